This design comes from an exercise in tuning for small area, a short achievable clock period and few clock cycles on the open sky130 flow, not from production work.
RTL that was checked went through simulation tests only; none was proved equivalent to the original.
The runs stand in the order in which they began. Some may have run side by side, so a run need not build on the results above it, and the first need not be the original design.
Not every run is shown, and edits may drop behaviour that the tests do not exercise.
Function not checked in runs 4 to 14: the RTL went through the layout flow alone.
No activity file was given, so power comes from the tool's default toggle rates.

<file path="run.sh">
#!/bin/bash
# synth_recipe.tcl (not shown) runs the flow's synth.tcl, then flattens the netlist and writes it again
# the make line also repeats each setting of config.mk as NAME=value (left out here)
make -C /OpenROAD-flow-scripts/flow DESIGN_CONFIG=/design/flow/config.mk WORK_HOME=/design/flow/orfs CLKGATE_MAP_FILE= SYNTH_SCRIPT=/design/flow/synth_recipe.tcl finish
</file>
<file path="config.mk">
export PLATFORM = sky130hd
export DESIGN_NAME = pred_eval_top
export DESIGN_NICKNAME = pred_eval_top
export VERILOG_FILES = /design/flow/design.v
export SDC_FILE = /design/flow/constraint.sdc
export NUM_CORES = 4
export LEC_CHECK = 0
export CAP_MARGIN = 20
export CORE_MARGIN = 2
export CORE_UTILIZATION = 40
export SETUP_SLACK_MARGIN = 0.3
export SLEW_MARGIN = 20
</file>
<file path="constraint.sdc">
create_clock -name core_clock -period 7.0 [get_ports {clk}]
set_input_delay 1.4000 -clock core_clock [delete_from_list [all_inputs] [get_ports {clk}]]
set_output_delay 1.4000 -clock core_clock [all_outputs]
set_load 0.01 [all_outputs]
</file>
<file path="design.v">
module kvs_LatchedRelay #(
    parameter WIDTH = 16
    )
    (
    input  wire             clk,
    input  wire             rst,
    input  wire             in_valid,
    output wire             in_ready,
    input  wire [WIDTH-1:0] in_data,
    output wire             out_valid,
    input  wire             out_ready,
    output wire [WIDTH-1:0] out_data
);
    reg inReady;
    reg [WIDTH-1:0] bufData;
    reg bufValid;
    reg useInputLine;
    wire outValid;
    assign in_ready = inReady;
    assign out_data = (useInputLine==1'b1) ? in_data : bufData;
    assign outValid = (useInputLine==1'b1) ? in_valid : bufValid;
    assign out_valid = outValid;
    always @(posedge clk) begin
        if (rst==1'b1) begin
            inReady <= 1'b0;
            bufValid <= 1'b0;
            useInputLine <= 1'b0;
        end else begin
            inReady <= out_ready | ~outValid;
            useInputLine <= out_ready;
            if ((out_ready==1'b0 && inReady==1'b1) || bufValid==1'b0) begin
                bufData <= in_data;
                bufValid <= in_valid;
                if (in_valid==1'b0) begin
                    useInputLine <= 1'b1;
                end
            end
        end
    end
endmodule
module nukv_Predicate_Eval #(
	parameter MEMORY_WIDTH = 512,
    parameter META_WIDTH = 96,
	parameter GENERATE_COMMANDS = 1,
	parameter SUPPORT_SCANS = 0
	)
    (
	input wire         clk,
	input wire         rst,
	input wire [META_WIDTH+MEMORY_WIDTH-1:0] pred_data,
	input wire pred_valid,
	input wire pred_scan,
	output reg pred_ready,
	input  wire [MEMORY_WIDTH-1:0] value_data,
	input  wire         value_valid,
	input  wire 		value_last,
	input  wire 		value_drop,
	output wire         value_ready,
	output wire [MEMORY_WIDTH-1:0] output_data,
	output wire         output_valid,
	output wire			output_last,
	output wire			output_drop,
	input  wire         output_ready,	
	output reg 	cmd_valid,
	output reg[15:0] cmd_length,
    output reg[META_WIDTH-1:0] cmd_meta,
	input  wire		cmd_ready, 
	input scan_on_outside,
	output reg error_input
);
    localparam[2:0] 
    	ST_IDLE = 0,
    	ST_READING = 1,
    	ST_LAST = 2;
    reg[2:0] state;
    wire[16+31:0] pred_data_config;
    wire[META_WIDTH-1: 0] pred_data_meta;
    assign pred_data_config = pred_data[META_WIDTH +: 48];
    assign pred_data_meta = pred_data[0 +: META_WIDTH];
    reg[11:0] find_offset;
    reg[3:0]  find_function;
    reg[31:0] find_value;
    reg out_valid;
    wire out_ready;
    reg[MEMORY_WIDTH-1:0] out_data;
    reg out_drop;
    reg out_last;
    wire out_b_valid;
    wire out_b_ready;
    wire[MEMORY_WIDTH-1:0] out_b_data;
    wire out_b_drop;
    wire out_b_last;
    reg[META_WIDTH-1: 0] meta_word;
    reg drop;
    reg[15:0] curr_offset;
    reg[15:0] total_length;
    reg[15:0] curr_offset_p128;
    reg scanning;
    reg entered_via_scan;
    wire enter_ifs;
    reg readInValue;
    wire stateBasedReady = (state==ST_IDLE) ? (pred_valid | scanning) : readInValue;
    assign value_ready = (stateBasedReady & out_ready);
    reg[31:0] slice[0:63];
    wire[MEMORY_WIDTH+31:0] value_data_ext = {32'd0, value_data};
    reg[MEMORY_WIDTH-1:0] slice_full;
    reg slice_valid;
    reg slice_drop;
    reg slice_last;
    integer xx;
    always @(posedge clk) begin
    	if (rst) begin
    		state <= ST_IDLE;
    		out_valid <= 0;
    		pred_ready <= 0;
    		scanning <= 0;    	
    		if (GENERATE_COMMANDS==1) begin
    			cmd_valid <= 0;
    		end
    		entered_via_scan <= 0;
    		error_input <= 0;
            readInValue <= 0;
            slice_valid <= 0;
    	end
    	else begin
    	    error_input <= 0;
    		if (GENERATE_COMMANDS==1 && cmd_valid==1 && cmd_ready==1) begin
    			cmd_valid <= 0;
    		end
    		if (out_valid==1 && out_ready==1) begin
    			out_valid <= 0;
                out_last <= 0;
                out_drop <= 0;
    		end
    		pred_ready <= 0;                        
            if (slice_valid==1 && out_ready==1) begin
                slice_valid <= 0;
            end
            if (value_valid==1 && value_ready==1) begin
                for (xx=0; xx<64; xx=xx+1) begin
                    slice[xx][31:0] <= value_data_ext[xx*8 +: 32];
                end
                slice_full <= value_data;
                slice_drop <= value_drop;
                slice_valid <= 1;
                slice_last <= value_last;
            end 
    		case (state)
    			ST_IDLE: begin
    				if (pred_valid==1 && value_valid==1 && out_ready==1 && (SUPPORT_SCANS==0 || scan_on_outside==0 || (SUPPORT_SCANS==1 && pred_scan==1))) begin
    					scanning <= SUPPORT_SCANS==1 ? pred_scan : 0;
    					entered_via_scan <= pred_scan;
    					pred_ready <= 1;
    					find_offset <= pred_data_config[11:0];
    					find_function <= pred_data_config[15:12];
    					find_value <= pred_data_config[16 +: 32];
                        meta_word <= pred_data_meta;
    					curr_offset <= 0;
                        curr_offset_p128 <= 128;
    					total_length <= value_data[15:0];    					
    					state <= ST_READING;
    					drop <= 0;
                        out_drop <= 0;
                        readInValue <= 1;
    					if (value_data[15:0] <= 64) begin
                            state <= ST_LAST;                                
                            if (value_valid==1 && value_ready==1) begin
                               readInValue <= 0;
                            end
    					end
    				end else if (SUPPORT_SCANS==1 && scanning==1 && value_valid==1 && out_ready==1) begin
    					entered_via_scan <= 1;	
    					curr_offset <= 0;
                        curr_offset_p128 <= 128;
    					total_length <= value_data[15:0];    					
    					state <= ST_READING;
    					drop <= 0;
                        out_drop <= 0;
                        readInValue <= 1;
    					if (value_data[15:0] <= 64) begin
    						if (value_data>0) begin
                                state <= ST_LAST;                               
                            end else begin
                                state <= ST_IDLE;
                            end
                            if (value_valid==1 && value_ready==1) begin
                                readInValue <= 0;
                            end
    					end
    				end else if (SUPPORT_SCANS==1 && pred_valid==1 && pred_scan==1 && pred_ready==0) begin
                        scanning <= 1;   
                        pred_ready <= 1;      
                        find_offset <= pred_data_config[11:0];
                        find_function <= pred_data_config[15:12];
                        find_value <= pred_data_config[16 +: 32];
                        meta_word <= pred_data_meta;                          
                    end
    			end
    			ST_READING: begin
    				if (slice_valid==1 && out_ready==1) begin
    					curr_offset <= curr_offset+64;
                        curr_offset_p128 <= curr_offset+64+128;
    					if (curr_offset_p128>=total_length) begin
    						state <= ST_LAST;    						
                            if (value_valid==1 && value_ready==1) begin
                                readInValue <= 0;
                            end
    					end else begin
    						state <= ST_READING;
    					end
    					if (find_offset!=0 && find_offset<curr_offset+64 && find_offset>=curr_offset) begin    					
    						drop <= 0;
    						case (find_function)
    							4'b0000 : 
    								if (slice[find_offset[5:0]]!=find_value) begin
    									drop <= 1;
    								end 
    							4'b0001 : 
    								if (slice[find_offset[5:0]]>find_value) begin
    									drop <= 1;
    								end
    							4'b0010 : 
    								if (slice[find_offset[5:0]]<find_value) begin
    									drop <= 1;
    								end    								
    							4'b0011 : 
    								if (slice[find_offset[5:0]]==find_value) begin
    									drop <= 1;
    								end    								
    						endcase
    					end
    					out_valid <= 1;
    					out_drop <= 0;
    					out_last <= 0;
    					out_data <= slice_full;
    				end
    			end
    			ST_LAST: begin
                    if (value_valid==1 && readInValue==0 && slice_valid==0) begin
                        readInValue <= 1;    
                    end else begin
                        readInValue <= 0;
                    end
                    if (value_valid==1 && value_ready==1) begin
                        readInValue <= 0;
                    end
    				if (slice_valid==1 && out_ready==1) begin
	    				out_valid <= 1;
	    				out_drop <= slice_drop | drop;
	    				out_last <= 1;
	    				out_data <= slice_full;
	    				if (GENERATE_COMMANDS==1 && scanning==1 && entered_via_scan==1) begin
	    					cmd_valid <= 1;
	    					cmd_length <= (total_length+7)/8;
                            cmd_meta <= meta_word;
	    					if (total_length==0 || total_length>1024) begin
	    					  error_input <= 1;
	    					  cmd_length <= 4;
                              out_drop <= 1;
	    					end
	    				end
	    				if (find_offset!=0 && find_offset<curr_offset+64 && find_offset>=curr_offset) begin
	    						case (find_function)
	    							4'b0000 : 
	    								if (slice[find_offset[5:0]]!=find_value) begin
	    									out_drop <= 1;
	    								end
	    							4'b0001 : 
	    								if (slice[find_offset[5:0]]>find_value) begin
	    									out_drop <= 1;
	    								end
	    							4'b0010 : 
	    								if (slice[find_offset[5:0]]<find_value) begin
	    									out_drop <= 1;
	    								end    								
	    							4'b0011 : 
	    								if (slice[find_offset[5:0]]==find_value) begin
	    									out_drop <= 1;
	    								end    								
	    						endcase
	   					end
	   					state <= ST_IDLE;
                        readInValue <= 0;
	   					entered_via_scan <= 0;
    				end
    			end
    		endcase    		
    	end
    end
	kvs_LatchedRelay #(
		.WIDTH(MEMORY_WIDTH+2)
	) relayreg (
	    .clk(clk),
	    .rst(rst),
	    .in_valid(out_valid),
	    .in_ready(out_ready),
	    .in_data({out_drop, out_last, out_data}),
	    .out_valid(output_valid),
	    .out_ready(output_ready),
	    .out_data({output_drop, output_last, output_data})
	);    
endmodule
module pred_eval_top (
    input  wire         clk,
    input  wire         rst,
    input  wire [47:0]  pred_config,
    input  wire         pred_valid,
    output wire         pred_ready,
    input  wire [511:0] value_data,
    input  wire         value_valid,
    input  wire         value_last,
    input  wire         value_drop,
    output wire         value_ready,
    output wire [511:0] output_data,
    output wire         output_valid,
    output wire         output_last,
    output wire         output_drop,
    input  wire         output_ready
);
    wire        cmd_valid_unused;
    wire [15:0] cmd_length_unused;
    wire [95:0] cmd_meta_unused;
    wire        error_input_unused;
    nukv_Predicate_Eval #(
        .MEMORY_WIDTH(512),
        .META_WIDTH(96),
        .GENERATE_COMMANDS(0),
        .SUPPORT_SCANS(0)
    ) pred_eval (
        .clk(clk),
        .rst(rst),
        .pred_data({464'd0, pred_config, 96'd0}),
        .pred_valid(pred_valid),
        .pred_scan(1'b0),
        .pred_ready(pred_ready),
        .value_data(value_data),
        .value_valid(value_valid),
        .value_last(value_last),
        .value_drop(value_drop),
        .value_ready(value_ready),
        .output_data(output_data),
        .output_valid(output_valid),
        .output_last(output_last),
        .output_drop(output_drop),
        .output_ready(output_ready),
        .cmd_valid(cmd_valid_unused),
        .cmd_length(cmd_length_unused),
        .cmd_meta(cmd_meta_unused),
        .cmd_ready(1'b1),
        .scan_on_outside(1'b0),
        .error_input(error_input_unused)
    );
endmodule
</file>
==> results of run 1 <==
-- area by class of cell --
| type | instances | area (sq um) | area share, % |
|---|---|---|---|
| Sequential cell | 1634 | 49000 | 54.9 |
| Timing Repair Buffer | 1380 | 13500 | 15.1 |
| Clock buffer | 209 | 4360 | 4.88 |
| Antenna cell | 22 | 55.1 | 0.0617 |
| Multi-Input combinational cell | 2373 | 18600 | 20.8 |
| Clock inverter | 87 | 778 | 0.872 |
| Tap cell | 2233 | 2790 | 3.13 |
| Inverter | 60 | 225 | 0.252 |
-- metal layers --
| layer | up-vias | share of wire (%) |
|---|---|---|
| li1 | 20405 | - |
| met4 | 56 | 7.7 |
| met2 | 4161 | 43 |
| met3 | 1281 | 13 |
| met1 | 27078 | 37 |
| met5 | - | 0.11 |
-- critical path, cell delays in order (launching register included) --
cell,delay [ns]
edfxtp_1,0.71
nor4bb_1,0.61
and3b_1,0.95
buf_4,0.47
buf_4,0.21
a22oi_1,0.08
nand2_1,0.14
nor4_1,0.05
nand2_1,0.17
o22a_1,0.42
ha_1,0.21
nand4_1,0.12
nor4_1,0.39
nand2_1,0.10
nor2_1,0.16
and4_1,0.27
ha_1,0.25
nor3_1,0.33
nor3_1,0.08
and4_1,0.20
a21oi_1,0.13
-- kinds of logic after synthesis --
group / Yosys count / synth area share [%]
flops: 1634 / 71.3
buf+inv: 321 / 1.95
simple gates: 679 / 5.00
xor+xnor: 14 / 0.179
compound gates: 1091 / 11.8
mux: 526 / 8.62
fa+ha+maj: 63 / 1.15
-- synthesized netlist by cell type (all sizes together), types with 9 or more instances --
cell type,instances
nand2,210
nor2,130
nand3,36
clkbuf,166
buf,95
nand4,160
dfxtp,9
nor3,37
mux2,522
o21ai,13
inv,59
a21oi,55
edfxtp,1625
a31oi,16
nor4,56
a22oi,948
ha,63
-- placed cells by master (no fill, tap or decap), types with 7 or more instances in the layout --
master / n
clkinv_2: 23
clkbuf_16: 168
clkdlybuf4s50_1: 1082
nor2_1: 68
clkbuf_1: 41
nor2_4: 17
nand4_1: 160
mux2_2: 522
nor2_2: 45
bufinv_16: 8
clkinv_1: 33
nor3_1: 37
xor2_1: 7
buf_4: 262
buf_12: 36
edfxtp_1: 1625
a222oi_1: 8
o21ai_0: 13
nand2_1: 208
nand3_1: 36
xnor2_1: 7
a22oi_1: 948
nor4_1: 55
a21oi_1: 54
dfxtp_1: 8
inv_1: 58
diode_2: 22
a31oi_1: 16
ha_1: 63
-- sequential cells by signal, summed over array words and instances, names as in the netlist, 2 cells and up --
register                    cells
pred_eval.relayreg.bufData    514
pred_eval.out_data            512
pred_eval.slice_full          440
pred_eval.slice                72
pred_eval.find_value           32
pred_eval.total_length         16
pred_eval.find_offset          12
pred_eval.curr_offset_p128     10
pred_eval.curr_offset           9
pred_eval.find_function         4
pred_eval.state                 2
-- power breakdown --
| group | leakage, nW | switching [mW] | internal [mW] |
|---|---|---|---|
| combinational | 12.4 | 1.13 | 0.976 |
| clock | 2.50 | 3.80 | 4.73 |
| sequential | 15.1 | 0.533 | 11.2 |
| total | 30.0 | 5.46 | 16.9 |
-- stage by stage --
stage          setup TNS, ns  area, sq um
2_1_floorplan       -4466.53        68700
3_3_place_gp               0        84100
3_5_place_dp               0        84100
4_1_cts                    0        89200
5_1_grt                    0        89200
6_report                   0        89300
-- how the worst max path moves through the flow --
stage / to / slack (ns) / cells after the start / start
3_5_place_dp: pred_eval.out_drop / 1.06 / 20 / pred_eval.find_offset[5]
4_1_cts: pred_eval.out_drop / 1.02 / 20 / pred_eval.find_offset[5]
6_report: pred_eval.out_drop / 0.78 / 20 / pred_eval.find_offset[3]
3_3_place_gp: pred_eval.out_drop / 1.0 / 20 / pred_eval.find_offset[5]
2_1_floorplan: pred_eval.relayreg.bufData[0] / -3.37 / 2 / rst
5_1_grt: pred_eval.out_drop / 0.61 / 20 / pred_eval.find_offset[5]
==> impl_metrics.csv, run 1 <==
group,metric,value,unit
cts,cts_buffer_depth,3,
synthesis,ys_seq_area_share,71.3,%
critical_path,cp.arrival,6.92,ns
pwr,vdd.ir_drop.worst,267,uV
placement,io_buffers,1082,
timing,post-route-min-period,6.22,ns
min_path,min_from,"pred_eval.out_data[412]",
finish,fillerInstances,14232,
timing,fin_skew,0.0439,ns
routing,viasPerCell,6.62,
global_route,grt_start_max_net_pins,142,
die,die_area,0.175,sq mm
min_path,hold_path_class,"flop to flop",
pwr,power_density,250,mW/mm^2
critical_path,r2r_end,"pred_eval.out_drop",
timing,worst_pin_slew,1.26,ns
job,max-cap-violations,0,
finish,final_core_util,52.2,%
finish,nNetsFinal,6245,
timing,setup_viol,0,
routing,vias,52981,
global_route,met2_usage,59.0,%
routing,drc_errors,0,
global_route,grt.total_usage,40.7,%
cts,holdBufCountCts,0,
die,die_w,418,um
global_route,globalRoute.totalOverflow,0,
global_route,met3_usage,16.7,%
synthesis,synth_area_leader_cell,"edfxtp_1",
critical_path,path_class,"flop to flop",
die,core_area,0.171,sq mm
routing,wl_per_cell,45.7,um
global_route,gr-max-usage-layer,"met2",
synthesis,async_reset_ff_share,0,%
critical_path,worst_ep_required_time,7.70,ns
routing,drt_pass1_iterations,7,
min_path,holdPathEnd,"pred_eval.relayreg.bufData[412]",
timing,rsz0062_at_grt,"false",
cts,cts_setup_buffers,0,
placement,hpwlAfterDp,272000,um
critical_path,r2r_setup_slack,0.78,ns
synthesis,synth_edf_count,1625,
global_route,grt_pass1_vias,50862,
synthesis,synth-warning-count,3,
synthesis,yosys.cell_types.count,55,
die,start_util,40.1,%
timing,maxSlewViolCount,0,
synthesis,synth_area,0.0686,sq mm
timing,slew_headroom,16.2,%
placement,dpl_worst_slack,1.06,ns
critical_path,startpoint_type,"flop",
critical_path,reg2regPathDepth,20,
synthesis,synth_fp_nets,4958,
synthesis,synth_top_area_share,71.1,%
finish,syn2layout_area_growth,30.1,%
cts,cts_resized,0,
placement,placed_cells,7680,
timing,whs,0.414,ns
pwr,p_leak,30.0,nW
routing,drt_wl_total,366000,um
critical_path,rr_startpoint,"pred_eval.find_offset[3]",
min_path,min_path_cells,0,
synthesis,syn_avg_cell_area,15.9,sq um
cts,clkTransAtPathRegs,0.08,ns
cts,cts_tree,"done",
synthesis,synth_top_flop_cell,"edfxtp_1",
synthesis,yosys-top-cells-area,"edfxtp_1, a22oi_1, mux2_2, nand4_1, ha_1",
die,num_rows,152,
finish,drive_above_1_share,19.6,%
timing,period_share,88.8,%
cts,cts_buffers,166,
finish,final_cells,7998,
timing,hold_viol,0,
run_status,outcome,"complete, no violations",
cts,clock_latency,0.85,ns
critical_path,crit_fanout,16,
cts,clock-sinks,1634,
critical_path,end_kind,"flop",
cts,root_buffer,"clkbuf_16",
placement,gp_congestion,1.05,
synthesis,synthCells,4328,
die,ios,1084,
timing,fin_ws,0.785,ns
routing,ant_nets,0,
routing,dr.first_iter.drc_count,8515,
cts,h-tree-depth,4,
die,die_h,418,um
global_route,antenna_found_initial,74,
timing,max_freq,161,MHz
synthesis,yosys_register_bits,1634,
global_route,grt_use_met1,50.1,%
pwr,power.total,22.3,mW
global_route,grt_pass1_wl,473000,um
Testbench counts, summed over its fixed seeds: cycles 30,653.
==> run 2: changes to the inputs <==
==> design.v (replaced) <==
module kvs_LatchedRelay #(
    parameter WIDTH = 16
    )
    (
    input  wire             clk,
    input  wire             rst,
    input  wire             in_valid,
    output wire             in_ready,
    input  wire [WIDTH-1:0] in_data,
    output wire             out_valid,
    input  wire             out_ready,
    output wire [WIDTH-1:0] out_data
);
    reg inReady;
    reg [WIDTH-1:0] bufData;
    reg bufValid;
    reg useInputLine;
    wire outValid;
    assign in_ready = inReady;
    assign out_data = (useInputLine==1'b1) ? in_data : bufData;
    assign outValid = (useInputLine==1'b1) ? in_valid : bufValid;
    assign out_valid = outValid;
    always @(posedge clk) begin
        if (rst==1'b1) begin
            inReady <= 1'b0;
            bufValid <= 1'b0;
            useInputLine <= 1'b0;
        end else begin
            inReady <= out_ready | ~outValid;
            useInputLine <= out_ready;
            if ((out_ready==1'b0 && inReady==1'b1) || bufValid==1'b0) begin
                bufData <= in_data;
                bufValid <= in_valid;
                if (in_valid==1'b0) begin
                    useInputLine <= 1'b1;
                end
            end
        end
    end
endmodule
module nukv_Predicate_Eval (
    input  wire         clk,
    input  wire         rst,
    input  wire [47:0]  pred_config,
    input  wire         pred_valid,
    output wire         pred_ready,
    input  wire [511:0] value_data,
    input  wire         value_valid,
    input  wire         value_last,
    input  wire         value_drop,
    output wire         value_ready,
    output wire [511:0] output_data,
    output wire         output_valid,
    output wire         output_last,
    output wire         output_drop,
    input  wire         output_ready
);
    wire [11:0] find_offset   = pred_config[11:0];
    wire [3:0]  find_function = pred_config[15:12];
    wire [31:0] find_value    = pred_config[47:16];
    reg  [5:0]  word_idx;    
    reg         drop;        
    reg         evaluated;   
    wire [543:0] value_data_ext = {32'd0, value_data};
    wire [31:0]  field = value_data_ext[find_offset[5:0]*8 +: 32];
    reg fail;
    always @(*) begin
        case (find_function)
            4'd0:    fail = (field != find_value);
            4'd1:    fail = (field >  find_value);
            4'd2:    fail = (field <  find_value);
            4'd3:    fail = (field == find_value);
            default: fail = 1'b0;
        endcase
    end
    wire hit   = (find_offset != 12'd0) && (find_offset[11:6] == word_idx);
    wire hold  = value_last & hit & ~evaluated;
    wire both  = pred_valid & value_valid & ~rst;
    wire go    = output_ready & ~hold & ~rst;
    assign value_ready  = pred_valid & go;
    assign pred_ready   = value_valid & value_last & go;
    assign output_valid = both & go;
    assign output_data  = value_data;
    assign output_last  = value_last;
    assign output_drop  = value_last & (value_drop | drop);
    always @(posedge clk) begin
        if (rst) begin
            word_idx  <= 6'd0;
            drop      <= 1'b0;
            evaluated <= 1'b0;
        end else if (both) begin
            if (hold) begin
                evaluated <= 1'b1;
                drop      <= fail;
            end else if (output_ready) begin
                if (value_last) begin
                    word_idx  <= 6'd0;
                    drop      <= 1'b0;
                    evaluated <= 1'b0;
                end else begin
                    word_idx <= word_idx + 6'd1;
                    if (hit)
                        drop <= fail;
                end
            end
        end
    end
endmodule
module pred_eval_top (
    input  wire         clk,
    input  wire         rst,
    input  wire [47:0]  pred_config,
    input  wire         pred_valid,
    output wire         pred_ready,
    input  wire [511:0] value_data,
    input  wire         value_valid,
    input  wire         value_last,
    input  wire         value_drop,
    output wire         value_ready,
    output wire [511:0] output_data,
    output wire         output_valid,
    output wire         output_last,
    output wire         output_drop,
    input  wire         output_ready
);
    nukv_Predicate_Eval pred_eval (
        .clk(clk),
        .rst(rst),
        .pred_config(pred_config),
        .pred_valid(pred_valid),
        .pred_ready(pred_ready),
        .value_data(value_data),
        .value_valid(value_valid),
        .value_last(value_last),
        .value_drop(value_drop),
        .value_ready(value_ready),
        .output_data(output_data),
        .output_valid(output_valid),
        .output_last(output_last),
        .output_drop(output_drop),
        .output_ready(output_ready)
    );
endmodule
==> impl_metrics.csv, run 2 <==
group,metric,value,unit
synthesis,synth_area_leader_cell,"mux4_2",
synthesis,async_reset_ff_share,0,%
synthesis,yosys_register_bits,8,
synthesis,syn_avg_cell_area,11.5,sq um
run_status,haltStage,"I/O pin placement (3_2_place_iop)",
synthesis,synthCells,1822,
run_status,outcome,"did not finish",
die,start_util,40.6,%
run_status,tool.error,"[ERROR PPL-0024] Number of IO pins (1084) exceeds maximum number of available positions (836). Increase the die perimeter from 929.50um to 1474.24um.",
die,die_h,232,um
die,die_w,232,um
synthesis,synthTopCellsByCount,"buf_4, mux4_2, mux2i_1",
synthesis,synth_top_area_share,56.0,%
synthesis,yosys.cell_types.count,56,
die,num_rows,83,
synthesis,synth-warning-count,1,
synthesis,synth_area,0.0209,sq mm
synthesis,synth_fp_nets,2422,
synthesis,yosys-top-cells-area,"mux4_2, buf_4, mux2i_1, ha_1, a21oi_1",
synthesis,synth_edf_count,0,
synthesis,ys_seq_area_share,0.768,%
synthesis,synth_top_flop_cell,"dfxtp_1",
synthesis,yosysMostFrequentCell,"buf_4",
==> run 2: logic make-up after synthesis <==
group,after synthesis,share of synthesized area [%]
buf+inv,721,23.1
mux,671,63.5
compound gates,204,6.17
simple gates,175,4.09
fa+ha+maj,33,1.98
xor+xnor,10,0.420
flops,8,0.768
Testbench counts for the RTL of run 2, summed over its fixed seeds: cycles 27,904.
==> run 3: changes to the inputs <==
--- a/config.mk
+++ b/config.mk
@@ -6,7 +6,7 @@
 export NUM_CORES = 4
 export LEC_CHECK = 0
 export CAP_MARGIN = 20
-export CORE_MARGIN = 2
-export CORE_UTILIZATION = 40
+export CORE_AREA = 5 5 375 375
+export DIE_AREA = 0 0 380 380
 export SETUP_SLACK_MARGIN = 0.3
 export SLEW_MARGIN = 20
==> impl_metrics.csv, run 3 <==
group,metric,value,unit
finish,drive_above_1_share,27.6,%
synthesis,syn_avg_cell_area,11.5,sq um
cts,cts_buffers,3,
pwr,power.total,2.62,mW
cts,cts_buffer_depth,2,
synthesis,synth_edf_count,0,
pwr,power_density,86.7,mW/mm^2
synthesis,synth_area_leader_cell,"mux4_2",
job,max-cap-violations,0,
timing,whs,0.475,ns
global_route,globalRoute.totalOverflow,0,
synthesis,async_reset_ff_share,0,%
critical_path,path_cells,"buf_8, buf_12, buf_4, mux4_2, mux4_2, nor2b_1, a211oi_1, a21oi_1, ha_1, nand4_1, nor4_1, buf_4, nand3_1, mux2_2, nand3_1, o31ai_1",
die,die_h,380,um
finish,final_cell_mix,"clkdlybuf4s50_1, mux4_2, mux2i_1, a21oi_1, buf_4",
finish,syn2layout_area_growth,44.8,%
finish,nNetsFinal,2901,
routing,ant_nets,0,
finish,design_area,0.0302,sq mm
min_path,min_path_cells,2,
cts,h-tree-depth,1,
die,num_rows,135,
synthesis,synth_area,0.0209,sq mm
finish,largest_reg_flops,6,
synthesis,yosysMostFrequentCell,"buf_4",
min_path,min_from,"pred_eval.evaluated",
cts,cts_setup_buffers,0,
placement,gp_congestion,0.971,
pwr,p_leak,10.1,nW
run_status,outcome,"complete, no violations",
timing,tns,0,ns
routing,vias,20461,
cts,root_buffer,"clkbuf_16",
critical_path,r2r_setup_slack,4.39,ns
synthesis,synthTopCellsByCount,"buf_4, mux4_2, mux2i_1",
global_route,grt_pass1_vias,20278,
pwr,power.switching,1.26,mW
synthesis,ys_seq_area_share,0.768,%
global_route,antenna_found_initial,94,
cts,clock-sinks,8,
timing,hold_viol,0,
finish,regMostFlops,"pred_eval.word_idx",
finish,reg.largest.list,"pred_eval.word_idx: 6 flops, pred_eval.drop: 1 flops, pred_eval.evaluated: 1 flops",
die,die_w,380,um
critical_path,r2r_end,"pred_eval.drop",
synthesis,synth-warning-count,1,
die,start_util,15.4,%
critical_path,startpoint_type,"primary input",
cts,cts_tree,"done",
critical_path,reg2regPathDepth,6,
synthesis,yosys_register_bits,8,
routing,viasPerCell,4.98,
synthesis,synth_fp_nets,2422,
routing,drc_errors,0,
cts,holdBufCountCts,0,
routing,wl_per_cell,40.6,um
pwr,p_int,1.36,mW
pwr,p_sw_share,48.0,%
global_route,grt.total_usage,21.9,%
placement,hpwlAfterDp,147000,um
synthesis,synthCells,1822,
timing,max_freq,170,MHz
die,die_area,0.144,sq mm
critical_path,worst_ep_required_time,7.13,ns
finish,layout_commonest_cell,"clkdlybuf4s50_1",
synthesis,synth_top_flop_cell,"dfxtp_1",
pwr,vdd.ir_drop.worst,53.7,uV
timing,period_share,84.2,%
synthesis,synth_top_area_share,56.0,%
critical_path,rr_startpoint,"pred_eval.word_idx[4]",
routing,drt_wl_total,167000,um
timing,slew_headroom,41.5,%
critical_path,end_kind,"flop",
placement,place_area,0.0301,sq mm
timing,maxSlewViolCount,0,
critical_path,path_class,"primary input to flop",
critical_path,max_stage_delay,0.50,ns
die,core_area,0.136,sq mm
critical_path,critPathSlowestCell,"mux4_2",
synthesis,yosys-top-cells-area,"mux4_2, buf_4, mux2i_1, ha_1, a21oi_1",
timing,worst_pin_slew,0.877,ns
global_route,grt_start_max_net_pins,86,
cts,clkTransAtPathRegs,0.05,ns
timing,post-route-min-period,5.89,ns
pwr,seqPwrFrac,1.8,%
critical_path,crit_fanout,53,
pwr,share_comb_of_total_power,94.2,%
timing,setup_viol,0,
routing,dr.first_iter.drc_count,2459,
synthesis,yosys.cell_types.count,56,
min_path,hold_path_class,"flop to flop",
pwr,power.clock.fraction,4.0,%
routing,drt_pass1_iterations,5,
finish,final_core_util,22.2,%
critical_path,cp.arrival,6.02,ns
cts,clock_latency,0.24,ns
cts,cts_resized,0,
die,ios,1084,
min_path,holdPathEnd,"pred_eval.evaluated",
global_route,grt_pass1_wl,214000,um
placement,io_buffers,1083,
timing,fin_skew,0.0116,ns
timing,rsz0062_at_grt,"false",
-- run 3: cell counts after synthesis --
Identical to the previous run, type by type.
-- run 3: cells by family (layout without fill, tap and decap cells) --
logic type / count (synthesis) / count (layout) / share of synthesized area (%)
muxes: 671 / 671 / 63.5
buffers and inverters: 721 / 1198 / 23.1
AOI/OAI and AO/OA: 204 / 204 / 6.17
other: 0 / 31 / 0
and+or+nand+nor: 175 / 175 / 4.09
xor gates and xnor gates: 10 / 10 / 0.420
DFF: 8 / 8 / 0.768
adders and majority gates: 33 / 33 / 1.98
-- run 3: worst max path at each step --
stage / slack (ns) / from / cells after the start / to
floorplan: 1.95 / pred_config[0] / 12 / pred_eval.drop
global route: 0.87 / pred_config[1] / 13 / pred_eval.drop
detailed placement: 0.72 / pred_config[1] / 13 / pred_eval.drop
global placement: 0.54 / pred_config[1] / 13 / pred_eval.drop
finish: 1.11 / pred_config[0] / 16 / pred_eval.drop
CTS: 0.99 / pred_config[1] / 13 / pred_eval.drop
-- run 3: stage by stage --
step,setup WS (ns),instances
floorplan,1.95,1822
global placement,0.536,4076
detailed placement,0.722,4077
CTS,0.986,4080
global route,0.867,4096
finish,1.11,4111
-- run 3: power by group through the flow --
| stage | registers (mW) | clock network, mW | logic (mW) |
|---|---|---|---|
| after floorplan | 0.0470 | 0 | 1.28 |
| after global placement | 0.0471 | 0 | 2.47 |
| after detailed placement | 0.0471 | 0 | 2.48 |
| after CTS | 0.0462 | 0.109 | 2.49 |
| after global routing | 0.0462 | 0.115 | 2.58 |
| final | 0.0462 | 0.105 | 2.47 |
-- run 3: cell type report --
cell class,instances,area (sq um)
well taps,1781,2230
flip-flops and latches,8,160
diodes,31,77.6
clock buffers,3,75.1
fillers,14590,106000
repair buffers,1158,11600
multi-input cells,1093,15900
inverters,37,139
-- run 3: worst max-delay path: cells and delay by family --
family,cells,cell delay (ns)
buffers and inverters,4,1.28
muxes,3,1.25
adders and majority gates,1,0.36
AOI/OAI and AO/OA,3,0.74
and+or+nand+nor,5,0.87
-- run 3: layer usage --
layer,vias up,track usage [%],part of all wire (%)
li1,7938,-,-
met1,10614,26.5,38
met2,1640,35.9,47
met3,225,10.0,13
met4,44,4.47,2.5
met5,-,0,0.18
==> run 4: changes to the inputs <==
--- a/design.v
+++ b/design.v
@@ -61,8 +61,38 @@
     reg  [5:0]  word_idx;    
     reg         drop;        
     reg         evaluated;   
-    wire [543:0] value_data_ext = {32'd0, value_data};
-    wire [31:0]  field = value_data_ext[find_offset[5:0]*8 +: 32];
+    wire [1:0] sh_hi  = find_offset[5:4];
+    wire [1:0] sh_mid = find_offset[3:2];
+    wire [1:0] sh_lo  = find_offset[1:0];
+    wire [1023:0] ext0 = {512'd0, value_data};
+    wire [151:0]  ext1;
+    wire [55:0]   ext2;
+    wire [31:0]   field;
+    genvar k;
+    generate
+        for (k = 0; k < 19; k = k + 1) begin : g_hi
+            assign ext1[k*8 +: 8] = mux4(sh_hi, ext0[k*8 +: 8], ext0[(k+16)*8 +: 8],
+                                         ext0[(k+32)*8 +: 8], ext0[(k+48)*8 +: 8]);
+        end
+        for (k = 0; k < 7; k = k + 1) begin : g_mid
+            assign ext2[k*8 +: 8] = mux4(sh_mid, ext1[k*8 +: 8], ext1[(k+4)*8 +: 8],
+                                         ext1[(k+8)*8 +: 8], ext1[(k+12)*8 +: 8]);
+        end
+        for (k = 0; k < 4; k = k + 1) begin : g_lo
+            assign field[k*8 +: 8] = mux4(sh_lo, ext2[k*8 +: 8], ext2[(k+1)*8 +: 8],
+                                          ext2[(k+2)*8 +: 8], ext2[(k+3)*8 +: 8]);
+        end
+    endgenerate
+    function [7:0] mux4;
+        input [1:0] sel;
+        input [7:0] a, b, c, d;
+        case (sel)
+            2'd0: mux4 = a;
+            2'd1: mux4 = b;
+            2'd2: mux4 = c;
+            default: mux4 = d;
+        endcase
+    endfunction
     reg fail;
     always @(*) begin
         case (find_function)
==> flow/run.sh (new file) <==
#!/bin/bash
# Standard ORFS layout, except that the port buffers are the smallest
# plain buffer (repair_design still upsizes any that need it).
set -euo pipefail
bash standard.sh BUFFER_PORTS_ARGS="-buffer_cell sky130_fd_sc_hd__buf_1" finish > standard.log 2>&1
==> standard.sh (new file) <==
#!/bin/bash
# synth_recipe.tcl (not shown) runs the flow's synth.tcl, then flattens the netlist and writes it again
# the make line also repeats each setting of config.mk as NAME=value (left out here)
make -C /OpenROAD-flow-scripts/flow DESIGN_CONFIG=/design/flow/config.mk WORK_HOME=/design/flow/orfs CLKGATE_MAP_FILE= SYNTH_SCRIPT=/design/flow/synth_recipe.tcl "${@:-finish}"
removed: run.sh
==> impl_metrics.csv, run 4 <==
group,metric,value,unit
routing,drt_wl_total,145000,um
timing,tns,0,ns
timing,slew_headroom,32.8,%
timing,post-route-min-period,5.92,ns
global_route,grt.total_usage,18.9,%
synthesis,synth-warning-count,1,
synthesis,syn_avg_cell_area,9.73,sq um
routing,viasPerCell,3.61,
synthesis,async_reset_ff_share,0,%
critical_path,r2r_end,"pred_eval.drop",
finish,design_area,0.0134,sq mm
synthesis,synth_area,0.0109,sq mm
die,start_util,8.02,%
critical_path,startpoint_type,"primary input",
die,num_rows,135,
critical_path,path_class,"primary input to primary output",
finish,nNetsFinal,2250,
synthesis,yosys_register_bits,8,
cts,root_buffer,"clkbuf_16",
synthesis,synth_fp_nets,1720,
finish,final_cell_mix,"buf_1, mux4_2, mux2i_1, nand2_1, inv_1",
synthesis,synth_edf_count,0,
timing,setup_viol,0,
finish,drive_above_1_share,13.8,%
job,max-cap-violations,0,
finish,layout_commonest_cell,"buf_1",
placement,gp_congestion,0.980,
synthesis,synthCells,1120,
cts,cts_buffers,3,
finish,reg.largest.list,"pred_eval.word_idx: 6 flops, pred_eval.drop: 1 flops, pred_eval.evaluated: 1 flops",
finish,syn2layout_area_growth,23.3,%
routing,vias,12513,
cts,cts_buffer_depth,2,
die,core_area,0.136,sq mm
cts,cts_tree,"done",
min_path,holdPathEnd,"pred_eval.evaluated",
global_route,grt_pass1_wl,172000,um
finish,final_core_util,9.89,%
routing,drc_errors,0,
placement,place_area,0.0133,sq mm
run_status,outcome,"complete, no violations",
routing,ant_nets,0,
min_path,min_path_cells,2,
pwr,vdd.ir_drop.worst,52.2,uV
global_route,grt_start_max_net_pins,65,
die,die_h,380,um
global_route,globalRoute.totalOverflow,0,
critical_path,rr_startpoint,"pred_eval.word_idx[1]",
die,die_w,380,um
synthesis,synthTopCellsByCount,"buf_4, mux4_2, mux2i_1",
timing,max_freq,169,MHz
critical_path,reg2regPathDepth,6,
critical_path,end_kind,"primary output",
timing,hold_viol,0,
cts,cts_resized,0,
routing,wl_per_cell,41.8,um
min_path,min_from,"pred_eval.evaluated",
pwr,p_leak,3.87,nW
cts,holdBufCountCts,0,
min_path,hold_path_class,"flop to flop",
synthesis,synth_top_area_share,38.0,%
synthesis,yosysMostFrequentCell,"buf_4",
timing,worst_pin_slew,0.999,ns
cts,h-tree-depth,1,
cts,clkTransAtPathRegs,0.05,ns
synthesis,ys_seq_area_share,1.47,%
global_route,antenna_found_initial,139,
routing,dr.first_iter.drc_count,1281,
timing,period_share,84.6,%
synthesis,yosys-top-cells-area,"mux4_2, buf_4, mux2i_1, ha_1, nand2_1",
finish,regMostFlops,"pred_eval.word_idx",
placement,hpwlAfterDp,137000,um
timing,fin_skew,0.0103,ns
cts,clock_latency,0.24,ns
cts,cts_setup_buffers,0,
synthesis,synth_area_leader_cell,"mux4_2",
pwr,power_density,105,mW/mm^2
cts,clock-sinks,8,
synthesis,synth_top_flop_cell,"dfxtp_1",
critical_path,r2r_setup_slack,4.88,ns
global_route,grt_pass1_vias,12128,
die,die_area,0.144,sq mm
routing,drt_pass1_iterations,5,
critical_path,worst_ep_required_time,5.60,ns
finish,largest_reg_flops,6,
synthesis,yosys.cell_types.count,42,
critical_path,cp.arrival,4.52,ns
timing,rsz0062_at_grt,"false",
placement,io_buffers,1083,
critical_path,crit_fanout,32,
timing,maxSlewViolCount,0,
die,ios,1084,
==> run 4: cell count changes after synthesis, sizes merged, moves of 8 or more <==
| cell | previous run | this run |
|---|---|---|
| mux4 | 519 | 184 |
| nor2 | 45 | 24 |
| clkbuf | 79 | 28 |
| o22ai | 11 | 0 |
| mux2i | 130 | 57 |
| o221ai | 8 | 0 |
| xor2 | 10 | 0 |
| xnor2 | 0 | 9 |
| nor2b | 26 | 3 |
| a21oi | 65 | 34 |
| buf | 605 | 547 |
| a211oi | 34 | 1 |
==> run 4: critical path, cell delays in order <==
cell and delay [ns]:
clkbuf_4 0.43, nor4_1 1.00, and3_1 0.36, o41ai_1 0.10, buf_4 0.18, nor3b_1 0.59
buf_1 0.37
==> run 4: kinds of logic after synthesis <==
| logic type | after synthesis | share of synthesized area, % |
|---|---|---|
| xor+xnor | 9 | 0.724 |
| fa+ha+maj | 33 | 3.79 |
| compound gates | 98 | 5.27 |
| buf+inv | 610 | 39.4 |
| mux | 257 | 45.0 |
| simple gates | 105 | 4.41 |
| flops | 8 | 1.47 |
==> run 4: layer usage <==
| layer | share of wire, % | up-vias | GRT usage, % |
|---|---|---|---|
| met5 | 0.20 | - | 0 |
| met2 | 45 | 1105 | 29.7 |
| met4 | 2.5 | 22 | 3.92 |
| li1 | - | 4711 | - |
| met3 | 16 | 238 | 12.6 |
| met1 | 37 | 6437 | 21.3 |
==> run 4: where the power goes <==
part,internal (mW),total (mW),switching (mW),leakage (nW)
sequential,0.0461,0.0464,0.000379,0.0645
combinational,0.428,1.26,0.837,3.76
clock,0.0742,0.102,0.0275,0.0372
total,0.548,1.41,0.865,3.87
==> run 4: worst max path at each step <==
| stage | slack, ns | endpoint | from | depth (start not counted) |
|---|---|---|---|---|
| after floorplan | 2.14 | pred_eval.drop | pred_config[5] | 15 |
| after global placement | 0.72 | pred_eval.drop | pred_config[4] | 15 |
| after detailed placement | 0.85 | pred_eval.drop | pred_config[4] | 15 |
| after CTS | 1.10 | pred_eval.drop | pred_config[4] | 15 |
| after global routing | 0.81 | pred_eval.drop | pred_config[4] | 15 |
| final | 1.08 | value_ready | pred_config[3] | 7 |
==> run 4: layout make-up <==
type | count | area [sq um]
sequential | 8 | 160
antenna | 34 | 85.1
fill | 16095 | 122000
clock buffer | 3 | 75.1
multi-input combinational | 502 | 6450
timing repair buffer | 1100 | 4300
inverter | 35 | 131
tap | 1781 | 2230
==> run 4: through the flow <==
stage | worst slack, ns | hold slack (ns) | power [mW] | std cells
after global routing | 0.810 | 0.520 | 1.51 | 3443
after floorplan | 2.14 | 0.446 | 0.788 | 1120
after global placement | 0.717 | 0.460 | 1.34 | 3426
after detailed placement | 0.847 | 0.469 | 1.33 | 3426
after CTS | 1.10 | 0.477 | 1.44 | 3429
final | 1.08 | 0.480 | 1.41 | 3463
==> run 5: changes to the inputs <==
--- a/design.v
+++ b/design.v
@@ -59,11 +59,13 @@
     wire [3:0]  find_function = pred_config[15:12];
     wire [31:0] find_value    = pred_config[47:16];
     reg  [5:0]  word_idx;    
+    reg         word_nz;     
     reg         drop;        
     reg         evaluated;   
-    wire [1:0] sh_hi  = find_offset[5:4];
-    wire [1:0] sh_mid = find_offset[3:2];
-    wire [1:0] sh_lo  = find_offset[1:0];
+    reg  [5:0]  sel;         
+    wire [1:0] sh_hi  = sel[5:4];
+    wire [1:0] sh_mid = sel[3:2];
+    wire [1:0] sh_lo  = sel[1:0];
     wire [1023:0] ext0 = {512'd0, value_data};
     wire [151:0]  ext1;
     wire [55:0]   ext2;
@@ -93,18 +95,46 @@
             default: mux4 = d;
         endcase
     endfunction
+    wire [31:0] cmp_gt0 = field & ~find_value;
+    wire [31:0] cmp_eq0 = ~(field ^ find_value);
+    wire [15:0] cmp_gt1, cmp_eq1;
+    wire [7:0]  cmp_gt2, cmp_eq2;
+    wire [3:0]  cmp_gt3, cmp_eq3;
+    wire [1:0]  cmp_gt4, cmp_eq4;
+    generate
+        for (k = 0; k < 16; k = k + 1) begin : g_c1
+            assign cmp_gt1[k] = cmp_gt0[2*k+1] | (cmp_eq0[2*k+1] & cmp_gt0[2*k]);
+            assign cmp_eq1[k] = cmp_eq0[2*k+1] & cmp_eq0[2*k];
+        end
+        for (k = 0; k < 8; k = k + 1) begin : g_c2
+            assign cmp_gt2[k] = cmp_gt1[2*k+1] | (cmp_eq1[2*k+1] & cmp_gt1[2*k]);
+            assign cmp_eq2[k] = cmp_eq1[2*k+1] & cmp_eq1[2*k];
+        end
+        for (k = 0; k < 4; k = k + 1) begin : g_c3
+            assign cmp_gt3[k] = cmp_gt2[2*k+1] | (cmp_eq2[2*k+1] & cmp_gt2[2*k]);
+            assign cmp_eq3[k] = cmp_eq2[2*k+1] & cmp_eq2[2*k];
+        end
+        for (k = 0; k < 2; k = k + 1) begin : g_c4
+            assign cmp_gt4[k] = cmp_gt3[2*k+1] | (cmp_eq3[2*k+1] & cmp_gt3[2*k]);
+            assign cmp_eq4[k] = cmp_eq3[2*k+1] & cmp_eq3[2*k];
+        end
+    endgenerate
+    wire field_gt = cmp_gt4[1] | (cmp_eq4[1] & cmp_gt4[0]);
+    wire field_eq = cmp_eq4[1] & cmp_eq4[0];
     reg fail;
     always @(*) begin
         case (find_function)
-            4'd0:    fail = (field != find_value);
-            4'd1:    fail = (field >  find_value);
-            4'd2:    fail = (field <  find_value);
-            4'd3:    fail = (field == find_value);
+            4'd0:    fail = ~field_eq;
+            4'd1:    fail = field_gt;
+            4'd2:    fail = ~field_gt & ~field_eq;
+            4'd3:    fail = field_eq;
             default: fail = 1'b0;
         endcase
     end
-    wire hit   = (find_offset != 12'd0) && (find_offset[11:6] == word_idx);
-    wire hold  = value_last & hit & ~evaluated;
+    wire hit   = (find_offset[11:6] == word_idx) &
+                 (word_nz | (find_offset[5:0] != 6'd0));
+    wire fresh = (sel == find_offset[5:0]);
+    wire hold  = hit & (~fresh | (value_last & ~evaluated));
     wire both  = pred_valid & value_valid & ~rst;
     wire go    = output_ready & ~hold & ~rst;
     assign value_ready  = pred_valid & go;
@@ -113,22 +143,29 @@
     assign output_data  = value_data;
     assign output_last  = value_last;
     assign output_drop  = value_last & (value_drop | drop);
+    always @(posedge clk)
+        sel <= find_offset[5:0];
     always @(posedge clk) begin
         if (rst) begin
             word_idx  <= 6'd0;
+            word_nz   <= 1'b0;
             drop      <= 1'b0;
             evaluated <= 1'b0;
         end else if (both) begin
             if (hold) begin
-                evaluated <= 1'b1;
-                drop      <= fail;
+                if (fresh) begin
+                    evaluated <= 1'b1;
+                    drop      <= fail;
+                end
             end else if (output_ready) begin
                 if (value_last) begin
                     word_idx  <= 6'd0;
+                    word_nz   <= 1'b0;
                     drop      <= 1'b0;
                     evaluated <= 1'b0;
                 end else begin
                     word_idx <= word_idx + 6'd1;
+                    word_nz  <= 1'b1;
                     if (hit)
                         drop <= fail;
                 end
--- a/config.mk
+++ b/config.mk
@@ -8,5 +8,5 @@
 export CAP_MARGIN = 20
 export CORE_AREA = 5 5 375 375
 export DIE_AREA = 0 0 380 380
-export SETUP_SLACK_MARGIN = 0.3
+export SETUP_SLACK_MARGIN = 2.0
 export SLEW_MARGIN = 20
==> impl_metrics.csv, run 5 <==
group,metric,value,unit
critical_path,cp.arrival,4.90,ns
timing,post-route-min-period,4.78,ns
timing,period_share,68.2,%
timing,fin_ws,2.22,ns
finish,final_core_util,10.2,%
die,die_w,380,um
synthesis,yosys.cell_types.count,46,
placement,gp_congestion,1.03,
synthesis,yosys-top-cells-area,"buf_4, mux4_2, mux2i_1, ha_1, a21oi_1",
placement,dpl_worst_slack,1.24,ns
synthesis,yosysMostFrequentCell,"buf_4",
timing,fin_skew,0.00235,ns
die,num_rows,135,
global_route,grt.total_usage,18.0,%
finish,drive_above_1_share,12.9,%
timing,worst_pin_slew,1.05,ns
cts,clock-sinks,15,
critical_path,path_class,"primary input to flop",
critical_path,crit_fanout,3,
timing,tns,0,ns
finish,nNetsFinal,2426,
cts,h-tree-depth,1,
cts,cts_buffers,3,
pwr,seqPwrFrac,7.3,%
run_status,outcome,"complete, no violations",
placement,placed_cells,3598,
pwr,vdd.ir_drop.worst,49.9,uV
timing,max_freq,209,MHz
pwr,p_sw_share,60.6,%
synthesis,synthTopCellsByCount,"buf_4, mux4_2, mux2i_1",
die,die_h,380,um
routing,ant_nets,0,
critical_path,rr_startpoint,"pred_eval.sel[4]",
min_path,min_from,"pred_eval.word_nz",
critical_path,r2r_setup_slack,2.32,ns
cts,holdBufCountCts,0,
job,max-cap-violations,0,
die,core_area,0.136,sq mm
cts,cts_tree,"done",
timing,rsz0062_at_grt,"false",
placement,place_area,0.0136,sq mm
synthesis,yosys.area_share.simple,7.05,%
global_route,grt_pass1_vias,12698,
min_path,min_path_cells,2,
placement,hpwlAfterDp,130000,um
pwr,power_density,104,mW/mm^2
min_path,hold_path_class,"flop to flop",
cts,clock_latency,0.25,ns
finish,layout_commonest_cell,"buf_1",
cts,root_buffer,"clkbuf_16",
pwr,power.total,1.44,mW
global_route,grt_pass1_wl,167000,um
critical_path,startpoint_type,"primary input",
critical_path,worst_ep_required_time,7.12,ns
synthesis,synth-xor-area-share,0.940,%
cts,cts_buffer_depth,2,
pwr,power.switching,875,uW
routing,drt_wl_total,139000,um
die,die_area,0.144,sq mm
synthesis,yosys_register_bits,15,
critical_path,end_kind,"flop",
routing,vias,13200,
die,start_util,8.24,%
timing,maxSlewViolCount,0,
finish,design_area,0.0139,sq mm
synthesis,synth_fp_nets,1890,
synthesis,synth_top_family_by_area,"buffers and inverters",
timing,slew_headroom,30.3,%
critical_path,reg2regPathDepth,18,
routing,dr.first_iter.drc_count,1065,
global_route,globalRoute.totalOverflow,0,
pwr,p_int,568,uW
finish,reg.largest.list,"pred_eval.sel: 6 flops, pred_eval.word_idx: 6 flops",
pwr,power.clock.fraction,8.1,%
synthesis,synth_area,0.0112,sq mm
synthesis,async_reset_ff_share,0,%
finish,syn2layout_area_growth,24.3,%
synthesis,synth_area_leader_cell,"buf_4",
synthesis,synth_edf_count,0,
pwr,share_comb_of_total_power,84.6,%
routing,wl_per_cell,38.3,um
synthesis,synth_compound_area_share,9.88,%
synthesis,synth.area.mux_share,36.4,%
timing,whs,0.498,ns
die,ios,1084,
synthesis,synthAdderAreaFrac,3.69,%
timing,hold_viol,0,
routing,viasPerCell,3.63,
synthesis,synth-warning-count,1,
synthesis,syn_avg_cell_area,8.67,sq um
critical_path,r2r_end,"pred_eval.drop",
global_route,antenna_found_initial,138,
routing,drt_pass1_iterations,7,
min_path,holdPathEnd,"pred_eval.word_nz",
finish,final_cells,3632,
cts,clkTransAtPathRegs,0.05,ns
finish,final_cell_mix,"buf_1, mux4_2, mux2i_1, nor2_1, nand2_1",
synthesis,ys_seq_area_share,2.68,%
routing,drc_errors,0,
pwr,p_leak,4.21,nW
placement,io_buffers,1083,
synthesis,synth_top_area_share,35.0,%
timing,setup_viol,0,
synthesis,synth_top_flop_cell,"dfxtp_1",
synthesis,synthCells,1290,
global_route,grt_start_max_net_pins,57,
==> run 5: cells by family (layout without fill, tap and decap cells) <==
group	after synthesis	after routing
compound gates	189	189
xor+xnor	12	12
other cells	0	26
mux	241	241
flops	15	15
buf+inv	626	1161
fa+ha+maj	33	33
simple gates	174	174
==> run 5: timing repair <==
item,4_1_cts,5_1_grt
gates resized for setup,17,20
endpoints found under the hold margin,0,0
setup endpoints to repair,1,2
pin swaps,1,0
setup buffers,3,1
==> run 5: worst max-delay path by stage <==
stage | startpoint | to | cells after the start
floorplan | value_data[509] | pred_eval.drop | 14
global placement | value_data[320] | pred_eval.drop | 14
detailed placement | value_data[320] | pred_eval.drop | 14
CTS | value_data[326] | pred_eval.drop | 15
global route | value_data[87] | pred_eval.drop | 16
finish | value_data[356] | pred_eval.drop | 15
==> run 5: final cells by class <==
class / instances / area, sq um
timing repair buffer: 1120 / 4460
antenna: 26 / 65.1
sequential: 15 / 318
multi-input combinational: 649 / 6620
tap: 1781 / 2230
inverter: 37 / 139
clock buffer: 4 / 78.8
fill: 16129 / 122000
==> run 5: layer usage <==
layer  vias to the layer above  track usage, %  routed length, um
met5                         -               0                133
met4                        22            3.22               4010
met3                       284            9.21              18900
met2                      1121            30.1              64000
met1                      6557            20.9              52000
li1                       5216               -                  -
==> run 5: power by group through the flow <==
stage | combinational [mW] | clock [mW] | sequential, mW
3_3_place_gp | 1.21 | 0 | 0.113
5_1_grt | 1.31 | 0.121 | 0.106
4_1_cts | 1.23 | 0.119 | 0.107
2_1_floorplan | 0.723 | 0 | 0.0903
6_report | 1.22 | 0.117 | 0.105
3_5_place_dp | 1.21 | 0 | 0.113
==> run 5: worst max-delay path, stage by stage <==
cell,delay (ns)
buf_1,0.13
mux4_2,0.49
mux2_2,0.35
nor2_1,0.14
a21oi_2,0.11
a21oi_1,0.44
a21oi_1,0.17
ha_1,0.33
nand4_1,0.21
nor4_4,0.39
a22oi_1,0.14
o2111ai_1,0.15
and2_1,0.17
o211a_1,0.16
o21ai_0,0.09
==> run 6: changes to the inputs <==
--- a/config.mk
+++ b/config.mk
@@ -8,5 +8,5 @@
 export CAP_MARGIN = 20
 export CORE_AREA = 5 5 375 375
 export DIE_AREA = 0 0 380 380
-export SETUP_SLACK_MARGIN = 2.0
+export SETUP_SLACK_MARGIN = 0.3
 export SLEW_MARGIN = 20
==> impl_metrics.csv, run 6 <==
group,metric,value,unit
timing,worst_pin_slew,1.19,ns
critical_path,cp.arrival,5.72,ns
cts,clock_latency,0.25,ns
critical_path,path_class,"primary input to flop",
routing,wl_per_cell,37.9,um
cts,cts_buffer_depth,2,
finish,layout_commonest_cell,"buf_1",
finish,syn2layout_area_growth,22.7,%
routing,drc_errors,0,
routing,vias,13124,
routing,drt_wl_total,138000,um
critical_path,r2r_end,"pred_eval.drop",
timing,post-route-min-period,5.55,ns
die,ios,1084,
synthesis,synthCells,1290,
placement,placed_cells,3598,
job,max-cap-violations,0,
synthesis,yosys_register_bits,15,
cts,clock-sinks,15,
cts,cts_tree,"done",
die,die_h,380,um
cts,cts_buffers,3,
timing,tns,0,ns
min_path,hold_path_class,"flop to flop",
cts,cts_setup_buffers,0,
placement,io_buffers,1083,
routing,ant_nets,0,
pwr,seqPwrFrac,7.7,%
routing,drt_pass1_iterations,8,
timing,period_share,79.3,%
pwr,share_comb_of_total_power,84.1,%
die,start_util,8.24,%
finish,final_cell_mix,"buf_1, mux4_2, mux2i_1, a21oi_1, nor2_1",
critical_path,startpoint_type,"primary input",
cts,h-tree-depth,1,
routing,viasPerCell,3.61,
die,core_area,0.136,sq mm
critical_path,end_kind,"flop",
timing,maxSlewViolCount,0,
min_path,min_path_cells,2,
synthesis,yosys-top-cells-area,"buf_4, mux4_2, mux2i_1, ha_1, a21oi_1",
cts,root_buffer,"clkbuf_16",
synthesis,yosys.cell_types.count,46,
critical_path,cp-startpoint,"value_data[320]",
cts,cts_resized,0,
finish,seq_area,318,sq um
timing,slew_headroom,20.9,%
synthesis,synth_top_area_share,35.0,%
timing,fin_skew,0.00167,ns
placement,gp_congestion,1.03,
synthesis,async_reset_ff_share,0,%
synthesis,synth_area_leader_cell,"buf_4",
critical_path,r2r_setup_slack,1.61,ns
synthesis,synth_area,0.0112,sq mm
synthesis,yosysMostFrequentCell,"buf_4",
pwr,p_int,559,uW
global_route,globalRoute.totalOverflow,0,
critical_path,rr_startpoint,"pred_eval.sel[4]",
finish,multi_input_area,0.00649,sq mm
critical_path,crit_fanout,3,
timing,max_freq,180,MHz
finish,reg.largest.list,"pred_eval.sel: 6 flops, pred_eval.word_idx: 6 flops",
finish,fillerInstances,16134,
critical_path,reg2regPathDepth,14,
synthesis,syn_avg_cell_area,8.67,sq um
timing,fin_ws,1.45,ns
critical_path,worst_ep_required_time,7.17,ns
run_status,outcome,"complete, no violations",
die,die_w,380,um
synthesis,synth_top_flop_cell,"dfxtp_1",
cts,holdBufCountCts,0,
finish,final_cells,3637,
routing,dr.first_iter.drc_count,1051,
cts,clkTransAtPathRegs,0.05,ns
global_route,grt_pass1_vias,12669,
synthesis,synth_edf_count,0,
pwr,power_density,103,mW/mm^2
pwr,power.switching,856,uW
synthesis,ys_seq_area_share,2.68,%
die,num_rows,135,
pwr,p_sw_share,60.5,%
timing,setup_viol,0,
synthesis,synth_fp_nets,1890,
global_route,antenna_found_initial,139,
timing,rsz0062_at_grt,"false",
placement,hpwlAfterDp,130000,um
timing,hold_viol,0,
pwr,power.total,1.41,mW
global_route,grt_pass1_wl,166000,um
die,die_area,0.144,sq mm
placement,dpl_worst_slack,1.24,ns
global_route,grt_start_max_net_pins,57,
synthesis,synth-warning-count,1,
critical_path,cp-endpoint,"pred_eval.drop",
pwr,vdd.ir_drop.worst,50.8,uV
global_route,grt.total_usage,18.0,%
synthesis,synthTopCellsByCount,"buf_4, mux4_2, mux2i_1",
finish,drive_above_1_share,11.1,%
pwr,p_leak,4.16,nW
finish,nNetsFinal,2422,
pwr,power.clock.fraction,8.2,%
run 6: cell counts after synthesis:
Identical to the previous run, type by type.
run 6: final cells by class:
| cell class | count | share of cell area, % |
|---|---|---|
| well taps | 1781 | 16.2 |
| multi-input cells | 649 | 47.3 |
| flip-flops and latches | 15 | 2.32 |
| clock buffers | 4 | 0.574 |
| diodes | 35 | 0.638 |
| repair buffers | 1116 | 32.0 |
| inverters | 37 | 1.01 |
run 6: kinds of logic (layout without fill, tap and decap cells):
| group | Yosys count | in the layout | share of synthesized area [%] |
|---|---|---|---|
| other | 0 | 35 | 0 |
| xor gates and xnor gates | 12 | 12 | 0.940 |
| adders and majority gates | 33 | 33 | 3.69 |
| buffers and inverters | 626 | 1157 | 39.4 |
| and+or+nand+nor | 174 | 174 | 7.05 |
| muxes | 241 | 241 | 36.4 |
| DFF | 15 | 15 | 2.68 |
| AOI/OAI and AO/OA | 189 | 189 | 9.88 |
run 6: how the worst min path moves through the flow:
stage                               start                     to  slack (ns)
finish                  pred_eval.word_nz      pred_eval.word_nz        0.50
floorplan           pred_eval.word_idx[1]  pred_eval.word_idx[1]        0.47
global route        pred_eval.word_idx[1]  pred_eval.word_idx[1]        0.53
detailed placement      pred_eval.word_nz      pred_eval.word_nz        0.49
CTS                     pred_eval.word_nz      pred_eval.word_nz        0.50
global placement        pred_eval.word_nz      pred_eval.word_nz        0.50
run 6: metal layers:
metal	track usage (%)	share of wire, %	vias up
li1	-	-	5207
met1	20.8	37	6535
met2	29.9	46	1094
met3	9.29	13	266
met4	3.29	3.1	22
met5	0	0.098	-
run 6: critical path: stages:
cell	delay, ns
buf_1	0.16
mux4_2	0.51
o21ai_0	0.56
a21oi_1	0.41
a21oi_1	0.64
a21oi_1	0.20
ha_1	0.33
nand4_1	0.14
nor4_1	0.52
a22oi_1	0.18
o2111ai_1	0.17
o21a_1	0.14
o311ai_0	0.15
o21ai_0	0.21
run 6: through the flow:
step	instance area (sq um)	utilization, %	hold WS [ns]
after floorplan	11200	-	0.468
after global placement	13600	9.99	0.500
after detailed placement	13600	9.99	0.493
after CTS	13600	10.0	0.501
after global routing	13700	10.1	0.527
final	13700	10.1	0.498
run 6: power by group through the flow:
stage	sequential, mW	clock (mW)	combinational [mW]
after floorplan	0.0903	0	0.723
after global placement	0.113	0	1.21
after detailed placement	0.113	0	1.21
after CTS	0.111	0.119	1.21
after global routing	0.111	0.122	1.28
final	0.109	0.116	1.19
==> run 7: changes to the inputs <==
--- a/design.v
+++ b/design.v
@@ -55,17 +55,17 @@
     output wire         output_drop,
     input  wire         output_ready
 );
-    wire [11:0] find_offset   = pred_config[11:0];
-    wire [3:0]  find_function = pred_config[15:12];
-    wire [31:0] find_value    = pred_config[47:16];
+    reg  [11:0] find_offset;
+    reg  [3:0]  find_function;
+    reg  [31:0] find_value;
+    reg         have_pred;   
     reg  [5:0]  word_idx;    
     reg         word_nz;     
     reg         drop;        
     reg         evaluated;   
-    reg  [5:0]  sel;         
-    wire [1:0] sh_hi  = sel[5:4];
-    wire [1:0] sh_mid = sel[3:2];
-    wire [1:0] sh_lo  = sel[1:0];
+    wire [1:0] sh_hi  = find_offset[5:4];
+    wire [1:0] sh_mid = find_offset[3:2];
+    wire [1:0] sh_lo  = find_offset[1:0];
     wire [1023:0] ext0 = {512'd0, value_data};
     wire [151:0]  ext1;
     wire [55:0]   ext2;
@@ -133,18 +133,29 @@
     end
     wire hit   = (find_offset[11:6] == word_idx) &
                  (word_nz | (find_offset[5:0] != 6'd0));
-    wire fresh = (sel == find_offset[5:0]);
-    wire hold  = hit & (~fresh | (value_last & ~evaluated));
-    wire both  = pred_valid & value_valid & ~rst;
+    wire hold  = hit & value_last & ~evaluated;
+    wire both  = have_pred & value_valid & ~rst;
     wire go    = output_ready & ~hold & ~rst;
-    assign value_ready  = pred_valid & go;
-    assign pred_ready   = value_valid & value_last & go;
+    wire done  = both & go & value_last;     
+    assign value_ready  = have_pred & go;
+    assign pred_ready   = ~rst & (~have_pred | (value_valid & value_last & go));
     assign output_valid = both & go;
     assign output_data  = value_data;
     assign output_last  = value_last;
     assign output_drop  = value_last & (value_drop | drop);
-    always @(posedge clk)
-        sel <= find_offset[5:0];
+    always @(posedge clk) begin
+        if (rst)
+            have_pred <= 1'b0;
+        else if (pred_valid & pred_ready)
+            have_pred <= 1'b1;
+        else if (done)
+            have_pred <= 1'b0;
+        if (pred_valid & pred_ready) begin
+            find_offset   <= pred_config[11:0];
+            find_function <= pred_config[15:12];
+            find_value    <= pred_config[47:16];
+        end
+    end
     always @(posedge clk) begin
         if (rst) begin
             word_idx  <= 6'd0;
@@ -153,10 +164,8 @@
             evaluated <= 1'b0;
         end else if (both) begin
             if (hold) begin
-                if (fresh) begin
-                    evaluated <= 1'b1;
-                    drop      <= fail;
-                end
+                evaluated <= 1'b1;
+                drop      <= fail;
             end else if (output_ready) begin
                 if (value_last) begin
                     word_idx  <= 6'd0;
--- a/config.mk
+++ b/config.mk
@@ -8,5 +8,5 @@
 export CAP_MARGIN = 20
 export CORE_AREA = 5 5 375 375
 export DIE_AREA = 0 0 380 380
-export SETUP_SLACK_MARGIN = 0.3
+export SETUP_SLACK_MARGIN = 2.0
 export SLEW_MARGIN = 20
==> impl_metrics.csv, run 7 <==
group,metric,value,unit
routing,dr.first_iter.drc_count,1393,
cts,holdBufCountCts,0,
critical_path,path_class,"flop to flop",
critical_path,cp.arrival,5.07,ns
finish,final_core_util,11.1,%
synthesis,yosys-top-cells-area,"mux4_2, buf_4, edfxtp_1, mux2i_1, ha_1",
timing,worst_pin_slew,1.13,ns
synthesis,syn_avg_cell_area,10.1,sq um
synthesis,yosysMostFrequentCell,"buf_4",
timing,setup_viol,0,
cts,root_buffer,"clkbuf_16",
timing,post-route-min-period,4.83,ns
placement,hpwlAfterDp,129000,um
finish,nNetsFinal,2361,
min_path,min_from,"pred_eval.word_nz",
synthesis,synth_fp_nets,1834,
cts,h-tree-depth,3,
cts,cts_buffers,9,
critical_path,worst_ep_required_time,7.24,ns
synthesis,yosys_register_bits,58,
cts,cts_tree,"done",
global_route,grt_start_max_net_pins,87,
synthesis,yosys.cell_types.count,41,
cts,cts_buffer_depth,2,
placement,gp_congestion,1.07,
routing,drt_pass1_iterations,7,
timing,period_share,69.0,%
global_route,grt_pass1_vias,13092,
run_status,outcome,"complete, no violations",
timing,tns,0,ns
synthesis,synth_edf_count,48,
synthesis,synth_top_area_share,32.9,%
timing,max_freq,207,MHz
timing,fin_skew,0.0129,ns
cts,cts_resized,0,
critical_path,crit_fanout,86,
critical_path,end_kind,"flop",
synthesis,synth_top_flop_cell,"edfxtp_1",
pwr,p_leak,4.50,nW
pwr,power_density,125,mW/mm^2
routing,drt_wl_total,140000,um
cts,cts_setup_buffers,0,
die,start_util,9.17,%
global_route,grt.total_usage,18.3,%
finish,regMostFlops,"pred_eval.find_value",
die,num_rows,135,
routing,ant_nets,0,
pwr,vdd.ir_drop.worst,93.8,uV
finish,largest_reg_flops,32,
die,ios,1084,
routing,drc_errors,0,
global_route,antenna_found_initial,155,
cts,clock-sinks,58,
cts,clkTransAtPathRegs,0.05,ns
critical_path,startpoint_type,"flop",
timing,slew_headroom,24.6,%
synthesis,async_reset_ff_share,0,%
die,die_area,0.144,sq mm
routing,viasPerCell,3.80,
finish,final_cell_mix,"buf_1, mux4_2, nand2_1, edfxtp_1, mux2i_1",
critical_path,r2r_end,"pred_eval.drop",
min_path,min_path_cells,2,
routing,vias,13599,
global_route,globalRoute.totalOverflow,0,
die,die_h,380,um
finish,reg.largest.list,"pred_eval.find_value: 32 flops, pred_eval.find_offset: 12 flops, pred_eval.word_idx: 6 flops",
synthesis,ys_seq_area_share,13.2,%
timing,hold_viol,0,
die,core_area,0.136,sq mm
cts,clock_latency,0.34,ns
routing,wl_per_cell,39.0,um
timing,maxSlewViolCount,0,
min_path,hold_path_class,"flop to flop",
critical_path,r2r_setup_slack,2.17,ns
synthesis,synth_area,0.0125,sq mm
synthesis,synthCells,1234,
timing,rsz0062_at_grt,"false",
finish,syn2layout_area_growth,21.3,%
finish,drive_above_1_share,12.5,%
min_path,holdPathEnd,"pred_eval.word_nz",
critical_path,reg2regPathDepth,14,
synthesis,synth_area_leader_cell,"mux4_2",
finish,fillerInstances,15914,
job,max-cap-violations,0,
die,die_w,380,um
synthesis,synth-warning-count,1,
placement,io_buffers,1083,
synthesis,synthTopCellsByCount,"buf_4, mux4_2, nand2_1",
global_route,grt_pass1_wl,169000,um
finish,layout_commonest_cell,"buf_1",
critical_path,rr_startpoint,"pred_eval.find_offset[4]",
run 7: changes by cell type after synthesis, moves of 9 or more:
cell / before / now
edfxtp_1: 0 / 48
nor2_1: 65 / 34
a31oi_1: 3 / 12
o211ai_1: 41 / 0
mux4_2: 124 / 182
o21ai_1: 24 / 12
mux2i_1: 81 / 45
a21oi_1: 79 / 28
o21ai_0: 27 / 42
nand2_1: 57 / 97
mux2_2: 32 / 8
run 7: kinds of logic after synthesis:
logic type	Yosys count	share of synthesized area [%]
AOI/OAI and AO/OA	112	5.06
xor gates and xnor gates	9	0.633
adders and majority gates	33	3.32
buffers and inverters	621	34.9
DFF	58	13.2
muxes	235	37.3
and+or+nand+nor	166	5.64
run 7: layout make-up:
type                       count  area, sq um  share of cell area [%]
antenna                       36         90.1                   0.597
clock inverter                 7         60.1                   0.398
multi-input combinational    555         6480                    42.9
timing repair buffer        1096         4220                    28.0
sequential                    58         1640                    10.9
tap                         1781         2230                    14.8
clock buffer                   9          225                    1.49
inverter                      41          154                    1.02
run 7: metal layers:
metal	vias up	part of all wire, %	GRT usage [%]
met4	58	2.5	3.23
met1	6891	37	20.3
met5	-	0.28	0
met3	331	14	11.3
met2	1256	46	30.1
li1	5063	-	-
run 7: metrics by stage:
step	setup WS [ns]	power [mW]	area, sq um	cells	hold slack, ns
4_1_cts	2.03	1.92	15000	3547	0.477
3_5_place_dp	1.95	1.47	14700	3531	0.464
2_1_floorplan	2.79	1.05	12500	1234	0.442
6_report	2.17	1.89	15100	3583	0.469
3_3_place_gp	1.81	1.46	14700	3531	0.450
5_1_grt	2.01	1.99	15000	3558	0.507
run 7: how the worst max path moves through the flow:
stage,end,slack (ns),from
global placement,pred_eval.drop,1.81,value_data[377]
finish,pred_eval.drop,2.17,pred_eval.find_offset[4]
detailed placement,pred_eval.drop,1.95,value_data[377]
floorplan,pred_eval.drop,2.79,value_data[481]
global route,pred_eval.drop,2.01,pred_eval.find_offset[4]
CTS,pred_eval.drop,2.03,pred_eval.find_offset[5]
run 7: power breakdown:
group	switching (mW)	internal (mW)	total [mW]
Combinational	0.702	0.363	1.07
Sequential	0.00526	0.389	0.394
Clock	0.165	0.271	0.435
run 7: critical path, cell delays in order (launching register included):
cell	delay (ns)
edfxtp_1	0.46
clkbuf_16	0.39
mux4_2	0.71
mux4_2	0.58
mux2_2	0.32
nor2_1	0.09
a31oi_1	0.06
ha_1	0.34
a21oi_1	0.17
nor2_1	0.07
a211oi_1	0.21
o21ai_0	0.15
a221oi_1	0.43
a21oi_1	0.12
o31ai_1	0.23
==> run 8: changes to the inputs <==
--- a/design.v
+++ b/design.v
@@ -96,41 +96,37 @@
         endcase
     endfunction
     wire [31:0] cmp_gt0 = field & ~find_value;
-    wire [31:0] cmp_eq0 = ~(field ^ find_value);
-    wire [15:0] cmp_gt1, cmp_eq1;
-    wire [7:0]  cmp_gt2, cmp_eq2;
-    wire [3:0]  cmp_gt3, cmp_eq3;
-    wire [1:0]  cmp_gt4, cmp_eq4;
+    wire [31:0] cmp_lt0 = ~field & find_value;
+    wire [15:0] cmp_gt1, cmp_lt1;
+    wire [7:0]  cmp_gt2, cmp_lt2;
+    wire [3:0]  cmp_gt3, cmp_lt3;
+    wire [1:0]  cmp_gt4, cmp_lt4;
     generate
         for (k = 0; k < 16; k = k + 1) begin : g_c1
-            assign cmp_gt1[k] = cmp_gt0[2*k+1] | (cmp_eq0[2*k+1] & cmp_gt0[2*k]);
-            assign cmp_eq1[k] = cmp_eq0[2*k+1] & cmp_eq0[2*k];
+            assign cmp_gt1[k] = cmp_gt0[2*k+1] | (~cmp_lt0[2*k+1] & cmp_gt0[2*k]);
+            assign cmp_lt1[k] = cmp_lt0[2*k+1] | (~cmp_gt0[2*k+1] & cmp_lt0[2*k]);
         end
         for (k = 0; k < 8; k = k + 1) begin : g_c2
-            assign cmp_gt2[k] = cmp_gt1[2*k+1] | (cmp_eq1[2*k+1] & cmp_gt1[2*k]);
-            assign cmp_eq2[k] = cmp_eq1[2*k+1] & cmp_eq1[2*k];
+            assign cmp_gt2[k] = cmp_gt1[2*k+1] | (~cmp_lt1[2*k+1] & cmp_gt1[2*k]);
+            assign cmp_lt2[k] = cmp_lt1[2*k+1] | (~cmp_gt1[2*k+1] & cmp_lt1[2*k]);
         end
         for (k = 0; k < 4; k = k + 1) begin : g_c3
-            assign cmp_gt3[k] = cmp_gt2[2*k+1] | (cmp_eq2[2*k+1] & cmp_gt2[2*k]);
-            assign cmp_eq3[k] = cmp_eq2[2*k+1] & cmp_eq2[2*k];
+            assign cmp_gt3[k] = cmp_gt2[2*k+1] | (~cmp_lt2[2*k+1] & cmp_gt2[2*k]);
+            assign cmp_lt3[k] = cmp_lt2[2*k+1] | (~cmp_gt2[2*k+1] & cmp_lt2[2*k]);
         end
         for (k = 0; k < 2; k = k + 1) begin : g_c4
-            assign cmp_gt4[k] = cmp_gt3[2*k+1] | (cmp_eq3[2*k+1] & cmp_gt3[2*k]);
-            assign cmp_eq4[k] = cmp_eq3[2*k+1] & cmp_eq3[2*k];
+            assign cmp_gt4[k] = cmp_gt3[2*k+1] | (~cmp_lt3[2*k+1] & cmp_gt3[2*k]);
+            assign cmp_lt4[k] = cmp_lt3[2*k+1] | (~cmp_gt3[2*k+1] & cmp_lt3[2*k]);
         end
     endgenerate
-    wire field_gt = cmp_gt4[1] | (cmp_eq4[1] & cmp_gt4[0]);
-    wire field_eq = cmp_eq4[1] & cmp_eq4[0];
-    reg fail;
-    always @(*) begin
-        case (find_function)
-            4'd0:    fail = ~field_eq;
-            4'd1:    fail = field_gt;
-            4'd2:    fail = ~field_gt & ~field_eq;
-            4'd3:    fail = field_eq;
-            default: fail = 1'b0;
-        endcase
-    end
+    wire field_gt = cmp_gt4[1] | (~cmp_lt4[1] & cmp_gt4[0]);
+    wire field_lt = cmp_lt4[1] | (~cmp_gt4[1] & cmp_lt4[0]);
+    wire fn_ne = (find_function == 4'd0);
+    wire fn_gt = (find_function == 4'd1);
+    wire fn_lt = (find_function == 4'd2);
+    wire fn_eq = (find_function == 4'd3);
+    wire fail  = field_gt ? (fn_ne | fn_gt) :
+                 field_lt ? (fn_ne | fn_lt) : fn_eq;
     wire hit   = (find_offset[11:6] == word_idx) &
                  (word_nz | (find_offset[5:0] != 6'd0));
     wire hold  = hit & value_last & ~evaluated;
@@ -156,27 +152,31 @@
             find_value    <= pred_config[47:16];
         end
     end
+    wire upd = both & hit & (value_last ? ~evaluated : go);
+    always @(posedge clk) begin
+        if (rst)
+            drop <= 1'b0;
+        else if (upd)
+            drop <= fail;
+        else if (done)
+            drop <= 1'b0;
+    end
     always @(posedge clk) begin
         if (rst) begin
             word_idx  <= 6'd0;
             word_nz   <= 1'b0;
-            drop      <= 1'b0;
             evaluated <= 1'b0;
         end else if (both) begin
             if (hold) begin
                 evaluated <= 1'b1;
-                drop      <= fail;
             end else if (output_ready) begin
                 if (value_last) begin
                     word_idx  <= 6'd0;
                     word_nz   <= 1'b0;
-                    drop      <= 1'b0;
                     evaluated <= 1'b0;
                 end else begin
                     word_idx <= word_idx + 6'd1;
                     word_nz  <= 1'b1;
-                    if (hit)
-                        drop <= fail;
                 end
             end
         end
==> impl_metrics.csv, run 8 <==
group,metric,value,unit
pwr,p_sw_share,46.6,%
pwr,p_leak,4.85,nW
timing,fin_ws,2.13,ns
timing,fin_skew,0.0152,ns
synthesis,synth_top_family_by_area,"buffers and inverters",
pwr,power.total,2.11,mW
pwr,power_density,130,mW/mm^2
synthesis,yosys.cell_types.count,79,
critical_path,max_stage_delay,0.65,ns
pwr,p_int,1.13,mW
cts,h-tree-depth,3,
timing,max_freq,205,MHz
pwr,power.switching,982,uW
synthesis,synth_fp_nets,1934,
finish,regMostFlops,"pred_eval.find_value",
critical_path,critPathSlowestCell,"and2b_2",
synthesis,ys_seq_area_share,12.3,%
critical_path,reg2regPathDepth,16,
synthesis,syn_avg_cell_area,9.73,sq um
global_route,antenna_found_initial,202,
cts,clock-sinks,58,
synthesis,synth_top_area_share,29.6,%
finish,final_cells,3764,
routing,drc_errors,0,
run_status,outcome,"complete, no violations",
critical_path,crit_buf_inv,2,
routing,drt_pass1_iterations,5,
routing,vias,15251,
job,max-cap-violations,0,
cts,holdBufCountCts,0,
critical_path,end_kind,"flop",
placement,dpl_worst_slack,1.33,ns
die,num_rows,135,
timing,period_share,69.6,%
synthesis,yosys-top-cells-area,"buf_4, mux4_2, edfxtp_1, mux2i_1, mux2_2",
synthesis,synthCells,1366,
timing,slew_headroom,39.8,%
global_route,grt_pass1_vias,14141,
min_path,min_path_cells,2,
min_path,hold_path_class,"flop to flop",
die,core_area,0.136,sq mm
synthesis,synth.area.mux_share,31.9,%
critical_path,r2r_end,"pred_eval.drop",
die,die_h,380,um
placement,io_buffers,1083,
cts,cts_buffers,9,
synthesis,synth_top_flop_cell,"edfxtp_1",
routing,ant_nets,0,
synthesis,synthAdderAreaFrac,2.39,%
routing,drt_wl_total,168000,um
critical_path,cp.arrival,5.15,ns
cts,root_buffer,"clkbuf_16",
synthesis,synth_compound_area_share,12.0,%
timing,hold_viol,0,
timing,post-route-min-period,4.87,ns
critical_path,worst_path_most_repeated_cell,"a221o_1",
timing,whs,0.472,ns
finish,reg.largest.list,"pred_eval.find_value: 32 flops, pred_eval.find_offset: 12 flops, pred_eval.word_idx: 6 flops",
synthesis,yosys_register_bits,58,
finish,final_cell_mix,"buf_1, mux4_2, mux2i_1, nand2_1, buf_4",
critical_path,rr_startpoint,"pred_eval.find_offset[5]",
global_route,globalRoute.totalOverflow,0,
cts,clkTransAtPathRegs,0.06,ns
critical_path,crit_fanout,57,
timing,worst_pin_slew,0.907,ns
min_path,min_from,"pred_eval.evaluated",
die,die_area,0.144,sq mm
pwr,seqPwrFrac,19.0,%
pwr,share_comb_of_total_power,55.8,%
synthesis,synthTopCellsByCount,"buf_4, mux4_2, mux2i_1",
routing,dr.first_iter.drc_count,1493,
die,die_w,380,um
synthesis,synth_area,0.0133,sq mm
routing,viasPerCell,4.05,
finish,drive_above_1_share,14.2,%
synthesis,synth-xor-area-share,0.527,%
cts,cts_buffer_depth,2,
pwr,power.clock.fraction,25.1,%
critical_path,startpoint_type,"flop",
finish,nNetsFinal,2492,
synthesis,synth-warning-count,1,
synthesis,synth_edf_count,48,
finish,layout_commonest_cell,"buf_1",
synthesis,async_reset_ff_share,0,%
finish,largest_reg_flops,32,
min_path,holdPathEnd,"pred_eval.evaluated",
global_route,grt_start_max_net_pins,58,
cts,clock_latency,0.34,ns
global_route,grt_pass1_wl,199000,um
synthesis,yosys.area_share.simple,6.92,%
finish,syn2layout_area_growth,22.0,%
critical_path,r2r_setup_slack,2.13,ns
die,start_util,9.79,%
placement,gp_congestion,1.06,
cts,cts_tree,"done",
placement,place_area,0.0155,sq mm
pwr,vdd.ir_drop.worst,92.4,uV
finish,fillerInstances,15888,
critical_path,path_cells,"buf_12, and2b_2, buf_4, a221o_1, a31oi_1, nor2b_1, a221o_1, nand2_1, a21o_1, maj3_2, o21ai_1, a32oi_1, o311ai_2, mux2_1, mux2i_1, o2bb2ai_1",
timing,setup_viol,0,
routing,wl_per_cell,44.7,um
placement,placed_cells,3679,
synthesis,yosysMostFrequentCell,"buf_4",
critical_path,path_class,"flop to flop",
timing,rsz0062_at_grt,"false",
critical_path,worst_ep_required_time,7.27,ns
timing,maxSlewViolCount,0,
timing,tns,0,ns
critical_path,cp_top_family,"compound AO/OA/AOI/OAI gates",
placement,hpwlAfterDp,155000,um
finish,design_area,0.0162,sq mm
global_route,grt.total_usage,22.0,%
finish,final_core_util,11.9,%
synthesis,synth_area_leader_cell,"buf_4",
die,ios,1084,
==> run 8: how the worst max path moves through the flow <==
stage	cells past startpoint	slack, ns	to	start
6_report	16	2.13	pred_eval.drop	pred_eval.find_offset[5]
5_1_grt	16	1.98	pred_eval.drop	pred_eval.find_offset[5]
4_1_cts	15	2.02	pred_eval.drop	value_data[137]
3_5_place_dp	13	1.33	pred_eval.drop	value_data[46]
3_3_place_gp	13	1.37	pred_eval.drop	value_data[46]
2_1_floorplan	14	2.52	pred_eval.drop	value_data[177]
==> run 8: timing repair <==
action | CTS | global route
setup endpoints to repair | 2 | 2
gates resized for setup | 11 | 10
buffers inserted | 11 | 4
==> run 8: metal layers <==
layer,track usage [%],routed length [um]
met2,36.6,77800
met4,7.68,7970
met3,15.9,28300
met5,0,575
met1,21.3,53400
==> run 8: cell families (layout without fill, tap and decap cells) <==
logic type	after synthesis	in the layout
flip-flops	58	58
buffers and inverters	603	1166
XOR/XNOR	8	8
multiplexers	253	253
AO/OA/AOI/OAI	221	221
other	0	54
adder cells (fa/ha/maj)	30	30
AND/OR/NAND/NOR	193	193
==> run 8: area by class of cell <==
class / instances / area (sq um) / share of cell area [%]
inverters: 11 / 41.3 / 0.255
diodes: 54 / 135 / 0.833
flip-flops and latches: 58 / 1640 / 10.1
clock inverters: 7 / 125 / 0.772
repair buffers: 1139 / 4550 / 28.1
well taps: 1781 / 2230 / 13.7
clock buffers: 9 / 225 / 1.39
multi-input cells: 705 / 7270 / 44.8
==> run 8: worst reg2reg max path, stage by stage (launching register included) <==
cell       delay, ns
edfxtp_1        0.49
buf_12          0.23
and2b_2         0.82
buf_4           0.31
a221o_1         0.34
a31oi_1         0.61
nor2b_1         0.23
a221o_1         0.22
nand2_1         0.10
a21o_1          0.17
maj3_2          0.30
o21ai_1         0.12
a32oi_1         0.14
o311ai_2        0.13
mux2_1          0.37
mux2i_1         0.12
o2bb2ai_1       0.12
==> run 8: power by group through the flow <==
stage	combinational [mW]	sequential, mW	clock, mW
CTS	1.17	0.401	0.540
detailed placement	1.16	0.411	0
global route	1.24	0.402	0.553
finish	1.18	0.401	0.530
floorplan	0.699	0.401	0
global placement	1.14	0.411	0
==> run 9: changes to the inputs <==
==> flow/run.sh (replaced) <==
#!/bin/bash
# Standard ORFS layout, except that the port buffers are the smallest
# plain buffer (repair_design still upsizes any that need it) and pins may
# sit on adjacent routing tracks, so the die need not be pin-limited.
set -euo pipefail
bash standard.sh \
  BUFFER_PORTS_ARGS="-buffer_cell sky130_fd_sc_hd__buf_1" \
  PLACE_PINS_ARGS="-min_distance 1 -min_distance_in_tracks" \
  finish > standard.log 2>&1
--- a/config.mk
+++ b/config.mk
@@ -6,7 +6,7 @@
 export NUM_CORES = 4
 export LEC_CHECK = 0
 export CAP_MARGIN = 20
-export CORE_AREA = 5 5 375 375
-export DIE_AREA = 0 0 380 380
+export CORE_AREA = 5 5 175 175
+export DIE_AREA = 0 0 180 180
 export SETUP_SLACK_MARGIN = 2.0
 export SLEW_MARGIN = 20
==> impl_metrics.csv, run 9 <==
group,metric,value,unit
routing,dr.first_iter.drc_count,1372,
finish,final_core_util,49.1,%
timing,rsz0062_at_grt,"false",
timing,worst_pin_slew,0.958,ns
global_route,grt_pass1_wl,94000,um
timing,tns,0,ns
die,start_util,46.4,%
timing,fin_ws,2.24,ns
placement,io_buffers,1083,
synthesis,synth_top_flop_cell,"edfxtp_1",
finish,drive_above_1_share,12.1,%
synthesis,async_reset_ff_share,0,%
critical_path,max_stage_delay,0.50,ns
synthesis,synth_area,0.0133,sq mm
global_route,grt_pass1_vias,13766,
finish,syn2layout_area_growth,5.65,%
critical_path,cp_top_family,"compound AO/OA/AOI/OAI gates",
min_path,min_path_cells,2,
critical_path,r2r_end,"pred_eval.drop",
routing,ant_nets,0,
timing,period_share,68.1,%
cts,cts_tree,"done",
finish,final_cell_mix,"buf_1, mux4_2, mux2i_1, nand2_1, edfxtp_1",
pwr,seqPwrFrac,21.8,%
critical_path,end_kind,"flop",
cts,clock-sinks,58,
cts,clkTransAtPathRegs,0.05,ns
cts,cts_buffers,9,
cts,cts_buffer_depth,2,
critical_path,crit_buf_inv,1,
pwr,vdd.ir_drop.worst,118,uV
synthesis,synthTopCellsByCount,"buf_4, mux4_2, mux2i_1",
global_route,grt_start_max_net_pins,87,
pwr,power_density,131,mW/mm^2
critical_path,cp.arrival,5.02,ns
critical_path,worst_path_most_repeated_cell,"maj3_2",
synthesis,synthCells,1366,
synthesis,syn_avg_cell_area,9.73,sq um
die,core_area,0.0286,sq mm
synthesis,synth_top_area_share,29.6,%
critical_path,r2r_setup_slack,2.34,ns
synthesis,yosys-top-cells-area,"buf_4, mux4_2, edfxtp_1, mux2i_1, mux2_2",
placement,hpwlAfterDp,58700,um
die,die_h,180,um
critical_path,startpoint_type,"primary input",
global_route,globalRoute.totalOverflow,0,
synthesis,yosys.cell_types.count,79,
critical_path,rr_startpoint,"pred_eval.find_offset[5]",
critical_path,path_class,"primary input to flop",
timing,setup_viol,0,
timing,hold_viol,0,
critical_path,critPathSlowestCell,"a221oi_1",
finish,nNetsFinal,2463,
synthesis,yosys_register_bits,58,
cts,clock_latency,0.33,ns
global_route,antenna_found_initial,25,
global_route,grt.total_usage,38.5,%
pwr,power.total,1.83,mW
min_path,holdPathEnd,"pred_eval.word_nz",
routing,drc_errors,0,
critical_path,worst_ep_required_time,7.25,ns
routing,drt_wl_total,68100,um
die,ios,1084,
routing,viasPerCell,6.11,
die,die_w,180,um
die,die_area,0.0324,sq mm
placement,gp_congestion,1.09,
critical_path,path_cells,"buf_1, mux4_1, a22o_1, a221oi_1, o22ai_1, nor2_1, maj3_2, maj3_2, maj3_2, a21o_1, a21oi_1, o311ai_1, mux2_1, mux2i_1, o2bb2ai_1",
routing,wl_per_cell,29.5,um
synthesis,synth-warning-count,1,
finish,reg.largest.list,"pred_eval.find_value: 32 flops, pred_eval.find_offset: 12 flops, pred_eval.word_idx: 6 flops",
pwr,share_comb_of_total_power,50.7,%
finish,regMostFlops,"pred_eval.find_value",
critical_path,reg2regPathDepth,14,
placement,dpl_worst_slack,1.98,ns
pwr,p_leak,4.67,nW
timing,fin_skew,0.00638,ns
synthesis,yosysMostFrequentCell,"buf_4",
pwr,power.switching,724,uW
run_status,outcome,"complete, no violations",
synthesis,synth_edf_count,48,
job,max-cap-violations,0,
cts,h-tree-depth,3,
die,num_rows,62,
min_path,hold_path_class,"flop to flop",
pwr,power.clock.fraction,27.5,%
finish,fillerInstances,2840,
pwr,p_int,1.11,mW
placement,placed_cells,2253,
min_path,min_from,"pred_eval.word_nz",
finish,largest_reg_flops,32,
critical_path,crit_fanout,3,
timing,max_freq,210,MHz
timing,slew_headroom,36.0,%
timing,post-route-min-period,4.76,ns
finish,layout_commonest_cell,"buf_1",
routing,vias,14095,
pwr,p_sw_share,39.5,%
timing,maxSlewViolCount,0,
synthesis,ys_seq_area_share,12.3,%
finish,final_cells,2306,
cts,root_buffer,"clkbuf_16",
synthesis,synth_area_leader_cell,"buf_4",
synthesis,synth_fp_nets,1934,
routing,drt_pass1_iterations,23,
## run 9: cell count changes in the layout (fill, tap and decap cells not counted), sizes merged
cell	delta
clkinvlp	+2
clkinv	-2
buf	-29
diode	-32
## run 9: how the worst max path moves through the flow
stage | start | to | slack [ns] | cells after the start
after floorplan | value_data[177] | pred_eval.drop | 2.52 | 14
final | value_data[217] | pred_eval.drop | 2.24 | 15
after CTS | pred_eval.find_offset[2] | pred_eval.drop | 2.00 | 15
after global routing | value_data[217] | pred_eval.drop | 2.05 | 15
after detailed placement | pred_eval.find_offset[4] | pred_eval.drop | 1.98 | 15
after global placement | value_data[177] | pred_eval.drop | 2.08 | 15
## run 9: area by class of cell
type                       instances  area, sq um  share of cell area [%]
sequential                        58         1640                    11.7
tap                              384          480                    3.42
timing repair buffer            1110         4310                    30.7
multi-input combinational        705         7170                    51.0
clock buffer                       9          225                    1.60
inverter                          11         45.0                   0.321
antenna                           22         55.1                   0.392
clock inverter                     7          116                   0.828
## run 9: repair_timing
item,in CTS,in global routing
setup buffers,3,12
resized for setup,0,8
setup endpoints to repair,1,1
hold buffers,0,0
hold endpoints to repair,0,0
## run 9: per-stage QoR
stage | hold WS [ns] | cell area (sq um)
after CTS | 0.484 | 13900
after global placement | 0.445 | 13500
after detailed placement | 0.470 | 13500
after global routing | 0.502 | 14000
after floorplan | 0.428 | 13300
final | 0.486 | 14000
## run 9: power by group through the flow
stage          clock network, mW  logic, mW  registers (mW)
5_1_grt                    0.529      0.978           0.401
3_3_place_gp                   0      0.898           0.412
3_5_place_dp                   0      0.899           0.411
2_1_floorplan                  0      0.699           0.401
4_1_cts                    0.507      0.908           0.403
6_report                   0.505      0.929           0.400
## run 9: kinds of logic after synthesis
kind of cell               Yosys count  share of synthesized area, %
buffers and inverters              603                          33.9
AOI/OAI and AO/OA                  221                          12.0
adders and majority gates           30                          2.39
xor gates and xnor gates             8                         0.527
muxes                              253                          31.9
and+or+nand+nor                    193                          6.92
DFF                                 58                          12.3
## run 9: layer usage
metal  wire, um  share of wire (%)  global-route usage [%]  vias up
li1           -                  -                       -     5669
met1      24000                 35                    43.9     6836
met2      32700                 48                    65.9     1289
met3       7120                 10                    10.3      297
met4       4270                6.3                    20.4        4
met5         22              0.032                       0        -
## run 9: worst reg2reg max path, delay by kind of cell (launching register included)
family | cells | cell delay [ns]
AOI/OAI and AO/OA | 7 | 1.79
DFF | 1 | 0.56
and+or+nand+nor | 1 | 0.10
muxes | 3 | 1.12
buffers and inverters | 2 | 0.70
adders and majority gates | 1 | 0.31
==> run 10: changes to the inputs <==
--- a/design.v
+++ b/design.v
@@ -55,17 +55,16 @@
     output wire         output_drop,
     input  wire         output_ready
 );
-    reg  [11:0] find_offset;
-    reg  [3:0]  find_function;
+    reg  [5:0]  find_word;   
+    reg         fail_gt;     
+    reg         fail_lt;     
+    reg         fail_eq;     
     reg  [31:0] find_value;
     reg         have_pred;   
     reg  [5:0]  word_idx;    
-    reg         word_nz;     
+    reg         armed;       
     reg         drop;        
-    reg         evaluated;   
-    wire [1:0] sh_hi  = find_offset[5:4];
-    wire [1:0] sh_mid = find_offset[3:2];
-    wire [1:0] sh_lo  = find_offset[1:0];
+    reg  [3:0] sh_hi, sh_mid, sh_lo;    
     wire [1023:0] ext0 = {512'd0, value_data};
     wire [151:0]  ext1;
     wire [55:0]   ext2;
@@ -73,27 +72,26 @@
     genvar k;
     generate
         for (k = 0; k < 19; k = k + 1) begin : g_hi
-            assign ext1[k*8 +: 8] = mux4(sh_hi, ext0[k*8 +: 8], ext0[(k+16)*8 +: 8],
+            assign ext1[k*8 +: 8] = sel4(sh_hi, ext0[k*8 +: 8], ext0[(k+16)*8 +: 8],
                                          ext0[(k+32)*8 +: 8], ext0[(k+48)*8 +: 8]);
         end
         for (k = 0; k < 7; k = k + 1) begin : g_mid
-            assign ext2[k*8 +: 8] = mux4(sh_mid, ext1[k*8 +: 8], ext1[(k+4)*8 +: 8],
+            assign ext2[k*8 +: 8] = sel4(sh_mid, ext1[k*8 +: 8], ext1[(k+4)*8 +: 8],
                                          ext1[(k+8)*8 +: 8], ext1[(k+12)*8 +: 8]);
         end
         for (k = 0; k < 4; k = k + 1) begin : g_lo
-            assign field[k*8 +: 8] = mux4(sh_lo, ext2[k*8 +: 8], ext2[(k+1)*8 +: 8],
+            assign field[k*8 +: 8] = sel4(sh_lo, ext2[k*8 +: 8], ext2[(k+1)*8 +: 8],
                                           ext2[(k+2)*8 +: 8], ext2[(k+3)*8 +: 8]);
         end
     endgenerate
-    function [7:0] mux4;
-        input [1:0] sel;
+    function [7:0] sel4;
+        input [3:0] oh;
         input [7:0] a, b, c, d;
-        case (sel)
-            2'd0: mux4 = a;
-            2'd1: mux4 = b;
-            2'd2: mux4 = c;
-            default: mux4 = d;
-        endcase
+        sel4 = ({8{oh[0]}} & a) | ({8{oh[1]}} & b) | ({8{oh[2]}} & c) | ({8{oh[3]}} & d);
+    endfunction
+    function [3:0] onehot2;
+        input [1:0] v;
+        onehot2 = 4'd1 << v;
     endfunction
     wire [31:0] cmp_gt0 = field & ~find_value;
     wire [31:0] cmp_lt0 = ~field & find_value;
@@ -121,18 +119,12 @@
     endgenerate
     wire field_gt = cmp_gt4[1] | (~cmp_lt4[1] & cmp_gt4[0]);
     wire field_lt = cmp_lt4[1] | (~cmp_gt4[1] & cmp_lt4[0]);
-    wire fn_ne = (find_function == 4'd0);
-    wire fn_gt = (find_function == 4'd1);
-    wire fn_lt = (find_function == 4'd2);
-    wire fn_eq = (find_function == 4'd3);
-    wire fail  = field_gt ? (fn_ne | fn_gt) :
-                 field_lt ? (fn_ne | fn_lt) : fn_eq;
-    wire hit   = (find_offset[11:6] == word_idx) &
-                 (word_nz | (find_offset[5:0] != 6'd0));
-    wire hold  = hit & value_last & ~evaluated;
+    wire hold  = armed & value_last;
     wire both  = have_pred & value_valid & ~rst;
     wire go    = output_ready & ~hold & ~rst;
-    wire done  = both & go & value_last;     
+    wire take  = both & go;                  
+    wire done  = take & value_last;          
+    wire load  = pred_valid & pred_ready;    
     assign value_ready  = have_pred & go;
     assign pred_ready   = ~rst & (~have_pred | (value_valid & value_last & go));
     assign output_valid = both & go;
@@ -142,45 +134,45 @@
     always @(posedge clk) begin
         if (rst)
             have_pred <= 1'b0;
-        else if (pred_valid & pred_ready)
+        else if (load)
             have_pred <= 1'b1;
         else if (done)
             have_pred <= 1'b0;
-        if (pred_valid & pred_ready) begin
-            find_offset   <= pred_config[11:0];
-            find_function <= pred_config[15:12];
+        if (load) begin
+            find_word     <= pred_config[11:6];
+            sh_hi         <= onehot2(pred_config[5:4]);
+            sh_mid        <= onehot2(pred_config[3:2]);
+            sh_lo         <= onehot2(pred_config[1:0]);
+            fail_gt <= (pred_config[15:12] == 4'd0) | (pred_config[15:12] == 4'd1);
+            fail_lt <= (pred_config[15:12] == 4'd0) | (pred_config[15:12] == 4'd2);
+            fail_eq <= (pred_config[15:12] == 4'd3);
             find_value    <= pred_config[47:16];
         end
     end
-    wire upd = both & hit & (value_last ? ~evaluated : go);
-    always @(posedge clk) begin
-        if (rst)
-            drop <= 1'b0;
-        else if (upd)
-            drop <= fail;
-        else if (done)
-            drop <= 1'b0;
-    end
+    wire [5:0] word_idx_next = word_idx + 6'd1;
     always @(posedge clk) begin
         if (rst) begin
-            word_idx  <= 6'd0;
-            word_nz   <= 1'b0;
-            evaluated <= 1'b0;
-        end else if (both) begin
-            if (hold) begin
-                evaluated <= 1'b1;
-            end else if (output_ready) begin
-                if (value_last) begin
-                    word_idx  <= 6'd0;
-                    word_nz   <= 1'b0;
-                    evaluated <= 1'b0;
-                end else begin
-                    word_idx <= word_idx + 6'd1;
-                    word_nz  <= 1'b1;
-                end
-            end
+            word_idx <= 6'd0;
+            armed    <= 1'b0;
+        end else begin
+            if (take)
+                word_idx <= value_last ? 6'd0 : word_idx_next;
+            if (load)
+                armed <= (pred_config[11:6] == 6'd0) & (pred_config[5:0] != 6'd0);
+            else if (both & hold)
+                armed <= 1'b0;
+            else if (take)
+                armed <= ~value_last & (find_word == word_idx_next);
         end
     end
+    wire upd  = both & armed & (value_last | output_ready);
+    wire keep = ~rst & ~upd & ~done;
+    wire drop_next = (field_gt & upd & fail_gt) |
+                     (field_lt & upd & fail_lt) |
+                     (~field_gt & ~field_lt & upd & fail_eq) |
+                     (keep & drop);
+    always @(posedge clk)
+        drop <= drop_next;
 endmodule
 module pred_eval_top (
     input  wire         clk,
==> impl_metrics.csv, run 10 <==
group,metric,value,unit
routing,drt_wl_total,67900,um
min_path,min_path_cells,2,
timing,slew_headroom,31.8,%
timing,fin_ws,2.24,ns
cts,clkTransAtPathRegs,0.05,ns
finish,nNetsFinal,2618,
timing,maxSlewViolCount,0,
synthesis,async_reset_ff_share,0,%
synthesis,ys_seq_area_share,14.0,%
synthesis,synth-warning-count,1,
timing,period_share,68.1,%
timing,worst_pin_slew,1.02,ns
finish,final_cell_mix,"buf_1, a22o_1, o21ai_0, a22oi_1",
cts,cts_buffers,9,
synthesis,syn_avg_cell_area,8.15,sq um
critical_path,path_cells,"buf_1, a22o_1, a221oi_1, o2111ai_1, a2111oi_1, o21ai_1, a2bb2oi_1, nor2_1, a21oi_1, o21bai_1, or4_1, a31oi_1, a2bb2oi_1",
synthesis,synth_top_flop_cell,"edfxtp_1",
finish,layout_commonest_cell,"buf_1",
pwr,power.total,1.68,mW
routing,drt_pass1_iterations,6,
die,die_area,0.0324,sq mm
critical_path,max_stage_delay,1.00,ns
critical_path,end_kind,"flop",
timing,rsz0062_at_grt,"false",
global_route,grt_pass1_wl,94500,um
cts,clock_latency,0.32,ns
die,num_rows,62,
critical_path,r2r_setup_slack,2.46,ns
synthesis,synthTopCellsByCount,"buf_4, a22o_1, o21ai_0",
run_status,outcome,"complete, no violations",
global_route,gr-max-usage-layer,"met2",
cts,cts_buffer_depth,2,
timing,max_freq,210,MHz
timing,fin_skew,0.00408,ns
critical_path,cp_top_family,"compound AO/OA/AOI/OAI gates",
global_route,grt.total_usage,37.7,%
critical_path,worst_path_most_repeated_cell,"a2bb2oi_1",
placement,hpwlAfterDp,56900,um
routing,drc_errors,0,
routing,vias,15605,
die,core_area,0.0286,sq mm
timing,setup_viol,0,
finish,final_cells,2458,
synthesis,synth_area,0.0127,sq mm
placement,placed_cells,2423,
finish,fillerInstances,3071,
global_route,grt_start_max_net_pins,118,
die,die_h,180,um
pwr,p_leak,4.14,nW
routing,wl_per_cell,27.6,um
synthesis,synth_top_area_share,31.3,%
global_route,grt_pass1_vias,14939,
critical_path,critPathSlowestCell,"a2111oi_1",
routing,dr.first_iter.drc_count,1653,
synthesis,synth_fp_nets,2121,
cts,holdBufCountCts,0,
die,die_w,180,um
critical_path,r2r_end,"pred_eval.drop",
global_route,globalRoute.totalOverflow,0,
finish,regMostFlops,"pred_eval.find_value",
die,start_util,44.2,%
critical_path,path_class,"primary input to flop",
critical_path,crit_buf_inv,1,
timing,whs,0.528,ns
finish,reg.largest.list,"pred_eval.find_value: 32 flops, pred_eval.find_word: 6 flops, pred_eval.word_idx: 6 flops",
global_route,grt_use_met1,43.7,%
cts,h-tree-depth,3,
critical_path,worst_ep_required_time,7.26,ns
cts,cts_setup_buffers,0,
timing,hold_viol,0,
finish,drive_above_1_share,2.73,%
finish,largest_reg_flops,32,
synthesis,yosysMostFrequentCell,"buf_4",
synthesis,synthCells,1553,
cts,clock-sinks,62,
critical_path,crit_fanout,4,
min_path,min_from,"pred_eval.word_idx[4]",
global_route,met2_usage,59.7,%
job,max-cap-violations,0,
synthesis,yosys.cell_types.count,68,
critical_path,rr_startpoint,"pred_eval.sh_hi[1]",
synthesis,yosys-top-cells-area,"buf_4, edfxtp_1, a22o_1, a22oi_1, o21ai_0",
global_route,met3_usage,13.8,%
synthesis,synth_edf_count,53,
cts,cts_tree,"done",
cts,root_buffer,"clkbuf_16",
finish,syn2layout_area_growth,4.03,%
critical_path,cp-startpoint,"value_data[122]",
placement,dpl_worst_slack,1.99,ns
placement,io_buffers,1083,
min_path,holdPathEnd,"pred_eval.word_idx[4]",
routing,ant_nets,0,
synthesis,synth_area_leader_cell,"buf_4",
min_path,hold_path_class,"flop to flop",
critical_path,reg2regPathDepth,13,
critical_path,startpoint_type,"primary input",
timing,post-route-min-period,4.76,ns
global_route,antenna_found_initial,28,
pwr,power_density,128,mW/mm^2
placement,gp_congestion,1.17,
die,ios,1084,
synthesis,yosys_register_bits,62,
cts,cts_resized,0,
timing,tns,0,ns
critical_path,cp.arrival,5.02,ns
routing,viasPerCell,6.35,
pwr,vdd.ir_drop.worst,138,uV
-- run 10: changes by cell type after synthesis, sizes merged, moves of 20 or more --
cell,change
a22oi,+90
o21ai,+106
nand2,-41
a222oi,+23
mux4,-129
mux2,-39
mux2i,-85
a22o,+146
a21boi,+62
maj3,-20
o41ai,+37
a41oi,+48
-- run 10: per-layer routing --
layer  routed length [um]  share of wire (%)
met1                25300                 37
met2                30200                 44
met4                 4320                6.4
met3                 8040                 12
met5                  105               0.15
-- run 10: cells by family after synthesis --
family	count (synthesis)	share of synthesized area [%]
xor gates and xnor gates	9	0.623
and+or+nand+nor	141	5.77
adders and majority gates	10	0.850
DFF	62	14.0
buffers and inverters	639	36.8
AOI/OAI and AO/OA	692	42.0
-- run 10: area by class of cell --
class | instances | area, sq um | share of cell area, %
diodes | 19 | 47.5 | 0.361
clock inverters | 4 | 48.8 | 0.370
clock buffers | 12 | 236 | 1.80
inverters | 22 | 82.6 | 0.627
flip-flops and latches | 62 | 1770 | 13.4
multi-input cells | 852 | 6240 | 47.4
repair buffers | 1103 | 4270 | 32.4
well taps | 384 | 480 | 3.65
-- run 10: how the worst max path moves through the flow --
stage,end,depth (start not counted)
2_1_floorplan,pred_eval.drop,11
3_3_place_gp,pred_eval.drop,13
3_5_place_dp,pred_eval.drop,13
4_1_cts,pred_eval.drop,13
5_1_grt,pred_eval.drop,13
6_report,pred_eval.drop,13
-- run 10: where the power goes --
| group | switching, mW | internal [mW] | leakage (nW) | total (mW) |
|---|---|---|---|---|
| Combinational | 0.544 | 0.286 | 3.43 | 0.830 |
| Sequential | 0.0110 | 0.418 | 0.569 | 0.429 |
| Clock | 0.150 | 0.275 | 0.141 | 0.424 |
| Total | 0.705 | 0.979 | 4.14 | 1.68 |
-- run 10: tightest hold or removal path: stages, from the launching register on --
cell     delay, ns
dfxtp_1       0.34
o21ai_0       0.08
a21oi_1       0.06
-- run 10: per-stage QoR --
step,cell area (sq um),utilization [%]
after floorplan,12700,-
final,13200,46.0
after detailed placement,12800,44.9
after CTS,13100,45.9
after global routing,13200,46.0
after global placement,12800,44.9
==> run 11: changes to the inputs <==
==> design.v (replaced) <==
module kvs_LatchedRelay #(
    parameter WIDTH = 16
    )
    (
    input  wire             clk,
    input  wire             rst,
    input  wire             in_valid,
    output wire             in_ready,
    input  wire [WIDTH-1:0] in_data,
    output wire             out_valid,
    input  wire             out_ready,
    output wire [WIDTH-1:0] out_data
);
    reg inReady;
    reg [WIDTH-1:0] bufData;
    reg bufValid;
    reg useInputLine;
    wire outValid;
    assign in_ready = inReady;
    assign out_data = (useInputLine==1'b1) ? in_data : bufData;
    assign outValid = (useInputLine==1'b1) ? in_valid : bufValid;
    assign out_valid = outValid;
    always @(posedge clk) begin
        if (rst==1'b1) begin
            inReady <= 1'b0;
            bufValid <= 1'b0;
            useInputLine <= 1'b0;
        end else begin
            inReady <= out_ready | ~outValid;
            useInputLine <= out_ready;
            if ((out_ready==1'b0 && inReady==1'b1) || bufValid==1'b0) begin
                bufData <= in_data;
                bufValid <= in_valid;
                if (in_valid==1'b0) begin
                    useInputLine <= 1'b1;
                end
            end
        end
    end
endmodule
module nukv_Predicate_Eval (
    input  wire         clk,
    input  wire         rst,
    input  wire [47:0]  pred_config,
    input  wire         pred_valid,
    output wire         pred_ready,
    input  wire [511:0] value_data,
    input  wire         value_valid,
    input  wire         value_last,
    input  wire         value_drop,
    output wire         value_ready,
    output wire [511:0] output_data,
    output wire         output_valid,
    output wire         output_last,
    output wire         output_drop,
    input  wire         output_ready
);
    reg         have_pred;   
    reg  [5:0]  find_word;   
    reg  [7:0]  sh_a;        
    reg  [7:0]  sh_b;        
    reg         fail_gt;     
    reg         fail_lt;     
    reg         fail_eq;     
    reg  [31:0] find_value;
    reg  [5:0]  word_idx;    
    reg         armed;       
    reg         cmp_valid;   
    reg  [3:0]  byte_gt;     
    reg  [3:0]  byte_lt;     
    wire [1023:0] ext0 = {512'd0, value_data};
    wire [87:0]   ext1;
    wire [31:0]   field;
    genvar k;
    generate
        for (k = 0; k < 11; k = k + 1) begin : g_a
            assign ext1[k*8 +: 8] = sel8(sh_a,
                ext0[(k+0)*8 +: 8],  ext0[(k+8)*8 +: 8],  ext0[(k+16)*8 +: 8], ext0[(k+24)*8 +: 8],
                ext0[(k+32)*8 +: 8], ext0[(k+40)*8 +: 8], ext0[(k+48)*8 +: 8], ext0[(k+56)*8 +: 8]);
        end
        for (k = 0; k < 4; k = k + 1) begin : g_b
            assign field[k*8 +: 8] = sel8(sh_b,
                ext1[(k+0)*8 +: 8], ext1[(k+1)*8 +: 8], ext1[(k+2)*8 +: 8], ext1[(k+3)*8 +: 8],
                ext1[(k+4)*8 +: 8], ext1[(k+5)*8 +: 8], ext1[(k+6)*8 +: 8], ext1[(k+7)*8 +: 8]);
        end
    endgenerate
    function [7:0] sel8;
        input [7:0] oh;
        input [7:0] d0, d1, d2, d3, d4, d5, d6, d7;
        sel8 = ({8{oh[0]}} & d0) | ({8{oh[1]}} & d1) | ({8{oh[2]}} & d2) | ({8{oh[3]}} & d3) |
               ({8{oh[4]}} & d4) | ({8{oh[5]}} & d5) | ({8{oh[6]}} & d6) | ({8{oh[7]}} & d7);
    endfunction
    function [7:0] onehot3;
        input [2:0] v;
        onehot3 = 8'd1 << v;
    endfunction
    function [1:0] cmp8;     
        input [7:0] a, b;
        reg [7:0] g0, l0;
        reg [3:0] g1, l1;
        reg [1:0] g2, l2;
        integer i;
        begin
            g0 = a & ~b;
            l0 = ~a & b;
            for (i = 0; i < 4; i = i + 1) begin
                g1[i] = g0[2*i+1] | (~l0[2*i+1] & g0[2*i]);
                l1[i] = l0[2*i+1] | (~g0[2*i+1] & l0[2*i]);
            end
            for (i = 0; i < 2; i = i + 1) begin
                g2[i] = g1[2*i+1] | (~l1[2*i+1] & g1[2*i]);
                l2[i] = l1[2*i+1] | (~g1[2*i+1] & l1[2*i]);
            end
            cmp8 = {g2[1] | (~l2[1] & g2[0]), l2[1] | (~g2[1] & l2[0])};
        end
    endfunction
    wire [3:0] field_gt, field_lt;
    generate
        for (k = 0; k < 4; k = k + 1) begin : g_cmp
            assign {field_gt[k], field_lt[k]} = cmp8(field[k*8 +: 8], find_value[k*8 +: 8]);
        end
    endgenerate
    wire res_gt = byte_gt[3] | (~byte_lt[3] & (byte_gt[2] | (~byte_lt[2] &
                  (byte_gt[1] | (~byte_lt[1] & byte_gt[0])))));
    wire res_lt = byte_lt[3] | (~byte_gt[3] & (byte_lt[2] | (~byte_gt[2] &
                  (byte_lt[1] | (~byte_gt[1] & byte_lt[0])))));
    wire fail   = cmp_valid & (res_gt ? fail_gt : res_lt ? fail_lt : fail_eq);
    wire hold  = armed & value_last;         
    wire both  = have_pred & value_valid & ~rst;
    wire go    = output_ready & ~hold & ~rst;
    wire take  = both & go;                  
    wire done  = take & value_last;          
    wire load  = pred_valid & pred_ready;    
    wire cmp   = both & armed & (value_last | output_ready);   
    assign value_ready  = have_pred & go;
    assign pred_ready   = ~rst & (~have_pred | (value_valid & value_last & go));
    assign output_valid = both & go;
    assign output_data  = value_data;
    assign output_last  = value_last;
    assign output_drop  = value_last & (value_drop | fail);
    always @(posedge clk) begin
        if (rst)
            have_pred <= 1'b0;
        else if (load)
            have_pred <= 1'b1;
        else if (done)
            have_pred <= 1'b0;
        if (load) begin
            find_word  <= pred_config[11:6];
            sh_a       <= onehot3(pred_config[5:3]);
            sh_b       <= onehot3(pred_config[2:0]);
            fail_gt    <= (pred_config[15:12] == 4'd0) | (pred_config[15:12] == 4'd1);
            fail_lt    <= (pred_config[15:12] == 4'd0) | (pred_config[15:12] == 4'd2);
            fail_eq    <= (pred_config[15:12] == 4'd3);
            find_value <= pred_config[47:16];
        end
    end
    wire [5:0] word_idx_next = word_idx + 6'd1;
    always @(posedge clk) begin
        if (rst) begin
            word_idx <= 6'd0;
            armed    <= 1'b0;
        end else begin
            if (take)
                word_idx <= value_last ? 6'd0 : word_idx_next;
            if (load)
                armed <= (pred_config[11:6] == 6'd0) & (pred_config[5:0] != 6'd0);
            else if (cmp)
                armed <= 1'b0;
            else if (take)
                armed <= ~value_last & (find_word == word_idx_next);
        end
    end
    always @(posedge clk) begin
        if (rst)
            cmp_valid <= 1'b0;
        else if (cmp)
            cmp_valid <= 1'b1;
        else if (done)
            cmp_valid <= 1'b0;
        if (cmp) begin
            byte_gt <= field_gt;
            byte_lt <= field_lt;
        end
    end
endmodule
module pred_eval_top (
    input  wire         clk,
    input  wire         rst,
    input  wire [47:0]  pred_config,
    input  wire         pred_valid,
    output wire         pred_ready,
    input  wire [511:0] value_data,
    input  wire         value_valid,
    input  wire         value_last,
    input  wire         value_drop,
    output wire         value_ready,
    output wire [511:0] output_data,
    output wire         output_valid,
    output wire         output_last,
    output wire         output_drop,
    input  wire         output_ready
);
    nukv_Predicate_Eval pred_eval (
        .clk(clk),
        .rst(rst),
        .pred_config(pred_config),
        .pred_valid(pred_valid),
        .pred_ready(pred_ready),
        .value_data(value_data),
        .value_valid(value_valid),
        .value_last(value_last),
        .value_drop(value_drop),
        .value_ready(value_ready),
        .output_data(output_data),
        .output_valid(output_valid),
        .output_last(output_last),
        .output_drop(output_drop),
        .output_ready(output_ready)
    );
endmodule
==> flow/run.sh (replaced) <==
#!/bin/bash
# Standard ORFS layout, except that the port buffers are the smallest
# plain buffer (repair_design still upsizes any that need it).
set -euo pipefail
bash standard.sh BUFFER_PORTS_ARGS="-buffer_cell sky130_fd_sc_hd__buf_1" finish > standard.log 2>&1
--- a/config.mk
+++ b/config.mk
@@ -6,7 +6,7 @@
 export NUM_CORES = 4
 export LEC_CHECK = 0
 export CAP_MARGIN = 20
-export CORE_AREA = 5 5 175 175
-export DIE_AREA = 0 0 180 180
+export CORE_AREA = 5 5 375 375
+export DIE_AREA = 0 0 380 380
 export SETUP_SLACK_MARGIN = 2.0
 export SLEW_MARGIN = 20
==> impl_metrics.csv, run 11 <==
group,metric,value,unit
global_route,grt_start_max_net_pins,60,
placement,hpwlAfterDp,139000,um
synthesis,yosys-top-cells-area,"buf_4, a22oi_1, edfxtp_1, a41oi_1, nand4_1",
critical_path,worst_ep_required_time,7.10,ns
job,max-cap-violations,0,
cts,cts_buffers,9,
critical_path,cp.arrival,4.71,ns
cts,cts_buffer_depth,2,
timing,tns,0,ns
synthesis,synthCells,1510,
pwr,power.total,1.95,mW
timing,worst_pin_slew,1.06,ns
placement,placed_cells,3805,
routing,wl_per_cell,40.3,um
timing,period_share,65.9,%
finish,syn2layout_area_growth,23.2,%
pwr,power_density,129,mW/mm^2
critical_path,crit_fanout,32,
die,num_rows,135,
synthesis,syn_avg_cell_area,8.17,sq um
routing,viasPerCell,4.37,
timing,max_freq,217,MHz
synthesis,yosys.cell_types.count,58,
pwr,p_leak,4.21,nW
synthesis,ys_seq_area_share,17.3,%
die,ios,1084,
min_path,hold_path_class,"flop to flop",
critical_path,worst_path_most_repeated_cell,"nor3_1",
synthesis,yosysMostFrequentCell,"buf_4",
routing,dr.first_iter.drc_count,2616,
cts,clock_latency,0.36,ns
cts,cts_setup_buffers,0,
critical_path,max_stage_delay,0.86,ns
finish,largest_reg_flops,32,
timing,fin_ws,2.38,ns
timing,slew_headroom,28.9,%
critical_path,path_class,"flop to flop",
synthesis,synthTopCellsByCount,"buf_4, a22oi_1, edfxtp_1",
pwr,vdd.ir_drop.worst,107,uV
finish,layout_commonest_cell,"buf_1",
synthesis,synth_top_area_share,31.4,%
placement,dpl_worst_slack,1.98,ns
timing,rsz0062_at_grt,"false",
finish,final_cell_mix,"buf_1, a22oi_1, edfxtp_1, nand4_1, buf_4",
synthesis,synth_fp_nets,2078,
cts,clkTransAtPathRegs,0.07,ns
cts,clock-sinks,74,
critical_path,critPathSlowestCell,"nor3_1",
routing,ant_nets,0,
finish,final_core_util,11.2,%
global_route,grt_pass1_vias,15475,
global_route,grt.total_usage,20.4,%
global_route,antenna_found_initial,139,
pwr,share_comb_of_total_power,48.3,%
synthesis,synth_top_flop_cell,"edfxtp_1",
timing,setup_viol,0,
synthesis,synth_edf_count,65,
synthesis,yosys_register_bits,74,
die,start_util,9.08,%
synthesis,synth-warning-count,1,
critical_path,crit_buf_inv,1,
cts,holdBufCountCts,0,
pwr,p_int,1.03,mW
pwr,power.switching,920,uW
global_route,grt_pass1_wl,190000,um
placement,io_buffers,1083,
routing,drt_pass1_iterations,9,
routing,vias,17018,
die,die_area,0.144,sq mm
run_status,outcome,"complete, no violations",
cts,root_buffer,"clkbuf_16",
routing,drc_errors,0,
finish,reg.largest.list,"pred_eval.find_value: 32 flops, pred_eval.sh_a: 8 flops, pred_eval.sh_b: 8 flops",
die,die_w,380,um
finish,drive_above_1_share,3.68,%
synthesis,synth_area,0.0123,sq mm
die,core_area,0.136,sq mm
synthesis,synth_area_leader_cell,"buf_4",
finish,nNetsFinal,2603,
global_route,globalRoute.totalOverflow,0,
critical_path,cp_top_family,"simple AND/OR/NAND/NOR gates",
cts,cts_resized,0,
timing,hold_viol,0,
critical_path,startpoint_type,"flop",
cts,cts_tree,"done",
pwr,p_sw_share,47.1,%
critical_path,end_kind,"flop",
finish,regMostFlops,"pred_eval.find_value",
placement,gp_congestion,1.08,
finish,final_cells,3893,
routing,drt_wl_total,157000,um
synthesis,async_reset_ff_share,0,%
critical_path,path_cells,"buf_4, a22oi_1, nand4_1, a22o_1, nor3_1, maj3_1, a21oi_1, nor3_1, o31ai_1",
timing,post-route-min-period,4.62,ns
pwr,seqPwrFrac,26.1,%
timing,fin_skew,0.0145,ns
timing,maxSlewViolCount,0,
cts,h-tree-depth,3,
die,die_h,380,um
pwr,power.clock.fraction,25.6,%
## run 11: changes by cell type after synthesis, moves of 27 or more
| cell | change |
|---|---|
| a21boi_0 | -53 |
| o21ai_0 | -97 |
| a22o_1 | -145 |
| o41ai_1 | -33 |
| nand4_1 | +40 |
| buf_2 | +27 |
| a22oi_1 | +253 |
## run 11: power by group through the flow
stage | clock network, mW | logic, mW | registers, mW
CTS | 0.513 | 0.939 | 0.509
global placement | 0 | 0.927 | 0.519
global route | 0.531 | 0.989 | 0.511
floorplan | 0 | 0.535 | 0.510
detailed placement | 0 | 0.936 | 0.519
finish | 0.500 | 0.944 | 0.510
## run 11: cell type report
class                      count  area [sq um]
fill                       15981        121000
timing repair buffer        1131          4500
inverter                      25          93.8
sequential                    74          2130
clock inverter                 7          85.1
tap                         1781          2230
multi-input combinational    794          5750
antenna                       72           180
clock buffer                   9           225
## run 11: worst paths after layout
check                 startpoint                   end  slack (ns)  cells past startpoint
min reg2reg  pred_eval.cmp_valid   pred_eval.cmp_valid        0.49                      2
max reg2reg    pred_eval.sh_a[5]  pred_eval.byte_gt[2]        2.38                      9
max            pred_eval.sh_a[5]  pred_eval.byte_gt[2]        2.38                      9
min          pred_eval.cmp_valid   pred_eval.cmp_valid        0.49                      2
## run 11: kinds of logic (layout without fill, tap and decap cells)
family | Yosys count | count (layout) | share of synthesized area (%)
buf+inv | 642 | 1172 | 36.2
compound gates | 566 | 566 | 35.1
simple gates | 196 | 196 | 8.82
flops | 74 | 74 | 17.3
fa+ha+maj | 24 | 24 | 1.97
xor+xnor | 8 | 8 | 0.568
other cells | 0 | 72 | 0
## run 11: routing by layer
layer	global-route usage, %	vias to the layer above	routed length (um)
met4	5.56	82	4610
li1	-	6560	-
met2	31.8	1624	68700
met1	23.1	8419	58600
met3	12.7	333	23900
met5	1.59	-	874
## run 11: per-stage QoR
step,area (sq um),hold slack [ns]
after floorplan,12300,0.437
after global placement,14700,0.447
after detailed placement,14700,0.466
after CTS,15000,0.476
after global routing,15100,0.506
final,15200,0.489
## run 11: worst reg2reg max path, cell delays in order (launching register included)
cell and delay [ns]:
edfxtp_1 0.77, buf_4 0.45, a22oi_1 0.39, nand4_1 0.67, a22o_1 0.44, nor3_1 0.86
maj3_1 0.33, a21oi_1 0.05, nor3_1 0.28, o31ai_1 0.12
==> run 12: changes to the inputs <==
==> flow/run.sh (replaced) <==
#!/bin/bash
# Standard ORFS layout, except that the port buffers are the smallest
# plain buffer (repair_design still upsizes any that need it) and pins may
# sit on adjacent routing tracks, so the die need not be pin-limited.
set -euo pipefail
bash standard.sh \
  BUFFER_PORTS_ARGS="-buffer_cell sky130_fd_sc_hd__buf_1" \
  PLACE_PINS_ARGS="-min_distance 1 -min_distance_in_tracks" \
  finish > standard.log 2>&1
--- a/config.mk
+++ b/config.mk
@@ -6,7 +6,7 @@
 export NUM_CORES = 4
 export LEC_CHECK = 0
 export CAP_MARGIN = 20
-export CORE_AREA = 5 5 375 375
-export DIE_AREA = 0 0 380 380
+export CORE_AREA = 5 5 175 175
+export DIE_AREA = 0 0 180 180
 export SETUP_SLACK_MARGIN = 2.0
 export SLEW_MARGIN = 20
==> impl_metrics.csv, run 12 <==
group,metric,value,unit
routing,drt_pass1_iterations,8,
finish,largest_reg_flops,32,
global_route,globalRoute.totalOverflow,0,
synthesis,synth_top_family_by_area,"buffers and inverters",
cts,cts_setup_buffers,0,
pwr,power.total,1.72,mW
synthesis,synth.area.mux_share,0,%
critical_path,crit_fanout,12,
synthesis,synth_area,0.0123,sq mm
timing,rsz0062_at_grt,"false",
synthesis,yosys.cell_types.count,58,
synthesis,synth_area_leader_cell,"buf_4",
finish,fillerInstances,3084,
die,start_util,43.1,%
timing,maxSlewViolCount,0,
critical_path,cp.arrival,2.68,ns
placement,hpwlAfterDp,64900,um
critical_path,end_kind,"primary output",
pwr,power_density,132,mW/mm^2
synthesis,synthCells,1510,
pwr,vdd.ir_drop.worst,176,uV
placement,placed_cells,2379,
routing,drc_errors,0,
routing,ant_nets,0,
job,max-cap-violations,0,
die,die_h,180,um
global_route,grt_pass1_vias,14887,
cts,clock_latency,0.33,ns
global_route,grt_start_max_net_pins,81,
timing,max_freq,245,MHz
synthesis,synth-warning-count,1,
critical_path,startpoint_type,"primary input",
critical_path,critPathSlowestCell,"nand2_1",
timing,slew_headroom,29.0,%
die,num_rows,62,
critical_path,path_class,"primary input to primary output",
cts,cts_tree,"done",
finish,reg.largest.list,"pred_eval.find_value: 32 flops, pred_eval.sh_a: 8 flops, pred_eval.sh_b: 8 flops",
finish,regMostFlops,"pred_eval.find_value",
cts,clock-sinks,74,
timing,post-route-min-period,4.08,ns
pwr,seqPwrFrac,29.9,%
timing,fin_ws,2.92,ns
routing,wl_per_cell,31.8,um
synthesis,yosys-top-cells-area,"buf_4, a22oi_1, edfxtp_1, a41oi_1, nand4_1",
cts,h-tree-depth,3,
synthesis,synthAdderAreaFrac,1.97,%
timing,whs,0.466,ns
finish,design_area,0.0130,sq mm
routing,drt_wl_total,77500,um
finish,final_cells,2435,
placement,gp_congestion,1.21,
placement,place_area,0.0126,sq mm
synthesis,yosys_register_bits,74,
finish,layout_commonest_cell,"buf_1",
timing,worst_pin_slew,1.06,ns
critical_path,worst_ep_required_time,5.60,ns
global_route,antenna_found_initial,52,
finish,final_core_util,45.5,%
timing,hold_viol,0,
pwr,p_int,1.01,mW
critical_path,max_stage_delay,0.27,ns
pwr,power.switching,706,uW
finish,seq_area,0.00213,sq mm
pwr,p_sw_share,41.1,%
timing,fin_skew,0.00476,ns
pwr,share_comb_of_total_power,44.3,%
cts,root_buffer,"clkbuf_16",
routing,vias,16178,
die,ios,1084,
routing,dr.first_iter.drc_count,2558,
cts,holdBufCountCts,0,
placement,dpl_worst_slack,2.92,ns
run_status,outcome,"complete, no violations",
placement,io_buffers,1083,
global_route,grt.total_usage,43.2,%
synthesis,yosysMostFrequentCell,"buf_4",
finish,syn2layout_area_growth,5.70,%
pwr,power.clock.fraction,25.8,%
synthesis,ys_seq_area_share,17.3,%
pwr,p_leak,4.02,nW
cts,cts_resized,0,
timing,tns,0,ns
timing,setup_viol,0,
cts,cts_buffers,9,
synthesis,synthTopCellsByCount,"buf_4, a22oi_1, edfxtp_1",
cts,cts_buffer_depth,2,
synthesis,synth_fp_nets,2078,
synthesis,yosys.area_share.simple,8.82,%
synthesis,async_reset_ff_share,0,%
min_path,hold_path_class,"flop to flop",
routing,viasPerCell,6.64,
die,die_area,0.0324,sq mm
die,core_area,0.0286,sq mm
synthesis,syn_avg_cell_area,8.17,sq um
finish,nNetsFinal,2574,
die,die_w,180,um
synthesis,synth_edf_count,65,
synthesis,synth_top_area_share,31.4,%
critical_path,path_cells,"buf_1, nor2b_1, nand2_1, a21oi_1, nand2_1, inv_1, buf_1",
timing,period_share,58.3,%
synthesis,synth_compound_area_share,35.1,%
synthesis,synth_top_flop_cell,"edfxtp_1",
finish,drive_above_1_share,2.14,%
global_route,grt_pass1_wl,105000,um
finish,multi_input_area,0.00573,sq mm
synthesis,synth-xor-area-share,0.568,%
cts,clkTransAtPathRegs,0.06,ns
finish,final_cell_mix,"buf_1, a22oi_1, edfxtp_1, nand4_1, a41oi_1",
[run 12: cell counts after synthesis]
Identical to the previous run, type by type.
[run 12: path summary, 6_finish.rpt]
check / from / endpoint / slack [ns] / cells after the start
worst max-delay path: rst / output_valid / 2.92 / 7
worst min-delay path: pred_eval.cmp_valid / pred_eval.cmp_valid / 0.47 / 2
worst max register to register: pred_eval.sh_a[0] / pred_eval.byte_lt[0] / 3.22 / 9
worst min register to register: pred_eval.cmp_valid / pred_eval.cmp_valid / 0.47 / 2
[run 12: metal layers]
| layer | GRT usage (%) | vias up | share of wire, % |
|---|---|---|---|
| li1 | - | 6466 | - |
| met1 | 52.1 | 7606 | 36 |
| met2 | 63.7 | 1655 | 42 |
| met3 | 20.8 | 425 | 16 |
| met4 | 22.0 | 26 | 6.4 |
| met5 | 2.22 | - | 0.21 |
[run 12: power groups by stage]
stage / Sequential [mW] / Clock (mW) / Combinational [mW]
after floorplan: 0.510 / 0 / 0.535
after global placement: 0.522 / 0 / 0.729
after detailed placement: 0.522 / 0 / 0.731
after CTS: 0.513 / 0.453 / 0.733
after global routing: 0.515 / 0.469 / 0.793
final: 0.514 / 0.443 / 0.760
[run 12: worst max-delay path, delay by kind of cell]
family          cells  cell delay, ns
simple gates        3            0.55
compound gates      1            0.20
buf+inv             3            0.53
[run 12: area by class of cell]
type / instances / area share (%)
clock buffer: 10 / 1.76
tap: 384 / 3.69
antenna: 40 / 0.768
sequential: 74 / 16.4
inverter: 25 / 0.720
timing repair buffer: 1102 / 32.3
clock inverter: 6 / 0.442
multi-input combinational: 794 / 44.0
[run 12: cell families after synthesis]
group	after synthesis
buffers and inverters	642
DFF	74
xor gates and xnor gates	8
adders and majority gates	24
AOI/OAI and AO/OA	566
and+or+nand+nor	196
==> run 13: changes to the inputs <==
--- a/config.mk
+++ b/config.mk
@@ -8,5 +8,5 @@
 export CAP_MARGIN = 20
 export CORE_AREA = 5 5 175 175
 export DIE_AREA = 0 0 180 180
-export SETUP_SLACK_MARGIN = 2.0
+export SETUP_SLACK_MARGIN = 4.0
 export SLEW_MARGIN = 20
==> impl_metrics.csv, run 13 <==
group,metric,value,unit
run_status,outcome,"did not finish",
run_status,haltStage,"global routing (5_1_grt)",
run_status,tool.error,"[ERROR GRT-0232] Routing congestion too high. Check the congestion heatmap in the GUI.",
die,die_w,180,um
placement,hpwlAfterDp,59800,um
global_route,grt_start_max_net_pins,79,
synthesis,ys_seq_area_share,17.3,%
synthesis,synth_fp_nets,2078,
synthesis,synth_top_flop_cell,"edfxtp_1",
cts,h-tree-depth,3,
die,num_rows,62,
cts,holdBufCountCts,0,
synthesis,synth_area,0.0123,sq mm
synthesis,synthCells,1510,
synthesis,synth_edf_count,65,
synthesis,synth-warning-count,1,
die,die_h,180,um
synthesis,yosys-top-cells-area,"buf_4, a22oi_1, edfxtp_1, a41oi_1, nand4_1",
synthesis,synthTopCellsByCount,"buf_4, a22oi_1, edfxtp_1",
cts,clock-sinks,74,
die,ios,1084,
cts,cts_buffers,9,
synthesis,syn_avg_cell_area,8.17,sq um
synthesis,async_reset_ff_share,0,%
synthesis,yosysMostFrequentCell,"buf_4",
placement,gp_congestion,1.17,
global_route,globalRoute.totalOverflow,236,
synthesis,yosys.cell_types.count,58,
synthesis,synth_area_leader_cell,"buf_4",
cts,root_buffer,"clkbuf_16",
synthesis,yosys_register_bits,74,
global_route,grt.total_usage,75.6,%
cts,cts_buffer_depth,2,
synthesis,synth_top_area_share,31.4,%
die,start_util,43.1,%
placement,io_buffers,1083,
-- run 13: cell counts after synthesis --
Identical to the previous run, type by type.
-- run 13: per-stage QoR --
step           instance area (sq um)  setup WS (ns)  instances  hold WS (ns)
2_1_floorplan                  12600           3.67       1510         0.437
3_3_place_gp                   12900           3.08       2383         0.456
3_5_place_dp                   12900           3.06       2383         0.456
4_1_cts                        19700           3.52       2505         0.475
-- run 13: per-layer routing --
layer	overflow	global-route usage, %
met5	1	31.6
met4	88	65.1
met2	136	89.7
met1	7	78.2
met3	4	65.6
-- run 13: timing repair --
| action | CTS |
|---|---|
| buffers inserted | 105 |
| endpoints found under the setup margin | 583 |
| cloned | 1 |
| gates resized for setup | 1853 |
| pin swaps | 40 |
-- run 13: kinds of logic after synthesis --
family,after synthesis,share of synthesized area (%)
simple gates,196,8.82
flops,74,17.3
buf+inv,642,36.2
xor+xnor,8,0.568
fa+ha+maj,24,1.97
compound gates,566,35.1
-- run 13: worst max path at each step --
stage	end	slack (ns)	cells past startpoint
floorplan	output_valid	3.67	5
global placement	output_valid	3.08	7
detailed placement	output_valid	3.06	7
CTS	value_ready	3.52	6
-- run 13: power groups by stage --
stage	sequential (mW)	clock [mW]	combinational, mW
after floorplan	0.509	0	0.547
after global placement	0.514	0	0.725
after detailed placement	0.514	0	0.731
after CTS	0.504	0.435	1.12
==> run 14: changes to the inputs <==
--- a/config.mk
+++ b/config.mk
@@ -8,5 +8,5 @@
 export CAP_MARGIN = 20
 export CORE_AREA = 5 5 175 175
 export DIE_AREA = 0 0 180 180
-export SETUP_SLACK_MARGIN = 4.0
+export SETUP_SLACK_MARGIN = 3.0
 export SLEW_MARGIN = 20
==> impl_metrics.csv, run 14 <==
group,metric,value,unit
run_status,outcome,"complete, no violations",
placement,place_area,0.0126,sq mm
die,num_rows,62,
die,die_h,180,um
timing,fin_ws,3.16,ns
finish,regMostFlops,"pred_eval.find_value",
cts,cts_tree,"done",
synthesis,synth_area,0.0123,sq mm
finish,nNetsFinal,2574,
timing,period_share,54.8,%
synthesis,synthCells,1510,
die,start_util,43.1,%
routing,dr.first_iter.drc_count,2626,
critical_path,startpoint_type,"primary input",
cts,root_buffer,"clkbuf_16",
timing,post-route-min-period,3.84,ns
critical_path,critPathSlowestCell,"clkbuf_2",
timing,worst_pin_slew,1.10,ns
synthesis,synthTopCellsByCount,"buf_4, a22oi_1, edfxtp_1",
finish,reg.largest.list,"pred_eval.find_value: 32 flops, pred_eval.sh_a: 8 flops, pred_eval.sh_b: 8 flops",
synthesis,ys_seq_area_share,17.3,%
critical_path,worst_ep_required_time,5.60,ns
finish,seq_area,0.00213,sq mm
critical_path,cp.arrival,2.44,ns
cts,h-tree-depth,3,
critical_path,max_stage_delay,0.19,ns
synthesis,yosys_register_bits,74,
critical_path,crit_buf_inv,3,
critical_path,cp_top_family,"buffers and inverters",
finish,fillerInstances,3083,
finish,layout_commonest_cell,"buf_1",
timing,fin_skew,0.00553,ns
timing,tns,0,ns
timing,maxSlewViolCount,0,
synthesis,yosys-top-cells-area,"buf_4, a22oi_1, edfxtp_1, a41oi_1, nand4_1",
synthesis,synth_top_area_share,31.4,%
critical_path,path_cells,"clkbuf_2, nor2b_2, nand2_1, a21oi_2, nand2_2, inv_1, buf_1",
pwr,p_leak,4.02,nW
synthesis,synth_area_leader_cell,"buf_4",
finish,final_cell_mix,"buf_1, a22oi_1, edfxtp_1, nand4_1, a41oi_1",
routing,vias,16122,
synthesis,synth-warning-count,1,
routing,wl_per_cell,31.9,um
pwr,vdd.ir_drop.worst,176,uV
global_route,antenna_found_initial,52,
placement,io_buffers,1083,
die,core_area,0.0286,sq mm
routing,ant_nets,0,
routing,drt_pass1_iterations,9,
cts,clock-sinks,74,
finish,multi_input_area,0.00574,sq mm
finish,design_area,0.0130,sq mm
synthesis,yosysMostFrequentCell,"buf_4",
cts,cts_buffer_depth,2,
synthesis,synth_edf_count,65,
critical_path,end_kind,"primary output",
finish,syn2layout_area_growth,5.70,%
routing,drc_errors,0,
synthesis,async_reset_ff_share,0,%
die,die_area,0.0324,sq mm
routing,viasPerCell,6.63,
cts,holdBufCountCts,0,
global_route,grt_pass1_vias,14887,
cts,clkTransAtPathRegs,0.06,ns
die,die_w,180,um
placement,hpwlAfterDp,64900,um
critical_path,crit_fanout,12,
placement,gp_congestion,1.21,
cts,cts_buffers,9,
cts,cts_setup_buffers,0,
global_route,grt.total_usage,43.2,%
synthesis,synth_top_flop_cell,"edfxtp_1",
synthesis,yosys.cell_types.count,58,
timing,whs,0.467,ns
synthesis,syn_avg_cell_area,8.17,sq um
placement,dpl_worst_slack,2.92,ns
pwr,power.total,1.72,mW
global_route,grt_start_max_net_pins,81,
finish,largest_reg_flops,32,
timing,setup_viol,0,
timing,hold_viol,0,
timing,rsz0062_at_grt,"false",
finish,drive_above_1_share,2.34,%
timing,slew_headroom,26.9,%
routing,drt_wl_total,77700,um
global_route,globalRoute.totalOverflow,0,
pwr,power_density,132,mW/mm^2
global_route,grt_pass1_wl,105000,um
synthesis,synth_fp_nets,2078,
cts,clock_latency,0.33,ns
min_path,hold_path_class,"flop to flop",
die,ios,1084,
critical_path,path_class,"primary input to primary output",
job,max-cap-violations,0,
timing,max_freq,261,MHz
==> run 14: layout make-up <==
cell class / count / area share, %
Antenna cell: 36 / 0.691
Clock buffer: 10 / 1.76
Clock inverter: 6 / 0.442
Inverter: 25 / 0.720
Multi-Input combinational cell: 794 / 44.1
Sequential cell: 74 / 16.4
Tap cell: 384 / 3.69
Timing Repair Buffer: 1102 / 32.3
==> run 14: cell families (layout without fill, tap and decap cells) <==
| logic type | Yosys count | count (layout) | share of synthesized area (%) |
|---|---|---|---|
| other | 0 | 36 | 0 |
| flip-flops | 74 | 74 | 17.3 |
| buffers and inverters | 642 | 1143 | 36.2 |
| AO/OA/AOI/OAI | 566 | 566 | 35.1 |
| AND/OR/NAND/NOR | 196 | 196 | 8.82 |
| adder cells (fa/ha/maj) | 24 | 24 | 1.97 |
| XOR/XNOR | 8 | 8 | 0.568 |
==> run 14: tightest hold or removal path, stage by stage (launching register included) <==
cell	delay, ns
dfxtp_1	0.31
nand2_1	0.06
a21oi_1	0.05
==> run 14: power by group <==
part	leakage, nW	switching [mW]	internal (mW)
logic	3.23	0.518	0.243
registers	0.665	0.0176	0.496
clock network	0.134	0.171	0.273
==> run 14: worst paths after layout <==
check	from	endpoint	slack, ns	cells past startpoint
setup / recovery	rst	output_valid	3.16	7
hold / removal	pred_eval.cmp_valid	pred_eval.cmp_valid	0.47	2
setup reg to reg	pred_eval.sh_b[2]	pred_eval.byte_lt[0]	3.18	8
hold reg to reg	pred_eval.cmp_valid	pred_eval.cmp_valid	0.47	2
==> run 14: stage by stage <==
| stage | cells | util (%) |
|---|---|---|
| 6_report | 2431 | 45.5 |
| 5_1_grt | 2421 | 45.4 |
| 4_1_cts | 2395 | 45.2 |
| 3_5_place_dp | 2379 | 44.2 |
| 3_3_place_gp | 2379 | 44.2 |
| 2_1_floorplan | 1510 | - |
==> run 14: routing by layer <==
layer,track usage (%),routed length [um],vias to the layer above,part of all wire [%]
met5,2.22,168,-,0.22
met4,22.0,4810,28,6.2
met3,20.8,12100,432,16
met2,63.7,32500,1619,42
met1,52.1,28100,7589,36
li1,-,-,6454,-
==> run 14: timing repair <==
item                                    CTS  global route
gates resized for setup                   1             3
pin swaps                                 0             0
endpoints found under the setup margin    1             1
==> run 15: changes to the inputs <==
--- a/design.v
+++ b/design.v
@@ -55,19 +55,22 @@
     output wire         output_drop,
     input  wire         output_ready
 );
-    reg         have_pred;   
+    wire [11:0] find_offset = pred_config[11:0];
+    wire [3:0]  find_function = pred_config[15:12];
+    wire [31:0] find_value  = pred_config[47:16];
+    reg         fresh;       
     reg  [5:0]  find_word;   
+    reg         off_lo_nz;   
     reg  [7:0]  sh_a;        
     reg  [7:0]  sh_b;        
+    reg  [5:0]  word_idx;    
+    reg         consumed;    
+    reg         cmp_valid;   
+    reg  [3:0]  byte_gt;     
+    reg  [3:0]  byte_lt;     
     reg         fail_gt;     
     reg         fail_lt;     
     reg         fail_eq;     
-    reg  [31:0] find_value;
-    reg  [5:0]  word_idx;    
-    reg         armed;       
-    reg         cmp_valid;   
-    reg  [3:0]  byte_gt;     
-    reg  [3:0]  byte_lt;     
     wire [1023:0] ext0 = {512'd0, value_data};
     wire [87:0]   ext1;
     wire [31:0]   field;
@@ -125,50 +128,38 @@
     wire res_lt = byte_lt[3] | (~byte_gt[3] & (byte_lt[2] | (~byte_gt[2] &
                   (byte_lt[1] | (~byte_gt[1] & byte_lt[0])))));
     wire fail   = cmp_valid & (res_gt ? fail_gt : res_lt ? fail_lt : fail_eq);
-    wire hold  = armed & value_last;         
-    wire both  = have_pred & value_valid & ~rst;
-    wire go    = output_ready & ~hold & ~rst;
-    wire take  = both & go;                  
+    wire off_zero = (find_word == 6'd0) & ~off_lo_nz;
+    wire armed = ~consumed & fresh & (find_word == word_idx) & ~off_zero;   
+    wire stall = ~consumed & (~fresh | (armed & value_last));
+    wire go    = output_ready & ~stall & ~rst;
+    wire take  = value_valid & go;           
     wire done  = take & value_last;          
-    wire load  = pred_valid & pred_ready;    
-    wire cmp   = both & armed & (value_last | output_ready);   
-    assign value_ready  = have_pred & go;
-    assign pred_ready   = ~rst & (~have_pred | (value_valid & value_last & go));
-    assign output_valid = both & go;
+    wire cmp   = ~rst & value_valid & armed & (value_last | output_ready);
+    wire free  = take & ~consumed & ~armed & (off_zero | value_last);
+    assign value_ready  = go;
+    assign pred_ready   = cmp | free;
+    assign output_valid = take;
     assign output_data  = value_data;
     assign output_last  = value_last;
     assign output_drop  = value_last & (value_drop | fail);
     always @(posedge clk) begin
-        if (rst)
-            have_pred <= 1'b0;
-        else if (load)
-            have_pred <= 1'b1;
-        else if (done)
-            have_pred <= 1'b0;
-        if (load) begin
-            find_word  <= pred_config[11:6];
-            sh_a       <= onehot3(pred_config[5:3]);
-            sh_b       <= onehot3(pred_config[2:0]);
-            fail_gt    <= (pred_config[15:12] == 4'd0) | (pred_config[15:12] == 4'd1);
-            fail_lt    <= (pred_config[15:12] == 4'd0) | (pred_config[15:12] == 4'd2);
-            fail_eq    <= (pred_config[15:12] == 4'd3);
-            find_value <= pred_config[47:16];
-        end
-    end
-    wire [5:0] word_idx_next = word_idx + 6'd1;
+        fresh     <= ~rst & pred_valid & ~pred_ready;
+        find_word <= find_offset[11:6];
+        off_lo_nz <= (find_offset[5:0] != 6'd0);
+        sh_a      <= onehot3(find_offset[5:3]);
+        sh_b      <= onehot3(find_offset[2:0]);
+    end
     always @(posedge clk) begin
         if (rst) begin
             word_idx <= 6'd0;
-            armed    <= 1'b0;
+            consumed <= 1'b0;
         end else begin
             if (take)
-                word_idx <= value_last ? 6'd0 : word_idx_next;
-            if (load)
-                armed <= (pred_config[11:6] == 6'd0) & (pred_config[5:0] != 6'd0);
-            else if (cmp)
-                armed <= 1'b0;
-            else if (take)
-                armed <= ~value_last & (find_word == word_idx_next);
+                word_idx <= value_last ? 6'd0 : word_idx + 6'd1;
+            if (done)
+                consumed <= 1'b0;
+            else if (cmp | free)
+                consumed <= 1'b1;
         end
     end
     always @(posedge clk) begin
@@ -181,6 +172,9 @@
         if (cmp) begin
             byte_gt <= field_gt;
             byte_lt <= field_lt;
+            fail_gt <= (find_function == 4'd0) | (find_function == 4'd1);
+            fail_lt <= (find_function == 4'd0) | (find_function == 4'd2);
+            fail_eq <= (find_function == 4'd3);
         end
     end
 endmodule
--- a/config.mk
+++ b/config.mk
@@ -8,5 +8,5 @@
 export CAP_MARGIN = 20
 export CORE_AREA = 5 5 175 175
 export DIE_AREA = 0 0 180 180
-export SETUP_SLACK_MARGIN = 3.0
+export SETUP_SLACK_MARGIN = 4.0
 export SLEW_MARGIN = 20
==> impl_metrics.csv, run 15 <==
group,metric,value,unit
run_status,outcome,"did not finish",
run_status,haltStage,"global routing (5_1_grt)",
run_status,tool.error,"[ERROR GRT-0116] Global routing finished with congestion. Check the congestion regions in the DRC Viewer.",
placement,io_buffers,1083,
synthesis,syn_avg_cell_area,7.49,sq um
synthesis,synth_fp_nets,2038,
synthesis,synth_top_area_share,35.1,%
die,ios,1084,
synthesis,synth-warning-count,1,
cts,h-tree-depth,2,
global_route,grt_pass1_vias,17506,
placement,hpwlAfterDp,62700,um
synthesis,synth_area,0.0110,sq mm
global_route,grt_pass1_wl,118000,um
die,num_rows,62,
synthesis,synthCells,1470,
synthesis,yosys.cell_types.count,60,
die,start_util,38.4,%
synthesis,synth_edf_count,11,
synthesis,async_reset_ff_share,0,%
placement,place_area,0.0115,sq mm
cts,cts_buffer_depth,2,
die,die_h,180,um
placement,gp_congestion,1.16,
synthesis,ys_seq_area_share,8.82,%
cts,root_buffer,"clkbuf_16",
synthesis,synth_top_flop_cell,"dfxtp_1",
cts,clock-sinks,43,
global_route,grt.total_usage,48.2,%
synthesis,yosysMostFrequentCell,"buf_4",
die,die_w,180,um
synthesis,synth_area_leader_cell,"buf_4",
synthesis,yosys_register_bits,43,
global_route,globalRoute.totalOverflow,8,
global_route,grt_start_max_net_pins,57,
synthesis,synthTopCellsByCount,"buf_4, a22oi_1, nand4_1",
synthesis,yosys-top-cells-area,"buf_4, a22oi_1, dfxtp_1, nand4_1, edfxtp_1",
cts,cts_buffers,5,
-- run 15: changes by cell type after synthesis, sizes merged, moves of 12 or more --
cell / change
maj3: -12
a22oi: +23
a41oi: -23
a31oi: -12
o21ai: -15
dfxtp: +23
edfxtp: -54
-- run 15: power by group through the flow --
stage,sequential (mW),combinational [mW],clock [mW]
floorplan,0.273,0.641,0
global placement,0.303,0.857,0
detailed placement,0.303,0.864,0
CTS,0.294,1.28,0.252
-- run 15: worst max path at each step --
| stage | endpoint | start | slack, ns | cells past startpoint |
|---|---|---|---|---|
| floorplan | pred_ready | value_last | 3.39 | 5 |
| global placement | pred_ready | value_last | 2.91 | 5 |
| detailed placement | pred_ready | value_last | 2.87 | 5 |
| CTS | pred_ready | value_last | 3.29 | 6 |
-- run 15: timing repair --
action,CTS
pin swaps,72
setup endpoints to repair,525
gates resized for setup,1906
hold buffers,0
setup buffers,48
-- run 15: logic make-up after synthesis --
kind of cell / count (synthesis) / share of synthesized area, %
buffers and inverters: 641 / 40.4
AOI/OAI and AO/OA: 558 / 38.5
and+or+nand+nor: 204 / 10.1
DFF: 43 / 8.82
adders and majority gates: 12 / 1.14
xor gates and xnor gates: 11 / 0.875
muxes: 1 / 0.0910
-- run 15: routing by layer --
layer	overflow	track usage [%]
met1	0	47.6
met2	6	72.6
met3	0	24.6
met4	2	45.4
met5	0	1.63
-- run 15: stage by stage --
stage / power, mW / setup slack [ns] / hold slack, ns / utilization [%] / std cells
floorplan: 0.914 / 3.39 / 0.429 / - / 1470
global placement: 1.16 / 2.91 / 0.455 / 40.1 / 2337
detailed placement: 1.17 / 2.87 / 0.478 / 40.1 / 2337
CTS: 1.82 / 3.29 / 0.487 / 62.0 / 2393
Testbench counts for the RTL of run 15, summed over its fixed seeds: cycles 28,135.
==> run 16: changes to the inputs <==
--- a/config.mk
+++ b/config.mk
@@ -8,5 +8,5 @@
 export CAP_MARGIN = 20
 export CORE_AREA = 5 5 175 175
 export DIE_AREA = 0 0 180 180
-export SETUP_SLACK_MARGIN = 4.0
+export SETUP_SLACK_MARGIN = 3.4
 export SLEW_MARGIN = 20
==> impl_metrics.csv, run 16 <==
group,metric,value,unit
routing,viasPerCell,6.47,
die,num_rows,62,
run_status,outcome,"complete, no violations",
critical_path,startpoint_type,"primary input",
timing,rsz0062_at_grt,"true",
routing,dr.first_iter.drc_count,2018,
timing,fin_skew,0.00478,ns
synthesis,synthCells,1470,
timing,tns,0,ns
finish,final_cell_mix,"buf_1, a22oi_1, nand4_1, nand2_1, buf_4",
critical_path,critPathSlowestCell,"o2111a_2",
finish,fillerInstances,3155,
global_route,grt_pass1_vias,14859,
cts,clock_latency,0.28,ns
die,die_area,0.0324,sq mm
timing,maxSlewViolCount,0,
die,core_area,0.0286,sq mm
pwr,p_int,701,uW
finish,design_area,0.0120,sq mm
global_route,grt_pass1_wl,98200,um
timing,setup_viol,0,
pwr,power.switching,716,uW
pwr,power.total,1.42,mW
die,ios,1084,
pwr,vdd.ir_drop.worst,92.8,uV
global_route,antenna_found_initial,46,
placement,placed_cells,2338,
synthesis,synth-warning-count,1,
pwr,power.clock.fraction,15.4,%
finish,reg.largest.list,"pred_eval.sh_a: 8 flops, pred_eval.sh_b: 8 flops",
global_route,grt_start_max_net_pins,59,
synthesis,yosys_register_bits,43,
critical_path,cp.arrival,2.33,ns
routing,ant_nets,0,
synthesis,yosys-top-cells-area,"buf_4, a22oi_1, dfxtp_1, nand4_1, edfxtp_1",
synthesis,yosys.cell_types.count,60,
synthesis,synth_area_leader_cell,"buf_4",
synthesis,yosysMostFrequentCell,"buf_4",
cts,clock-sinks,43,
timing,period_share,53.3,%
routing,vias,15602,
cts,h-tree-depth,2,
placement,gp_congestion,1.14,
job,max-cap-violations,0,
cts,cts_buffers,5,
synthesis,async_reset_ff_share,0,%
timing,hold_viol,0,
pwr,power_density,119,mW/mm^2
placement,dpl_worst_slack,2.85,ns
cts,cts_tree,"done",
timing,max_freq,268,MHz
routing,drc_errors,0,
pwr,share_comb_of_total_power,63.7,%
synthesis,ys_seq_area_share,8.82,%
routing,drt_wl_total,72500,um
die,start_util,38.4,%
synthesis,synth_fp_nets,2038,
placement,hpwlAfterDp,60000,um
synthesis,synth_edf_count,11,
global_route,grt.total_usage,39.5,%
routing,drt_pass1_iterations,8,
synthesis,synth_top_area_share,35.1,%
finish,final_cells,2410,
timing,post-route-min-period,3.73,ns
critical_path,max_stage_delay,0.27,ns
finish,syn2layout_area_growth,8.63,%
finish,nNetsFinal,2548,
critical_path,path_cells,"buf_8, inv_8, o21a_1, o2111a_2, a31o_4, buf_6",
timing,fin_ws,3.27,ns
critical_path,path_class,"primary input to primary output",
finish,drive_above_1_share,4.14,%
critical_path,crit_fanout,3,
critical_path,worst_ep_required_time,5.60,ns
pwr,p_sw_share,50.5,%
placement,place_area,0.0114,sq mm
routing,wl_per_cell,30.1,um
finish,layout_commonest_cell,"buf_1",
placement,io_buffers,1083,
global_route,globalRoute.totalOverflow,0,
finish,final_core_util,41.8,%
synthesis,syn_avg_cell_area,7.49,sq um
pwr,seqPwrFrac,20.9,%
synthesis,synth_area,0.0110,sq mm
die,die_h,180,um
die,die_w,180,um
synthesis,synth_top_flop_cell,"dfxtp_1",
pwr,p_leak,3.47,nW
cts,cts_buffer_depth,2,
cts,root_buffer,"clkbuf_16",
timing,slew_headroom,53.6,%
critical_path,end_kind,"primary output",
timing,whs,0.464,ns
synthesis,synthTopCellsByCount,"buf_4, a22oi_1, nand4_1",
cts,clkTransAtPathRegs,0.06,ns
timing,worst_pin_slew,0.696,ns
min_path,hold_path_class,"flop to flop",
-- run 16: cell counts after synthesis --
Identical to the previous run, type by type.
-- run 16: timing repair --
action | 4_1_cts | 5_1_grt
resized for setup | 16 | 20
pin swaps | 5 | 17
setup buffers | 8 | 11
hold buffers | 0 | 0
endpoints found under the setup margin | 7 | 10
-- run 16: power by group through the flow --
| stage | clock [mW] | combinational (mW) | sequential [mW] |
|---|---|---|---|
| floorplan | 0 | 0.627 | 0.273 |
| global placement | 0 | 0.834 | 0.303 |
| detailed placement | 0 | 0.841 | 0.303 |
| CTS | 0.225 | 0.854 | 0.298 |
| global route | 0.235 | 0.953 | 0.297 |
| finish | 0.218 | 0.902 | 0.296 |
-- run 16: worst paths after layout --
kind,depth (start not counted),start,to,slack [ns]
max,6,value_last,pred_ready,3.27
min,2,pred_eval.cmp_valid,pred_eval.cmp_valid,0.46
min reg2reg,2,pred_eval.cmp_valid,pred_eval.cmp_valid,0.46
max reg2reg,8,pred_eval.sh_a[2],pred_eval.byte_lt[2],3.47
-- run 16: worst max-delay path, delay by kind of cell --
family	cells	cell delay (ns)
AO/OA/AOI/OAI	3	0.69
buffers and inverters	3	0.24
-- run 16: cell type report --
cell class	instances	area (sq um)	share of cell area, %
multi-input combinational	786	5730	48.0
sequential	43	1000	8.38
antenna	45	113	0.942
tap	384	480	4.02
clock inverter	2	12.5	0.105
timing repair buffer	1117	4380	36.6
clock buffer	6	129	1.08
inverter	27	109	0.911
-- run 16: cell families after synthesis --
group | Yosys count | synth area share [%]
flip-flops | 43 | 8.82
XOR/XNOR | 11 | 0.875
AO/OA/AOI/OAI | 558 | 38.5
buffers and inverters | 641 | 40.4
AND/OR/NAND/NOR | 204 | 10.1
adder cells (fa/ha/maj) | 12 | 1.14
multiplexers | 1 | 0.0910
-- run 16: metal layers --
metal | vias to the layer above | global-route usage (%) | share of wire (%)
met3 | 441 | 11.8 | 12
met1 | 7214 | 44.4 | 34
met2 | 1667 | 62.7 | 44
li1 | 6272 | - | -
met5 | - | 0 | 0.083
met4 | 8 | 30.5 | 9.3
==> run 17: changes to the inputs <==
--- a/config.mk
+++ b/config.mk
@@ -8,5 +8,5 @@
 export CAP_MARGIN = 20
 export CORE_AREA = 5 5 175 175
 export DIE_AREA = 0 0 180 180
-export SETUP_SLACK_MARGIN = 3.4
+export SETUP_SLACK_MARGIN = 3.0
 export SLEW_MARGIN = 20
==> impl_metrics.csv, run 17 <==
group,metric,value,unit
run_status,outcome,"complete, no violations",
critical_path,startpoint_type,"primary input",
synthesis,synth_top_flop_cell,"dfxtp_1",
job,max-cap-violations,0,
finish,nNetsFinal,2532,
routing,wl_per_cell,29.0,um
critical_path,reg2regPathDepth,9,
critical_path,r2r_setup_slack,3.53,ns
synthesis,synth_fp_nets,2038,
routing,ant_nets,0,
global_route,grt.total_usage,38.2,%
placement,hpwlAfterDp,57800,um
die,num_rows,62,
global_route,antenna_found_initial,37,
pwr,power_density,125,mW/mm^2
synthesis,synth-warning-count,1,
synthesis,yosys-top-cells-area,"buf_4, a22oi_1, dfxtp_1, nand4_1, edfxtp_1",
die,die_area,0.0324,sq mm
timing,tns,0,ns
synthesis,synth_area,0.0110,sq mm
finish,final_cell_mix,"buf_1, a22oi_1, nand4_1, nand2_1, a21oi_1",
min_path,min_path_cells,2,
timing,slew_headroom,46.8,%
synthesis,syn_avg_cell_area,7.49,sq um
routing,drt_pass1_iterations,7,
critical_path,path_class,"primary input to primary output",
routing,drc_errors,0,
synthesis,yosys.cell_types.count,60,
pwr,share_comb_of_total_power,59.6,%
global_route,grt_start_max_net_pins,59,
critical_path,rr_startpoint,"pred_eval.sh_a[1]",
synthesis,yosys_register_bits,43,
placement,gp_congestion,1.14,
pwr,power.switching,700,uW
routing,vias,15208,
finish,syn2layout_area_growth,5.88,%
placement,io_buffers,1083,
cts,h-tree-depth,2,
synthesis,yosysMostFrequentCell,"buf_4",
cts,clock_latency,0.28,ns
cts,cts_buffers,5,
pwr,power.clock.fraction,20.0,%
critical_path,cp.arrival,2.49,ns
pwr,vdd.ir_drop.worst,112,uV
finish,fillerInstances,3125,
critical_path,r2r_end,"pred_eval.byte_gt[3]",
timing,max_freq,257,MHz
min_path,hold_path_class,"flop to flop",
cts,root_buffer,"clkbuf_16",
timing,worst_pin_slew,0.799,ns
timing,post-route-min-period,3.89,ns
pwr,p_int,755,uW
synthesis,ys_seq_area_share,8.82,%
die,die_h,180,um
synthesis,async_reset_ff_share,0,%
die,die_w,180,um
cts,cts_tree,"done",
global_route,globalRoute.totalOverflow,0,
timing,maxSlewViolCount,0,
timing,setup_viol,0,
synthesis,synth_top_area_share,35.1,%
cts,clock-sinks,43,
finish,reg.largest.list,"pred_eval.sh_a: 8 flops, pred_eval.sh_b: 8 flops",
timing,period_share,55.6,%
timing,fin_ws,3.11,ns
die,start_util,38.4,%
routing,drt_wl_total,69100,um
critical_path,end_kind,"primary output",
timing,fin_skew,0.00464,ns
cts,clkTransAtPathRegs,0.06,ns
global_route,grt_pass1_vias,14686,
routing,viasPerCell,6.38,
timing,rsz0062_at_grt,"false",
synthesis,synthCells,1470,
synthesis,synth_edf_count,11,
critical_path,worst_ep_required_time,5.60,ns
pwr,seqPwrFrac,20.4,%
min_path,holdPathEnd,"pred_eval.cmp_valid",
finish,layout_commonest_cell,"buf_1",
die,core_area,0.0286,sq mm
pwr,p_sw_share,48.1,%
cts,cts_buffer_depth,2,
timing,hold_viol,0,
finish,drive_above_1_share,2.29,%
global_route,grt_pass1_wl,95900,um
die,ios,1084,
pwr,p_leak,3.35,nW
routing,dr.first_iter.drc_count,1943,
min_path,min_from,"pred_eval.cmp_valid",
synthesis,synth_area_leader_cell,"buf_4",
critical_path,crit_fanout,4,
synthesis,synthTopCellsByCount,"buf_4, a22oi_1, nand4_1",
placement,dpl_worst_slack,2.72,ns
run 17: cell counts after synthesis:
Identical to the previous run, type by type.
run 17: how the worst max path moves through the flow:
stage	from	endpoint	slack [ns]	cells after the start
4_1_cts	value_last	pred_ready	3.03	6
3_5_place_dp	rst	pred_ready	2.72	6
3_3_place_gp	rst	pred_ready	2.76	6
6_report	value_last	pred_ready	3.11	6
2_1_floorplan	rst	pred_ready	3.22	4
5_1_grt	value_last	pred_ready	3.06	6
run 17: critical path: stages:
cell and delay [ns]:
buf_1 0.13, inv_1 0.09, o21a_1 0.21, o2111a_2 0.27, a31o_2 0.25, buf_1 0.13
run 17: layout make-up:
class	instances	area, sq um	area share [%]
multi-input cells	786	5590	48.0
clock buffers	6	129	1.11
diodes	36	90.1	0.773
flip-flops and latches	43	998	8.57
well taps	384	480	4.12
inverters	27	101	0.870
clock inverters	2	60.1	0.515
repair buffers	1101	4200	36.0
run 17: cell families (layout without fill, tap and decap cells):
| family | after synthesis | after routing | share of synthesized area, % |
|---|---|---|---|
| adder cells (fa/ha/maj) | 12 | 12 | 1.14 |
| buffers and inverters | 641 | 1136 | 40.4 |
| other | 0 | 36 | 0 |
| AND/OR/NAND/NOR | 204 | 204 | 10.1 |
| multiplexers | 1 | 1 | 0.0910 |
| flip-flops | 43 | 43 | 8.82 |
| AO/OA/AOI/OAI | 558 | 558 | 38.5 |
| XOR/XNOR | 11 | 11 | 0.875 |
run 17: metrics by stage:
step	instances	power (mW)	hold slack, ns	utilization, %	instance area (sq um)
floorplan	1470	0.900	0.429	-	11000
global placement	2339	1.13	0.451	39.6	11300
detailed placement	2339	1.14	0.449	39.6	11300
CTS	2347	1.44	0.458	40.3	11500
global route	2382	1.52	0.479	40.7	11600
finish	2385	1.46	0.455	40.7	11700
run 17: power groups by stage:
stage                     clock network [mW]  registers, mW  logic [mW]
after floorplan                            0          0.273       0.627
after global placement                     0          0.300       0.832
after detailed placement                   0          0.301       0.843
after CTS                              0.296          0.296       0.846
after global routing                   0.307          0.298       0.919
final                                  0.291          0.297       0.868
run 17: per-layer routing:
layer | track usage (%) | part of all wire (%)
met3 | 11.3 | 12
met1 | 43.4 | 36
met4 | 25.4 | 8.1
met2 | 62.2 | 45
met5 | 0 | 0.088
run 17: repair_timing:
| action | in CTS | in global routing |
|---|---|---|
| buffers inserted | 0 | 2 |
| hold buffers | 0 | 0 |
| endpoints found under the setup margin | 1 | 1 |
| gates resized for setup | 3 | 0 |
==> run 18: changes to the inputs <==
--- a/design.v
+++ b/design.v
@@ -58,19 +58,23 @@
     wire [11:0] find_offset = pred_config[11:0];
     wire [3:0]  find_function = pred_config[15:12];
     wire [31:0] find_value  = pred_config[47:16];
-    reg         fresh;       
-    reg  [5:0]  find_word;   
-    reg         off_lo_nz;   
     reg  [7:0]  sh_a;        
     reg  [7:0]  sh_b;        
     reg  [5:0]  word_idx;    
     reg         consumed;    
+    reg  [3:0]  cur_gt;      
+    reg  [3:0]  cur_lt;      
+    reg         cmp_last;    
     reg         cmp_valid;   
-    reg  [3:0]  byte_gt;     
-    reg  [3:0]  byte_lt;     
+    reg  [3:0]  held_gt;     
+    reg  [3:0]  held_lt;
     reg         fail_gt;     
     reg         fail_lt;     
     reg         fail_eq;     
+    reg         armed;       
+    reg         waiting;     
+    reg         free_any;    
+    reg         free_last;   
     wire [1023:0] ext0 = {512'd0, value_data};
     wire [87:0]   ext1;
     wire [31:0]   field;
@@ -123,55 +127,56 @@
             assign {field_gt[k], field_lt[k]} = cmp8(field[k*8 +: 8], find_value[k*8 +: 8]);
         end
     endgenerate
+    wire [3:0] byte_gt = cmp_last ? cur_gt : held_gt;
+    wire [3:0] byte_lt = cmp_last ? cur_lt : held_lt;
     wire res_gt = byte_gt[3] | (~byte_lt[3] & (byte_gt[2] | (~byte_lt[2] &
                   (byte_gt[1] | (~byte_lt[1] & byte_gt[0])))));
     wire res_lt = byte_lt[3] | (~byte_gt[3] & (byte_lt[2] | (~byte_gt[2] &
                   (byte_lt[1] | (~byte_gt[1] & byte_lt[0])))));
     wire fail   = cmp_valid & (res_gt ? fail_gt : res_lt ? fail_lt : fail_eq);
-    wire off_zero = (find_word == 6'd0) & ~off_lo_nz;
-    wire armed = ~consumed & fresh & (find_word == word_idx) & ~off_zero;   
-    wire stall = ~consumed & (~fresh | (armed & value_last));
+    wire stall = waiting | (armed & value_last);
     wire go    = output_ready & ~stall & ~rst;
     wire take  = value_valid & go;           
     wire done  = take & value_last;          
     wire cmp   = ~rst & value_valid & armed & (value_last | output_ready);
-    wire free  = take & ~consumed & ~armed & (off_zero | value_last);
+    wire free  = ~rst & value_valid & output_ready & (free_any | (free_last & value_last));
     assign value_ready  = go;
     assign pred_ready   = cmp | free;
     assign output_valid = take;
     assign output_data  = value_data;
     assign output_last  = value_last;
     assign output_drop  = value_last & (value_drop | fail);
+    wire       consumed_n = ~rst & ~done & (consumed | cmp | free);
+    wire       fresh_n    = ~rst & pred_valid & ~pred_ready;
+    wire [5:0] word_idx_n = (rst | done) ? 6'd0 : take ? word_idx + 6'd1 : word_idx;
+    wire       off_zero_n = (find_offset == 12'd0);
+    wire       open_n     = ~consumed_n & fresh_n;      
+    wire       armed_n    = open_n & ~off_zero_n & (find_offset[11:6] == word_idx_n);
     always @(posedge clk) begin
-        fresh     <= ~rst & pred_valid & ~pred_ready;
-        find_word <= find_offset[11:6];
-        off_lo_nz <= (find_offset[5:0] != 6'd0);
         sh_a      <= onehot3(find_offset[5:3]);
         sh_b      <= onehot3(find_offset[2:0]);
+        word_idx  <= word_idx_n;
+        consumed  <= consumed_n;
+        armed     <= armed_n;
+        waiting   <= ~consumed_n & ~fresh_n;
+        free_any  <= open_n & off_zero_n;
+        free_last <= open_n & ~armed_n;
     end
     always @(posedge clk) begin
-        if (rst) begin
-            word_idx <= 6'd0;
-            consumed <= 1'b0;
-        end else begin
-            if (take)
-                word_idx <= value_last ? 6'd0 : word_idx + 6'd1;
-            if (done)
-                consumed <= 1'b0;
-            else if (cmp | free)
-                consumed <= 1'b1;
-        end
-    end
-    always @(posedge clk) begin
+        cur_gt   <= field_gt;
+        cur_lt   <= field_lt;
+        cmp_last <= cmp;
         if (rst)
             cmp_valid <= 1'b0;
         else if (cmp)
             cmp_valid <= 1'b1;
         else if (done)
             cmp_valid <= 1'b0;
+        if (cmp_last) begin
+            held_gt <= cur_gt;
+            held_lt <= cur_lt;
+        end
         if (cmp) begin
-            byte_gt <= field_gt;
-            byte_lt <= field_lt;
             fail_gt <= (find_function == 4'd0) | (find_function == 4'd1);
             fail_lt <= (find_function == 4'd0) | (find_function == 4'd2);
             fail_eq <= (find_function == 4'd3);
==> flow/run.sh (replaced) <==
#!/bin/bash
# Standard ORFS layout, except that the port buffers are the smallest
# plain buffer (repair_design still upsizes any that need it) and pins may
# sit on adjacent routing tracks, so the die need not be pin-limited. The
# clock pin is placed first, with no other pin near it (flow/io.tcl).
set -euo pipefail
bash standard.sh \
  BUFFER_PORTS_ARGS="-buffer_cell sky130_fd_sc_hd__buf_1" \
  PLACE_PINS_ARGS="-min_distance 1 -min_distance_in_tracks -exclude left:84-96" \
  IO_CONSTRAINTS="$PWD/flow/io.tcl" \
  finish > standard.log 2>&1
==> flow/io.tcl (new file) <==
# The clock port, whose net the clock tree routes with wider spacing, sits
# alone mid-way up the left edge; place_pins keeps the other pins away from
# that stretch of the edge.
place_pin -pin_name clk -layer met3 -location {0.4 90.1} -pin_size {0.8 0.3} -force_to_die_boundary
--- a/config.mk
+++ b/config.mk
@@ -8,5 +8,5 @@
 export CAP_MARGIN = 20
 export CORE_AREA = 5 5 175 175
 export DIE_AREA = 0 0 180 180
-export SETUP_SLACK_MARGIN = 3.0
+export SETUP_SLACK_MARGIN = 3.4
 export SLEW_MARGIN = 20
==> impl_metrics.csv, run 18 <==
group,metric,value,unit
timing,post-route-min-period,3.59,ns
die,die_area,0.0324,sq mm
pwr,power.total,1.50,mW
synthesis,synth-xor-area-share,0.855,%
timing,slew_headroom,23.4,%
die,die_h,180,um
die,num_rows,62,
global_route,grt_start_max_net_pins,89,
timing,fin_skew,0.00482,ns
synthesis,synth_top_family_by_area,"buffers and inverters",
synthesis,synth_edf_count,3,
synthesis,synth_top_flop_cell,"dfxtp_1",
timing,rsz0062_at_grt,"true",
synthesis,yosys.cell_types.count,64,
die,start_util,39.3,%
finish,reg.largest.list,"pred_eval.sh_a: 8 flops, pred_eval.sh_b: 8 flops, pred_eval.word_idx: 6 flops",
critical_path,path_class,"primary input to primary output",
critical_path,cp.arrival,2.19,ns
global_route,grt_pass1_wl,102000,um
timing,worst_pin_slew,1.15,ns
global_route,grt.total_usage,41.8,%
routing,drt_wl_total,76200,um
global_route,antenna_found_initial,75,
critical_path,end_kind,"primary output",
min_path,min_from,"pred_eval.held_gt[0]",
timing,whs,0.464,ns
global_route,globalRoute.totalOverflow,0,
die,core_area,0.0286,sq mm
synthesis,synthAdderAreaFrac,1.49,%
cts,h-tree-depth,2,
synthesis,yosys-top-cells-area,"buf_4, a22oi_1, dfxtp_1, nand4_1, a41oi_1",
cts,cts_buffer_depth,2,
critical_path,r2r_setup_slack,3.46,ns
synthesis,yosys.area_share.simple,9.35,%
critical_path,reg2regPathDepth,8,
placement,hpwlAfterDp,63500,um
pwr,vdd.ir_drop.worst,118,uV
run_status,outcome,"complete, no violations",
placement,io_buffers,1083,
routing,dr.first_iter.drc_count,2169,
cts,cts_buffers,5,
global_route,grt_pass1_vias,14924,
cts,clock-sinks,48,
timing,setup_viol,0,
cts,root_buffer,"clkbuf_16",
timing,hold_viol,0,
die,ios,1083,
synthesis,synth_area,0.0113,sq mm
finish,layout_commonest_cell,"buf_1",
finish,syn2layout_area_growth,6.56,%
min_path,min_path_cells,2,
placement,gp_congestion,1.16,
synthesis,synth_area_leader_cell,"buf_4",
critical_path,crit_fanout,4,
routing,drt_pass1_iterations,10,
pwr,power_density,125,mW/mm^2
finish,final_cell_mix,"buf_1, a22oi_1, nand4_1, dfxtp_1, nor2_1",
cts,holdBufCountCts,0,
synthesis,synth-warning-count,1,
routing,viasPerCell,6.42,
cts,clkTransAtPathRegs,0.07,ns
critical_path,rr_startpoint,"pred_eval.sh_b[0]",
routing,wl_per_cell,31.4,um
timing,period_share,51.2,%
synthesis,synthCells,1473,
routing,vias,15580,
min_path,hold_path_class,"flop to flop",
synthesis,yosys_register_bits,48,
routing,ant_nets,0,
synthesis,synth_fp_nets,2041,
critical_path,startpoint_type,"primary input",
timing,max_freq,279,MHz
synthesis,ys_seq_area_share,8.80,%
timing,maxSlewViolCount,0,
synthesis,yosysMostFrequentCell,"buf_4",
synthesis,synthTopCellsByCount,"buf_4, a22oi_1, nand4_1",
synthesis,syn_avg_cell_area,7.65,sq um
timing,tns,0,ns
min_path,holdPathEnd,"pred_eval.held_gt[0]",
pwr,p_leak,3.41,nW
finish,final_core_util,41.9,%
cts,clock_latency,0.29,ns
job,max-cap-violations,0,
cts,cts_tree,"done",
critical_path,worst_ep_required_time,5.60,ns
finish,nNetsFinal,2540,
synthesis,synth_top_area_share,34.3,%
finish,drive_above_1_share,4.00,%
synthesis,synth.area.mux_share,0.867,%
synthesis,async_reset_ff_share,0,%
routing,drc_errors,0,
die,die_w,180,um
synthesis,synth_compound_area_share,38.5,%
critical_path,r2r_end,"pred_eval.cur_gt[1]",
[run 18: cell types whose count changed after synthesis, sizes merged, moves of 6 or more]
cell and change:
a41oi +13, mux2 +6, xnor2 +6, nand2 -17
dfxtp +13, a211oi -7, o21ai +6, o211ai -6
nor2 +7, xor2 -6, edfxtp -8
[run 18: metal layers]
layer,global-route usage [%],routed length (um),vias up
met5,0,201,-
met4,37.5,7850,20
met3,15.5,9090,426
met2,66.4,34100,1579
met1,43.1,24900,7251
li1,-,-,6304
[run 18: worst max path at each step]
stage          depth (start not counted)  slack (ns)            to          from
6_report                               4        3.41  output_valid           rst
5_1_grt                                4        3.37  output_valid           rst
4_1_cts                                4        3.41   value_ready  output_ready
3_5_place_dp                           4        3.07  output_valid           rst
3_3_place_gp                           4        3.11  output_valid           rst
2_1_floorplan                          2        3.46  output_valid    value_last
[run 18: final cells by class]
type | count | area [sq um]
Inverter | 24 | 93.8
Tap cell | 384 | 480
Clock buffer | 5 | 125
Fill cell | 3191 | 16600
Multi-Input combinational cell | 786 | 5780
Sequential cell | 48 | 1020
Timing Repair Buffer | 1107 | 4280
Clock inverter | 3 | 46.3
Antenna cell | 69 | 173
[run 18: logic make-up after synthesis]
logic type | count (synthesis)
AO/OA/AOI/OAI | 562
multiplexers | 9
buffers and inverters | 639
AND/OR/NAND/NOR | 188
adder cells (fa/ha/maj) | 16
XOR/XNOR | 11
flip-flops | 48
[run 18: critical path, cell delays in order]
cell       delay [ns]
buf_8            0.10
nand2b_4         0.14
a2111oi_4        0.35
buf_2            0.19
[run 18: where the power goes]
part / leakage (nW) / internal, mW / switching (mW)
logic: 2.92 / 0.295 / 0.601
clock network: 0.0809 / 0.170 / 0.108
registers: 0.407 / 0.296 / 0.0347
total: 3.41 / 0.761 / 0.743
[run 18: metrics by stage]
stage / instances / instance area (sq um) / setup slack (ns)
2_1_floorplan: 1473 / 11300 / 3.46
3_3_place_gp: 2341 / 11500 / 3.11
3_5_place_dp: 2341 / 11500 / 3.07
4_1_cts: 2350 / 11700 / 3.41
5_1_grt: 2415 / 12000 / 3.37
6_report: 2426 / 12000 / 3.41
[run 18: what timing repair did]
action	in CTS	in global routing
setup endpoints to repair	3	9
cloned	0	0
hold endpoints to repair	0	0
setup buffers	1	6
resized for setup	4	19
pin swaps	1	2
Testbench counts for the RTL of run 18, summed over its fixed seeds: cycles 28,135.
==> run 19: changes to the inputs <==
--- a/config.mk
+++ b/config.mk
@@ -8,5 +8,5 @@
 export CAP_MARGIN = 20
 export CORE_AREA = 5 5 175 175
 export DIE_AREA = 0 0 180 180
-export SETUP_SLACK_MARGIN = 3.4
+export SETUP_SLACK_MARGIN = 3.7
 export SLEW_MARGIN = 20
==> impl_metrics.csv, run 19 <==
group,metric,value,unit
finish,layout_commonest_cell,"buf_1",
global_route,grt.total_usage,41.8,%
die,ios,1083,
placement,io_buffers,1083,
timing,maxSlewViolCount,0,
cts,cts_tree,"done",
global_route,grt_pass1_vias,14981,
synthesis,syn_avg_cell_area,7.65,sq um
critical_path,startpoint_type,"flop",
critical_path,reg2regPathDepth,8,
synthesis,yosys_register_bits,48,
routing,ant_nets,0,
cts,cts_buffer_depth,2,
timing,post-route-min-period,3.48,ns
synthesis,synth_top_area_share,34.3,%
finish,syn2layout_area_growth,9.67,%
synthesis,ys_seq_area_share,8.80,%
synthesis,yosys-top-cells-area,"buf_4, a22oi_1, dfxtp_1, nand4_1, a41oi_1",
critical_path,rr_startpoint,"pred_eval.sh_a[4]",
routing,dr.first_iter.drc_count,2057,
synthesis,synth_area_leader_cell,"buf_4",
synthesis,synth_area,0.0113,sq mm
finish,nNetsFinal,2549,
timing,setup_viol,0,
finish,final_cell_mix,"buf_1, a22oi_1, nand4_1, dfxtp_1, nor2_1",
pwr,power_density,123,mW/mm^2
routing,drt_pass1_iterations,10,
min_path,holdPathEnd,"pred_eval.held_gt[0]",
critical_path,end_kind,"primary output",
placement,placed_cells,2338,
min_path,min_path_cells,2,
timing,tns,0,ns
die,start_util,39.3,%
critical_path,worst_ep_required_time,5.60,ns
timing,slew_headroom,32.7,%
pwr,vdd.ir_drop.worst,107,uV
finish,final_cells,2424,
cts,cts_buffers,5,
critical_path,cp.arrival,2.08,ns
die,die_area,0.0324,sq mm
die,core_area,0.0286,sq mm
routing,wl_per_cell,31.2,um
synthesis,synth_top_flop_cell,"dfxtp_1",
die,die_w,180,um
critical_path,r2r_setup_slack,3.87,ns
cts,clock_latency,0.29,ns
synthesis,synth-warning-count,1,
synthesis,synth_fp_nets,2041,
cts,clock-sinks,48,
critical_path,path_cells,"mux2_4, a21oi_2, o21a_1, nor2_2, o311ai_1, o211a_1, o21a_1, buf_2",
global_route,grt_start_max_net_pins,66,
finish,drive_above_1_share,7.37,%
critical_path,r2r_end,"pred_eval.cur_lt[2]",
die,num_rows,62,
global_route,antenna_found_initial,61,
min_path,hold_path_class,"flop to flop",
synthesis,synthTopCellsByCount,"buf_4, a22oi_1, nand4_1",
timing,hold_viol,0,
cts,root_buffer,"clkbuf_16",
timing,max_freq,287,MHz
global_route,globalRoute.totalOverflow,0,
cts,h-tree-depth,2,
run_status,outcome,"complete, no violations",
synthesis,synthCells,1473,
synthesis,yosysMostFrequentCell,"buf_4",
routing,drc_errors,0,
placement,hpwlAfterDp,62900,um
synthesis,async_reset_ff_share,0,%
critical_path,max_stage_delay,0.43,ns
cts,holdBufCountCts,0,
timing,rsz0062_at_grt,"true",
critical_path,crit_fanout,7,
global_route,grt_pass1_wl,103000,um
synthesis,synth_edf_count,3,
critical_path,path_class,"flop to primary output",
routing,viasPerCell,6.51,
min_path,min_from,"pred_eval.held_gt[0]",
routing,vias,15773,
critical_path,worst_path_most_repeated_cell,"o21a_1",
timing,fin_skew,0.00606,ns
finish,reg.largest.list,"pred_eval.sh_a: 8 flops, pred_eval.sh_b: 8 flops, pred_eval.word_idx: 6 flops",
cts,clkTransAtPathRegs,0.07,ns
placement,gp_congestion,1.16,
critical_path,critPathSlowestCell,"dfxtp_4",
synthesis,yosys.cell_types.count,64,
pwr,p_leak,3.56,nW
routing,drt_wl_total,75600,um
timing,period_share,49.7,%
timing,worst_pin_slew,1.01,ns
die,die_h,180,um
job,max-cap-violations,0,
## run 19: changes by cell type in the layout (fill, tap and decap cells not counted), sizes merged
cell      previous run  this run
buf               1106      1107
bufinv               1         0
clkbuf               6        15
clkinv               0         1
clkinvlp             2         1
diode               69        58
## run 19: layout make-up
| cell class | instances | area [sq um] |
|---|---|---|
| diodes | 58 | 145 |
| clock buffers | 6 | 150 |
| clock inverters | 2 | 16.3 |
| fillers | 3151 | 16300 |
| inverters | 24 | 91.3 |
| multi-input cells | 786 | 6050 |
| flip-flops and latches | 48 | 1030 |
| well taps | 384 | 480 |
| repair buffers | 1116 | 4390 |
## run 19: where the power goes
part	internal, mW	switching (mW)
registers	0.296	0.0401
clock network	0.155	0.105
logic	0.317	0.605
total	0.768	0.750
## run 19: worst max-delay path by stage
| stage | endpoint | cells after the start | from |
|---|---|---|---|
| floorplan | output_valid | 2 | value_last |
| global placement | output_valid | 4 | rst |
| detailed placement | output_valid | 4 | rst |
| CTS | output_drop | 8 | pred_eval.cmp_last |
| global route | output_drop | 8 | pred_eval.cmp_last |
| finish | output_drop | 8 | pred_eval.cmp_last |
## run 19: logic make-up after synthesis
group	after synthesis	share of synthesized area, %
multiplexers	9	0.867
flip-flops	48	8.80
buffers and inverters	639	40.1
AO/OA/AOI/OAI	562	38.5
AND/OR/NAND/NOR	188	9.35
XOR/XNOR	11	0.855
adder cells (fa/ha/maj)	16	1.49
## run 19: repair_timing
item / 4_1_cts / 5_1_grt
setup buffers: 7 / 13
pin swaps: 11 / 51
cloned: 0 / 0
setup endpoints to repair: 15 / 18
gates resized for setup: 49 / 58
## run 19: critical path, delay by kind of cell (launching register included)
family,cells,cell delay [ns]
AO/OA/AOI/OAI,5,0.87
buffers and inverters,1,0.12
flip-flops,1,0.43
multiplexers,1,0.33
AND/OR/NAND/NOR,1,0.05
## run 19: metal layers
metal / part of all wire, % / track usage (%) / vias up
met4: 8.5 / 29.9 / 14
met5: 0.11 / 0 / -
met2: 44 / 66.3 / 1565
li1: - / - / 6323
met3: 13 / 15.5 / 429
met1: 34 / 46.0 / 7442
## run 19: through the flow
step	setup slack [ns]	power (mW)	util, %	hold slack, ns	instance area, sq um
final	3.52	1.52	43.1	0.473	12400
after global routing	3.42	1.58	43.0	0.485	12300
after CTS	3.53	1.47	41.5	0.469	11900
after detailed placement	3.11	1.19	40.2	0.451	11500
after global placement	3.13	1.18	40.2	0.438	11500
after floorplan	3.46	0.944	-	0.420	11300
==> run 20: changes to the inputs <==
--- a/config.mk
+++ b/config.mk
@@ -6,7 +6,7 @@
 export NUM_CORES = 4
 export LEC_CHECK = 0
 export CAP_MARGIN = 20
-export CORE_AREA = 5 5 175 175
-export DIE_AREA = 0 0 180 180
+export CORE_AREA = 5 5 195 195
+export DIE_AREA = 0 0 200 200
 export SETUP_SLACK_MARGIN = 3.7
 export SLEW_MARGIN = 20
==> impl_metrics.csv, run 20 <==
group,metric,value,unit
synthesis,yosysMostFrequentCell,"buf_4",
timing,maxSlewViolCount,0,
finish,final_cell_mix,"buf_1, a22oi_1, nand4_1, dfxtp_1, nor2_1",
critical_path,startpoint_type,"primary input",
job,max-cap-violations,0,
synthesis,yosys_register_bits,48,
critical_path,path_class,"primary input to primary output",
routing,viasPerCell,6.26,
synthesis,ys_seq_area_share,8.80,%
global_route,globalRoute.totalOverflow,0,
cts,clock_latency,0.28,ns
finish,fillerInstances,3941,
finish,syn2layout_area_growth,11.5,%
routing,drt_pass1_iterations,7,
global_route,grt_pass1_wl,101000,um
finish,layout_commonest_cell,"buf_1",
synthesis,synth_area_leader_cell,"buf_4",
die,start_util,31.7,%
global_route,gr-max-usage-layer,"met2",
timing,whs,0.466,ns
die,ios,1083,
finish,design_area,0.0126,sq mm
cts,clock-sinks,48,
finish,reg.largest.list,"pred_eval.sh_a: 8 flops, pred_eval.sh_b: 8 flops, pred_eval.word_idx: 6 flops",
cts,cts_buffer_depth,2,
critical_path,worst_ep_required_time,5.60,ns
critical_path,crit_fanout,3,
die,die_w,200,um
die,core_area,0.0356,sq mm
critical_path,end_kind,"primary output",
synthesis,synthTopCellsByCount,"buf_4, a22oi_1, nand4_1",
die,die_area,0.0400,sq mm
synthesis,synth_edf_count,3,
cts,root_buffer,"clkbuf_16",
global_route,antenna_found_initial,42,
global_route,met2_usage,58.0,%
routing,ant_nets,0,
routing,drt_wl_total,77600,um
routing,dr.first_iter.drc_count,1909,
die,die_h,200,um
placement,place_area,0.0116,sq mm
synthesis,synth_area,0.0113,sq mm
synthesis,async_reset_ff_share,0,%
synthesis,synth_top_area_share,34.3,%
cts,clkTransAtPathRegs,0.06,ns
synthesis,synthCells,1473,
placement,placed_cells,2419,
timing,rsz0062_at_grt,"true",
die,num_rows,69,
synthesis,synth_fp_nets,2041,
synthesis,synth-warning-count,1,
cts,h-tree-depth,2,
timing,max_freq,288,MHz
finish,nNetsFinal,2552,
placement,hpwlAfterDp,64100,um
finish,final_cells,2476,
pwr,vdd.ir_drop.worst,151,uV
pwr,power_density,122,mW/mm^2
pwr,p_leak,3.59,nW
cts,cts_buffers,5,
placement,gp_congestion,1.10,
critical_path,cp.arrival,2.07,ns
synthesis,yosys.cell_types.count,64,
critical_path,r2r_setup_slack,3.86,ns
routing,drc_errors,0,
synthesis,syn_avg_cell_area,7.65,sq um
synthesis,yosys-top-cells-area,"buf_4, a22oi_1, dfxtp_1, nand4_1, a41oi_1",
routing,wl_per_cell,31.4,um
global_route,grt_start_max_net_pins,54,
global_route,grt_pass1_vias,14533,
timing,hold_viol,0,
global_route,grt_use_met1,38.2,%
cts,cts_tree,"done",
global_route,grt.total_usage,34.4,%
finish,drive_above_1_share,8.11,%
timing,post-route-min-period,3.47,ns
timing,fin_skew,0.00352,ns
placement,io_buffers,1083,
routing,vias,15491,
timing,tns,0,ns
timing,setup_viol,0,
min_path,hold_path_class,"flop to flop",
run_status,outcome,"complete, no violations",
timing,period_share,49.5,%
global_route,met3_usage,12.0,%
timing,slew_headroom,48.3,%
synthesis,synth_top_flop_cell,"dfxtp_1",
timing,worst_pin_slew,0.775,ns
run 20: cell counts after synthesis:
Identical to the previous run, type by type.
run 20: critical path, stage by stage:
cell and delay (ns):
buf_8 0.10, nand2b_4 0.15, a2111oi_4 0.22, buf_2 0.19
run 20: kinds of logic (layout without fill, tap and decap cells):
group | Yosys count | count (layout) | share of synthesized area [%]
AND/OR/NAND/NOR | 188 | 188 | 9.35
XOR/XNOR | 11 | 11 | 0.855
adder cells (fa/ha/maj) | 16 | 16 | 1.49
buffers and inverters | 639 | 1151 | 40.1
multiplexers | 9 | 9 | 0.867
flip-flops | 48 | 48 | 8.80
other | 0 | 30 | 0
AO/OA/AOI/OAI | 562 | 562 | 38.5
run 20: path summary, 6_finish.rpt:
| path | startpoint | to | depth (start not counted) |
|---|---|---|---|
| max | rst | output_valid | 4 |
| min | pred_eval.held_gt[0] | pred_eval.held_gt[0] | 2 |
| max reg2reg | pred_eval.sh_a[2] | pred_eval.cur_gt[1] | 10 |
| min reg2reg | pred_eval.held_gt[0] | pred_eval.held_gt[0] | 2 |
run 20: power breakdown:
part	switching [mW]	internal, mW
clock	0.0941	0.154
sequential	0.0372	0.296
combinational	0.622	0.323
total	0.754	0.772
run 20: per-layer routing:
metal / vias to the layer above / share of wire (%) / wire [um]
met5: - / 0.23 / 177
met4: 22 / 6.4 / 5000
met3: 387 / 12 / 9480
met2: 1520 / 46 / 35700
met1: 7264 / 35 / 27300
li1: 6298 / - / -
run 20: repair_timing:
action | 4_1_cts | 5_1_grt
cloned | 0 | 0
hold buffers | 0 | 0
buffers inserted | 10 | 9
hold endpoints to repair | 0 | 0
setup endpoints to repair | 14 | 18
pin swaps | 16 | 41
gates resized for setup | 56 | 71
run 20: through the flow:
stage	utilization, %	worst slack, ns	total power, mW
2_1_floorplan	-	3.46	0.944
3_3_place_gp	32.7	3.02	1.19
3_5_place_dp	32.7	3.03	1.20
4_1_cts	34.0	3.55	1.47
5_1_grt	35.2	3.43	1.60
6_report	35.3	3.53	1.53
run 20: layout make-up:
cell class,instances,area (sq um),area share (%)
antenna,30,75.1,0.598
timing repair buffer,1119,4450,35.5
multi-input combinational,786,6170,49.1
clock inverter,1,5.00,0.0399
clock buffer,7,154,1.23
sequential,48,1030,8.17
tap,461,577,4.59
inverter,24,96.3,0.767
==> run 21: changes to the inputs <==
--- a/config.mk
+++ b/config.mk
@@ -6,7 +6,7 @@
 export NUM_CORES = 4
 export LEC_CHECK = 0
 export CAP_MARGIN = 20
-export CORE_AREA = 5 5 195 195
-export DIE_AREA = 0 0 200 200
+export CORE_AREA = 5 5 185 185
+export DIE_AREA = 0 0 190 190
 export SETUP_SLACK_MARGIN = 3.7
 export SLEW_MARGIN = 20
==> impl_metrics.csv, run 21 <==
group,metric,value,unit
run_status,outcome,"complete, no violations",
timing,maxSlewViolCount,0,
cts,root_buffer,"clkbuf_16",
synthesis,ys_seq_area_share,8.80,%
synthesis,synth-xor-area-share,0.855,%
synthesis,synthTopCellsByCount,"buf_4, a22oi_1, nand4_1",
routing,drt_wl_total,78500,um
die,num_rows,66,
die,core_area,0.0323,sq mm
finish,design_area,0.0126,sq mm
global_route,globalRoute.totalOverflow,0,
cts,clock_latency,0.29,ns
synthesis,yosys.cell_types.count,64,
finish,final_cell_mix,"buf_1, a22oi_1, nand4_1, dfxtp_1, nor2_1",
timing,period_share,49.7,%
finish,drive_above_1_share,8.41,%
cts,clock-sinks,48,
synthesis,syn_avg_cell_area,7.65,sq um
placement,hpwlAfterDp,65500,um
cts,cts_tree,"done",
pwr,power.total,1.55,mW
timing,setup_viol,0,
synthesis,synthAdderAreaFrac,1.49,%
synthesis,synth_compound_area_share,38.5,%
pwr,vdd.ir_drop.worst,105,uV
finish,seq_area,0.00102,sq mm
synthesis,synth_top_flop_cell,"dfxtp_1",
placement,io_buffers,1083,
synthesis,synth_top_family_by_area,"buffers and inverters",
die,ios,1083,
die,die_h,190,um
routing,drc_errors,0,
critical_path,cp.arrival,2.08,ns
synthesis,yosys-top-cells-area,"buf_4, a22oi_1, dfxtp_1, nand4_1, a41oi_1",
synthesis,yosys_register_bits,48,
finish,final_cells,2483,
timing,slew_headroom,31.8,%
routing,viasPerCell,6.37,
finish,nNetsFinal,2553,
global_route,grt_start_max_net_pins,65,
critical_path,path_class,"primary input to primary output",
timing,hold_viol,0,
global_route,grt.total_usage,38.7,%
min_path,min_from,"pred_eval.cmp_valid",
critical_path,cp-startpoint,"rst",
synthesis,synth_fp_nets,2041,
cts,cts_buffers,5,
critical_path,worst_ep_required_time,5.60,ns
timing,max_freq,287,MHz
die,start_util,34.9,%
placement,gp_congestion,1.16,
cts,holdBufCountCts,0,
global_route,antenna_found_initial,68,
cts,h-tree-depth,2,
synthesis,synth.area.mux_share,0.867,%
placement,place_area,0.0116,sq mm
die,die_area,0.0361,sq mm
min_path,hold_path_class,"flop to flop",
routing,ant_nets,0,
synthesis,synth-warning-count,1,
pwr,power_density,123,mW/mm^2
synthesis,async_reset_ff_share,0,%
job,max-cap-violations,0,
pwr,p_leak,3.60,nW
timing,post-route-min-period,3.48,ns
timing,fin_skew,0.00769,ns
global_route,grt_pass1_vias,14605,
global_route,grt_pass1_wl,103000,um
die,die_w,190,um
finish,syn2layout_area_growth,11.9,%
cts,clkTransAtPathRegs,0.06,ns
synthesis,synth_area,0.0113,sq mm
finish,multi_input_area,0.00619,sq mm
critical_path,rr_startpoint,"pred_eval.sh_b[0]",
routing,vias,15823,
finish,fillerInstances,3566,
critical_path,crit_fanout,5,
routing,drt_pass1_iterations,9,
critical_path,startpoint_type,"primary input",
synthesis,synth_area_leader_cell,"buf_4",
synthesis,synthCells,1473,
routing,dr.first_iter.drc_count,1832,
synthesis,synth_edf_count,3,
timing,rsz0062_at_grt,"true",
cts,cts_buffer_depth,2,
timing,worst_pin_slew,1.02,ns
finish,reg.largest.list,"pred_eval.sh_a: 8 flops, pred_eval.sh_b: 8 flops, pred_eval.word_idx: 6 flops",
routing,wl_per_cell,31.6,um
synthesis,synth_top_area_share,34.3,%
critical_path,end_kind,"primary output",
synthesis,yosys.area_share.simple,9.35,%
placement,placed_cells,2400,
synthesis,yosysMostFrequentCell,"buf_4",
timing,tns,0,ns
finish,layout_commonest_cell,"buf_1",
## run 21: cell families (layout without fill, tap and decap cells)
| logic type | Yosys count | after routing |
|---|---|---|
| multiplexers | 9 | 9 |
| AO/OA/AOI/OAI | 562 | 562 |
| buffers and inverters | 639 | 1152 |
| XOR/XNOR | 11 | 11 |
| adder cells (fa/ha/maj) | 16 | 16 |
| AND/OR/NAND/NOR | 188 | 188 |
| other | 0 | 55 |
| flip-flops | 48 | 48 |
## run 21: metrics by stage
step | setup WS, ns | util, % | hold slack [ns]
after floorplan | 3.46 | - | 0.420
after global placement | 3.13 | 36.0 | 0.438
after detailed placement | 3.09 | 36.0 | 0.451
after CTS | 3.55 | 37.2 | 0.464
after global routing | 3.44 | 38.9 | 0.479
final | 3.52 | 39.0 | 0.467
## run 21: area by class of cell
type | instances | area share [%]
clock inverter | 2 | 0.139
antenna | 55 | 1.09
sequential | 48 | 8.13
multi-input combinational | 786 | 49.1
inverter | 24 | 0.715
clock buffer | 6 | 1.19
timing repair buffer | 1120 | 35.2
tap | 442 | 4.39
## run 21: path summary, 6_finish.rpt
kind / end / cells after the start / slack [ns]
max reg2reg: pred_eval.cur_lt[0] / 9 / 3.89
min: pred_eval.cmp_valid / 1 / 0.47
max: output_valid / 4 / 3.52
min reg2reg: pred_eval.cmp_valid / 1 / 0.47
## run 21: timing repair
action | in CTS | in global routing
resized for setup | 56 | 77
endpoints found under the setup margin | 18 | 14
pin swaps | 10 | 48
buffers inserted | 9 | 11
## run 21: critical path: stages
cell and delay, ns:
buf_6 0.11, nand2b_4 0.16, a2111oi_4 0.22, buf_2 0.19
## run 21: power by group
group / total [mW] / internal (mW) / switching (mW)
Sequential: 0.335 / 0.296 / 0.0397
Clock: 0.260 / 0.155 / 0.105
Combinational: 0.952 / 0.326 / 0.626
Total: 1.55 / 0.777 / 0.771
## run 21: routing by layer
metal	part of all wire (%)	vias up	GRT usage (%)
met1	33	7421	41.6
met3	14	467	15.5
met2	44	1578	61.5
met4	8.6	26	28.2
met5	0.20	-	0.275
li1	-	6331	-
==> run 22: changes to the inputs <==
--- a/config.mk
+++ b/config.mk
@@ -6,7 +6,7 @@
 export NUM_CORES = 4
 export LEC_CHECK = 0
 export CAP_MARGIN = 20
-export CORE_AREA = 5 5 185 185
-export DIE_AREA = 0 0 190 190
-export SETUP_SLACK_MARGIN = 3.7
+export CORE_AREA = 5 5 175 175
+export DIE_AREA = 0 0 180 180
+export SETUP_SLACK_MARGIN = 3.55
 export SLEW_MARGIN = 20
==> impl_metrics.csv, run 22 <==
group,metric,value,unit
run_status,outcome,"complete, no violations",
routing,drc_errors,0,
critical_path,r2r_end,"pred_eval.cur_lt[2]",
critical_path,worst_ep_required_time,7.23,ns
pwr,power.switching,738,uW
placement,hpwlAfterDp,62900,um
min_path,hold_path_class,"flop to flop",
die,ios,1083,
routing,vias,15607,
critical_path,cp.arrival,3.70,ns
global_route,grt.total_usage,41.7,%
die,core_area,0.0286,sq mm
critical_path,path_class,"primary input to flop",
pwr,power.clock.fraction,17.5,%
global_route,grt_start_max_net_pins,66,
timing,post-route-min-period,3.46,ns
cts,h-tree-depth,2,
finish,drive_above_1_share,4.52,%
finish,reg.largest.list,"pred_eval.sh_a: 8 flops, pred_eval.sh_b: 8 flops, pred_eval.word_idx: 6 flops",
synthesis,synth-warning-count,1,
critical_path,crit_fanout,3,
critical_path,r2r_setup_slack,3.72,ns
pwr,share_comb_of_total_power,60.0,%
timing,fin_skew,0.00490,ns
pwr,p_sw_share,49.7,%
cts,cts_buffers,5,
global_route,grt_pass1_wl,103000,um
timing,slew_headroom,34.6,%
synthesis,yosys_register_bits,48,
synthesis,synth_top_flop_cell,"dfxtp_1",
pwr,power_density,123,mW/mm^2
cts,cts_buffer_depth,2,
finish,layout_commonest_cell,"buf_1",
finish,syn2layout_area_growth,7.02,%
die,die_h,180,um
cts,clock-sinks,48,
placement,gp_congestion,1.16,
synthesis,synth_area,0.0113,sq mm
timing,rsz0062_at_grt,"true",
critical_path,startpoint_type,"primary input",
synthesis,ys_seq_area_share,8.80,%
die,num_rows,62,
critical_path,cp-startpoint,"value_data[372]",
pwr,p_int,749,uW
routing,drt_wl_total,75200,um
timing,hold_viol,0,
routing,viasPerCell,6.49,
routing,ant_nets,0,
cts,clkTransAtPathRegs,0.07,ns
cts,root_buffer,"clkbuf_16",
finish,final_cell_mix,"buf_1, a22oi_1, nand4_1, dfxtp_1, nor2_1",
routing,wl_per_cell,31.3,um
critical_path,cp-endpoint,"pred_eval.cur_lt[0]",
job,max-cap-violations,0,
critical_path,rr_startpoint,"pred_eval.sh_a[6]",
critical_path,reg2regPathDepth,8,
timing,period_share,49.5,%
synthesis,synthCells,1473,
synthesis,yosys.cell_types.count,64,
pwr,vdd.ir_drop.worst,108,uV
timing,max_freq,289,MHz
synthesis,yosys-top-cells-area,"buf_4, a22oi_1, dfxtp_1, nand4_1, a41oi_1",
die,die_area,0.0324,sq mm
global_route,globalRoute.totalOverflow,0,
finish,design_area,0.0121,sq mm
timing,worst_pin_slew,0.981,ns
global_route,grt_pass1_vias,14992,
pwr,p_leak,3.42,nW
timing,maxSlewViolCount,0,
synthesis,async_reset_ff_share,0,%
cts,cts_tree,"done",
pwr,power.total,1.49,mW
synthesis,synth_edf_count,3,
placement,place_area,0.0115,sq mm
synthesis,synthTopCellsByCount,"buf_4, a22oi_1, nand4_1",
cts,holdBufCountCts,0,
finish,nNetsFinal,2534,
placement,io_buffers,1083,
synthesis,syn_avg_cell_area,7.65,sq um
cts,clock_latency,0.28,ns
critical_path,end_kind,"flop",
synthesis,yosysMostFrequentCell,"buf_4",
timing,setup_viol,0,
die,die_w,180,um
routing,dr.first_iter.drc_count,1988,
pwr,seqPwrFrac,22.5,%
timing,tns,0,ns
synthesis,synth_area_leader_cell,"buf_4",
routing,drt_pass1_iterations,8,
synthesis,synth_fp_nets,2041,
die,start_util,39.3,%
global_route,antenna_found_initial,61,
synthesis,synth_top_area_share,34.3,%
[run 22: through the flow]
| stage | util (%) | hold slack, ns | std cells | worst slack [ns] |
|---|---|---|---|---|
| after floorplan | - | 0.420 | 1473 | 3.46 |
| after global placement | 40.2 | 0.438 | 2338 | 3.13 |
| after detailed placement | 40.2 | 0.451 | 2338 | 3.11 |
| after CTS | 41.0 | 0.469 | 2349 | 3.50 |
| after global routing | 42.0 | 0.485 | 2395 | 3.45 |
| final | 42.1 | 0.469 | 2405 | 3.54 |
[run 22: area by class of cell]
cell class,count,area [sq um]
timing repair buffer,1101,4260
tap,384,480
clock inverter,2,16.3
antenna,54,135
multi-input combinational,786,5890
fill,3172,16600
sequential,48,1030
inverter,24,91.3
clock buffer,6,150
[run 22: critical path: stages]
cell and delay [ns]:
buf_1 0.12, a22oi_1 0.32, nand4_1 0.30, a2111o_1 0.54, o21ai_1 0.27, maj3_1 0.26
o221ai_1 0.14, nor3_1 0.21, a21o_1 0.14
[run 22: metal layers]
| layer | vias up | global-route usage [%] | wire, um |
|---|---|---|---|
| li1 | 6281 | - | - |
| met2 | 1566 | 66.5 | 33300 |
| met4 | 16 | 29.4 | 6540 |
| met3 | 432 | 15.8 | 9340 |
| met5 | - | 0 | 104 |
| met1 | 7312 | 45.5 | 25900 |
[run 22: worst min-delay path by stage]
stage / from / end / slack [ns] / cells after the start
after floorplan: pred_eval.held_gt[0] / pred_eval.held_gt[0] / 0.42 / 2
after global placement: pred_eval.held_gt[0] / pred_eval.held_gt[0] / 0.44 / 2
after detailed placement: pred_eval.held_gt[0] / pred_eval.held_gt[0] / 0.45 / 2
after CTS: pred_eval.held_gt[0] / pred_eval.held_gt[0] / 0.47 / 2
after global routing: pred_eval.cmp_valid / pred_eval.cmp_valid / 0.49 / 1
final: pred_eval.cmp_valid / pred_eval.cmp_valid / 0.47 / 1
[run 22: timing repair]
action	CTS	global route
pin swaps	4	10
buffers inserted	3	2
setup endpoints to repair	10	12
hold endpoints to repair	0	0
resized for setup	18	40
[run 22: logic make-up (layout without fill, tap and decap cells)]
| kind of cell | Yosys count | after routing | share of synthesized area (%) |
|---|---|---|---|
| other | 0 | 54 | 0 |
| muxes | 9 | 9 | 0.867 |
| AOI/OAI and AO/OA | 562 | 562 | 38.5 |
| DFF | 48 | 48 | 8.80 |
| xor gates and xnor gates | 11 | 11 | 0.855 |
| adders and majority gates | 16 | 16 | 1.49 |
| and+or+nand+nor | 188 | 188 | 9.35 |
| buffers and inverters | 639 | 1133 | 40.1 |
[run 22: power groups by stage]
stage                     sequential [mW]  clock [mW]  combinational (mW)
final                               0.335       0.260               0.893
after global routing                0.336       0.277               0.942
after CTS                           0.331       0.264               0.859
after detailed placement            0.338           0               0.853
after global placement              0.337           0               0.845
after floorplan                     0.308           0               0.635
==> run 23: changes to the inputs <==
--- a/config.mk
+++ b/config.mk
@@ -7,6 +7,7 @@
 export LEC_CHECK = 0
 export CAP_MARGIN = 20
 export CORE_AREA = 5 5 175 175
+export CTS_BUF_LIST = sky130_fd_sc_hd__clkbuf_8
 export DIE_AREA = 0 0 180 180
 export SETUP_SLACK_MARGIN = 3.55
 export SLEW_MARGIN = 20
==> impl_metrics.csv, run 23 <==
group,metric,value,unit
run_status,outcome,"complete, no violations",
cts,clock_latency,0.30,ns
critical_path,end_kind,"primary output",
synthesis,synth.area.mux_share,0.867,%
synthesis,synth_top_flop_cell,"dfxtp_1",
synthesis,ys_seq_area_share,8.80,%
cts,cts_buffer_depth,2,
finish,final_cell_mix,"buf_1, a22oi_1, nand4_1, dfxtp_1, nor2_1",
timing,post-route-min-period,3.51,ns
global_route,grt_start_max_net_pins,66,
synthesis,synthAdderAreaFrac,1.49,%
synthesis,synth_top_family_by_area,"buffers and inverters",
critical_path,path_cells,"buf_2, nand2b_4, a2111oi_4, buf_2",
routing,viasPerCell,6.49,
placement,placed_cells,2338,
routing,vias,15626,
job,max-cap-violations,0,
die,ios,1083,
cts,clkTransAtPathRegs,0.09,ns
placement,io_buffers,1083,
routing,drc_errors,0,
synthesis,synth-warning-count,1,
routing,drt_wl_total,75200,um
finish,reg.largest.list,"pred_eval.sh_a: 8 flops, pred_eval.sh_b: 8 flops, pred_eval.word_idx: 6 flops",
timing,period_share,50.1,%
cts,cts_buffers,5,
critical_path,path_class,"primary input to primary output",
synthesis,synth_top_area_share,34.3,%
die,die_area,0.0324,sq mm
die,die_w,180,um
global_route,globalRoute.totalOverflow,0,
synthesis,syn_avg_cell_area,7.65,sq um
synthesis,synthTopCellsByCount,"buf_4, a22oi_1, nand4_1",
min_path,min_path_cells,1,
cts,cts_tree,"done",
global_route,antenna_found_initial,61,
min_path,hold_path_class,"flop to flop",
finish,final_cells,2407,
synthesis,yosys-top-cells-area,"buf_4, a22oi_1, dfxtp_1, nand4_1, a41oi_1",
routing,dr.first_iter.drc_count,1839,
critical_path,max_stage_delay,0.21,ns
global_route,grt_pass1_wl,103000,um
global_route,grt_pass1_vias,15004,
cts,root_buffer,"clkbuf_8",
critical_path,critPathSlowestCell,"a2111oi_4",
routing,drt_pass1_iterations,8,
synthesis,synth_area_leader_cell,"buf_4",
global_route,grt.total_usage,41.7,%
critical_path,startpoint_type,"primary input",
timing,worst_pin_slew,0.973,ns
synthesis,synth_fp_nets,2041,
routing,ant_nets,0,
cts,holdBufCountCts,0,
die,start_util,39.3,%
critical_path,cp.arrival,2.11,ns
synthesis,synth_edf_count,3,
timing,rsz0062_at_grt,"true",
finish,fillerInstances,3183,
synthesis,yosys.area_share.simple,9.35,%
timing,tns,0,ns
timing,fin_skew,0.00822,ns
die,num_rows,62,
synthesis,synth_compound_area_share,38.5,%
cts,clock-sinks,48,
finish,syn2layout_area_growth,6.39,%
critical_path,crit_fanout,5,
cts,h-tree-depth,2,
synthesis,yosysMostFrequentCell,"buf_4",
synthesis,yosys.cell_types.count,64,
timing,setup_viol,0,
finish,nNetsFinal,2536,
timing,maxSlewViolCount,0,
finish,layout_commonest_cell,"buf_1",
routing,wl_per_cell,31.2,um
synthesis,synthCells,1473,
placement,gp_congestion,1.16,
placement,hpwlAfterDp,62900,um
synthesis,synth-xor-area-share,0.855,%
synthesis,async_reset_ff_share,0,%
critical_path,reg2regPathDepth,8,
pwr,vdd.ir_drop.worst,93.0,uV
timing,slew_headroom,35.1,%
pwr,p_leak,3.39,nW
synthesis,synth_area,0.0113,sq mm
die,core_area,0.0286,sq mm
pwr,power_density,119,mW/mm^2
timing,max_freq,285,MHz
finish,drive_above_1_share,4.42,%
timing,hold_viol,0,
synthesis,yosys_register_bits,48,
die,die_h,180,um
critical_path,worst_ep_required_time,5.60,ns
critical_path,worst_path_most_repeated_cell,"buf_2",
-- run 23: cell counts after synthesis --
No cell type changed its count.
-- run 23: where the power goes --
group / switching [mW] / internal, mW
clock network: 0.0973 / 0.108
logic: 0.594 / 0.297
registers: 0.0393 / 0.295
total: 0.730 / 0.700
-- run 23: area by class of cell --
type	instances	area [sq um]	area share, %
sequential	48	1030	8.57
timing repair buffer	1103	4260	35.5
inverter	24	91.3	0.762
antenna	54	135	1.13
clock buffer	5	68.8	0.574
multi-input combinational	786	5880	49.0
clock inverter	3	46.3	0.386
tap	384	480	4.01
-- run 23: path summary, 6_finish.rpt --
check / startpoint / slack, ns / end
worst max-delay path: rst / 3.49 / output_valid
worst min-delay path: pred_eval.cmp_valid / 0.48 / pred_eval.cmp_valid
worst max register to register: pred_eval.sh_a[5] / 3.70 / pred_eval.cur_lt[2]
worst min register to register: pred_eval.cmp_valid / 0.48 / pred_eval.cmp_valid
-- run 23: repair_timing --
| action | CTS | global route |
|---|---|---|
| resized for setup | 24 | 23 |
| setup buffers | 3 | 4 |
| cloned | 0 | 0 |
| pin swaps | 5 | 8 |
| endpoints found under the setup margin | 9 | 12 |
-- run 23: per-layer routing --
metal	track usage, %	vias up	wire, um
li1	-	6267	-
met1	45.5	7335	25600
met2	66.6	1589	33400
met3	15.8	419	9760
met4	29.3	16	6320
met5	0	-	111
-- run 23: stage by stage --
stage	hold WS [ns]	area [sq um]	utilization (%)	worst slack, ns	total power [mW]
after floorplan	0.420	11300	-	3.46	0.944
after global placement	0.438	11500	40.2	3.13	1.18
after detailed placement	0.451	11500	40.2	3.11	1.19
after CTS	0.476	11700	40.9	3.50	1.40
after global routing	0.490	12000	41.8	3.39	1.50
final	0.476	12000	41.9	3.49	1.43
-- run 23: kinds of logic (layout without fill, tap and decap cells) --
family                   after synthesis  after routing
other                                  0             54
AND/OR/NAND/NOR                      188            188
XOR/XNOR                              11             11
multiplexers                           9              9
AO/OA/AOI/OAI                        562            562
buffers and inverters                639           1135
flip-flops                            48             48
adder cells (fa/ha/maj)               16             16
-- run 23: worst max-delay path: cells and delay by family --
kind | cells | cell delay [ns]
buffers and inverters | 2 | 0.33
AOI/OAI and AO/OA | 1 | 0.21
and+or+nand+nor | 1 | 0.17

[afterwards: timing with drivers on the ports]
The results above use ideal ports. As a check the final layouts listed here were re-extracted and re-timed, cells and wires unchanged. Step 1 assumes that a clkbuf_16 drives the clock port and a buf_2 every other input. Step 2, shift: input delay + t, output delay - t, t = (earliest + latest rising clock arrival at the registers) / 2. This alone moves slack from input paths to output paths. Three values: ideal, step 1, step 2; two values: the first two.
run	t, ns	slack for setup (ns)	hold slack, ns	slew at the worst register clock pin (ns)	pins driven straight from the clock port
run 1	0.924	0.785 / 0.785 / 0.785	0.414 / 0.414 / 0.414	0.08 / 0.08	1
run 3	0.281	1.109 / 1.086 / 0.805	0.475 / 0.475 / 0.475	0.05 / 0.05	1
run 4	0.270	1.080 / 1.055 / 0.840	0.480 / 0.480 / 0.480	0.05 / 0.05	1
run 5	0.283	2.224 / 2.211 / 1.928	0.498 / 0.498 / 0.498	0.05 / 0.05	1
run 6	0.283	1.449 / 1.451 / 1.168	0.498 / 0.498 / 0.498	0.05 / 0.05	1
run 7	0.373	2.171 / 2.171 / 1.898	0.469 / 0.469 / 0.469	0.06 / 0.06	1
run 8	0.372	2.128 / 2.118 / 1.745	0.472 / 0.472 / 0.472	0.06 / 0.06	1
run 9	0.356	2.236 / 2.197 / 1.841	0.486 / 0.486 / 0.486	0.05 / 0.05	1
run 10	0.365	2.236 / 2.254 / 1.888	0.528 / 0.528 / 0.528	0.05 / 0.05	1
run 11	0.413	2.385 / 2.385 / 2.074	0.489 / 0.489 / 0.489	0.07 / 0.07	1
run 12	0.362	2.920 / 2.896 / 2.878	0.466 / 0.466 / 0.466	0.06 / 0.06	1
run 14	0.362	3.162 / 3.137 / 2.872	0.467 / 0.467 / 0.467	0.06 / 0.06	1
run 16	0.309	3.272 / 3.203 / 3.042	0.464 / 0.464 / 0.464	0.06 / 0.06	1
run 17	0.305	3.110 / 3.084 / 2.961	0.455 / 0.455 / 0.455	0.06 / 0.06	1
run 18	0.330	3.414 / 3.368 / 3.200	0.464 / 0.464 / 0.464	0.07 / 0.07	1
run 19	0.322	3.519 / 3.480 / 3.405	0.473 / 0.473 / 0.473	0.07 / 0.07	1
run 20	0.321	3.533 / 3.473 / 3.380	0.466 / 0.466 / 0.466	0.06 / 0.06	1
run 21	0.330	3.521 / 3.471 / 3.405	0.467 / 0.467 / 0.467	0.07 / 0.07	1
run 22	0.321	3.538 / 3.485 / 3.228	0.469 / 0.469 / 0.469	0.07 / 0.07	1
run 23	0.332	3.494 / 3.467 / 3.243	0.476 / 0.476 / 0.476	0.10 / 0.10	1
After both steps setup and hold are still met in every run listed. For run 9, which loses most, drivers alone change the setup slack by -0.039 ns; drivers and shift together by -0.395 ns.
